From an optimization exercise on the open Yosys and OpenROAD flow, aimed at small area; shortcuts taken in it are not production practice.
In this exercise RTL edits were held to simulation tests only and were not proved equivalent to the original.
Order is by start time. A run may have started before the one above it ended, and the first run may already hold edits.
Some runs may be left out. An edit can pass the tests and still lose a function that they never use.
Power figures rest on the tool's default switching activity, not on a simulated workload.

<file path="flow/config.mk">
export PLATFORM = sky130hd
export DESIGN_NAME = gen_fifo_ctrl_mult_ch_top
export DESIGN_NICKNAME = gen_fifo_ctrl_mult_ch_top
export VERILOG_FILES = /design/flow/design.v
export SDC_FILE = /design/flow/constraint.sdc
export NUM_CORES = 4
export LEC_CHECK = 0
export CAP_MARGIN = 20
export CORE_MARGIN = 2
export CORE_UTILIZATION = 40
export SLEW_MARGIN = 20
</file>
<file path="flow/constraint.sdc">
create_clock -name core_clock -period 10.0 [get_ports {clk}]
set_input_delay 2.0000 -clock core_clock [delete_from_list [all_inputs] [get_ports {clk}]]
set_output_delay 2.0000 -clock core_clock [all_outputs]
set_load 0.01 [all_outputs]
</file>
<file path="flow/design.v">
module gen_arb_strict_top #(
    parameter WID = 4  
) (
    input  logic [WID-1:0] rqsts ,  
    output logic [WID-1:0] grnts    
);
    logic [WID-1:0] prev_g ;  
    genvar i;
    generate
        for (i = 0; i < WID; i = i + 1) begin: gen_arb_loop
            if (i==0) begin: gen_1st_stage_cond
                assign prev_g[i] = 1'b0     ;  
                assign grnts[i]  = rqsts[i] ;  
            end
            else begin: gen_rest_cond
                assign prev_g[i] = prev_g[i-1] | rqsts[i-1] ;  
                assign grnts[i]  = ~prev_g[i]  & rqsts[i]   ;  
            end
        end
    endgenerate
endmodule
module gen_arb_rr_updt_mask #(
    parameter WID = 16  
) (
    input wire [    0:0] clk   ,  
    input wire [    0:0] rst_n ,  
    input wire [WID-1:0] grnts ,  
    output reg [WID-1:0] mask     
);
wire [WID-1:0] mask_next ;  
genvar II;
generate
    for (II = 0; II < WID ; II = II + 1 ) begin
        if (II==0) begin
            assign mask_next[II] = 1'b0 ;  
        end
        else begin 
            assign mask_next[II] = mask_next[II-1] | grnts[II-1] ; 
        end
    end
endgenerate
always_ff @(posedge clk) begin
    if (!rst_n) begin
        mask <= {WID{1'b0}} ; 
    end
    else begin
        mask <= mask_next ; 
    end
end
endmodule
module gen_arb_rr_top #(
    parameter WID = 16  
) (
    input wire [    0:0] clk   ,  
    input wire [    0:0] rst_n ,  
    input wire [WID-1:0] rqsts ,  
    output reg [WID-1:0] grnts    
);
wire [WID-1:0] base_grnts   ;  
wire [WID-1:0] mask         ;  
wire [WID-1:0] masked_rqsts ;  
wire [WID-1:0] masked_grnts ;  
wire [    0:0] mask_grntd   ;  
assign masked_rqsts = mask & rqsts                           ;  
assign mask_grntd   = |(masked_grnts)                        ;  
assign grnts        = mask_grntd ? masked_grnts : base_grnts ;  
gen_arb_strict_top #(.WID(WID)) i0_arb_strict (
    .rqsts (rqsts       ), 
    .grnts (base_grnts  )
);
gen_arb_strict_top #(.WID(WID)) i1_arb_strict (
    .rqsts (masked_rqsts), 
    .grnts (masked_grnts)
);
gen_arb_rr_updt_mask #(.WID(WID)) i_arb_round_robin_update_mask (
    .clk   (clk  ),
    .rst_n (rst_n),
    .grnts (grnts),
    .mask  (mask )
); 
endmodule
module gen_cnt_top #(
    parameter  CNT_W = 4    
) (
    input  logic [      0:0] clk   ,  
    input  logic [      0:0] rst_n ,  
    input  logic [CNT_W-1:0] lim   ,  
    input  logic [      0:0] inc   ,  
    input  logic [      0:0] dec   ,  
    input  logic [      0:0] clr   ,  
    output logic [CNT_W-1:0] count    
);
logic             msk_inc     ;  
logic             msk_dec     ;  
logic             wrap_cond   ;  
logic [CNT_W-1:0] count_next  ;  
assign msk_inc = inc & ~dec ; 
assign msk_dec = dec & ~inc ; 
assign wrap_cond  = (count==lim) & msk_inc ;  
assign count_next = clr | wrap_cond ? CNT_W'(0) : msk_inc ? count + CNT_W'(1) : msk_dec ? count - CNT_W'(1) : count ; 
always_ff @( posedge clk) begin 
    if (!rst_n) begin
        count <= CNT_W'(0) ;  
    end
    else begin
        count <= count_next ;  
    end
end
endmodule
module gen_crd_mng_top #(
   parameter int CRD_INIT_AMOUNT  = 8 ,  
   parameter int MAX_CRD_GRNT_VAL = 1 ,  
   parameter int MAX_CRD_USED_VAL = 1 ,  
   parameter int CRD_RST_AMOUNT   = CRD_INIT_AMOUNT ,  
   localparam int CRD_CNT_W  = $clog2(CRD_INIT_AMOUNT)  + 1 ,  
   localparam int CRD_GRNT_W = $clog2(MAX_CRD_GRNT_VAL) + 1 ,  
   localparam int CRD_USED_W = $clog2(MAX_CRD_USED_VAL) + 1    
)(
   input  logic                  clk          ,  
   input  logic                  rst_n        ,  
   input  logic [CRD_GRNT_W-1:0] crd_grnt_val ,  
   input  logic                  crd_grnt_en  ,  
   input  logic [CRD_USED_W-1:0] crd_used_val ,  
   input  logic                  crd_used_en  ,  
   output logic [CRD_CNT_W -1:0] crd_cnt      ,  
   output logic                  crd_exist       
);
logic [CRD_CNT_W-1:0] crd_cnt_next     ; 
logic                 inc_y_dec_y_cond ; 
logic                 inc_y_dec_n_cond ; 
logic                 inc_n_dec_y_cond ; 
logic                 inc_n_dec_n_cond ; 
logic [CRD_CNT_W-1:0] inc_y_dec_y_val  ; 
logic [CRD_CNT_W-1:0] inc_y_dec_n_val  ; 
logic [CRD_CNT_W-1:0] inc_n_dec_y_val  ; 
logic [CRD_CNT_W-1:0] inc_n_dec_n_val  ; 
logic [CRD_CNT_W-1:0] crd_grnt_ext     ; 
logic [CRD_CNT_W-1:0] crd_used_ext     ; 
logic [CRD_CNT_W-1:0] crd_used_min     ; 
assign inc_y_dec_y_cond =  crd_grnt_en &  crd_used_en ; 
assign inc_y_dec_n_cond =  crd_grnt_en & ~crd_used_en ; 
assign inc_n_dec_y_cond = ~crd_grnt_en &  crd_used_en ; 
assign inc_n_dec_n_cond = ~crd_grnt_en & ~crd_used_en ; 
assign crd_grnt_ext    = crd_grnt_val                                                  ;  
assign crd_used_ext    = crd_used_val                                                  ;  
assign inc_y_dec_y_val = crd_cnt + crd_grnt_ext - crd_used_ext                         ; 
assign inc_y_dec_n_val = crd_cnt + crd_grnt_ext                                        ; 
assign inc_n_dec_y_val = crd_cnt                - crd_used_ext                         ; 
assign inc_n_dec_n_val = crd_cnt                                                       ; 
assign crd_cnt_next = {CRD_CNT_W{inc_y_dec_y_cond}} & inc_y_dec_y_val | 
                      {CRD_CNT_W{inc_y_dec_n_cond}} & inc_y_dec_n_val | 
                      {CRD_CNT_W{inc_n_dec_y_cond}} & inc_n_dec_y_val | 
                      {CRD_CNT_W{inc_n_dec_n_cond}} & inc_n_dec_n_val ; 
assign crd_used_min = MAX_CRD_USED_VAL ; 
assign crd_exist = crd_cnt >= crd_used_min ; 
always_ff @(posedge clk)  
   if (!rst_n)  
      crd_cnt <= CRD_RST_AMOUNT[CRD_CNT_W-1:0];
   else  
      crd_cnt <= crd_cnt_next ; 
endmodule
module gen_dec_top #(
   parameter  DAT_IN_W  =             2 ,  
   localparam DAT_OUT_W = 2 ** DAT_IN_W    
)(
   input  logic [DAT_IN_W -1:0] dat_in ,  
   input  logic                 en     ,  
   output logic [DAT_OUT_W-1:0] dat_out   
);
genvar BIT ; 
generate
   for (BIT=0; BIT<DAT_OUT_W; BIT++) begin: gen_dec_loop
      assign dat_out[BIT] = (dat_in==DAT_IN_W'(BIT)) & en ; 
   end
endgenerate
endmodule
module gen_enc_top #(
   parameter  DAT_IN_W  =               4 ,  
   localparam DAT_OUT_W = $clog2(DAT_IN_W)   
)(
   input  logic [DAT_IN_W -1:0] dat_in ,  
   output logic [DAT_OUT_W-1:0] dat_out   
);
always_comb begin
   dat_out = DAT_OUT_W'(0) ; 
   for (int i=0; i<DAT_IN_W; i++) begin
      dat_out = dat_in[i] ? DAT_OUT_W'(i) : dat_out ; 
   end
end
endmodule
module gen_pipe_top #(
   parameter           DEPTH       =    2 ,  
   parameter           DAT_W       =    4 ,  
   parameter bit [0:0] LOW_PWR_OPT = 1'b1    
) (
   input  logic [      0:0] clk     ,  
   input  logic [      0:0] rst_n   ,  
   input  logic [DAT_W-1:0] dat_in  ,  
   input  logic [      0:0] vld_in  ,  
   output logic [DAT_W-1:0] dat_out ,  
	output logic [      0:0] vld_out    
);
logic [DEPTH:0][DAT_W-1:0] pipe_dat ; 
logic [DEPTH:0]            pipe_vld ; 
genvar ST ; 
generate
   for (ST = 0; ST<DEPTH; ST++) begin : gen_pipe_loop
      if (ST==0) begin : gen_1st_stage_cond 
         always_ff @(posedge clk) begin
            if (!rst_n) begin
               pipe_dat[1] <= DAT_W'(0) ; 
               pipe_vld[1] <= 1'b0      ;
            end
            else if (pipe_vld[ST] | ~LOW_PWR_OPT) begin
               pipe_dat[1] <= dat_in ; 
               pipe_vld[1] <= vld_in ;
            end
         end
      end
      else begin : gen_2nd_stage_cond
         always_ff @(posedge clk) begin
            if (!rst_n) begin
               pipe_dat[ST+1] <= DAT_W'(0) ; 
               pipe_vld[ST+1] <= 1'b0      ;
            end
            else if (pipe_vld[ST] | ~LOW_PWR_OPT) begin
               pipe_dat[ST+1] <= pipe_dat[ST] ; 
               pipe_vld[ST+1] <= pipe_vld[ST] ;
            end
         end
      end
   end
endgenerate
assign dat_out = DEPTH==0 ? dat_in : pipe_dat[DEPTH] ; 
assign vld_out = DEPTH==0 ? vld_in : pipe_vld[DEPTH] ; 
endmodule
module gen_fifo_ctrl_cfg_size_top #(
    parameter  PTR_W =         4 ,  
    localparam CNT_W = PTR_W + 1    
) (
    input  logic [      0:0] clk        ,  
    input  logic [      0:0] rst_n      ,  
    input  logic [CNT_W-1:0] cfg_size   ,  
    input  logic [CNT_W-1:0] cfg_af_th  ,  
    input  logic [CNT_W-1:0] cfg_ae_th  ,  
    input  logic [      0:0] clr        ,  
    input  logic [      0:0] push       ,  
    input  logic [      0:0] pop        ,  
    output logic [PTR_W-1:0] rd_ptr     ,  
    output logic [PTR_W-1:0] wr_ptr     ,  
    output logic [CNT_W-1:0] sts_count  ,  
    output logic [      0:0] sts_full   ,  
    output logic [      0:0] sts_af     ,  
    output logic [      0:0] sts_ae     ,  
    output logic [      0:0] sts_empty  ,  
    output logic [      0:0] err_ovfl   ,  
    output logic [      0:0] err_udfl      
);
logic             rd_ptr_inc_cond ; 
logic             wr_ptr_inc_cond ; 
logic [PTR_W-1:0] ptr_lim         ; 
assign sts_full  = (sts_count == cfg_size)      ;  
assign sts_af    = (sts_count >= cfg_af_th)     ;  
assign sts_ae    = (sts_count <= cfg_ae_th)     ;  
assign sts_empty = (sts_count == CNT_W'(0))     ;  
assign err_ovfl  = push & sts_full              ;  
assign err_udfl  = pop & sts_empty              ;  
assign ptr_lim = cfg_size[PTR_W-1:0] - PTR_W'(1) ; 
assign rd_ptr_inc_cond = pop & ~sts_empty ;  
gen_cnt_top #(.CNT_W(PTR_W)) i_rd_ptr_cnt (
   .clk   (clk            ),  
   .rst_n (rst_n          ),  
   .lim   (ptr_lim        ),  
   .inc   (rd_ptr_inc_cond),  
   .dec   (1'b0           ),  
   .clr   (clr            ),  
   .count (rd_ptr         )   
);
assign wr_ptr_inc_cond = push & ~sts_full ;  
gen_cnt_top #(.CNT_W(PTR_W)) i_wr_ptr_cnt (
   .clk   (clk            ),  
   .rst_n (rst_n          ),  
   .lim   (ptr_lim        ),  
   .inc   (wr_ptr_inc_cond),  
   .dec   (1'b0           ),  
   .clr   (clr            ),  
   .count (wr_ptr         )   
);
gen_cnt_top #(.CNT_W(CNT_W)) i_count_cnt (
   .clk   (clk            ),  
   .rst_n (rst_n          ),  
   .lim   ({CNT_W{1'b1}}  ),  
   .inc   (wr_ptr_inc_cond),  
   .dec   (rd_ptr_inc_cond),  
   .clr   (clr            ),  
   .count (sts_count      )   
);
endmodule
module gen_fifo_ctrl_mult_ch_top #(
   parameter           CH_N         =    8 ,  
   parameter           ADD_W        =    8 ,  
   parameter           DAT_W        =   32 ,  
   parameter           RQST_CRDT_N  =    8 ,  
   parameter bit [0:0] RR_ARB_OPT   = 1'b1 ,  
   parameter           DLY_USER2MEM =    0 ,  
   parameter           DLY_MEM2USER =    1 ,  
   localparam RQST_CRDT_W = $clog2(RQST_CRDT_N) + 1 ,  
   localparam CH_W        = $clog2(CH_N)            ,  
   localparam CNT_W       = ADD_W + 1                  
)(
   input  logic                              clk               ,  
   input  logic                              rst_n             ,  
   input  logic [CH_N-1:0][ADD_W       -1:0] cfg_vec_dat_base  ,  
   input  logic [CH_N-1:0][CNT_W       -1:0] cfg_vec_dat_size  ,  
   input  logic [CH_N-1:0][CNT_W       -1:0] cfg_vec_dat_af_th ,  
   input  logic [CH_N-1:0][CNT_W       -1:0] cfg_vec_dat_ae_th ,  
   input  logic [CH_N-1:0][RQST_CRDT_W -1:0] cfg_vec_crd_af_th ,  
   input  logic [CH_N-1:0][RQST_CRDT_W -1:0] cfg_vec_crd_ae_th ,  
   input  logic                              clr_rqst          ,  
   input  logic           [CH_W        -1:0] clr_ch_num        ,  
   input  logic                              rd_rqst           ,  
   input  logic           [CH_W        -1:0] rd_ch_num         ,  
   input  logic                              usr_in_vld        ,  
   input  logic           [CH_W        -1:0] usr_in_ch_num     ,  
   input  logic           [DAT_W       -1:0] usr_in_dat        ,  
   output logic                              usr_out_vld       ,  
   output logic           [CH_W        -1:0] usr_out_ch_num    ,  
   output logic           [DAT_W       -1:0] usr_out_dat       ,  
   output logic [CH_N-1:0][CNT_W       -1:0] sts_vec_dat_count ,  
   output logic [CH_N-1:0]                   sts_vec_dat_full  ,  
   output logic [CH_N-1:0]                   sts_vec_dat_af    ,  
   output logic [CH_N-1:0]                   sts_vec_dat_ae    ,  
   output logic [CH_N-1:0]                   sts_vec_dat_empty ,  
   output logic [CH_N-1:0][RQST_CRDT_W -1:0] sts_vec_crd_count ,  
   output logic [CH_N-1:0]                   sts_vec_crd_full  ,  
   output logic [CH_N-1:0]                   sts_vec_crd_af    ,  
   output logic [CH_N-1:0]                   sts_vec_crd_ae    ,  
   output logic [CH_N-1:0]                   sts_vec_crd_empty ,  
   output logic [CH_N-1:0]                   err_vec_dat_ovfl  ,  
   output logic [CH_N-1:0]                   err_vec_dat_udfl  ,  
   output logic [CH_N-1:0]                   err_vec_rqst_ovfl ,  
   output logic [CH_N-1:0]                   err_vec_rqst_udfl ,  
   output logic                              err_clr_rqst_ovfl ,  
   output logic                              func_ch_clrd      ,  
   output logic                              mem_cs            ,  
   output logic                              mem_wen           ,  
   output logic           [ADD_W       -1:0] mem_add           ,  
   output logic           [DAT_W       -1:0] mem_dat_in        ,  
   input  logic           [DAT_W       -1:0] mem_dat_out          
);
typedef enum bit [1:0] {CLR_IDLE=2'b00, CLR_IN_PROG=2'b01, CLR_DONE=2'b10, CLR_RESERVED=2'b11} clr_sts_e ; 
logic                       usr_in_vld_masked     ; 
logic [CH_N-1:0]            clr_ch_oh             ; 
logic [CH_W-1:0]            push_rqst_ch_num      ;                                
logic                       push_rqst_vld         ;                                
logic [CH_N-1:0]            push_ch_oh            ; 
logic [CH_N-1:0][ADD_W-1:0] rd_ptr_vec            ; 
logic [CH_N-1:0][ADD_W-1:0] wr_ptr_vec            ; 
logic [CH_N-1:0][ADD_W-1:0] addr_vec              ; 
logic [CH_N-1:0]            rd_rqst_ch_oh         ;  
logic [CH_N-1:0]            crd_exists_ch         ;  
logic [CH_N-1:0]            pop_ch_oh             ;  
logic [CH_W-1:0]            pop_ch_num            ;  
logic [CH_W-1:0]            addr_mux_sel          ;  
clr_sts_e                   clr_sts_next          ; 
logic                       clr_ch_crd_exist      ;
logic [CH_W-1:0]            int_clr_ch_num_next   ;                             
logic [CH_N-1:0]            int_clr_ch_oh_next    ;                             
logic [CH_N-1:0]            arb_rd_rqsts_vec      ; 
logic [CH_N-1:0]            arb_rd_rqsts_clr_mask ; 
clr_sts_e                   clr_sts_curr          ; 
logic [CH_W-1:0]            int_clr_ch_num        ;                             
gen_dec_top #(
   .DAT_IN_W(CH_W         )   
) i0_gen_dec_top (
   .dat_in  (rd_ch_num    ),  
   .en      (rd_rqst      ),  
   .dat_out (rd_rqst_ch_oh)   
);
gen_dec_top #(
   .DAT_IN_W(CH_W             )   
) i1_gen_dec_top (
   .dat_in  (push_rqst_ch_num ),  
   .en      (push_rqst_vld    ),  
   .dat_out (push_ch_oh       )   
);
genvar CH_IDX ; 
generate
   for (CH_IDX=0; CH_IDX<CH_N; CH_IDX++) begin: gen_controls_loop
      gen_crd_mng_top #(
         .CRD_INIT_AMOUNT  (RQST_CRDT_N),  
         .MAX_CRD_GRNT_VAL (1          ),  
         .MAX_CRD_USED_VAL (1          ),  
         .CRD_RST_AMOUNT   (0          )   
      ) i_gen_crd_mng_top (
         .clk          (clk                       ),  
         .rst_n        (rst_n                     ),  
         .crd_grnt_val (1'b1                      ),  
         .crd_grnt_en  (rd_rqst_ch_oh    [CH_IDX] & ~sts_vec_crd_full[CH_IDX]),  
         .crd_used_val (1'b1                      ),  
         .crd_used_en  (pop_ch_oh        [CH_IDX] ),  
         .crd_cnt      (sts_vec_crd_count[CH_IDX] ),  
         .crd_exist    (crd_exists_ch    [CH_IDX] )   
      );
      assign sts_vec_crd_full [CH_IDX] = sts_vec_crd_count[CH_IDX]==RQST_CRDT_W'(RQST_CRDT_N) ;  
      assign sts_vec_crd_af   [CH_IDX] = sts_vec_crd_count[CH_IDX]>=cfg_vec_crd_af_th[CH_IDX] ;  
      assign sts_vec_crd_ae   [CH_IDX] = sts_vec_crd_count[CH_IDX]<=cfg_vec_crd_ae_th[CH_IDX] ;  
      assign sts_vec_crd_empty[CH_IDX] = sts_vec_crd_count[CH_IDX]==RQST_CRDT_W'(0)           ;  
      assign err_vec_rqst_ovfl[CH_IDX] = sts_vec_crd_full [CH_IDX]& rd_rqst_ch_oh[CH_IDX]     ;  
      assign err_vec_rqst_udfl[CH_IDX] = sts_vec_crd_empty[CH_IDX]& pop_ch_oh    [CH_IDX]     ;  
      gen_fifo_ctrl_cfg_size_top #(
         .PTR_W(ADD_W)   
      ) i_gen_fifo_ctrl_cfg_size_top (
         .clk       (clk                       ),  
         .rst_n     (rst_n                     ),  
         .cfg_size  (cfg_vec_dat_size [CH_IDX] ),  
         .cfg_af_th (cfg_vec_dat_af_th[CH_IDX] ),  
         .cfg_ae_th (cfg_vec_dat_ae_th[CH_IDX] ),  
         .clr       (clr_ch_oh        [CH_IDX] ),  
         .push      (push_ch_oh       [CH_IDX] ),  
         .pop       (pop_ch_oh        [CH_IDX] ),  
         .rd_ptr    (rd_ptr_vec       [CH_IDX] ),  
         .wr_ptr    (wr_ptr_vec       [CH_IDX] ),  
         .sts_count (sts_vec_dat_count[CH_IDX] ),  
         .sts_full  (sts_vec_dat_full [CH_IDX] ),  
         .sts_af    (sts_vec_dat_af   [CH_IDX] ),  
         .sts_ae    (sts_vec_dat_ae   [CH_IDX] ),  
         .sts_empty (sts_vec_dat_empty[CH_IDX] ),  
         .err_ovfl  (err_vec_dat_ovfl [CH_IDX] ),  
         .err_udfl  (err_vec_dat_udfl [CH_IDX] )   
      );
      assign addr_vec[CH_IDX] = push_ch_oh[CH_IDX] ? wr_ptr_vec[CH_IDX] : rd_ptr_vec[CH_IDX] ;  
   end
endgenerate 
assign arb_rd_rqsts_vec = arb_rd_rqsts_clr_mask & crd_exists_ch & {CH_N{~usr_in_vld_masked}} ;  
generate 
   if (RR_ARB_OPT) begin: gen_rr_arb_cond
      gen_arb_rr_top #(
         .WID(CH_N)   
      ) i_gen_arb_rr_top (
         .clk   (clk             ),  
         .rst_n (rst_n           ),  
         .rqsts (arb_rd_rqsts_vec),  
         .grnts (pop_ch_oh       )  
      );
   end
   else begin: gen_strict_arb_cond
      gen_arb_strict_top #(
         .WID(CH_N)   
      ) i_gen_arb_strict_top (
         .rqsts (arb_rd_rqsts_vec),  
         .grnts (pop_ch_oh       )   
      );
   end
endgenerate
gen_enc_top #(
   .DAT_IN_W(CH_N)   
) i_gen_enc_top (
   .dat_in  (pop_ch_oh ),  
   .dat_out (pop_ch_num)   
);
assign addr_mux_sel = usr_in_vld_masked ? usr_in_ch_num : pop_ch_num ; 
assign mem_add = addr_vec[addr_mux_sel] + cfg_vec_dat_base[addr_mux_sel] ;  
assign push_rqst_vld    = usr_in_vld_masked ; 
assign push_rqst_ch_num = usr_in_ch_num     ; 
gen_pipe_top #(
   .DEPTH      (DLY_USER2MEM + DLY_MEM2USER),  
   .DAT_W      (1 + CH_W                   ),  
   .LOW_PWR_OPT(1'b0                       )   
) i_gen_pipe_top (
   .clk     (clk                                                                     ),  
   .rst_n   (rst_n                                                                   ),  
   .dat_in  ({(|(pop_ch_oh)), pop_ch_num                                           }),  
   .vld_in  (1'b1                                                                    ),  
   .dat_out ({usr_out_vld   , usr_out_ch_num                                       }),  
   .vld_out (                                                                        )   
);
assign mem_cs      = 1'b1              ; 
assign mem_dat_in  = usr_in_dat        ; 
assign mem_wen     = usr_in_vld_masked & ~sts_vec_dat_full[usr_in_ch_num] ;  
assign usr_out_dat = mem_dat_out       ;
assign int_clr_ch_num_next = clr_rqst & clr_sts_curr==CLR_IDLE ? clr_ch_num : int_clr_ch_num ; 
assign clr_ch_crd_exist = crd_exists_ch[int_clr_ch_num_next] ; 
always_ff @(posedge clk) begin
   if (!rst_n) begin
      clr_sts_curr   <= CLR_IDLE  ; 
      int_clr_ch_num <= CH_W'(0)  ; 
   end
   else begin
      clr_sts_curr   <= clr_sts_next        ; 
      int_clr_ch_num <= int_clr_ch_num_next ; 
   end
end
always_comb begin   
   case (clr_sts_curr)
      CLR_IDLE   : begin
         if (clr_rqst & ~clr_ch_crd_exist)
            clr_sts_next = CLR_DONE ; 
         else if (clr_rqst) 
            clr_sts_next = CLR_IN_PROG ; 
         else 
            clr_sts_next = CLR_IDLE ; 
      end
      CLR_IN_PROG: begin 
         if (~clr_ch_crd_exist)
            clr_sts_next = CLR_DONE ; 
         else
            clr_sts_next = CLR_IN_PROG ; 
      end
      CLR_DONE   : clr_sts_next = CLR_IDLE ; 
      default    : clr_sts_next = CLR_IDLE ;  
   endcase
end
gen_dec_top #(
   .DAT_IN_W(CH_W       )   
) i2_gen_dec_top (
   .dat_in  (int_clr_ch_num_next ),  
   .en      (1'b1                ),  
   .dat_out (int_clr_ch_oh_next  )   
);
assign arb_rd_rqsts_clr_mask = clr_sts_curr==CLR_IN_PROG ? int_clr_ch_oh_next : {CH_N{1'b1}} ; 
assign err_clr_rqst_ovfl = clr_rqst & clr_sts_curr!=CLR_IDLE ; 
assign func_ch_clrd = clr_sts_curr==CLR_DONE ; 
assign clr_ch_oh = int_clr_ch_oh_next & {CH_N{clr_sts_curr==CLR_DONE}} ; 
assign usr_in_vld_masked = usr_in_vld & (int_clr_ch_num_next!=usr_in_ch_num | clr_sts_curr==CLR_IDLE) ; 
endmodule
</file>
<file path="flow/run.sh">
#!/bin/bash
# synth_recipe.tcl (not shown) runs the flow's synth.tcl, then flattens the netlist and writes it again
# the make line also repeats each setting of config.mk as NAME=value (left out here)
make -C /OpenROAD-flow-scripts/flow DESIGN_CONFIG=/design/flow/config.mk WORK_HOME=/design/flow/orfs CLKGATE_MAP_FILE= SYNTH_SCRIPT=/design/flow/synth_recipe.tcl finish
</file>
==> results.toml, run 1 <==
[worst_setup_path]
crit_path_end_kind = "output pin"
crit_chain = "clkdlybuf4s50_1 > or3b_1 > mux2i_4 > xnor2_1 > o21a_4 > or4_4 > nand2b_4 > a211oi_4 > and3_2 > a32oi_1 > nand3_1 > ha_1 > a21o_1 > a21oi_1 > o21bai_1 > a21oi_1 > o21bai_1 > a21oi_1 > xnor2_1 > clkdlybuf4s50_1"
critPathArrivalTime_ns = 7.56
critical_path.startpoint_type = "primary input"
worst-path-stages = 20
worstPathMaxFanout = 14
worst_path_largest_cell_delay_ns = 0.63
crit_slowest_cell = "sky130_fd_sc_hd__or4_4"
reg2reg_depth = 22
worst-endpoint-required_ns = 8.00
critPathMostFrequentCell = "sky130_fd_sc_hd__a21oi_1"
worstSetupPathType = "in -> out"
critical-path-top-delay-family = "simple AND/OR/NAND/NOR gates"
critPathBufInv = 2

[timing]
maxSlewHeadroom = 0.2674
report.final.hold_viol_count = 0
final-max-slew-violation-count = 0
finalWorstPathRequiredPeriod_ns = 9.564
fin_worst_skew_ns = 0.01177
max_slew.worst_pin.slew_ns = 1.090
final_min_period_over_clock_period = 0.9564
rsz0062_at_grt = "no"
max_freq_ghz = 0.1046
report.final.setup_viol = 0
fin_tns_setup_ns = 0

[clocking]
cts.sinks = 248
tritoncts_clock_tree = "built"
clkSlewWorstSetupHoldPaths_ns = 0.06
clock_tree.buffer_depth = 3
post_cts_resize_count = 0
buffer_count_from_post_cts_setup_fixing = 0
hold_bufs_at_cts = 0
h-tree-depth = 2
total_cts_buffers = 35
clock_tree.root_cell = "sky130_fd_sc_hd__clkbuf_16"
clock_latency_ns = 0.54

[power]
power.static_leakage_nw = 14.50
cell_internal_pwr_mw = 4.752
clockPowerShare = 0.142
netSwitchingPower_mw = 4.090
relative_contribution_of_combinational_cells_to_total_power = 0.681
sw_frac_of_total = 0.4626
max-vdd-ir-drop_mv = 0.3444
pwr-share-seq = 0.177
power_density_mw_per_mm2 = 270.3

[yosys]
yosys_most_used_dff = "sky130_fd_sc_hd__dfxtp_1"
synth_simple_gate_area_frac = 0.2214
yosys_warnings = 8
mux_contribution_to_synthesized_area = 0.04359
synth_top_family_by_area = "simple AND/OR/NAND/NOR gates"
yosys.area_share.adder = 0.1702
avg_inst_size_synth_sq_um = 7.826
async_flop_share = 0
synth-xor-area-share = 0.1578
mappedNetlistArea_sq_mm = 0.02569
synth_cell_types = 85
synth.ff_latch_count = 248
synth_edf_count = 0
synth_compound_gate_area_share = 0.1233
post_synth_inst_count = 3283
synth_seq_area_share = 0.1932

[floorplanning]
chipWidth_um = 257.4
ioPinCount = 702
core_region_area_sq_mm = 0.06331
row_count = 92
initial_core_util = 0.4058
die_height_um = 257.4
dieArea_sq_mm = 0.06627

[detailed_routing]
route.detailed.wl_per_inst_um = 18.90
vias_after_detailed_routing = 23691
post-route-drc-count = 0
initialDrtViolationCount = 1318
drt_pass1_iterations = 5
vias_per_cell = 5.156
antenna_violating_nets_post_route = 0
finalWirelength_um = 86860

[placement]
place.detailed.instances = 4532
dp_hpwl_um = 70890
number_of_port_buffers = 572
globalplace.congestion = 0.9410

[worst_hold_path]
worst_hold_path.num_cells = 2
hold_path.class = "reg -> reg"

[flow_run]
cap_viol_max_count = 0

[grt]
global_route.overflow_total = 0
grt_first_pass_wirelength_um = 133000
first_global_vias = 22648
number_of_antenna_violations_at_the_first_check_in_global_routing = 11
globalRouteTotalUtil = 0.2534
grt_max_degree = 55

[outcome]
run_status = "complete, no violations"

[final_layout]
drive_above_1_share = 0.04058
fill_cells = 6239
areaGrowthSynthToFinish_pct = 27.30
final_core_utilization = 0.5166
final-instance-count-excl-fill = 4595
finish.net_count = 4489
## layout make-up
class | count | area (sq um) | area share
well taps | 846 | 1059 | 0.03236
inverters | 285 | 1070 | 0.03271
clock buffers | 49 | 1031 | 0.03152
repair buffers | 603 | 5958 | 0.1822
diodes | 3 | 7.507 | 0.0002295
multi-input cells | 2550 | 18510 | 0.5658
clock inverters | 11 | 111.4 | 0.003405
flip-flops and latches | 248 | 4965 | 0.1518
## power by group through the flow
stage               combinational, mW  clock (mW)  sequential (mW)
global route                     6.65        1.32             1.61
finish                           6.02        1.25             1.57
detailed placement               5.98           0             1.59
floorplan                        3.85           0             1.47
CTS                              6.03        1.28             1.57
global placement                 5.95           0             1.60
## metal layers
metal	GRT usage	vias up	part of all wire
met5	0	-	0.00093
met2	0.4233	641	0.46
met1	0.3209	10887	0.43
li1	-	12018	-
met3	0.06718	131	0.076
met4	0.06888	14	0.025
## worst register-to-register path, stage by stage (launching register included)
cell and delay (ns):
sky130_fd_sc_hd__dfxtp_1 0.49, sky130_fd_sc_hd__inv_1 0.15, sky130_fd_sc_hd__ha_1 0.21, sky130_fd_sc_hd__nor4b_1 0.64
sky130_fd_sc_hd__a211oi_1 0.20, sky130_fd_sc_hd__nor4_1 0.49, sky130_fd_sc_hd__and4_1 0.26, sky130_fd_sc_hd__o211a_1 0.16
sky130_fd_sc_hd__buf_4 0.20, sky130_fd_sc_hd__nor2b_1 0.73, sky130_fd_sc_hd__inv_1 0.18, sky130_fd_sc_hd__ha_1 0.29
sky130_fd_sc_hd__inv_1 0.27, sky130_fd_sc_hd__ha_1 0.34, sky130_fd_sc_hd__a21o_1 0.18, sky130_fd_sc_hd__a21oi_1 0.26
sky130_fd_sc_hd__o21bai_1 0.09, sky130_fd_sc_hd__a21oi_1 0.23, sky130_fd_sc_hd__o21bai_1 0.09, sky130_fd_sc_hd__a21oi_1 0.17
sky130_fd_sc_hd__xnor2_1 0.09, sky130_fd_sc_hd__or3_1 0.31, sky130_fd_sc_hd__a21oi_1 0.14
## metrics by stage
stage | total power, mW | hold WS (ns) | cell area (sq um) | worst slack (ns)
global placement | 7.549 | 0.4754 | 31490 | 0.3997
finish | 8.842 | 0.5025 | 32710 | 0.4362
CTS | 8.884 | 0.4962 | 32660 | 0.3254
global route | 9.577 | 0.5199 | 32700 | 0.0002451
detailed placement | 7.576 | 0.4888 | 31520 | 0.3525
floorplan | 5.323 | 0.4581 | 25690 | 2.045
## cell usage after synthesis (7+ instances only)
cell                       number  share of area
sky130_fd_sc_hd__nor2_1       386          0.056
sky130_fd_sc_hd__nand2_1      198          0.029
sky130_fd_sc_hd__nand2b_1      69          0.017
sky130_fd_sc_hd__and4_1        13         0.0044
sky130_fd_sc_hd__buf_4        115          0.034
sky130_fd_sc_hd__and2_1        12         0.0029
sky130_fd_sc_hd__nor3b_1       13         0.0038
sky130_fd_sc_hd__a211oi_1       8         0.0023
sky130_fd_sc_hd__or3_1         20         0.0049
sky130_fd_sc_hd__nor2b_1       62          0.015
sky130_fd_sc_hd__xor2_1       221          0.075
sky130_fd_sc_hd__o21bai_1      27         0.0079
sky130_fd_sc_hd__nor3_1        49         0.0095
sky130_fd_sc_hd__o31ai_1       14         0.0041
sky130_fd_sc_hd__o211ai_1      12         0.0035
sky130_fd_sc_hd__a41o_1        16         0.0062
sky130_fd_sc_hd__o21a_1        18         0.0053
sky130_fd_sc_hd__ha_1         335           0.16
sky130_fd_sc_hd__a32oi_1       17         0.0058
sky130_fd_sc_hd__fa_1           9         0.0070
sky130_fd_sc_hd__o21ai_0       85          0.017
sky130_fd_sc_hd__a21o_1        44          0.013
sky130_fd_sc_hd__nand3_1      108          0.021
sky130_fd_sc_hd__a21oi_1      201          0.039
sky130_fd_sc_hd__xnor2_1      242          0.082
sky130_fd_sc_hd__nor4_1        33         0.0080
sky130_fd_sc_hd__mux2_2         9         0.0039
sky130_fd_sc_hd__nand4_1       83          0.020
sky130_fd_sc_hd__mux2i_1       95          0.037
sky130_fd_sc_hd__buf_2         25         0.0049
sky130_fd_sc_hd__o21ai_1        7         0.0014
sky130_fd_sc_hd__inv_1        283          0.041
sky130_fd_sc_hd__nor4b_1       12         0.0041
sky130_fd_sc_hd__and3_1        35         0.0085
sky130_fd_sc_hd__a31oi_1       10         0.0024
sky130_fd_sc_hd__or4_1          7         0.0020
sky130_fd_sc_hd__dfxtp_1      248           0.19
sky130_fd_sc_hd__clkbuf_1      53         0.0077
sky130_fd_sc_hd__nand3b_1      10         0.0029
## cells in the final DEF, fill, tap and decap left out, types with 11 or more instances in the layout
cell,netlist,final
sky130_fd_sc_hd__nand3_1,108,108
sky130_fd_sc_hd__ha_1,335,335
sky130_fd_sc_hd__nor4b_1,12,11
sky130_fd_sc_hd__and4_1,13,13
sky130_fd_sc_hd__buf_4,115,31
sky130_fd_sc_hd__nor3b_1,13,11
sky130_fd_sc_hd__o211ai_1,12,12
sky130_fd_sc_hd__a32oi_1,17,17
sky130_fd_sc_hd__nor2b_1,62,62
sky130_fd_sc_hd__clkbuf_16,0,37
sky130_fd_sc_hd__o21a_1,18,18
sky130_fd_sc_hd__nand2_1,198,198
sky130_fd_sc_hd__a41o_1,16,16
sky130_fd_sc_hd__nand4_1,83,83
sky130_fd_sc_hd__clkdlybuf4s50_1,0,572
sky130_fd_sc_hd__a21oi_1,201,201
sky130_fd_sc_hd__and3_1,35,34
sky130_fd_sc_hd__mux2i_1,95,95
sky130_fd_sc_hd__o21bai_1,27,27
sky130_fd_sc_hd__or3_1,20,20
sky130_fd_sc_hd__xnor2_1,242,242
sky130_fd_sc_hd__a21o_1,44,44
sky130_fd_sc_hd__inv_1,283,283
sky130_fd_sc_hd__and2_1,12,12
sky130_fd_sc_hd__nand2b_1,69,69
sky130_fd_sc_hd__nor2_1,386,385
sky130_fd_sc_hd__dfxtp_1,248,248
sky130_fd_sc_hd__o21ai_0,85,85
sky130_fd_sc_hd__nor4_1,33,29
sky130_fd_sc_hd__xor2_1,221,221
sky130_fd_sc_hd__nor3_1,49,49
## logic make-up after synthesis
family	after synthesis
and+or+nand+nor	1142
AOI/OAI and AO/OA	493
buffers and inverters	485
xor gates and xnor gates	463
adders and majority gates	344
DFF	248
muxes	107
other	1
## worst paths after layout
kind	slack, ns	from	to
min reg2reg	0.50	flop	flop
min	0.50	flop	flop
max reg2reg	3.74	gen_controls_loop[7].i_gen_crd_mng_top.crd_cnt[1]	flop
max	0.44	clr_rqst	mem_add[7]
==> inputs of run 2 (changes only) <==
--- a/flow/design.v
+++ b/flow/design.v
@@ -348,179 +348,163 @@
    output logic           [DAT_W       -1:0] mem_dat_in        ,  
    input  logic           [DAT_W       -1:0] mem_dat_out          
 );
-typedef enum bit [1:0] {CLR_IDLE=2'b00, CLR_IN_PROG=2'b01, CLR_DONE=2'b10, CLR_RESERVED=2'b11} clr_sts_e ; 
-logic                       usr_in_vld_masked     ; 
-logic [CH_N-1:0]            clr_ch_oh             ; 
-logic [CH_W-1:0]            push_rqst_ch_num      ;                                
-logic                       push_rqst_vld         ;                                
-logic [CH_N-1:0]            push_ch_oh            ; 
-logic [CH_N-1:0][ADD_W-1:0] rd_ptr_vec            ; 
-logic [CH_N-1:0][ADD_W-1:0] wr_ptr_vec            ; 
-logic [CH_N-1:0][ADD_W-1:0] addr_vec              ; 
-logic [CH_N-1:0]            rd_rqst_ch_oh         ;  
-logic [CH_N-1:0]            crd_exists_ch         ;  
-logic [CH_N-1:0]            pop_ch_oh             ;  
-logic [CH_W-1:0]            pop_ch_num            ;  
-logic [CH_W-1:0]            addr_mux_sel          ;  
-clr_sts_e                   clr_sts_next          ; 
-logic                       clr_ch_crd_exist      ;
-logic [CH_W-1:0]            int_clr_ch_num_next   ;                             
-logic [CH_N-1:0]            int_clr_ch_oh_next    ;                             
-logic [CH_N-1:0]            arb_rd_rqsts_vec      ; 
-logic [CH_N-1:0]            arb_rd_rqsts_clr_mask ; 
-clr_sts_e                   clr_sts_curr          ; 
-logic [CH_W-1:0]            int_clr_ch_num        ;                             
-gen_dec_top #(
-   .DAT_IN_W(CH_W         )   
-) i0_gen_dec_top (
-   .dat_in  (rd_ch_num    ),  
-   .en      (rd_rqst      ),  
-   .dat_out (rd_rqst_ch_oh)   
-);
-gen_dec_top #(
-   .DAT_IN_W(CH_W             )   
-) i1_gen_dec_top (
-   .dat_in  (push_rqst_ch_num ),  
-   .en      (push_rqst_vld    ),  
-   .dat_out (push_ch_oh       )   
-);
-genvar CH_IDX ; 
-generate
-   for (CH_IDX=0; CH_IDX<CH_N; CH_IDX++) begin: gen_controls_loop
-      gen_crd_mng_top #(
-         .CRD_INIT_AMOUNT  (RQST_CRDT_N),  
-         .MAX_CRD_GRNT_VAL (1          ),  
-         .MAX_CRD_USED_VAL (1          ),  
-         .CRD_RST_AMOUNT   (0          )   
-      ) i_gen_crd_mng_top (
-         .clk          (clk                       ),  
-         .rst_n        (rst_n                     ),  
-         .crd_grnt_val (1'b1                      ),  
-         .crd_grnt_en  (rd_rqst_ch_oh    [CH_IDX] & ~sts_vec_crd_full[CH_IDX]),  
-         .crd_used_val (1'b1                      ),  
-         .crd_used_en  (pop_ch_oh        [CH_IDX] ),  
-         .crd_cnt      (sts_vec_crd_count[CH_IDX] ),  
-         .crd_exist    (crd_exists_ch    [CH_IDX] )   
-      );
-      assign sts_vec_crd_full [CH_IDX] = sts_vec_crd_count[CH_IDX]==RQST_CRDT_W'(RQST_CRDT_N) ;  
-      assign sts_vec_crd_af   [CH_IDX] = sts_vec_crd_count[CH_IDX]>=cfg_vec_crd_af_th[CH_IDX] ;  
-      assign sts_vec_crd_ae   [CH_IDX] = sts_vec_crd_count[CH_IDX]<=cfg_vec_crd_ae_th[CH_IDX] ;  
-      assign sts_vec_crd_empty[CH_IDX] = sts_vec_crd_count[CH_IDX]==RQST_CRDT_W'(0)           ;  
-      assign err_vec_rqst_ovfl[CH_IDX] = sts_vec_crd_full [CH_IDX]& rd_rqst_ch_oh[CH_IDX]     ;  
-      assign err_vec_rqst_udfl[CH_IDX] = sts_vec_crd_empty[CH_IDX]& pop_ch_oh    [CH_IDX]     ;  
-      gen_fifo_ctrl_cfg_size_top #(
-         .PTR_W(ADD_W)   
-      ) i_gen_fifo_ctrl_cfg_size_top (
-         .clk       (clk                       ),  
-         .rst_n     (rst_n                     ),  
-         .cfg_size  (cfg_vec_dat_size [CH_IDX] ),  
-         .cfg_af_th (cfg_vec_dat_af_th[CH_IDX] ),  
-         .cfg_ae_th (cfg_vec_dat_ae_th[CH_IDX] ),  
-         .clr       (clr_ch_oh        [CH_IDX] ),  
-         .push      (push_ch_oh       [CH_IDX] ),  
-         .pop       (pop_ch_oh        [CH_IDX] ),  
-         .rd_ptr    (rd_ptr_vec       [CH_IDX] ),  
-         .wr_ptr    (wr_ptr_vec       [CH_IDX] ),  
-         .sts_count (sts_vec_dat_count[CH_IDX] ),  
-         .sts_full  (sts_vec_dat_full [CH_IDX] ),  
-         .sts_af    (sts_vec_dat_af   [CH_IDX] ),  
-         .sts_ae    (sts_vec_dat_ae   [CH_IDX] ),  
-         .sts_empty (sts_vec_dat_empty[CH_IDX] ),  
-         .err_ovfl  (err_vec_dat_ovfl [CH_IDX] ),  
-         .err_udfl  (err_vec_dat_udfl [CH_IDX] )   
-      );
-      assign addr_vec[CH_IDX] = push_ch_oh[CH_IDX] ? wr_ptr_vec[CH_IDX] : rd_ptr_vec[CH_IDX] ;  
+localparam [1:0] CLR_IDLE = 2'b00, CLR_IN_PROG = 2'b01, CLR_DONE = 2'b10 ;
+function automatic logic f_ge9 (input logic [CNT_W-1:0] a, input logic [CNT_W-1:0] b) ;  
+   logic r ;
+   r = 1'b1 ;
+   for (int i=0; i<CNT_W; i++) r = (a[i] & ~b[i]) | (a[i] & r) | (~b[i] & r) ;
+   f_ge9 = r ;
+endfunction
+function automatic logic f_ge4 (input logic [RQST_CRDT_W-1:0] a, input logic [RQST_CRDT_W-1:0] b) ;  
+   logic r ;
+   r = 1'b1 ;
+   for (int i=0; i<RQST_CRDT_W; i++) r = (a[i] & ~b[i]) | (a[i] & r) | (~b[i] & r) ;
+   f_ge4 = r ;
+endfunction
+function automatic logic [RQST_CRDT_W-1:0] f_updn4 (input logic [RQST_CRDT_W-1:0] a, input logic up, input logic dn) ;
+   logic [RQST_CRDT_W-1:0] r ;
+   logic cu, cd ;
+   cu = up ; cd = dn ;
+   for (int i=0; i<RQST_CRDT_W; i++) begin
+      r[i] = a[i] ^ (cu | cd) ;
+      cu = cu & a[i] ;
+      cd = cd & ~a[i] ;
    end
-endgenerate 
-assign arb_rd_rqsts_vec = arb_rd_rqsts_clr_mask & crd_exists_ch & {CH_N{~usr_in_vld_masked}} ;  
-generate 
-   if (RR_ARB_OPT) begin: gen_rr_arb_cond
-      gen_arb_rr_top #(
-         .WID(CH_N)   
-      ) i_gen_arb_rr_top (
-         .clk   (clk             ),  
-         .rst_n (rst_n           ),  
-         .rqsts (arb_rd_rqsts_vec),  
-         .grnts (pop_ch_oh       )  
-      );
+   f_updn4 = r ;
+endfunction
+logic [CH_N-1:0][CNT_W-1:0]       cnt_q   ;
+logic [CH_N-1:0][ADD_W-1:0]       rd_q    ;
+logic [CH_N-1:0][RQST_CRDT_W-1:0] crd_q   ;
+logic                             ovld_q  ;
+logic [CH_W-1:0]                  och_q   ;
+logic [1:0]                       cst_q   ;
+logic [CH_W-1:0]                  cch_q   ;
+logic            cst_idle, cst_prog, cst_done ;
+logic [CH_W-1:0] icn ;
+logic [CH_N-1:0] crd_ex ;
+logic            cce ;
+logic [1:0]      cst_n ;
+logic            uvm ;
+assign cst_idle = cst_q == CLR_IDLE    ;
+assign cst_prog = cst_q == CLR_IN_PROG ;
+assign cst_done = cst_q == CLR_DONE    ;
+assign icn      = (clr_rqst & cst_idle) ? clr_ch_num : cch_q ;
+assign cce      = crd_ex[icn] ;
+always_comb begin
+   case (cst_q)
+      CLR_IDLE    : cst_n = clr_rqst ? (cce ? CLR_IN_PROG : CLR_DONE) : CLR_IDLE ;
+      CLR_IN_PROG : cst_n = cce ? CLR_IN_PROG : CLR_DONE ;
+      default     : cst_n = CLR_IDLE ;
+   endcase
+end
+assign uvm = usr_in_vld & (cst_idle | (cch_q != usr_in_ch_num)) ;
+logic [CH_N-1:0] rq, rq_m, rr_mask ;
+logic            gv, gv_m ;
+logic [CH_W-1:0] g_idx, g_idx_m, pop_ch ;
+always_comb begin
+   for (int i=0; i<CH_N; i++) begin
+      rq[i]      = crd_ex[i] & ~uvm & (~cst_prog | (cch_q == CH_W'(i))) ;
+      rr_mask[i] = ovld_q & (i > och_q) ;
    end
-   else begin: gen_strict_arb_cond
-      gen_arb_strict_top #(
-         .WID(CH_N)   
-      ) i_gen_arb_strict_top (
-         .rqsts (arb_rd_rqsts_vec),  
-         .grnts (pop_ch_oh       )   
-      );
+   rq_m = rq & rr_mask ;
+   gv = 1'b0 ; g_idx = '0 ;
+   for (int i=CH_N-1; i>=0; i--) if (rq[i]) begin gv = 1'b1 ; g_idx = CH_W'(i) ; end
+   gv_m = 1'b0 ; g_idx_m = '0 ;
+   for (int i=CH_N-1; i>=0; i--) if (rq_m[i]) begin gv_m = 1'b1 ; g_idx_m = CH_W'(i) ; end
+   pop_ch = gv_m ? g_idx_m : g_idx ;
+end
+logic [CH_N-1:0] dat_full, dat_empty ;
+logic [CH_W-1:0] sel ;
+logic [ADD_W-1:0] rd_s, base_s, wr_s, ptr_s ;
+logic [CNT_W-1:0] cnt_s, size_s, sum_s, rd_inc, cnt_n ;
+logic [CNT_W:0]   dif_s ;
+logic [ADD_W-1:0] rd_n ;
+logic             full_s, empty_s, push_ev, pop_ev ;
+assign sel     = uvm ? usr_in_ch_num : pop_ch ;
+assign rd_s    = rd_q[sel] ;
+assign cnt_s   = cnt_q[sel] ;
+assign size_s  = cfg_vec_dat_size[sel] ;
+assign base_s  = cfg_vec_dat_base[sel] ;
+assign full_s  = dat_full[usr_in_ch_num] ;
+assign empty_s = dat_empty[pop_ch] ;
+assign sum_s   = {1'b0, rd_s} + cnt_s ;
+assign dif_s   = {1'b0, sum_s} - {1'b0, size_s} ;
+assign wr_s    = dif_s[CNT_W] ? sum_s[ADD_W-1:0] : dif_s[ADD_W-1:0] ;
+assign ptr_s   = uvm ? wr_s : rd_s ;
+assign mem_add = ptr_s + base_s ;
+assign rd_inc  = {1'b0, rd_s} + 1'b1 ;
+assign rd_n    = (rd_inc == size_s) ? '0 : rd_inc[ADD_W-1:0] ;
+assign cnt_n   = uvm ? cnt_s + 1'b1 : cnt_s - 1'b1 ;
+assign push_ev = uvm & ~full_s ;
+assign pop_ev  = gv & ~empty_s ;
+genvar CH ;
+generate
+   for (CH=0; CH<CH_N; CH++) begin: gen_ch
+      logic is_sel, clr_ch, ld_cnt, ld_rd, crd_inc, crd_dec, pop_c, push_c, rdq_c ;
+      assign is_sel  = sel == CH_W'(CH) ;
+      assign clr_ch  = cst_done & (cch_q == CH_W'(CH)) ;
+      assign ld_cnt  = is_sel & (push_ev | pop_ev) ;
+      assign ld_rd   = is_sel & pop_ev ;
+      assign pop_c   = gv & (pop_ch == CH_W'(CH)) ;
+      assign push_c  = uvm & (usr_in_ch_num == CH_W'(CH)) ;
+      assign rdq_c   = rd_rqst & (rd_ch_num == CH_W'(CH)) ;
+      always_ff @(posedge clk) begin
+         if (!rst_n | clr_ch) begin
+            cnt_q[CH] <= '0 ;
+            rd_q [CH] <= '0 ;
+         end
+         else begin
+            if (ld_cnt) cnt_q[CH] <= cnt_n ;
+            if (ld_rd ) rd_q [CH] <= rd_n ;
+         end
+      end
+      assign crd_inc = rdq_c & ~sts_vec_crd_full[CH] ;
+      assign crd_dec = pop_c ;
+      always_ff @(posedge clk) begin
+         if (!rst_n)
+            crd_q[CH] <= '0 ;
+         else
+            crd_q[CH] <= f_updn4(crd_q[CH], crd_inc & ~crd_dec, crd_dec & ~crd_inc) ;
+      end
+      assign crd_ex[CH]            = |crd_q[CH] ;
+      assign sts_vec_crd_count[CH] = crd_q[CH] ;
+      assign sts_vec_crd_full [CH] = crd_q[CH][RQST_CRDT_W-1] ;  
+      assign sts_vec_crd_af   [CH] = f_ge4(crd_q[CH], cfg_vec_crd_af_th[CH]) ;
+      assign sts_vec_crd_ae   [CH] = f_ge4(cfg_vec_crd_ae_th[CH], crd_q[CH]) ;
+      assign sts_vec_crd_empty[CH] = ~crd_ex[CH] ;
+      assign err_vec_rqst_ovfl[CH] = rdq_c & sts_vec_crd_full[CH] ;
+      assign err_vec_rqst_udfl[CH] = 1'b0 ;  
+      assign sts_vec_dat_count[CH] = cnt_q[CH] ;
+      assign dat_full [CH]         = cnt_q[CH] == cfg_vec_dat_size[CH] ;
+      assign dat_empty[CH]         = cnt_q[CH] == '0 ;
+      assign sts_vec_dat_full [CH] = dat_full[CH] ;
+      assign sts_vec_dat_empty[CH] = dat_empty[CH] ;
+      assign sts_vec_dat_af   [CH] = f_ge9(cnt_q[CH], cfg_vec_dat_af_th[CH]) ;
+      assign sts_vec_dat_ae   [CH] = f_ge9(cfg_vec_dat_ae_th[CH], cnt_q[CH]) ;
+      assign err_vec_dat_ovfl [CH] = push_c & dat_full[CH] ;
+      assign err_vec_dat_udfl [CH] = pop_c & dat_empty[CH] ;
    end
 endgenerate
-gen_enc_top #(
-   .DAT_IN_W(CH_N)   
-) i_gen_enc_top (
-   .dat_in  (pop_ch_oh ),  
-   .dat_out (pop_ch_num)   
-);
-assign addr_mux_sel = usr_in_vld_masked ? usr_in_ch_num : pop_ch_num ; 
-assign mem_add = addr_vec[addr_mux_sel] + cfg_vec_dat_base[addr_mux_sel] ;  
-assign push_rqst_vld    = usr_in_vld_masked ; 
-assign push_rqst_ch_num = usr_in_ch_num     ; 
-gen_pipe_top #(
-   .DEPTH      (DLY_USER2MEM + DLY_MEM2USER),  
-   .DAT_W      (1 + CH_W                   ),  
-   .LOW_PWR_OPT(1'b0                       )   
-) i_gen_pipe_top (
-   .clk     (clk                                                                     ),  
-   .rst_n   (rst_n                                                                   ),  
-   .dat_in  ({(|(pop_ch_oh)), pop_ch_num                                           }),  
-   .vld_in  (1'b1                                                                    ),  
-   .dat_out ({usr_out_vld   , usr_out_ch_num                                       }),  
-   .vld_out (                                                                        )   
-);
-assign mem_cs      = 1'b1              ; 
-assign mem_dat_in  = usr_in_dat        ; 
-assign mem_wen     = usr_in_vld_masked & ~sts_vec_dat_full[usr_in_ch_num] ;  
-assign usr_out_dat = mem_dat_out       ;
-assign int_clr_ch_num_next = clr_rqst & clr_sts_curr==CLR_IDLE ? clr_ch_num : int_clr_ch_num ; 
-assign clr_ch_crd_exist = crd_exists_ch[int_clr_ch_num_next] ; 
 always_ff @(posedge clk) begin
    if (!rst_n) begin
-      clr_sts_curr   <= CLR_IDLE  ; 
-      int_clr_ch_num <= CH_W'(0)  ; 
+      cst_q  <= CLR_IDLE ;
+      cch_q  <= '0 ;
+      ovld_q <= 1'b0 ;
+      och_q  <= '0 ;
    end
    else begin
-      clr_sts_curr   <= clr_sts_next        ; 
-      int_clr_ch_num <= int_clr_ch_num_next ; 
+      cst_q  <= cst_n ;
+      cch_q  <= icn ;
+      ovld_q <= gv ;
+      och_q  <= pop_ch ;
    end
 end
-always_comb begin   
-   case (clr_sts_curr)
-      CLR_IDLE   : begin
-         if (clr_rqst & ~clr_ch_crd_exist)
-            clr_sts_next = CLR_DONE ; 
-         else if (clr_rqst) 
-            clr_sts_next = CLR_IN_PROG ; 
-         else 
-            clr_sts_next = CLR_IDLE ; 
-      end
-      CLR_IN_PROG: begin 
-         if (~clr_ch_crd_exist)
-            clr_sts_next = CLR_DONE ; 
-         else
-            clr_sts_next = CLR_IN_PROG ; 
-      end
-      CLR_DONE   : clr_sts_next = CLR_IDLE ; 
-      default    : clr_sts_next = CLR_IDLE ;  
-   endcase
-end
-gen_dec_top #(
-   .DAT_IN_W(CH_W       )   
-) i2_gen_dec_top (
-   .dat_in  (int_clr_ch_num_next ),  
-   .en      (1'b1                ),  
-   .dat_out (int_clr_ch_oh_next  )   
-);
-assign arb_rd_rqsts_clr_mask = clr_sts_curr==CLR_IN_PROG ? int_clr_ch_oh_next : {CH_N{1'b1}} ; 
-assign err_clr_rqst_ovfl = clr_rqst & clr_sts_curr!=CLR_IDLE ; 
-assign func_ch_clrd = clr_sts_curr==CLR_DONE ; 
-assign clr_ch_oh = int_clr_ch_oh_next & {CH_N{clr_sts_curr==CLR_DONE}} ; 
-assign usr_in_vld_masked = usr_in_vld & (int_clr_ch_num_next!=usr_in_ch_num | clr_sts_curr==CLR_IDLE) ; 
+assign usr_out_vld       = ovld_q ;
+assign usr_out_ch_num    = och_q ;
+assign usr_out_dat       = mem_dat_out ;
+assign mem_cs            = 1'b1 ;
+assign mem_dat_in        = usr_in_dat ;
+assign mem_wen           = push_ev ;
+assign err_clr_rqst_ovfl = clr_rqst & ~cst_idle ;
+assign func_ch_clrd      = cst_done ;
 endmodule
==> results.toml, run 2 <==
[outcome]
run_status = "finished with violations"
failed_layout_checks = "setup timing"

[detailed_routing]
vias_after_detailed_routing = 19160
drt-met1-wl_um = 34070
routed.top_layer = "met5"
initialDrtViolationCount = 1881
antenna_violating_nets_post_route = 0
met2RoutedLength_um = 42770
drt_pass1_iterations = 6
vias_per_cell = 5.859
route.met3.wl_um = 8244
finalWirelength_um = 94500
route.detailed.wl_per_inst_um = 28.90
post-route-drc-count = 0

[worst_setup_path]
rr_startpoint = "cch_q[2]"
crit_slowest_cell = "sky130_fd_sc_hd__fa_2"
worst-endpoint-required_ns = 8.00
critPathMostFrequentCell = "sky130_fd_sc_hd__a21o_1"
worstSetupPathType = "in -> out"
reg2reg_depth = 22
crit_path_end_kind = "output pin"
worstPathMaxFanout = 5
timing.reg2reg.setup_slack_ns = 3.82
worst_path_largest_cell_delay_ns = 0.61
critPathArrivalTime_ns = 8.52
r2r-end = "cnt_q[35]"
critical_path.startpoint_type = "primary input"

[placement]
placed_area_sq_mm = 0.02320
number_of_port_buffers = 564
globalplace.congestion = 1.045
dp_hpwl_um = 79350
place.detailed.instances = 3213

[final_layout]
largest_registers = "cnt_q: 72 flops, rd_q: 64 flops, crd_q: 32 flops"
layout_commonest_cell = "sky130_fd_sc_hd__clkdlybuf4s50_1"
layout_common_cells = "sky130_fd_sc_hd__clkdlybuf4s50_1 (552), sky130_fd_sc_hd__nand2_1 (235), sky130_fd_sc_hd__buf_4 (195), sky130_fd_sc_hd__dfxtp_1 (177), sky130_fd_sc_hd__nor2_1 (173)"
final-instance-count-excl-fill = 3270
areaGrowthSynthToFinish_pct = 46.74
largest_register_ff_count = 72
drive_above_1_share = 0.1301
finish.net_count = 3197
fill_cells = 3713
finish.instance_area_sq_mm = 0.02432
multi_input_area_sq_mm = 0.01161
layout.area.seq_sq_mm = 0.003543
largest-register = "cnt_q"

[grt]
grt_max_degree = 65
globalRouteTotalUtil = 0.4212
grt_first_pass_wirelength_um = 132500
global_route.overflow_total = 0
number_of_antenna_violations_at_the_first_check_in_global_routing = 2
first_global_vias = 18947

[yosys]
yosys-top-cells-area = "sky130_fd_sc_hd__dfxtp_1 (21%), sky130_fd_sc_hd__maj3_1 (9.7%), sky130_fd_sc_hd__xnor2_1 (5.7%)"
yosys_warnings = 1
synth_largest_type_area_fraction = 0.2138
synth_top_cell_by_area = "sky130_fd_sc_hd__dfxtp_1"
netlist_top_cells_count = "sky130_fd_sc_hd__nand2_1 (236), sky130_fd_sc_hd__dfxtp_1 (177), sky130_fd_sc_hd__nor2_1 (176)"
yosys_most_used_dff = "sky130_fd_sc_hd__dfxtp_1"
synth_seq_area_share = 0.2138
synth.ff_latch_count = 177
post-synth-top-count-cell = "sky130_fd_sc_hd__nand2_1"
synth_edf_count = 0
synth_cell_types = 93
mappedNetlistArea_sq_mm = 0.01658
avg_inst_size_synth_sq_um = 7.764
async_flop_share = 0
post_synth_inst_count = 2135

[timing]
max_slew.worst_pin.slew_ns = 1.172
fin_tns_setup_ns = -1.177
maxSlewHeadroom = 0.2135
fin_worst_skew_ns = 0.02010
post-route-worst-setup-slack_ns = -0.5215
report.final.hold_viol_count = 0
rsz0062_at_grt = "yes"
final_min_period_over_clock_period = 1.052
final-max-slew-violation-count = 0
finalWorstPathRequiredPeriod_ns = 10.52
max_freq_ghz = 0.09504
report.final.setup_viol = 4
final.hold.worst_slack_ns = 0.5070

[floorplanning]
chipWidth_um = 207.6
dieArea_sq_mm = 0.04309
ioPinCount = 702
row_count = 74
initial_core_util = 0.4060
core_region_area_sq_mm = 0.04083
die_height_um = 207.6

[power]
relative_contribution_of_combinational_cells_to_total_power = 0.829
sw_frac_of_total = 0.5178
max-vdd-ir-drop_mv = 0.3610
clockPowerShare = 0.065
netSwitchingPower_mw = 5.879
cell_internal_pwr_mw = 5.476
power_density_mw_per_mm2 = 466.8
pwr-share-seq = 0.106
power.static_leakage_nw = 9.235

[clocking]
total_cts_buffers = 17
clock_latency_ns = 0.47
clock_tree.buffer_depth = 2
clock_tree.root_cell = "sky130_fd_sc_hd__clkbuf_16"
hold_bufs_at_cts = 0
cts.sinks = 177
h-tree-depth = 4
clkSlewWorstSetupHoldPaths_ns = 0.08
tritoncts_clock_tree = "built"

[worst_hold_path]
worst_hold_path.num_cells = 1
hold_path.class = "reg -> reg"
timing.hold.worst_endpoint = "rd_q[19]"
hp-start = "rd_q[19]"

[flow_run]
cap_viol_max_count = 0
## run 2: cell types whose count changed after synthesis, moves of 38 or more
cell | previous run | this run
sky130_fd_sc_hd__maj3_1 | 0 | 160
sky130_fd_sc_hd__xnor2_1 | 242 | 108
sky130_fd_sc_hd__nand2b_1 | 69 | 30
sky130_fd_sc_hd__xor2_1 | 221 | 31
sky130_fd_sc_hd__nand4_1 | 83 | 21
sky130_fd_sc_hd__nand2_1 | 198 | 236
sky130_fd_sc_hd__nor2_1 | 386 | 176
sky130_fd_sc_hd__a32o_1 | 0 | 66
sky130_fd_sc_hd__dfxtp_1 | 248 | 177
sky130_fd_sc_hd__a21oi_1 | 201 | 66
sky130_fd_sc_hd__ha_1 | 335 | 48
sky130_fd_sc_hd__inv_1 | 283 | 135
## run 2: metal layers
| layer | vias up | track usage |
|---|---|---|
| met2 | 1196 | 0.6893 |
| met4 | 2 | 0.3438 |
| met1 | 9103 | 0.4660 |
| li1 | 8579 | - |
| met5 | - | 0.01112 |
| met3 | 280 | 0.09924 |
## run 2: kinds of logic after synthesis
| kind of cell | Yosys count | synth area share |
|---|---|---|
| and+or+nand+nor | 771 | 0.2263 |
| DFF | 177 | 0.2138 |
| buffers and inverters | 353 | 0.1119 |
| muxes | 106 | 0.06770 |
| AOI/OAI and AO/OA | 373 | 0.1657 |
| other | 2 | 0.0004530 |
| adders and majority gates | 212 | 0.1377 |
| xor gates and xnor gates | 141 | 0.07646 |
## run 2: through the flow
step	worst slack [ns]	util	power [mW]
after detailed placement	-1.613	0.5682	9.919
after global routing	-0.8492	0.5957	11.92
after CTS	-0.6492	0.5896	10.89
after global placement	-1.464	0.5680	9.845
after floorplan	-0.5869	-	5.736
final	-0.5215	0.5957	11.36
## run 2: critical path, delay by kind of cell
family	cells	cell delay, ns
AOI/OAI and AO/OA	19	3.43
adders and majority gates	4	1.25
buffers and inverters	6	0.64
and+or+nand+nor	5	0.52
xor gates and xnor gates	3	0.44
muxes	1	0.21
## run 2: repair_timing
item,in CTS,in global routing
setup buffers,19,9
setup endpoints to repair,8,8
pin swaps,41,41
gates cloned,0,0
gates resized for setup,73,44
## run 2: cell type report
cell class,count,share of cell area
diodes,2,0.0002058
clock inverters,15,0.007921
flip-flops and latches,177,0.1457
inverters,137,0.02176
repair buffers,778,0.3024
multi-input cells,1612,0.4772
clock buffers,17,0.01749
well taps,532,0.02736
## run 2: how the worst max path moves through the flow
stage | endpoint | start
floorplan | mem_add[7] | usr_in_ch_num[2]
global placement | mem_add[7] | usr_in_ch_num[0]
detailed placement | mem_add[7] | usr_in_ch_num[2]
CTS | mem_add[7] | usr_in_ch_num[1]
global route | mem_add[7] | usr_in_ch_num[2]
finish | mem_add[7] | usr_in_ch_num[2]
## run 2: power groups by stage
stage / registers [mW] / clock network, mW / logic [mW]
2_1_floorplan: 1.12 / 0 / 4.61
6_report: 1.20 / 0.735 / 9.42
3_5_place_dp: 1.20 / 0 / 8.72
5_1_grt: 1.21 / 0.759 / 9.95
3_3_place_gp: 1.20 / 0 / 8.65
4_1_cts: 1.19 / 0.735 / 8.96
==> inputs of run 3 (changes only) <==
--- a/flow/design.v
+++ b/flow/design.v
@@ -398,65 +398,90 @@
    endcase
 end
 assign uvm = usr_in_vld & (cst_idle | (cch_q != usr_in_ch_num)) ;
-logic [CH_N-1:0] rq, rq_m, rr_mask ;
-logic            gv, gv_m ;
-logic [CH_W-1:0] g_idx, g_idx_m, pop_ch ;
+logic [CH_N-1:0] rq, rq_m, rr_mask, g_base, g_msk, gnt_oh, pg_oh, pg_sel ;
+logic            gv, gv_m, pb, pm ;
+logic [CH_W-1:0] pop_ch ;
 always_comb begin
    for (int i=0; i<CH_N; i++) begin
-      rq[i]      = crd_ex[i] & ~uvm & (~cst_prog | (cch_q == CH_W'(i))) ;
+      rq[i]      = crd_ex[i] & (~cst_prog | (cch_q == CH_W'(i))) ;  
       rr_mask[i] = ovld_q & (i > och_q) ;
    end
    rq_m = rq & rr_mask ;
-   gv = 1'b0 ; g_idx = '0 ;
-   for (int i=CH_N-1; i>=0; i--) if (rq[i]) begin gv = 1'b1 ; g_idx = CH_W'(i) ; end
-   gv_m = 1'b0 ; g_idx_m = '0 ;
-   for (int i=CH_N-1; i>=0; i--) if (rq_m[i]) begin gv_m = 1'b1 ; g_idx_m = CH_W'(i) ; end
-   pop_ch = gv_m ? g_idx_m : g_idx ;
+   pb = 1'b0 ; pm = 1'b0 ;
+   for (int i=0; i<CH_N; i++) begin
+      g_base[i] = rq[i]   & ~pb ; pb = pb | rq[i]   ;
+      g_msk [i] = rq_m[i] & ~pm ; pm = pm | rq_m[i] ;
+   end
+   gv_m   = pm ;
+   pg_oh  = gv_m ? g_msk : g_base ;        
+   pg_sel = pg_oh ;
+   pg_sel[0] = pg_oh[0] | ~pb ;            
+   gv     = pb & ~uvm ;
+   gnt_oh = pg_oh & {CH_N{~uvm}} ;
+   pop_ch = '0 ;
+   for (int i=0; i<CH_N; i++) pop_ch = pop_ch | ({CH_W{gnt_oh[i]}} & CH_W'(i)) ;
 end
-logic [CH_N-1:0] dat_full, dat_empty ;
-logic [CH_W-1:0] sel ;
-logic [ADD_W-1:0] rd_s, base_s, wr_s, ptr_s ;
-logic [CNT_W-1:0] cnt_s, size_s, sum_s, rd_inc, cnt_n ;
-logic [CNT_W:0]   dif_s ;
+logic [CH_N-1:0] dat_full, dat_empty, sel_oh, usr_oh ;
+logic [ADD_W-1:0] rd_s, base_s ;
+logic [CNT_W-1:0] cnt_s, size_s, rd_inc, cnt_n, afth_s, aeth_s ;
+logic             full_n, af_n, ae_n ;
 logic [ADD_W-1:0] rd_n ;
 logic             full_s, empty_s, push_ev, pop_ev ;
-assign sel     = uvm ? usr_in_ch_num : pop_ch ;
-assign rd_s    = rd_q[sel] ;
-assign cnt_s   = cnt_q[sel] ;
-assign size_s  = cfg_vec_dat_size[sel] ;
-assign base_s  = cfg_vec_dat_base[sel] ;
-assign full_s  = dat_full[usr_in_ch_num] ;
-assign empty_s = dat_empty[pop_ch] ;
-assign sum_s   = {1'b0, rd_s} + cnt_s ;
-assign dif_s   = {1'b0, sum_s} - {1'b0, size_s} ;
-assign wr_s    = dif_s[CNT_W] ? sum_s[ADD_W-1:0] : dif_s[ADD_W-1:0] ;
-assign ptr_s   = uvm ? wr_s : rd_s ;
-assign mem_add = ptr_s + base_s ;
+always_comb begin
+   for (int i=0; i<CH_N; i++) begin
+      usr_oh[i] = usr_in_ch_num == CH_W'(i) ;
+      sel_oh[i] = uvm ? usr_oh[i] : pg_sel[i] ;
+   end
+   rd_s = '0 ; cnt_s = '0 ; size_s = '0 ; base_s = '0 ; afth_s = '0 ; aeth_s = '0 ; full_s = 1'b0 ; empty_s = 1'b0 ;
+   for (int i=0; i<CH_N; i++) begin
+      rd_s    = rd_s    | ({ADD_W{sel_oh[i]}} & rd_q[i]) ;
+      cnt_s   = cnt_s   | ({CNT_W{sel_oh[i]}} & cnt_q[i]) ;
+      size_s  = size_s  | ({CNT_W{sel_oh[i]}} & cfg_vec_dat_size[i]) ;
+      base_s  = base_s  | ({ADD_W{sel_oh[i]}} & cfg_vec_dat_base[i]) ;
+      afth_s  = afth_s  | ({CNT_W{sel_oh[i]}} & cfg_vec_dat_af_th[i]) ;
+      aeth_s  = aeth_s  | ({CNT_W{sel_oh[i]}} & cfg_vec_dat_ae_th[i]) ;
+      full_s  = full_s  | (usr_oh[i] & dat_full[i]) ;
+      empty_s = empty_s | (gnt_oh[i] & dat_empty[i]) ;
+   end
+end
+logic [ADD_W-1:0] wa0, wa1, ra ;
+logic [CNT_W:0]   wrap_sum ;
+logic             wrap ;
+assign wa0      = base_s + rd_s + cnt_s[ADD_W-1:0] ;
+assign wa1      = base_s + rd_s + cnt_s[ADD_W-1:0] + ~size_s[ADD_W-1:0] + 1'b1 ;
+assign wrap_sum = {2'b0, rd_s} + {1'b0, cnt_s} + {1'b0, ~size_s} + 1'b1 ;
+assign wrap     = wrap_sum[CNT_W] ;  
+assign ra       = base_s + rd_s ;
+assign mem_add  = ~uvm ? ra : wrap ? wa1 : wa0 ;
 assign rd_inc  = {1'b0, rd_s} + 1'b1 ;
 assign rd_n    = (rd_inc == size_s) ? '0 : rd_inc[ADD_W-1:0] ;
 assign cnt_n   = uvm ? cnt_s + 1'b1 : cnt_s - 1'b1 ;
+assign full_n  = cnt_n == size_s ;
+assign af_n    = f_ge9(cnt_n, afth_s) ;
+assign ae_n    = f_ge9(aeth_s, cnt_n) ;
 assign push_ev = uvm & ~full_s ;
 assign pop_ev  = gv & ~empty_s ;
 genvar CH ;
 generate
    for (CH=0; CH<CH_N; CH++) begin: gen_ch
-      logic is_sel, clr_ch, ld_cnt, ld_rd, crd_inc, crd_dec, pop_c, push_c, rdq_c ;
-      assign is_sel  = sel == CH_W'(CH) ;
-      assign clr_ch  = cst_done & (cch_q == CH_W'(CH)) ;
-      assign ld_cnt  = is_sel & (push_ev | pop_ev) ;
-      assign ld_rd   = is_sel & pop_ev ;
-      assign pop_c   = gv & (pop_ch == CH_W'(CH)) ;
-      assign push_c  = uvm & (usr_in_ch_num == CH_W'(CH)) ;
-      assign rdq_c   = rd_rqst & (rd_ch_num == CH_W'(CH)) ;
+      logic clr_ch, keep, ld_cnt, ld_rd, keep_cnt, keep_rd, crd_inc, crd_dec, pop_c, push_c, rdq_c ;
+      assign clr_ch   = cst_done & (cch_q == CH_W'(CH)) ;
+      assign keep     = rst_n & ~clr_ch ;
+      assign ld_cnt   = keep &  (sel_oh[CH] & (push_ev | pop_ev)) ;
+      assign keep_cnt = keep & ~(sel_oh[CH] & (push_ev | pop_ev)) ;
+      assign ld_rd    = keep &  (sel_oh[CH] & pop_ev) ;
+      assign keep_rd  = keep & ~(sel_oh[CH] & pop_ev) ;
+      assign pop_c    = gnt_oh[CH] ;
+      assign push_c   = uvm & usr_oh[CH] ;
+      assign rdq_c    = rd_rqst & (rd_ch_num == CH_W'(CH)) ;
+      logic full_q, af_q, ae_q, af_0 ;
+      assign af_0 = ~|cfg_vec_dat_af_th[CH] ;  
       always_ff @(posedge clk) begin
-         if (!rst_n | clr_ch) begin
-            cnt_q[CH] <= '0 ;
-            rd_q [CH] <= '0 ;
-         end
-         else begin
-            if (ld_cnt) cnt_q[CH] <= cnt_n ;
-            if (ld_rd ) rd_q [CH] <= rd_n ;
-         end
+         cnt_q[CH] <= ({CNT_W{ld_cnt}} & cnt_n) | ({CNT_W{keep_cnt}} & cnt_q[CH]) ;
+         rd_q [CH] <= ({ADD_W{ld_rd }} & rd_n ) | ({ADD_W{keep_rd }} & rd_q [CH]) ;
+         full_q    <= (ld_cnt & full_n) | (keep_cnt & full_q) ;
+         af_q      <= (ld_cnt & af_n  ) | (keep_cnt & af_q  ) | (~keep & af_0) ;
+         ae_q      <= (ld_cnt & ae_n  ) | (keep_cnt & ae_q  ) | ~keep ;
       end
       assign crd_inc = rdq_c & ~sts_vec_crd_full[CH] ;
       assign crd_dec = pop_c ;
@@ -475,12 +500,12 @@
       assign err_vec_rqst_ovfl[CH] = rdq_c & sts_vec_crd_full[CH] ;
       assign err_vec_rqst_udfl[CH] = 1'b0 ;  
       assign sts_vec_dat_count[CH] = cnt_q[CH] ;
-      assign dat_full [CH]         = cnt_q[CH] == cfg_vec_dat_size[CH] ;
+      assign dat_full [CH]         = full_q ;
       assign dat_empty[CH]         = cnt_q[CH] == '0 ;
       assign sts_vec_dat_full [CH] = dat_full[CH] ;
       assign sts_vec_dat_empty[CH] = dat_empty[CH] ;
-      assign sts_vec_dat_af   [CH] = f_ge9(cnt_q[CH], cfg_vec_dat_af_th[CH]) ;
-      assign sts_vec_dat_ae   [CH] = f_ge9(cfg_vec_dat_ae_th[CH], cnt_q[CH]) ;
+      assign sts_vec_dat_af   [CH] = af_q ;
+      assign sts_vec_dat_ae   [CH] = ae_q ;
       assign err_vec_dat_ovfl [CH] = push_c & dat_full[CH] ;
       assign err_vec_dat_udfl [CH] = pop_c & dat_empty[CH] ;
    end
==> flow/flow/run.sh (new file) <==
#!/bin/bash
# Standard ORFS flow (standard.sh), with the I/O port buffers made
# from the smallest buffer cell instead of the default choice.
set -euo pipefail
export BUFFER_PORTS_ARGS="-buffer_cell sky130_fd_sc_hd__buf_1"
bash standard.sh > standard_flow.log 2>&1
==> flow/standard.sh (new file) <==
#!/bin/bash
# synth_recipe.tcl (not shown) runs the flow's synth.tcl, then flattens the netlist and writes it again
# the make line also repeats each setting of config.mk as NAME=value (left out here)
make -C /OpenROAD-flow-scripts/flow DESIGN_CONFIG=/design/flow/config.mk WORK_HOME=/design/flow/orfs CLKGATE_MAP_FILE= SYNTH_SCRIPT=/design/flow/synth_recipe.tcl "${@:-finish}"
--- a/flow/config.mk
+++ b/flow/config.mk
@@ -7,5 +7,5 @@
 export LEC_CHECK = 0
 export CAP_MARGIN = 20
 export CORE_MARGIN = 2
-export CORE_UTILIZATION = 40
+export CORE_UTILIZATION = 25
 export SLEW_MARGIN = 20
removed: flow/run.sh
==> results.toml, run 3 <==
[yosys]
post_synth_inst_count = 2056
synth_cell_types = 87
post-synth-top-count-cell = "sky130_fd_sc_hd__nand2_1"
avg_inst_size_synth_sq_um = 7.597
synth_seq_area_share = 0.2576
mappedNetlistArea_sq_mm = 0.01562
netlist_top_cells_count = "sky130_fd_sc_hd__nand2_1 (269), sky130_fd_sc_hd__nor2_1 (243), sky130_fd_sc_hd__dfxtp_1 (201)"
async_flop_share = 0
yosys-top-cells-area = "sky130_fd_sc_hd__dfxtp_1 (26%), sky130_fd_sc_hd__nand2_1 (6.5%), sky130_fd_sc_hd__a222oi_1 (6.1%)"
yosys_warnings = 1
synth_top_cell_by_area = "sky130_fd_sc_hd__dfxtp_1"
synth.ff_latch_count = 201
yosys_most_used_dff = "sky130_fd_sc_hd__dfxtp_1"
synth_edf_count = 0
synth_largest_type_area_fraction = 0.2576

[worst_hold_path]
timing.hold.worst_endpoint = "rd_q[49]"
hp-start = "rd_q[49]"
hold_path.class = "reg -> reg"
worst_hold_path.num_cells = 2

[worst_setup_path]
timing.reg2reg.setup_slack_ns = 2.58
critPathArrivalTime_ns = 7.70
critical_path.startpoint_type = "primary input"
worstSetupPathType = "in -> out"
worstPathMaxFanout = 11
r2r-end = "gen_ch[7].ae_q"
rr_startpoint = "crd_q[28]"
reg2reg_depth = 25
crit_path_end_kind = "output pin"
worst-endpoint-required_ns = 8.00

[final_layout]
largest_register_ff_count = 72
final_core_utilization = 0.3120
finish.net_count = 2989
layout_common_cells = "sky130_fd_sc_hd__buf_1 (557), sky130_fd_sc_hd__nand2_1 (269), sky130_fd_sc_hd__nor2_1 (242), sky130_fd_sc_hd__dfxtp_1 (201), sky130_fd_sc_hd__a21oi_1 (121)"
finish.instance_area_sq_mm = 0.01925
drive_above_1_share = 0.08734
areaGrowthSynthToFinish_pct = 23.25
largest-register = "cnt_q"
fill_cells = 6773
largest_registers = "cnt_q: 72 flops, rd_q: 64 flops, crd_q: 32 flops"
final-instance-count-excl-fill = 3360
layout_commonest_cell = "sky130_fd_sc_hd__buf_1"

[detailed_routing]
route.detailed.wl_per_inst_um = 26.90
vias_per_cell = 5.489
finalWirelength_um = 90370
drt_pass1_iterations = 7
post-route-drc-count = 0
initialDrtViolationCount = 2355
antenna_violating_nets_post_route = 0
vias_after_detailed_routing = 18443

[flow_run]
cap_viol_max_count = 0

[grt]
grt_max_degree = 65
grt_first_pass_wirelength_um = 122000
global_route.overflow_total = 0
globalRouteTotalUtil = 0.2643
first_global_vias = 16478
number_of_antenna_violations_at_the_first_check_in_global_routing = 6

[timing]
finalWorstPathRequiredPeriod_ns = 9.699
final_min_period_over_clock_period = 0.9699
maxSlewHeadroom = 0.2921
max_slew.worst_pin.slew_ns = 1.059
final-max-slew-violation-count = 0
report.final.setup_viol = 0
post-route-worst-setup-slack_ns = 0.3009
report.final.hold_viol_count = 0
fin_worst_skew_ns = 0.02626
max_freq_ghz = 0.1031

[floorplanning]
row_count = 91
die_height_um = 254.0
dieArea_sq_mm = 0.06450
core_region_area_sq_mm = 0.06171
initial_core_util = 0.2531
ioPinCount = 702
chipWidth_um = 254.0

[clocking]
clkSlewWorstSetupHoldPaths_ns = 0.06
clock_tree.buffer_depth = 3
cts.sinks = 201
clock_tree.root_cell = "sky130_fd_sc_hd__clkbuf_16"
total_cts_buffers = 24
tritoncts_clock_tree = "built"
h-tree-depth = 1
hold_bufs_at_cts = 0
clock_latency_ns = 0.56

[placement]
place.detailed.instances = 3305
number_of_port_buffers = 564
dp_hpwl_um = 73260
dp_slack_ns = -0.02381
placed_area_sq_mm = 0.01828
globalplace.congestion = 0.9443

[outcome]
run_status = "complete, no violations"

[power]
relative_contribution_of_combinational_cells_to_total_power = 0.753
netSwitchingPower_mw = 4.773
pwr-share-seq = 0.143
cell_internal_pwr_mw = 3.841
power_density_mw_per_mm2 = 447.4
sw_frac_of_total = 0.5541
clockPowerShare = 0.104
power.static_leakage_nw = 6.704
max-vdd-ir-drop_mv = 0.2155
[run 3: changes by cell type after synthesis, moves of 59 or more]
cell	before	now
sky130_fd_sc_hd__a21oi_1	66	125
sky130_fd_sc_hd__a222oi_1	0	95
sky130_fd_sc_hd__a32o_1	66	1
sky130_fd_sc_hd__inv_1	135	72
sky130_fd_sc_hd__maj3_1	160	41
sky130_fd_sc_hd__mux2i_1	93	16
sky130_fd_sc_hd__nand3_1	114	25
sky130_fd_sc_hd__nor2_1	176	243
sky130_fd_sc_hd__xnor2_1	108	46
[run 3: what timing repair did]
| item | 4_1_cts | 5_1_grt |
|---|---|---|
| setup buffers | 0 | 7 |
| cloned | 0 | 0 |
| gates resized for setup | 1 | 23 |
| pin swaps | 3 | 11 |
| hold endpoints to repair | 0 | 0 |
| endpoints found under the setup margin | 1 | 5 |
[run 3: kinds of logic after synthesis]
kind of cell,count (synthesis),synth area share
compound gates,482,0.2273
xor+xnor,76,0.04406
fa+ha+maj,107,0.08443
buf+inv,331,0.1147
flops,201,0.2576
mux,18,0.01314
other cells,2,0.0004808
simple gates,839,0.2583
[run 3: layout make-up]
cell class | count | area [sq um] | area share
timing repair buffer | 670 | 3032 | 0.1575
tap | 837 | 1047 | 0.05440
antenna | 4 | 10.01 | 0.0005200
clock buffer | 33 | 664.4 | 0.03451
inverter | 73 | 274.0 | 0.01423
clock inverter | 11 | 138.9 | 0.007214
multi-input combinational | 1531 | 10060 | 0.5226
sequential | 201 | 4024 | 0.2090
[run 3: through the flow]
step	power, mW	TNS [ns]	hold WS [ns]
after floorplan	4.991	0	0.4313
after global placement	7.426	0	0.4420
after detailed placement	7.467	-0.02381	0.4440
after CTS	8.382	0	0.4530
after global routing	9.160	-0.01094	0.4739
final	8.614	0	0.4543
[run 3: per-layer routing]
| metal | global-route usage | vias up | share of wire |
|---|---|---|---|
| li1 | - | 8273 | - |
| met1 | 0.3242 | 8751 | 0.38 |
| met2 | 0.4367 | 1230 | 0.46 |
| met3 | 0.07334 | 181 | 0.12 |
| met4 | 0.1010 | 8 | 0.040 |
| met5 | 0.01081 | - | 0.0015 |
[run 3: critical path, stage by stage]
cell and delay (ns):
sky130_fd_sc_hd__buf_1 0.09, sky130_fd_sc_hd__xor2_1 0.14, sky130_fd_sc_hd__o41a_1 0.58, sky130_fd_sc_hd__buf_6 0.19, sky130_fd_sc_hd__a31o_2 0.23, sky130_fd_sc_hd__or2_4 0.30
sky130_fd_sc_hd__buf_6 0.16, sky130_fd_sc_hd__buf_4 0.18, sky130_fd_sc_hd__a222oi_1 0.34, sky130_fd_sc_hd__buf_4 0.17, sky130_fd_sc_hd__nand4_1 0.23, sky130_fd_sc_hd__ha_4 0.38
sky130_fd_sc_hd__xor2_2 0.19, sky130_fd_sc_hd__ha_1 0.32, sky130_fd_sc_hd__xor2_2 0.18, sky130_fd_sc_hd__ha_1 0.33, sky130_fd_sc_hd__o21ai_1 0.10, sky130_fd_sc_hd__nand2b_1 0.09
sky130_fd_sc_hd__a21o_1 0.18, sky130_fd_sc_hd__a21o_1 0.20, sky130_fd_sc_hd__a21o_1 0.19, sky130_fd_sc_hd__a21oi_2 0.15, sky130_fd_sc_hd__xnor2_1 0.10, sky130_fd_sc_hd__and3_1 0.19
sky130_fd_sc_hd__o21ai_2 0.15, sky130_fd_sc_hd__xnor2_1 0.15, sky130_fd_sc_hd__buf_2 0.16
[run 3: worst max-delay path by stage]
| stage | start | end | slack, ns | cells after the start |
|---|---|---|---|---|
| 5_1_grt | usr_in_ch_num[1] | mem_add[7] | -0.01 | 25 |
| 3_5_place_dp | usr_in_ch_num[1] | mem_add[7] | -0.02 | 25 |
| 6_report | usr_in_ch_num[1] | mem_add[7] | 0.30 | 27 |
| 3_3_place_gp | usr_in_ch_num[1] | mem_add[7] | 0.1 | 28 |
| 2_1_floorplan | usr_in_ch_num[2] | mem_add[7] | 0.06 | 27 |
| 4_1_cts | usr_in_ch_num[0] | mem_add[7] | 0.007 | 25 |
[run 3: power by group through the flow]
| stage | clock, mW | sequential, mW | combinational (mW) |
|---|---|---|---|
| 2_1_floorplan | 0 | 1.17 | 3.82 |
| 3_3_place_gp | 0 | 1.24 | 6.19 |
| 3_5_place_dp | 0 | 1.23 | 6.23 |
| 4_1_cts | 0.904 | 1.22 | 6.26 |
| 5_1_grt | 0.941 | 1.24 | 6.97 |
| 6_report | 0.900 | 1.23 | 6.49 |
==> inputs of run 4 (changes only) <==
--- a/flow/config.mk
+++ b/flow/config.mk
@@ -7,5 +7,6 @@
 export LEC_CHECK = 0
 export CAP_MARGIN = 20
 export CORE_MARGIN = 2
-export CORE_UTILIZATION = 25
+export CORE_UTILIZATION = 40
+export CTS_BUF_LIST = sky130_fd_sc_hd__clkbuf_4
 export SLEW_MARGIN = 20
==> results.toml, run 4 <==
[worst_setup_path]
worst_path_largest_cell_delay_ns = 0.76
critical_path.startpoint_type = "flop"
worst-endpoint-required_ns = 8.00
critPathArrivalTime_ns = 7.73
crit_path_end_kind = "output pin"
worstPathMaxFanout = 9
crit_slowest_cell = "sky130_fd_sc_hd__nor4_2"
worstSetupPathType = "reg -> out"
critPathMostFrequentCell = "sky130_fd_sc_hd__a21o_1"

[placement]
dp_hpwl_um = 76870
number_of_port_buffers = 564
dp_slack_ns = 0.2677
globalplace.congestion = 1.076

[final_layout]
areaGrowthSynthToFinish_pct = 18.74
largest_register_ff_count = 72
multi_input_area_sq_mm = 0.009965
largest_registers = "cnt_q: 72 flops, rd_q: 64 flops, crd_q: 32 flops"
finish.net_count = 3019
layout_common_cells = "sky130_fd_sc_hd__buf_1 (564), sky130_fd_sc_hd__nand2_1 (269), sky130_fd_sc_hd__nor2_1 (242), sky130_fd_sc_hd__dfxtp_1 (200), sky130_fd_sc_hd__a21oi_1 (124)"
largest-register = "cnt_q"
fill_cells = 4032
drive_above_1_share = 0.09540
layout.area.seq_sq_mm = 0.004025
layout_commonest_cell = "sky130_fd_sc_hd__buf_1"

[yosys]
post_synth_inst_count = 2056
yosys-top-cells-area = "sky130_fd_sc_hd__dfxtp_1 (26%), sky130_fd_sc_hd__nand2_1 (6.5%), sky130_fd_sc_hd__a222oi_1 (6.1%)"
yosys_warnings = 1
synth.ff_latch_count = 201
avg_inst_size_synth_sq_um = 7.597
synth_top_cell_by_area = "sky130_fd_sc_hd__dfxtp_1"
synth_largest_type_area_fraction = 0.2576
async_flop_share = 0
post-synth-top-count-cell = "sky130_fd_sc_hd__nand2_1"
synth_cell_types = 87
netlist_top_cells_count = "sky130_fd_sc_hd__nand2_1 (269), sky130_fd_sc_hd__nor2_1 (243), sky130_fd_sc_hd__dfxtp_1 (201)"
yosys_most_used_dff = "sky130_fd_sc_hd__dfxtp_1"
mappedNetlistArea_sq_mm = 0.01562
synth_edf_count = 0
synth_seq_area_share = 0.2576

[floorplanning]
initial_core_util = 0.4051
ioPinCount = 702
chipWidth_um = 201.6
dieArea_sq_mm = 0.04065
core_region_area_sq_mm = 0.03856
row_count = 72
die_height_um = 201.6

[flow_run]
cap_viol_max_count = 0

[grt]
gr-usage-met3 = 0.2381
grt_first_pass_wirelength_um = 128500
globalRouteTotalUtil = 0.4355
global_route.peak_usage_layer = "met2"
gr-usage-met2 = 0.6284
first_global_vias = 17636
number_of_antenna_violations_at_the_first_check_in_global_routing = 8
use_met1 = 0.5440
grt_max_degree = 65
global_route.overflow_total = 0

[detailed_routing]
route.detailed.wl_per_inst_um = 30.03
finalWirelength_um = 92850
drt_pass1_iterations = 11
antenna_violating_nets_post_route = 0
vias_after_detailed_routing = 19196
post-route-drc-count = 0
initialDrtViolationCount = 2931
vias_per_cell = 6.208

[clocking]
clkSlewWorstSetupHoldPaths_ns = 0.07
tritoncts_clock_tree = "built"
clock_tree.root_cell = "sky130_fd_sc_hd__clkbuf_4"
clock_tree.buffer_depth = 3
cts.sinks = 201
hold_bufs_at_cts = 0
clock_latency_ns = 0.74
total_cts_buffers = 53
buffer_count_from_post_cts_setup_fixing = 0
h-tree-depth = 2

[power]
max-vdd-ir-drop_mv = 0.2757
power.static_leakage_nw = 6.649
power_density_mw_per_mm2 = 451.5

[timing]
final_min_period_over_clock_period = 0.9725
post-route-worst-setup-slack_ns = 0.2748
max_slew.worst_pin.slew_ns = 1.219
max_freq_ghz = 0.1028
final-max-slew-violation-count = 0
fin_tns_setup_ns = 0
report.final.hold_viol_count = 0
finalWorstPathRequiredPeriod_ns = 9.725
maxSlewHeadroom = 0.1764
fin_worst_skew_ns = 0.03430
report.final.setup_viol = 0
rsz0062_at_grt = "no"

[worst_hold_path]
hold_path.class = "reg -> reg"

[outcome]
run_status = "complete, no violations"
run 4: cell count changes in the layout (fill, tap and decap cells not counted), moves of 4 or more:
cell / change
sky130_fd_sc_hd__clkbuf_16: -24
sky130_fd_sc_hd__clkbuf_1: -6
sky130_fd_sc_hd__buf_1: +7
sky130_fd_sc_hd__buf_12: -5
sky130_fd_sc_hd__clkinv_2: -4
sky130_fd_sc_hd__clkinv_1: +10
sky130_fd_sc_hd__clkbuf_4: +78
run 4: logic make-up after synthesis:
logic type      after synthesis  share of synthesized area
flops                       201                     0.2576
xor+xnor                     76                    0.04406
simple gates                839                     0.2583
mux                          18                    0.01314
other cells                   2                  0.0004808
compound gates              482                     0.2273
fa+ha+maj                   107                    0.08443
buf+inv                     331                     0.1147
run 4: metrics by stage:
stage | std cells | power [mW] | utilization | hold WS (ns) | instance area, sq um
detailed placement | 2994 | 7.385 | 0.4629 | 0.4499 | 17850
global placement | 2993 | 7.320 | 0.4625 | 0.4494 | 17830
floorplan | 2063 | 4.991 | - | 0.4313 | 15650
finish | 3092 | 8.374 | 0.4810 | 0.4610 | 18550
global route | 3090 | 8.800 | 0.4809 | 0.4847 | 18540
CTS | 3086 | 8.155 | 0.4804 | 0.4592 | 18520
run 4: where the power goes:
part / switching (mW) / total, mW / internal [mW]
registers: 0.242 / 1.21 / 0.968
clock network: 0.370 / 0.752 / 0.382
logic: 4.18 / 6.41 / 2.24
total: 4.79 / 8.37 / 3.59
run 4: path summary, 6_finish.rpt:
kind,from,slack [ns],endpoint,depth (start not counted)
hold / removal,rd_q[49],0.46,rd_q[49],2
hold reg to reg,rd_q[49],0.46,rd_q[49],2
setup reg to reg,crd_q[7],2.38,gen_ch[3].af_q,27
setup / recovery,crd_q[7],0.27,mem_add[7],25
run 4: area by class of cell:
class | instances | share of cell area
well taps | 518 | 0.03495
diodes | 6 | 0.0008096
inverters | 73 | 0.01477
clock inverters | 14 | 0.004790
multi-input cells | 1531 | 0.5373
flip-flops and latches | 201 | 0.2170
repair buffers | 671 | 0.1588
clock buffers | 78 | 0.03157
run 4: what timing repair did:
item                                    in CTS  in global routing
endpoints found under the setup margin       0                  3
gates resized for setup                      0                  5
endpoints found under the hold margin        0                  0
run 4: worst max-delay path: cells and delay by family, from the launching register on:
kind,cells,cell delay (ns)
XOR/XNOR,3,0.44
AO/OA/AOI/OAI,11,2.44
buffers and inverters,3,0.61
flip-flops,1,0.30
adder cells (fa/ha/maj),4,1.48
AND/OR/NAND/NOR,4,1.72
run 4: layer usage:
metal  wire length (um)  part of all wire
met3              15660              0.17
met4               3292             0.035
met2              38460              0.41
met1              35250              0.38
met5                176            0.0019
==> inputs of run 5 (changes only) <==
==> flow/flow/run.sh (replaced) <==
#!/bin/bash
# Standard ORFS flow (standard.sh) with:
#  - I/O port buffers made from the smallest buffer cell,
#  - clock tree built from larger sink clusters and without dummy loads.
set -euo pipefail
export BUFFER_PORTS_ARGS="-buffer_cell sky130_fd_sc_hd__buf_1"
export CTS_ARGS="-sink_clustering_enable -repair_clock_nets -buf_list sky130_fd_sc_hd__clkbuf_8 -sink_clustering_size 14 -sink_clustering_max_diameter 60 -dont_use_dummy_load"
bash standard.sh > standard_flow.log 2>&1
--- a/flow/config.mk
+++ b/flow/config.mk
@@ -5,8 +5,7 @@
 export SDC_FILE = /design/flow/constraint.sdc
 export NUM_CORES = 4
 export LEC_CHECK = 0
-export CAP_MARGIN = 20
+export CAP_MARGIN = 5
 export CORE_MARGIN = 2
 export CORE_UTILIZATION = 40
-export CTS_BUF_LIST = sky130_fd_sc_hd__clkbuf_4
-export SLEW_MARGIN = 20
+export SLEW_MARGIN = 5
==> results.toml, run 5 <==
[final_layout]
fill_cells = 4075
layout_common_cells = "sky130_fd_sc_hd__buf_1 (563), sky130_fd_sc_hd__nand2_1 (269), sky130_fd_sc_hd__nor2_1 (242), sky130_fd_sc_hd__dfxtp_1 (201), sky130_fd_sc_hd__a21oi_1 (123)"
drive_above_1_share = 0.07369
multi_input_area_sq_mm = 0.009971
largest_register_ff_count = 72
areaGrowthSynthToFinish_pct = 16.23
layout.area.seq_sq_mm = 0.004024
layout_commonest_cell = "sky130_fd_sc_hd__buf_1"
largest_registers = "cnt_q: 72 flops, rd_q: 64 flops, crd_q: 32 flops"
largest-register = "cnt_q"
finish.net_count = 2987
final-instance-count-excl-fill = 3021

[timing]
final-max-slew-violation-count = 0
fin_worst_skew_ns = 0.05779
max_freq_ghz = 0.1026
finalWorstPathRequiredPeriod_ns = 9.751
fin_tns_setup_ns = 0
rsz0062_at_grt = "no"
report.final.setup_viol = 0
final_min_period_over_clock_period = 0.9751
report.final.hold_viol_count = 0
max_slew.worst_pin.slew_ns = 1.283
maxSlewHeadroom = 0.1417

[detailed_routing]
route.detailed.wl_per_inst_um = 30.64
vias_per_cell = 6.251
vias_after_detailed_routing = 18883
finalWirelength_um = 92550
post-route-drc-count = 0
antenna_violating_nets_post_route = 0
initialDrtViolationCount = 2693
drt_pass1_iterations = 11

[clocking]
tritoncts_clock_tree = "built"
cts.sinks = 201
clkSlewWorstSetupHoldPaths_ns = 0.09
clock_tree.buffer_depth = 3
h-tree-depth = 1
clock_tree.root_cell = "sky130_fd_sc_hd__clkbuf_8"
total_cts_buffers = 19
hold_bufs_at_cts = 0
clock_latency_ns = 0.56

[worst_setup_path]
worst_path_largest_cell_delay_ns = 0.57
worst-endpoint-required_ns = 8.00
worstSetupPathType = "in -> out"
reg2reg_depth = 26
critPathMostFrequentCell = "sky130_fd_sc_hd__xnor2_1"
crit_path_end_kind = "output pin"
worstPathMaxFanout = 21
critical_path.startpoint_type = "primary input"
crit_slowest_cell = "sky130_fd_sc_hd__a222oi_1"
critPathArrivalTime_ns = 7.75

[yosys]
yosys_most_used_dff = "sky130_fd_sc_hd__dfxtp_1"
avg_inst_size_synth_sq_um = 7.597
synth_cell_types = 87
synth_largest_type_area_fraction = 0.2576
mappedNetlistArea_sq_mm = 0.01562
yosys-top-cells-area = "sky130_fd_sc_hd__dfxtp_1 (26%), sky130_fd_sc_hd__nand2_1 (6.5%), sky130_fd_sc_hd__a222oi_1 (6.1%)"
synth_edf_count = 0
async_flop_share = 0
netlist_top_cells_count = "sky130_fd_sc_hd__nand2_1 (269), sky130_fd_sc_hd__nor2_1 (243), sky130_fd_sc_hd__dfxtp_1 (201)"
yosys_warnings = 1
post-synth-top-count-cell = "sky130_fd_sc_hd__nand2_1"
synth.ff_latch_count = 201
synth_top_cell_by_area = "sky130_fd_sc_hd__dfxtp_1"
post_synth_inst_count = 2056
synth_seq_area_share = 0.2576

[power]
power_density_mw_per_mm2 = 444.6
power.static_leakage_nw = 6.400
post-layout-total-power_mw = 8.071
max-vdd-ir-drop_mv = 0.2787

[grt]
global_route.overflow_total = 0
globalRouteTotalUtil = 0.4326
grt_first_pass_wirelength_um = 127500
grt_max_degree = 65
number_of_antenna_violations_at_the_first_check_in_global_routing = 8
first_global_vias = 17299

[floorplanning]
chipWidth_um = 201.6
ioPinCount = 702
row_count = 72
die_height_um = 201.6
initial_core_util = 0.4051
dieArea_sq_mm = 0.04065
core_region_area_sq_mm = 0.03856

[outcome]
run_status = "complete, no violations"

[placement]
globalplace.congestion = 1.076
place.detailed.instances = 2993
dp_hpwl_um = 76890
number_of_port_buffers = 564

[flow_run]
cap_viol_max_count = 0

[worst_hold_path]
hold_path.class = "reg -> reg"
worst_hold_path.num_cells = 2
run 5: changes by cell type in the layout (fill, tap and decap cells not counted), moves of 2 or more:
cell / change
sky130_fd_sc_hd__buf_4: +2
sky130_fd_sc_hd__clkinv_1: -9
sky130_fd_sc_hd__clkbuf_4: -78
sky130_fd_sc_hd__clkbuf_8: +19
run 5: layout make-up:
class	instances	share of cell area
Inverter	73	0.01509
Multi-Input combinational cell	1531	0.5492
Antenna cell	6	0.0008270
Timing Repair Buffer	673	0.1631
Tap cell	518	0.03570
Sequential cell	201	0.2216
Clock buffer	19	0.01440
run 5: power by group:
part	switching (mW)	internal (mW)
clock network	0.289	0.171
logic	4.17	2.23
registers	0.239	0.967
total	4.70	3.37
run 5: timing repair:
item | 4_1_cts | 5_1_grt
setup buffers | 0 | 3
endpoints found under the setup margin | 0 | 3
gates resized for setup | 0 | 7
run 5: path summary, 6_finish.rpt:
| path | slack [ns] | end | from |
|---|---|---|---|
| worst max-delay path | 0.25 | mem_add[7] | usr_in_ch_num[0] |
| worst min-delay path | 0.46 | rd_q[1] | rd_q[1] |
| worst max register to register | 2.45 | gen_ch[7].af_q | crd_q[7] |
| worst min register to register | 0.46 | rd_q[1] | rd_q[1] |
run 5: cell families (layout without fill, tap and decap cells):
logic type / count (synthesis) / count (layout) / share of synthesized area
AND/OR/NAND/NOR: 839 / 839 / 0.2583
AO/OA/AOI/OAI: 482 / 482 / 0.2273
buffers and inverters: 331 / 765 / 0.1147
flip-flops: 201 / 201 / 0.2576
adder cells (fa/ha/maj): 107 / 107 / 0.08443
XOR/XNOR: 76 / 76 / 0.04406
multiplexers: 18 / 18 / 0.01314
other: 2 / 15 / 0.0004808
run 5: stage by stage:
| step | setup slack [ns] | util | cell area (sq um) | hold WS, ns |
|---|---|---|---|---|
| finish | 0.2492 | 0.4709 | 18150 | 0.4638 |
| global route | 0.01596 | 0.4708 | 18150 | 0.4887 |
| CTS | 0.1845 | 0.4693 | 18090 | 0.4609 |
| detailed placement | 0.2418 | 0.4625 | 17830 | 0.4485 |
| global placement | 0.3488 | 0.4625 | 17830 | 0.4494 |
| floorplan | 0.05739 | - | 15650 | 0.4313 |
run 5: critical path, delay by kind of cell:
family	cells	cell delay, ns
buf+inv	6	0.95
fa+ha+maj	3	1.04
xor+xnor	5	0.87
simple gates	4	0.80
compound gates	7	2.06
run 5: layer usage:
metal | GRT usage | share of wire | wire, um
met5 | 0.02857 | 0.0019 | 175
met4 | 0.1555 | 0.041 | 3754
met2 | 0.6203 | 0.41 | 37990
met1 | 0.5399 | 0.38 | 35260
met3 | 0.2379 | 0.17 | 15370
==> inputs of run 6 (changes only) <==
==> flow/flow/run.sh (replaced) <==
#!/bin/bash
# Standard ORFS flow (standard.sh) with:
#  - synthesis as standard (same ORFS synth.tcl and synth_recipe.tcl, so the
#    same registers and names), except that ABC maps with flow/abc_relaxed.script:
#    an area-oriented script (fraig, scorr, dc2, dch, &nf -R 1000, then ORFS.s
#    buffering and sizing steps),
#  - I/O port buffers made from the smallest buffer cell,
#  - clock tree built from larger sink clusters and without dummy loads.
# Each step's full log is kept by ORFS under orfs/logs/; make's output goes to
# standard_flow.log in this folder.
set -euo pipefail
W=$PWD
mkdir -p "$W/mysyn"
# synth.tcl sourcing the modified preamble
sed "s|source \$::env(SCRIPTS_DIR)/synth_preamble.tcl|source $W/mysyn/synth_preamble.tcl|" \
  "$FLOW_HOME/scripts/synth.tcl" > "$W/mysyn/synth.tcl"
# preamble choosing the relaxed ABC script
sed "s|set abc_script \$::env(SCRIPTS_DIR)/abc_speed.script|set abc_script $W/flow/abc_relaxed.script|" \
  "$FLOW_HOME/scripts/synth_preamble.tcl" > "$W/mysyn/synth_preamble.tcl"
grep -q "abc_relaxed.script" "$W/mysyn/synth_preamble.tcl"
grep -q "mysyn/synth_preamble.tcl" "$W/mysyn/synth.tcl"
# The standard flow's synthesis script, sourcing the modified synth.tcl
sed "s|source \$::env(SCRIPTS_DIR)/synth.tcl|source $W/mysyn/synth.tcl|" \
  "$W/synth_recipe.tcl" > "$W/mysyn/synth_recipe.tcl"
grep -q "mysyn/synth.tcl" "$W/mysyn/synth_recipe.tcl"
# standard.sh with that synthesis script
sed "s|SYNTH_SCRIPT=[^ ]*|SYNTH_SCRIPT=$W/mysyn/synth_recipe.tcl|" "$W/standard.sh" > "$W/mysyn/standard.sh"
grep -q "mysyn/synth_recipe.tcl" "$W/mysyn/standard.sh"
export BUFFER_PORTS_ARGS="-buffer_cell sky130_fd_sc_hd__buf_1"
export CTS_ARGS="-sink_clustering_enable -repair_clock_nets -buf_list sky130_fd_sc_hd__clkbuf_8 -sink_clustering_size 14 -sink_clustering_max_diameter 60 -dont_use_dummy_load"
bash "$W/mysyn/standard.sh" > standard_flow.log 2>&1
==> flow/flow/abc_relaxed.script (new file) <==
strash
&get -n
&fraig -x
&put
scorr
dc2
strash
&get -n
&dch -f
&nf -R 1000
&put
buffer -c
topo
stime -c
upsize -c
dnsize -c
==> results.toml, run 6 <==
[yosys]
post-synth-top-count-cell = "sky130_fd_sc_hd__nand2_1"
synth-xor-area-share = 0.03560
yosys-top-cells-area = "sky130_fd_sc_hd__dfxtp_1 (29%), sky130_fd_sc_hd__a222oi_1 (7.1%), sky130_fd_sc_hd__buf_4 (6.8%)"
synth_edf_count = 0
synth_top_family_by_area = "compound AO/OA/AOI/OAI gates"
avg_inst_size_synth_sq_um = 7.849
async_flop_share = 0
yosys.area_share.adder = 0.08373
post_synth_inst_count = 1782
mux_contribution_to_synthesized_area = 0.008409
synth_compound_gate_area_share = 0.2636
synth_cell_types = 69
synth_seq_area_share = 0.2877
netlist_top_cells_count = "sky130_fd_sc_hd__nand2_1 (242), sky130_fd_sc_hd__dfxtp_1 (201), sky130_fd_sc_hd__o21ai_0 (169)"
yosys_warnings = 1
synth_largest_type_area_fraction = 0.2877
synth_top_cell_by_area = "sky130_fd_sc_hd__dfxtp_1"
yosys_most_used_dff = "sky130_fd_sc_hd__dfxtp_1"
mappedNetlistArea_sq_mm = 0.01399
synth.ff_latch_count = 201
synth_simple_gate_area_frac = 0.2024

[outcome]
flow.stopped_at = "I/O pin placement (3_2_place_iop)"
run_status = "stopped before the end"
err = "[ERROR PPL-0024] Number of IO pins (702) exceeds maximum number of available positions (686). Increase the die perimeter from 763.98um to 954.72um."

[floorplanning]
die_height_um = 191.0
row_count = 68
initial_core_util = 0.4059
chipWidth_um = 191.0
## run 6: cells by family after synthesis
group / Yosys count
simple gates: 575
compound gates: 551
buf+inv: 296
flops: 201
fa+ha+maj: 92
xor+xnor: 56
mux: 9
other cells: 2
==> inputs of run 7 (changes only) <==
--- a/flow/flow/run.sh
+++ b/flow/flow/run.sh
@@ -2,8 +2,7 @@
 # Standard ORFS flow (standard.sh) with:
 #  - synthesis as standard (same ORFS synth.tcl and synth_recipe.tcl, so the
 #    same registers and names), except that ABC maps with flow/abc_relaxed.script:
-#    an area-oriented script (fraig, scorr, dc2, dch, &nf -R 1000, then ORFS.s
-#    buffering and sizing steps),
+#    ORFS's abc_speed.script with a delay relaxation on &nf (-R 1000) for area,
 #  - I/O port buffers made from the smallest buffer cell,
 #  - clock tree built from larger sink clusters and without dummy loads.
 # Each step's full log is kept by ORFS under orfs/logs/; make's output goes to
==> flow/flow/abc_relaxed.script (replaced) <==
&get -n
&st
&dch
&nf -R 1000
&st
&syn2
&if -g -K 6
&synch2
&nf -R 1000
&st
&syn2
&if -g -K 6
&synch2
&nf -R 1000
&st
&syn2
&if -g -K 6
&synch2
&nf -R 1000
&st
&syn2
&if -g -K 6
&synch2
&nf -R 1000
&st
&syn2
&if -g -K 6
&synch2
&nf -R 1000
&put
buffer -c
topo
stime -c
upsize -c
dnsize -c
==> results.toml, run 7 <==
[worst_setup_path]
critical_path.startpoint_type = "primary input"
worstPathMaxFanout = 12
rr_startpoint = "crd_q[4]"
r2r-end = "gen_ch[5].ae_q"
crit_path_end_kind = "output pin"
critPathArrivalTime_ns = 7.63
worstSetupPathType = "in -> out"
timing.reg2reg.setup_slack_ns = 1.88
reg2reg_depth = 26
worst-endpoint-required_ns = 8.00

[detailed_routing]
initialDrtViolationCount = 2118
route.detailed.wl_per_inst_um = 26.31
drt-met1-wl_um = 28680
route.met3.wl_um = 11000
drt_pass1_iterations = 9
finalWirelength_um = 74510
routed.top_layer = "met5"
vias_per_cell = 5.952
met2RoutedLength_um = 32650
antenna_violating_nets_post_route = 0
vias_after_detailed_routing = 16855
post-route-drc-count = 0

[floorplanning]
initial_core_util = 0.4073
die_height_um = 197.5
core_region_area_sq_mm = 0.03679
chipWidth_um = 197.5
ioPinCount = 702
dieArea_sq_mm = 0.03902
row_count = 70

[clocking]
tritoncts_clock_tree = "built"
cts.sinks = 201
clock_tree.buffer_depth = 3
h-tree-depth = 1
hold_bufs_at_cts = 0
total_cts_buffers = 22
clkSlewWorstSetupHoldPaths_ns = 0.07
clock_tree.root_cell = "sky130_fd_sc_hd__clkbuf_8"
clock_latency_ns = 0.57

[grt]
globalRouteTotalUtil = 0.3639
grt_first_pass_wirelength_um = 104600
first_global_vias = 15528
global_route.overflow_total = 0
grt_max_degree = 50
number_of_antenna_violations_at_the_first_check_in_global_routing = 5

[yosys]
avg_inst_size_synth_sq_um = 7.771
synth_edf_count = 0
post-synth-top-count-cell = "sky130_fd_sc_hd__nand2_1"
synth_top_cell_by_area = "sky130_fd_sc_hd__dfxtp_1"
synth.ff_latch_count = 201
post_synth_inst_count = 1928
synth_seq_area_share = 0.2686
yosys_warnings = 1
yosys_most_used_dff = "sky130_fd_sc_hd__dfxtp_1"
yosys-top-cells-area = "sky130_fd_sc_hd__dfxtp_1 (27%), sky130_fd_sc_hd__nand2_1 (7.1%), sky130_fd_sc_hd__buf_4 (6.1%)"
async_flop_share = 0
synth_largest_type_area_fraction = 0.2686
netlist_top_cells_count = "sky130_fd_sc_hd__nand2_1 (283), sky130_fd_sc_hd__dfxtp_1 (201), sky130_fd_sc_hd__nor2_1 (169)"
synth_cell_types = 70
mappedNetlistArea_sq_mm = 0.01498

[timing]
final.hold.worst_slack_ns = 0.4911
final_min_period_over_clock_period = 0.9625
maxSlewHeadroom = 0.2261
report.final.hold_viol_count = 0
finalWorstPathRequiredPeriod_ns = 9.625
fin_tns_setup_ns = 0
max_freq_ghz = 0.1039
max_slew.worst_pin.slew_ns = 1.150
fin_worst_skew_ns = 0.07084
report.final.setup_viol = 0
final-max-slew-violation-count = 0

[worst_hold_path]
timing.hold.worst_endpoint = "rd_q[26]"
hold_path.class = "reg -> reg"
hp-start = "rd_q[26]"
worst_hold_path.num_cells = 2

[final_layout]
multi_input_area_sq_mm = 0.009447
layout_commonest_cell = "sky130_fd_sc_hd__buf_1"
layout.area.seq_sq_mm = 0.004024
largest_registers = "cnt_q: 72 flops, rd_q: 64 flops, crd_q: 32 flops"
fill_cells = 3831
finish.instance_area_sq_mm = 0.01736
areaGrowthSynthToFinish_pct = 15.89
layout_common_cells = "sky130_fd_sc_hd__buf_1 (564), sky130_fd_sc_hd__nand2_1 (282), sky130_fd_sc_hd__dfxtp_1 (201), sky130_fd_sc_hd__nor2_1 (169), sky130_fd_sc_hd__a21oi_1 (131)"
largest-register = "cnt_q"
drive_above_1_share = 0.06644
finish.net_count = 2853
largest_register_ff_count = 72

[placement]
placed_area_sq_mm = 0.01699
dp_hpwl_um = 60570
globalplace.congestion = 0.9788
number_of_port_buffers = 564

[power]
max-vdd-ir-drop_mv = 0.2485
power_density_mw_per_mm2 = 466.9
power.static_leakage_nw = 6.535

[outcome]
run_status = "complete, no violations"

[flow_run]
cap_viol_max_count = 0
-- run 7: layer usage --
metal / up-vias / global-route usage
met2: 1100 / 0.5631
li1: 7634 / -
met3: 147 / 0.1547
met5: - / 0
met4: 6 / 0.09719
met1: 7968 / 0.4629
-- run 7: worst max path at each step --
| stage | from | endpoint | slack [ns] | depth (start not counted) |
|---|---|---|---|---|
| floorplan | usr_in_ch_num[0] | mem_add[7] | 0.02 | 28 |
| global placement | usr_in_ch_num[2] | mem_add[7] | 0.34 | 26 |
| detailed placement | usr_in_ch_num[2] | mem_add[7] | 0.28 | 26 |
| CTS | usr_in_ch_num[2] | mem_add[7] | 0.25 | 29 |
| global route | usr_in_ch_num[0] | mem_add[7] | -0.009 | 25 |
| finish | usr_in_ch_num[0] | mem_add[7] | 0.37 | 25 |
-- run 7: report_power, final --
| group | internal (mW) | switching, mW | total [mW] | leakage (nW) |
|---|---|---|---|---|
| sequential | 0.992 | 0.299 | 1.29 | 1.63 |
| combinational | 2.32 | 4.01 | 6.33 | 4.75 |
| clock | 0.196 | 0.294 | 0.489 | 0.158 |
-- run 7: repair_timing --
| action | CTS | global route |
|---|---|---|
| setup endpoints to repair | 0 | 6 |
| setup buffers | 0 | 6 |
| resized for setup | 0 | 7 |
-- run 7: logic make-up after synthesis --
family,Yosys count,share of synthesized area
AOI/OAI and AO/OA,394,0.1861
xor gates and xnor gates,79,0.04618
adders and majority gates,117,0.09528
buffers and inverters,307,0.1095
DFF,201,0.2686
muxes,62,0.04309
other,2,0.0005012
and+or+nand+nor,766,0.2509
-- run 7: metrics by stage --
| stage | instances | setup slack (ns) | utilization | power [mW] |
|---|---|---|---|---|
| floorplan | 1935 | 0.02137 | - | 5.365 |
| detailed placement | 2803 | 0.2841 | 0.4618 | 7.455 |
| global placement | 2803 | 0.3372 | 0.4618 | 7.421 |
| finish | 2832 | 0.3745 | 0.4720 | 8.107 |
| global route | 2832 | -0.009322 | 0.4720 | 8.655 |
| CTS | 2825 | 0.2484 | 0.4701 | 7.961 |
-- run 7: critical path, stage by stage --
cell and delay [ns]:
sky130_fd_sc_hd__buf_1 0.13, sky130_fd_sc_hd__xor2_1 0.16, sky130_fd_sc_hd__o41a_1 0.54, sky130_fd_sc_hd__buf_4 0.21, sky130_fd_sc_hd__nand2_1 0.15, sky130_fd_sc_hd__buf_4 0.17
sky130_fd_sc_hd__o21ai_4 0.15, sky130_fd_sc_hd__a222oi_1 0.36, sky130_fd_sc_hd__nand4_1 0.17, sky130_fd_sc_hd__ha_1 0.27, sky130_fd_sc_hd__fa_2 0.64, sky130_fd_sc_hd__fa_1 0.49
sky130_fd_sc_hd__ha_1 0.31, sky130_fd_sc_hd__nor2b_1 0.13, sky130_fd_sc_hd__o21ai_0 0.13, sky130_fd_sc_hd__nand2b_1 0.10, sky130_fd_sc_hd__a21o_1 0.19, sky130_fd_sc_hd__a21o_1 0.20
sky130_fd_sc_hd__a21o_1 0.18, sky130_fd_sc_hd__a21oi_1 0.16, sky130_fd_sc_hd__xor2_1 0.19, sky130_fd_sc_hd__a21oi_1 0.11, sky130_fd_sc_hd__nor3_2 0.18, sky130_fd_sc_hd__xnor2_1 0.13
sky130_fd_sc_hd__buf_1 0.17
-- run 7: layout make-up --
type | count | area share
multi-input combinational | 1427 | 0.5440
inverter | 68 | 0.01484
tap | 468 | 0.03372
timing repair buffer | 645 | 0.1581
antenna | 1 | 0.0001441
clock buffer | 22 | 0.01744
sequential | 201 | 0.2317
==> inputs of run 8 (changes only) <==
--- a/flow/design.v
+++ b/flow/design.v
@@ -372,6 +372,18 @@
    end
    f_updn4 = r ;
 endfunction
+function automatic logic f_crd_ge (input logic [RQST_CRDT_W-1:0] c, input logic [RQST_CRDT_W-1:0] t) ;  
+   logic r ;
+   r = 1'b1 ;
+   for (int i=0; i<RQST_CRDT_W-1; i++) r = (c[i] & ~t[i]) | (c[i] & r) | (~t[i] & r) ;
+   f_crd_ge = c[RQST_CRDT_W-1] ? (~t[RQST_CRDT_W-1] | ~|t[RQST_CRDT_W-2:0]) : (~t[RQST_CRDT_W-1] & r) ;
+endfunction
+function automatic logic f_crd_le (input logic [RQST_CRDT_W-1:0] c, input logic [RQST_CRDT_W-1:0] t) ;  
+   logic r ;
+   r = 1'b1 ;
+   for (int i=0; i<RQST_CRDT_W-1; i++) r = (t[i] & ~c[i]) | (t[i] & r) | (~c[i] & r) ;
+   f_crd_le = c[RQST_CRDT_W-1] ? t[RQST_CRDT_W-1] : (t[RQST_CRDT_W-1] | r) ;
+endfunction
 logic [CH_N-1:0][CNT_W-1:0]       cnt_q   ;
 logic [CH_N-1:0][ADD_W-1:0]       rd_q    ;
 logic [CH_N-1:0][RQST_CRDT_W-1:0] crd_q   ;
@@ -494,8 +506,8 @@
       assign crd_ex[CH]            = |crd_q[CH] ;
       assign sts_vec_crd_count[CH] = crd_q[CH] ;
       assign sts_vec_crd_full [CH] = crd_q[CH][RQST_CRDT_W-1] ;  
-      assign sts_vec_crd_af   [CH] = f_ge4(crd_q[CH], cfg_vec_crd_af_th[CH]) ;
-      assign sts_vec_crd_ae   [CH] = f_ge4(cfg_vec_crd_ae_th[CH], crd_q[CH]) ;
+      assign sts_vec_crd_af   [CH] = f_crd_ge(crd_q[CH], cfg_vec_crd_af_th[CH]) ;
+      assign sts_vec_crd_ae   [CH] = f_crd_le(crd_q[CH], cfg_vec_crd_ae_th[CH]) ;
       assign sts_vec_crd_empty[CH] = ~crd_ex[CH] ;
       assign err_vec_rqst_ovfl[CH] = rdq_c & sts_vec_crd_full[CH] ;
       assign err_vec_rqst_udfl[CH] = 1'b0 ;  
--- a/flow/flow/run.sh
+++ b/flow/flow/run.sh
@@ -2,7 +2,8 @@
 # Standard ORFS flow (standard.sh) with:
 #  - synthesis as standard (same ORFS synth.tcl and synth_recipe.tcl, so the
 #    same registers and names), except that ABC maps with flow/abc_relaxed.script:
-#    ORFS's abc_speed.script with a delay relaxation on &nf (-R 1000) for area,
+#    an area-oriented script (fraig, scorr, dc2, dch, then &nf with delay
+#    relaxation -R 1000, followed by ORFS's usual buffering and sizing steps),
 #  - I/O port buffers made from the smallest buffer cell,
 #  - clock tree built from larger sink clusters and without dummy loads.
 # Each step's full log is kept by ORFS under orfs/logs/; make's output goes to
==> flow/flow/abc_relaxed.script (replaced) <==
strash
&get -n
&fraig -x
&put
scorr
dc2
strash
&get -n
&dch -f
&nf -R 1000 -F 8 -C 32
&put
buffer -c
topo
stime -c
upsize -c
dnsize -c
--- a/flow/config.mk
+++ b/flow/config.mk
@@ -6,6 +6,6 @@
 export NUM_CORES = 4
 export LEC_CHECK = 0
 export CAP_MARGIN = 5
-export CORE_MARGIN = 2
-export CORE_UTILIZATION = 40
+export CORE_AREA = 2 2 198 198
+export DIE_AREA = 0 0 200 200
 export SLEW_MARGIN = 5
==> results.toml, run 8 <==
[detailed_routing]
finalWirelength_um = 77390
vias_after_detailed_routing = 16131
drt_pass1_iterations = 13
antenna_violating_nets_post_route = 0
vias_per_cell = 6.221
post-route-drc-count = 0
route.detailed.wl_per_inst_um = 29.85
initialDrtViolationCount = 2186

[yosys]
synth_largest_type_area_fraction = 0.2898
post-synth-top-count-cell = "sky130_fd_sc_hd__dfxtp_1"
netlist_top_cells_count = "sky130_fd_sc_hd__dfxtp_1 (201), sky130_fd_sc_hd__nand2_1 (141), sky130_fd_sc_hd__a22o_1 (139)"
synth_edf_count = 0
async_flop_share = 0
post_synth_inst_count = 1657
synth.ff_latch_count = 201
mappedNetlistArea_sq_mm = 0.01389
synth_seq_area_share = 0.2898
yosys-top-cells-area = "sky130_fd_sc_hd__dfxtp_1 (29%), sky130_fd_sc_hd__a22o_1 (8.8%), sky130_fd_sc_hd__a222oi_1 (7.4%)"
yosys_most_used_dff = "sky130_fd_sc_hd__dfxtp_1"
synth_top_cell_by_area = "sky130_fd_sc_hd__dfxtp_1"
yosys_warnings = 1
synth_cell_types = 71
avg_inst_size_synth_sq_um = 8.380

[floorplanning]
chipWidth_um = 200
initial_core_util = 0.3678
core_region_area_sq_mm = 0.03776
ioPinCount = 702
die_height_um = 200
row_count = 71
dieArea_sq_mm = 0.04000

[timing]
fin_worst_skew_ns = 0.06808
final_min_period_over_clock_period = 0.9528
report.final.hold_viol_count = 0
final-max-slew-violation-count = 0
max_freq_ghz = 0.1050
finalWorstPathRequiredPeriod_ns = 9.528
max_slew.worst_pin.slew_ns = 1.265
maxSlewHeadroom = 0.1566
report.final.setup_viol = 0

[final_layout]
largest_registers = "cnt_q: 72 flops, rd_q: 64 flops, crd_q: 32 flops"
largest_register_ff_count = 72
finish.net_count = 2560
finish.instance_area_sq_mm = 0.01606
areaGrowthSynthToFinish_pct = 15.64
layout_commonest_cell = "sky130_fd_sc_hd__buf_1"
layout_common_cells = "sky130_fd_sc_hd__buf_1 (560), sky130_fd_sc_hd__dfxtp_1 (201), sky130_fd_sc_hd__a22o_1 (139), sky130_fd_sc_hd__nand2_1 (134), sky130_fd_sc_hd__a222oi_1 (103)"
drive_above_1_share = 0.05507
largest-register = "cnt_q"
fill_cells = 3932

[worst_setup_path]
crit_slowest_cell = "sky130_fd_sc_hd__a221oi_1"
critical_path.startpoint_type = "primary input"
worst-endpoint-required_ns = 8.00
worstSetupPathType = "in -> out"
worst-path-stages = 25
critical-path-top-delay-family = "compound AO/OA/AOI/OAI gates"
crit_path_end_kind = "output pin"
critPathMostFrequentCell = "sky130_fd_sc_hd__o21ai_0"
worst_path_largest_cell_delay_ns = 0.68
worstPathMaxFanout = 34
critPathBufInv = 6
critPathArrivalTime_ns = 7.53
reg2reg_depth = 31

[clocking]
tritoncts_clock_tree = "built"
total_cts_buffers = 18
clock_latency_ns = 0.55
h-tree-depth = 1
hold_bufs_at_cts = 0
cts.sinks = 201
clkSlewWorstSetupHoldPaths_ns = 0.09
clock_tree.buffer_depth = 3
clock_tree.root_cell = "sky130_fd_sc_hd__clkbuf_8"

[grt]
globalRouteTotalUtil = 0.3634
grt_max_degree = 49
first_global_vias = 14581
number_of_antenna_violations_at_the_first_check_in_global_routing = 12
grt_first_pass_wirelength_um = 104300
global_route.overflow_total = 0

[outcome]
run_status = "complete, no violations"

[power]
power.static_leakage_nw = 6.019
post-layout-total-power_mw = 7.646
power_density_mw_per_mm2 = 476.2
max-vdd-ir-drop_mv = 0.2299

[worst_hold_path]
hold_path.class = "reg -> reg"
worst_hold_path.num_cells = 1

[flow_run]
cap_viol_max_count = 0

[placement]
globalplace.congestion = 1.035
number_of_port_buffers = 564
placed_area_sq_mm = 0.01574
dp_hpwl_um = 62180
run 8: path summary, 6_finish.rpt:
check | slack (ns) | to | start
worst max-delay path | 0.47 | mem_add[4] | usr_in_ch_num[1]
worst min-delay path | 0.49 | rd_q[8] | rd_q[8]
worst max register to register | 2.53 | gen_ch[3].full_q | crd_q[9]
worst min register to register | 0.49 | rd_q[8] | rd_q[8]
run 8: kinds of logic (layout without fill, tap and decap cells):
logic type / after synthesis / in the layout / share of synthesized area
other cells: 2 / 21 / 0.0005408
simple gates: 405 / 405 / 0.1497
compound gates: 598 / 598 / 0.3232
xor+xnor: 49 / 49 / 0.03091
buf+inv: 311 / 717 / 0.1203
flops: 201 / 201 / 0.2898
mux: 9 / 9 / 0.008650
fa+ha+maj: 82 / 82 / 0.07695
run 8: repair_timing:
item | CTS | global route
setup endpoints to repair | 0 | 2
setup buffers | 0 | 2
resized for setup | 0 | 10
run 8: area by class of cell:
type,count,area (sq um),share of cell area
antenna,12,30.03,0.001870
clock buffer,18,247.7,0.01543
inverter,85,319.1,0.01987
multi-input combinational,1152,8263,0.5146
sequential,201,4024,0.2506
tap,511,639.4,0.03982
timing repair buffer,614,2535,0.1579
run 8: stage by stage:
step	cells	setup TNS, ns	setup WS (ns)	utilization	hold slack (ns)
6_report	2593	0	0.4722	0.4253	0.4862
5_1_grt	2593	-0.007190	-0.007190	0.4253	0.5007
4_1_cts	2579	0	0.3043	0.4234	0.4812
3_5_place_dp	2561	0	0.3263	0.4168	0.4633
3_3_place_gp	2561	0	0.4041	0.4168	0.4474
2_1_floorplan	1664	0	0.07614	-	0.4358
run 8: report_power, final:
part           internal, mW  switching, mW  total (mW)
clock network         0.162          0.282       0.444
logic                  2.12           3.78        5.90
registers             0.993          0.312        1.31
run 8: per-layer routing:
layer / GRT usage / part of all wire / up-vias
met5: 0.01235 / 0.00083 / -
met4: 0.3070 / 0.096 / 2
met3: 0.07661 / 0.090 / 218
met2: 0.5934 / 0.46 / 1093
met1: 0.4059 / 0.35 / 7754
li1: - / - / 7064
==> inputs of run 9 (changes only) <==
--- a/flow/flow/run.sh
+++ b/flow/flow/run.sh
@@ -4,6 +4,8 @@
 #    same registers and names), except that ABC maps with flow/abc_relaxed.script:
 #    an area-oriented script (fraig, scorr, dc2, dch, then &nf with delay
 #    relaxation -R 1000, followed by ORFS's usual buffering and sizing steps),
+#    and with no separate adder mapping (ADDER_MAP_FILE empty), so that ABC
+#    maps the adders together with the rest of the logic,
 #  - I/O port buffers made from the smallest buffer cell,
 #  - clock tree built from larger sink clusters and without dummy loads.
 # Each step's full log is kept by ORFS under orfs/logs/; make's output goes to
@@ -26,6 +28,7 @@
 # standard.sh with that synthesis script
 sed "s|SYNTH_SCRIPT=[^ ]*|SYNTH_SCRIPT=$W/mysyn/synth_recipe.tcl|" "$W/standard.sh" > "$W/mysyn/standard.sh"
 grep -q "mysyn/synth_recipe.tcl" "$W/mysyn/standard.sh"
+export ADDER_MAP_FILE=
 export BUFFER_PORTS_ARGS="-buffer_cell sky130_fd_sc_hd__buf_1"
 export CTS_ARGS="-sink_clustering_enable -repair_clock_nets -buf_list sky130_fd_sc_hd__clkbuf_8 -sink_clustering_size 14 -sink_clustering_max_diameter 60 -dont_use_dummy_load"
 bash "$W/mysyn/standard.sh" > standard_flow.log 2>&1
==> results.toml, run 9 <==
[worst_setup_path]
worstSetupPathType = "in -> out"
worst-endpoint-required_ns = 8.00
crit_path_end_kind = "output pin"
critical_path.startpoint_type = "primary input"
critPathArrivalTime_ns = 7.65
timing.reg2reg.setup_slack_ns = 2.58
worstPathMaxFanout = 11

[yosys]
synth_edf_count = 0
mappedNetlistArea_sq_mm = 0.01360
post-synth-top-count-cell = "sky130_fd_sc_hd__dfxtp_1"
yosys-top-cells-area = "sky130_fd_sc_hd__dfxtp_1 (30%), sky130_fd_sc_hd__a22o_1 (8.8%), sky130_fd_sc_hd__a222oi_1 (7.7%)"
async_flop_share = 0
synth_largest_type_area_fraction = 0.2958
yosys_most_used_dff = "sky130_fd_sc_hd__dfxtp_1"
yosys.area_share.adder = 0.03955
netlist_top_cells_count = "sky130_fd_sc_hd__dfxtp_1 (201), sky130_fd_sc_hd__a22o_1 (137), sky130_fd_sc_hd__nand2_1 (137)"
synth_simple_gate_area_frac = 0.1785
synth_seq_area_share = 0.2958
synth_top_cell_by_area = "sky130_fd_sc_hd__dfxtp_1"
synth_compound_gate_area_share = 0.2989
mux_contribution_to_synthesized_area = 0.006255
synth.ff_latch_count = 201
post_synth_inst_count = 1650
yosys_warnings = 1
synth-xor-area-share = 0.06852
synth_top_family_by_area = "compound AO/OA/AOI/OAI gates"
avg_inst_size_synth_sq_um = 8.244
synth_cell_types = 81

[grt]
globalRouteTotalUtil = 0.3590
number_of_antenna_violations_at_the_first_check_in_global_routing = 4
global_route.overflow_total = 0
grt_first_pass_wirelength_um = 103700
first_global_vias = 14131
grt_max_degree = 53

[detailed_routing]
finalWirelength_um = 76710
route.detailed.wl_per_inst_um = 29.49
antenna_violating_nets_post_route = 0
drt_pass1_iterations = 10
vias_per_cell = 6.177
vias_after_detailed_routing = 16066
initialDrtViolationCount = 2432
post-route-drc-count = 0

[clocking]
clock_latency_ns = 0.56
h-tree-depth = 1
total_cts_buffers = 20
clock_tree.buffer_depth = 3
clock_tree.root_cell = "sky130_fd_sc_hd__clkbuf_8"
hold_bufs_at_cts = 0
tritoncts_clock_tree = "built"
cts.sinks = 201
clkSlewWorstSetupHoldPaths_ns = 0.09

[outcome]
run_status = "complete, no violations"

[timing]
fin_worst_skew_ns = 0.06658
finalWorstPathRequiredPeriod_ns = 9.649
report.final.setup_viol = 0
final_min_period_over_clock_period = 0.9649
max_slew.worst_pin.slew_ns = 1.317
rsz0062_at_grt = "no"
maxSlewHeadroom = 0.1187
max_freq_ghz = 0.1036
final-max-slew-violation-count = 0
report.final.hold_viol_count = 0
fin_tns_setup_ns = 0
final.hold.worst_slack_ns = 0.4647

[final_layout]
finish.net_count = 2511
layout_commonest_cell = "sky130_fd_sc_hd__buf_1"
largest_register_ff_count = 72
areaGrowthSynthToFinish_pct = 17.86
layout_common_cells = "sky130_fd_sc_hd__buf_1 (560), sky130_fd_sc_hd__dfxtp_1 (201), sky130_fd_sc_hd__a22o_1 (137), sky130_fd_sc_hd__nand2_1 (133), sky130_fd_sc_hd__nor2_1 (115)"
finish.instance_area_sq_mm = 0.01603
largest_registers = "cnt_q: 72 flops, rd_q: 64 flops, crd_q: 32 flops"
final_core_utilization = 0.4247
largest-register = "cnt_q"
drive_above_1_share = 0.07858
fill_cells = 4016

[placement]
placed_area_sq_mm = 0.01566
number_of_port_buffers = 564
dp_hpwl_um = 62030
globalplace.congestion = 0.9515

[worst_hold_path]
hold_path.class = "reg -> reg"

[floorplanning]
row_count = 71
initial_core_util = 0.3603
ioPinCount = 702
dieArea_sq_mm = 0.04000
die_height_um = 200
chipWidth_um = 200
core_region_area_sq_mm = 0.03776

[power]
cell_internal_pwr_mw = 3.170
sw_frac_of_total = 0.5566
post-layout-total-power_mw = 7.150
power_density_mw_per_mm2 = 445.9
max-vdd-ir-drop_mv = 0.1793
netSwitchingPower_mw = 3.980
relative_contribution_of_combinational_cells_to_total_power = 0.756
pwr-share-seq = 0.179
power.static_leakage_nw = 5.618
clockPowerShare = 0.065

[flow_run]
cap_viol_max_count = 0
## run 9: changes by cell type after synthesis, moves of 16 or more
cell	previous run	this run
sky130_fd_sc_hd__and3_1	16	35
sky130_fd_sc_hd__xnor2_1	36	78
sky130_fd_sc_hd__clkbuf_1	57	77
sky130_fd_sc_hd__maj3_1	16	38
sky130_fd_sc_hd__a21oi_1	103	78
sky130_fd_sc_hd__nand3_1	40	24
sky130_fd_sc_hd__nor2_1	56	115
sky130_fd_sc_hd__inv_1	80	46
sky130_fd_sc_hd__ha_1	55	0
sky130_fd_sc_hd__buf_2	33	10
## run 9: stage by stage
| step | instances | worst slack (ns) |
|---|---|---|
| after floorplan | 1657 | 0.5243 |
| after global placement | 2573 | 0.3199 |
| after detailed placement | 2573 | 0.2230 |
| after CTS | 2593 | 0.1853 |
| after global routing | 2600 | 0.0005320 |
| final | 2601 | 0.3508 |
## run 9: path summary, 6_finish.rpt
path	start	endpoint	cells after the start
worst min-delay path	gen_ch[5].af_q	gen_ch[5].af_q	2
worst max-delay path	usr_in_ch_num[1]	mem_add[7]	26
worst max register to register	crd_q[0]	gen_ch[1].af_q	23
worst min register to register	gen_ch[5].af_q	gen_ch[5].af_q	2
## run 9: final cells by class
type | instances | area (sq um) | area share
clock buffer | 20 | 275.3 | 0.01717
inverter | 49 | 183.9 | 0.01147
sequential | 201 | 4024 | 0.2510
multi-input combinational | 1178 | 8192 | 0.5109
tap | 511 | 639.4 | 0.03988
antenna | 3 | 7.507 | 0.0004682
timing repair buffer | 639 | 2711 | 0.1691
## run 9: power groups by stage
stage / combinational, mW / clock, mW / sequential [mW]
floorplan: 3.48 / 0 / 1.22
global placement: 5.17 / 0 / 1.28
detailed placement: 5.23 / 0 / 1.29
CTS: 5.26 / 0.464 / 1.27
global route: 5.75 / 0.495 / 1.30
finish: 5.41 / 0.462 / 1.28
## run 9: kinds of logic (layout without fill, tap and decap cells)
group	Yosys count	after routing
buffers and inverters	278	708
AOI/OAI and AO/OA	524	524
muxes	6	6
other	2	12
xor gates and xnor gates	103	103
adders and majority gates	52	52
and+or+nand+nor	484	484
DFF	201	201
## run 9: per-layer routing
metal,vias to the layer above,track usage,share of wire
met2,1168,0.5113,0.41
met1,7742,0.4729,0.39
met4,2,0.09465,0.027
met5,-,0,0.00016
met3,149,0.1863,0.17
li1,7005,-,-
## run 9: repair_timing
item                                    in CTS  in global routing
setup buffers                                0                  5
resized for setup                            0                 13
endpoints found under the setup margin       0                  1
endpoints found under the hold margin        0                  0
## run 9: critical path, cell delays in order
cell	delay, ns
sky130_fd_sc_hd__buf_1	0.09
sky130_fd_sc_hd__buf_4	0.17
sky130_fd_sc_hd__o2111ai_2	0.22
sky130_fd_sc_hd__o21ai_2	0.09
sky130_fd_sc_hd__buf_4	0.17
sky130_fd_sc_hd__nand2_1	0.21
sky130_fd_sc_hd__nand2_4	0.19
sky130_fd_sc_hd__a222oi_1	0.33
sky130_fd_sc_hd__and3_1	0.26
sky130_fd_sc_hd__or2_4	0.15
sky130_fd_sc_hd__nand2_1	0.09
sky130_fd_sc_hd__or2_1	0.25
sky130_fd_sc_hd__maj3_1	0.41
sky130_fd_sc_hd__maj3_1	0.42
sky130_fd_sc_hd__xnor2_1	0.18
sky130_fd_sc_hd__or2_2	0.30
sky130_fd_sc_hd__nand2_1	0.09
sky130_fd_sc_hd__o21ai_1	0.11
sky130_fd_sc_hd__maj3_1	0.41
sky130_fd_sc_hd__maj3_2	0.34
sky130_fd_sc_hd__maj3_1	0.35
sky130_fd_sc_hd__xnor2_1	0.14
sky130_fd_sc_hd__or3_1	0.30
sky130_fd_sc_hd__a21oi_1	0.13
sky130_fd_sc_hd__a21oi_1	0.07
sky130_fd_sc_hd__buf_4	0.17
==> inputs of run 10 (changes only) <==
--- a/flow/design.v
+++ b/flow/design.v
@@ -372,18 +372,6 @@
    end
    f_updn4 = r ;
 endfunction
-function automatic logic f_crd_ge (input logic [RQST_CRDT_W-1:0] c, input logic [RQST_CRDT_W-1:0] t) ;  
-   logic r ;
-   r = 1'b1 ;
-   for (int i=0; i<RQST_CRDT_W-1; i++) r = (c[i] & ~t[i]) | (c[i] & r) | (~t[i] & r) ;
-   f_crd_ge = c[RQST_CRDT_W-1] ? (~t[RQST_CRDT_W-1] | ~|t[RQST_CRDT_W-2:0]) : (~t[RQST_CRDT_W-1] & r) ;
-endfunction
-function automatic logic f_crd_le (input logic [RQST_CRDT_W-1:0] c, input logic [RQST_CRDT_W-1:0] t) ;  
-   logic r ;
-   r = 1'b1 ;
-   for (int i=0; i<RQST_CRDT_W-1; i++) r = (t[i] & ~c[i]) | (t[i] & r) | (~c[i] & r) ;
-   f_crd_le = c[RQST_CRDT_W-1] ? t[RQST_CRDT_W-1] : (t[RQST_CRDT_W-1] | r) ;
-endfunction
 logic [CH_N-1:0][CNT_W-1:0]       cnt_q   ;
 logic [CH_N-1:0][ADD_W-1:0]       rd_q    ;
 logic [CH_N-1:0][RQST_CRDT_W-1:0] crd_q   ;
@@ -506,8 +494,8 @@
       assign crd_ex[CH]            = |crd_q[CH] ;
       assign sts_vec_crd_count[CH] = crd_q[CH] ;
       assign sts_vec_crd_full [CH] = crd_q[CH][RQST_CRDT_W-1] ;  
-      assign sts_vec_crd_af   [CH] = f_crd_ge(crd_q[CH], cfg_vec_crd_af_th[CH]) ;
-      assign sts_vec_crd_ae   [CH] = f_crd_le(crd_q[CH], cfg_vec_crd_ae_th[CH]) ;
+      assign sts_vec_crd_af   [CH] = f_ge4(crd_q[CH], cfg_vec_crd_af_th[CH]) ;
+      assign sts_vec_crd_ae   [CH] = f_ge4(cfg_vec_crd_ae_th[CH], crd_q[CH]) ;
       assign sts_vec_crd_empty[CH] = ~crd_ex[CH] ;
       assign err_vec_rqst_ovfl[CH] = rdq_c & sts_vec_crd_full[CH] ;
       assign err_vec_rqst_udfl[CH] = 1'b0 ;  
--- a/flow/config.mk
+++ b/flow/config.mk
@@ -5,7 +5,7 @@
 export SDC_FILE = /design/flow/constraint.sdc
 export NUM_CORES = 4
 export LEC_CHECK = 0
-export CAP_MARGIN = 5
+export CAP_MARGIN = 20
 export CORE_AREA = 2 2 198 198
 export DIE_AREA = 0 0 200 200
-export SLEW_MARGIN = 5
+export SLEW_MARGIN = 20
==> results.toml, run 10 <==
[outcome]
run_status = "complete, no violations"

[yosys]
synth_largest_type_area_fraction = 0.2982
synth_edf_count = 0
mappedNetlistArea_sq_mm = 0.01349
yosys_warnings = 1
netlist_top_cells_count = "sky130_fd_sc_hd__dfxtp_1 (201), sky130_fd_sc_hd__nand2_1 (174), sky130_fd_sc_hd__buf_4 (121)"
async_flop_share = 0
avg_inst_size_synth_sq_um = 8.055
post_synth_inst_count = 1675
synth_cell_types = 71
yosys_most_used_dff = "sky130_fd_sc_hd__dfxtp_1"
yosys-top-cells-area = "sky130_fd_sc_hd__dfxtp_1 (30%), sky130_fd_sc_hd__a222oi_1 (7.2%), sky130_fd_sc_hd__buf_4 (6.7%)"
synth_top_cell_by_area = "sky130_fd_sc_hd__dfxtp_1"
synth_seq_area_share = 0.2982
post-synth-top-count-cell = "sky130_fd_sc_hd__dfxtp_1"
synth.ff_latch_count = 201

[floorplanning]
dieArea_sq_mm = 0.04000
row_count = 71
die_height_um = 200
core_region_area_sq_mm = 0.03776
chipWidth_um = 200
ioPinCount = 702
initial_core_util = 0.3573

[worst_setup_path]
worst-endpoint-required_ns = 8.00
rr_startpoint = "crd_q[8]"
worst-path-stages = 26
r2r-end = "gen_ch[2].af_q"
crit_path_end_kind = "output pin"
worstSetupPathType = "in -> out"
critical_path.startpoint_type = "primary input"
crit_slowest_cell = "sky130_fd_sc_hd__a2111o_1"
worst_setup_path_startpoint = "usr_in_ch_num[2]"
worstPathMaxFanout = 6
critPathMostFrequentCell = "sky130_fd_sc_hd__xnor2_1"
timing.reg2reg.setup_slack_ns = 2.07
critPathArrivalTime_ns = 7.65
reg2reg_depth = 25
critical-path-top-delay-family = "compound AO/OA/AOI/OAI gates"
critPathCapture = "mem_add[7]"
critPathBufInv = 3
worst_path_largest_cell_delay_ns = 0.42

[clocking]
clock_latency_ns = 0.57
h-tree-depth = 1
total_cts_buffers = 21
hold_bufs_at_cts = 0
clkSlewWorstSetupHoldPaths_ns = 0.09
clock_tree.root_cell = "sky130_fd_sc_hd__clkbuf_8"
tritoncts_clock_tree = "built"
clock_tree.buffer_depth = 3
cts.sinks = 201

[final_layout]
finish.instance_area_sq_mm = 0.01604
largest-register = "cnt_q"
areaGrowthSynthToFinish_pct = 18.86
layout_commonest_cell = "sky130_fd_sc_hd__buf_1"
drive_above_1_share = 0.07987
largest_register_ff_count = 72
layout_common_cells = "sky130_fd_sc_hd__buf_1 (564), sky130_fd_sc_hd__dfxtp_1 (201), sky130_fd_sc_hd__nand2_1 (171), sky130_fd_sc_hd__o21ai_0 (114), sky130_fd_sc_hd__a222oi_1 (97)"
final_core_utilization = 0.4248
largest_registers = "cnt_q: 72 flops, rd_q: 64 flops, crd_q: 32 flops"
fill_cells = 4014
finish.net_count = 2540

[placement]
dp_hpwl_um = 61330
globalplace.congestion = 1.079
number_of_port_buffers = 564
dp_slack_ns = 0.1149
placed_area_sq_mm = 0.01554

[power]
power_density_mw_per_mm2 = 408.8
max-vdd-ir-drop_mv = 0.2031
power.static_leakage_nw = 5.492

[timing]
post-route-worst-setup-slack_ns = 0.3521
report.final.setup_viol = 0
finalWorstPathRequiredPeriod_ns = 9.648
maxSlewHeadroom = 0.2169
fin_tns_setup_ns = 0
final.hold.worst_slack_ns = 0.4494
final_min_period_over_clock_period = 0.9648
fin_worst_skew_ns = 0.09102
max_freq_ghz = 0.1037
report.final.hold_viol_count = 0
final-max-slew-violation-count = 0
max_slew.worst_pin.slew_ns = 1.162

[detailed_routing]
drt_pass1_iterations = 13
vias_after_detailed_routing = 15925
initialDrtViolationCount = 2422
antenna_violating_nets_post_route = 0
post-route-drc-count = 0
route.detailed.wl_per_inst_um = 28.57
vias_per_cell = 6.053
finalWirelength_um = 75160

[grt]
grt_max_degree = 42
global_route.overflow_total = 0
first_global_vias = 14262
globalRouteTotalUtil = 0.3505
number_of_antenna_violations_at_the_first_check_in_global_routing = 3
grt_first_pass_wirelength_um = 101400

[worst_hold_path]
hold_path.class = "reg -> reg"

[flow_run]
cap_viol_max_count = 0
## run 10: area by class of cell
type | instances | area (sq um) | share of cell area
tap | 511 | 639.4 | 0.03987
sequential | 201 | 4024 | 0.2509
inverter | 60 | 225.2 | 0.01404
antenna | 4 | 10.01 | 0.0006242
clock buffer | 21 | 289.0 | 0.01802
timing repair buffer | 639 | 2696 | 0.1681
multi-input combinational | 1195 | 8153 | 0.5084
## run 10: cell families after synthesis
group,Yosys count,share of synthesized area
other,2,0.0005566
adders and majority gates,73,0.05574
and+or+nand+nor,500,0.1812
xor gates and xnor gates,102,0.06733
muxes,5,0.005657
AOI/OAI and AO/OA,506,0.2758
DFF,201,0.2982
buffers and inverters,286,0.1155
## run 10: what timing repair did
| action | CTS | global route |
|---|---|---|
| gates resized for setup | 0 | 20 |
| buffers inserted | 0 | 10 |
| endpoints found under the setup margin | 0 | 3 |
## run 10: worst min-delay path: cells and delay by family (launching register included)
family / cells / cell delay (ns)
flip-flops: 1 / 0.32
AND/OR/NAND/NOR: 2 / 0.09
## run 10: through the flow
stage,total power [mW],cells
finish,6.556,2631
global route,6.909,2630
CTS,6.319,2617
detailed placement,5.843,2596
global placement,5.785,2596
floorplan,4.266,1682
## run 10: layer usage
layer	wire length (um)	track usage	vias up
li1	-	-	7003
met1	28840	0.4486	7650
met2	30840	0.4943	1076
met3	12080	0.1764	194
met4	3214	0.1383	2
met5	191	0.03333	-
## run 10: worst min-delay path by stage
| stage | cells after the start | slack, ns | endpoint | from |
|---|---|---|---|---|
| after detailed placement | 2 | 0.44 | gen_ch[7].af_q | gen_ch[7].af_q |
| after floorplan | 2 | 0.42 | gen_ch[6].af_q | gen_ch[6].af_q |
| after CTS | 2 | 0.45 | gen_ch[7].af_q | gen_ch[7].af_q |
| after global placement | 2 | 0.43 | gen_ch[7].af_q | gen_ch[7].af_q |
| final | 2 | 0.45 | gen_ch[7].af_q | gen_ch[7].af_q |
| after global routing | 2 | 0.46 | gen_ch[7].af_q | gen_ch[7].af_q |
## run 10: power by group
group | internal (mW) | switching (mW)
combinational | 1.81 | 3.05
clock | 0.187 | 0.281
sequential | 0.967 | 0.262
total | 2.97 | 3.59
==> inputs of run 11 (changes only) <==
--- a/flow/design.v
+++ b/flow/design.v
@@ -372,6 +372,18 @@
    end
    f_updn4 = r ;
 endfunction
+function automatic logic f_crd_ge (input logic [RQST_CRDT_W-1:0] c, input logic [RQST_CRDT_W-1:0] t) ;  
+   logic r ;
+   r = 1'b1 ;
+   for (int i=0; i<RQST_CRDT_W-1; i++) r = (c[i] & ~t[i]) | (c[i] & r) | (~t[i] & r) ;
+   f_crd_ge = c[RQST_CRDT_W-1] ? (~t[RQST_CRDT_W-1] | ~|t[RQST_CRDT_W-2:0]) : (~t[RQST_CRDT_W-1] & r) ;
+endfunction
+function automatic logic f_crd_le (input logic [RQST_CRDT_W-1:0] c, input logic [RQST_CRDT_W-1:0] t) ;  
+   logic r ;
+   r = 1'b1 ;
+   for (int i=0; i<RQST_CRDT_W-1; i++) r = (t[i] & ~c[i]) | (t[i] & r) | (~c[i] & r) ;
+   f_crd_le = c[RQST_CRDT_W-1] ? t[RQST_CRDT_W-1] : (t[RQST_CRDT_W-1] | r) ;
+endfunction
 logic [CH_N-1:0][CNT_W-1:0]       cnt_q   ;
 logic [CH_N-1:0][ADD_W-1:0]       rd_q    ;
 logic [CH_N-1:0][RQST_CRDT_W-1:0] crd_q   ;
@@ -494,8 +506,8 @@
       assign crd_ex[CH]            = |crd_q[CH] ;
       assign sts_vec_crd_count[CH] = crd_q[CH] ;
       assign sts_vec_crd_full [CH] = crd_q[CH][RQST_CRDT_W-1] ;  
-      assign sts_vec_crd_af   [CH] = f_ge4(crd_q[CH], cfg_vec_crd_af_th[CH]) ;
-      assign sts_vec_crd_ae   [CH] = f_ge4(cfg_vec_crd_ae_th[CH], crd_q[CH]) ;
+      assign sts_vec_crd_af   [CH] = f_crd_ge(crd_q[CH], cfg_vec_crd_af_th[CH]) ;
+      assign sts_vec_crd_ae   [CH] = f_crd_le(crd_q[CH], cfg_vec_crd_ae_th[CH]) ;
       assign sts_vec_crd_empty[CH] = ~crd_ex[CH] ;
       assign err_vec_rqst_ovfl[CH] = rdq_c & sts_vec_crd_full[CH] ;
       assign err_vec_rqst_udfl[CH] = 1'b0 ;  
--- a/flow/flow/run.sh
+++ b/flow/flow/run.sh
@@ -3,7 +3,8 @@
 #  - synthesis as standard (same ORFS synth.tcl and synth_recipe.tcl, so the
 #    same registers and names), except that ABC maps with flow/abc_relaxed.script:
 #    an area-oriented script (fraig, scorr, dc2, dch, then &nf with delay
-#    relaxation -R 1000, followed by ORFS's usual buffering and sizing steps),
+#    relaxation -R 1000, followed by ORFS's buffering and down-sizing steps but
+#    no up-sizing, left to the placement's timing repair),
 #    and with no separate adder mapping (ADDER_MAP_FILE empty), so that ABC
 #    maps the adders together with the rest of the logic,
 #  - I/O port buffers made from the smallest buffer cell,
==> flow/flow/abc_relaxed.script (replaced) <==
strash
&get -n
&fraig -x
&put
scorr
dc2
strash
&get -n
&dch -f
&nf -R 1000 -F 8 -C 32
&put
buffer -c
topo
stime -c
dnsize -c
==> results.toml, run 11 <==
[power]
pwr-share-seq = 0.173
relative_contribution_of_combinational_cells_to_total_power = 0.764
max-vdd-ir-drop_mv = 0.2558
clockPowerShare = 0.064
netSwitchingPower_mw = 4.027
power.static_leakage_nw = 5.712
cell_internal_pwr_mw = 3.364
sw_frac_of_total = 0.5449
post-layout-total-power_mw = 7.392
power_density_mw_per_mm2 = 457.5

[yosys]
yosys_most_used_dff = "sky130_fd_sc_hd__dfxtp_1"
post_synth_inst_count = 1650
synth_top_cell_by_area = "sky130_fd_sc_hd__dfxtp_1"
async_flop_share = 0
avg_inst_size_synth_sq_um = 8.112
synth_seq_area_share = 0.3006
synth.ff_latch_count = 201
netlist_top_cells_count = "sky130_fd_sc_hd__dfxtp_1 (201), sky130_fd_sc_hd__nand2_1 (139), sky130_fd_sc_hd__a22o_1 (137)"
yosys-top-cells-area = "sky130_fd_sc_hd__dfxtp_1 (30%), sky130_fd_sc_hd__a22o_1 (9.0%), sky130_fd_sc_hd__a222oi_1 (7.8%)"
mappedNetlistArea_sq_mm = 0.01339
synth_largest_type_area_fraction = 0.3006
yosys_warnings = 1
synth_edf_count = 0
post-synth-top-count-cell = "sky130_fd_sc_hd__dfxtp_1"
synth_cell_types = 60

[placement]
globalplace.congestion = 0.9708
number_of_port_buffers = 564
dp_hpwl_um = 63010
place.detailed.instances = 2595
placed_area_sq_mm = 0.01563

[worst_setup_path]
reg2reg_depth = 29
crit_path_end_kind = "output pin"
worstPathMaxFanout = 4
r2r-end = "gen_ch[0].ae_q"
rr_startpoint = "cch_q[1]"
critPathArrivalTime_ns = 7.67
timing.reg2reg.setup_slack_ns = 2.24
worstSetupPathType = "in -> out"
worst-endpoint-required_ns = 8.00
critical_path.startpoint_type = "primary input"

[timing]
final_min_period_over_clock_period = 0.9673
final.hold.worst_slack_ns = 0.4563
fin_worst_skew_ns = 0.07981
report.final.setup_viol = 0
final-max-slew-violation-count = 0
report.final.hold_viol_count = 0
maxSlewHeadroom = 0.1475
finalWorstPathRequiredPeriod_ns = 9.673
max_slew.worst_pin.slew_ns = 1.274
max_freq_ghz = 0.1034

[final_layout]
finish.net_count = 2534
layout_common_cells = "sky130_fd_sc_hd__buf_1 (556), sky130_fd_sc_hd__dfxtp_1 (201), sky130_fd_sc_hd__a22o_1 (137), sky130_fd_sc_hd__nand2_1 (134), sky130_fd_sc_hd__nor2_1 (114)"
largest_register_ff_count = 72
final-instance-count-excl-fill = 2622
largest-register = "cnt_q"
areaGrowthSynthToFinish_pct = 20.70
drive_above_1_share = 0.08199
fill_cells = 4031
final_core_utilization = 0.4279
largest_registers = "cnt_q: 72 flops, rd_q: 64 flops, crd_q: 32 flops"
layout_commonest_cell = "sky130_fd_sc_hd__buf_1"
finish.instance_area_sq_mm = 0.01616

[grt]
global_route.overflow_total = 0
globalRouteTotalUtil = 0.3639
grt_first_pass_wirelength_um = 105400
first_global_vias = 14400
number_of_antenna_violations_at_the_first_check_in_global_routing = 3
grt_max_degree = 54

[detailed_routing]
antenna_violating_nets_post_route = 0
finalWirelength_um = 77630
route.detailed.wl_per_inst_um = 29.61
post-route-drc-count = 0
initialDrtViolationCount = 2556
vias_after_detailed_routing = 16105
vias_per_cell = 6.142
drt_pass1_iterations = 10

[floorplanning]
core_region_area_sq_mm = 0.03776
row_count = 71
ioPinCount = 702
die_height_um = 200
dieArea_sq_mm = 0.04000
initial_core_util = 0.3545
chipWidth_um = 200

[clocking]
clock_latency_ns = 0.56
hold_bufs_at_cts = 0
h-tree-depth = 1
total_cts_buffers = 21
clock_tree.root_cell = "sky130_fd_sc_hd__clkbuf_8"
clock_tree.buffer_depth = 3
tritoncts_clock_tree = "built"
clkSlewWorstSetupHoldPaths_ns = 0.09
cts.sinks = 201

[worst_hold_path]
hp-start = "gen_ch[5].af_q"
timing.hold.worst_endpoint = "gen_ch[5].af_q"
worst_hold_path.num_cells = 2
hold_path.class = "reg -> reg"

[flow_run]
cap_viol_max_count = 0

[outcome]
run_status = "complete, no violations"
[run 11: cells by family after synthesis]
| kind of cell | share of synthesized area |
|---|---|
| simple gates | 0.1752 |
| fa+ha+maj | 0.03889 |
| compound gates | 0.2990 |
| buf+inv | 0.1120 |
| mux | 0.006356 |
| flops | 0.3006 |
| other cells | 0.0005611 |
| xor+xnor | 0.06740 |
[run 11: worst max path at each step]
stage | slack, ns | to | from | depth (start not counted)
finish | 0.33 | mem_add[7] | usr_in_ch_num[1] | 24
global route | -0.0005 | mem_add[7] | usr_in_ch_num[1] | 25
CTS | 0.02 | mem_add[7] | usr_in_ch_num[0] | 24
detailed placement | -0.03 | mem_add[7] | usr_in_ch_num[0] | 24
global placement | 0.16 | mem_add[7] | usr_in_ch_num[0] | 24
floorplan | 0.06 | mem_add[7] | usr_in_ch_num[0] | 26
[run 11: power groups by stage]
stage / Clock, mW / Sequential, mW / Combinational [mW]
3_5_place_dp: 0 / 1.27 / 5.36
4_1_cts: 0.471 / 1.26 / 5.40
5_1_grt: 0.505 / 1.29 / 6.01
2_1_floorplan: 0 / 1.21 / 3.33
3_3_place_gp: 0 / 1.27 / 5.29
6_report: 0.472 / 1.28 / 5.64
[run 11: cell type report]
type                    count  area, sq um  share of cell area
clock buffers              21        289.0             0.01789
multi-input cells        1178         8094              0.5010
diodes                      1        2.502           0.0001549
repair buffers            661         2924              0.1810
flip-flops and latches    201         4024              0.2491
inverters                  49        183.9             0.01138
well taps                 511        639.4             0.03957
[run 11: what timing repair did]
action | CTS | global route
resized for setup | 2 | 37
setup endpoints to repair | 1 | 3
pin swaps | 0 | 8
cloned | 0 | 1
buffers inserted | 0 | 3
[run 11: per-stage QoR]
step	TNS (ns)	setup slack (ns)
6_report	0	0.3270
5_1_grt	-0.0004778	-0.0004778
4_1_cts	0	0.01955
3_5_place_dp	-0.02828	-0.02828
3_3_place_gp	0	0.1600
2_1_floorplan	0	0.05954
[run 11: critical path, stage by stage]
cell and delay [ns]:
sky130_fd_sc_hd__buf_1 0.10, sky130_fd_sc_hd__a21oi_1 0.17, sky130_fd_sc_hd__o2111ai_2 0.19, sky130_fd_sc_hd__o21ai_4 0.28, sky130_fd_sc_hd__nand2_1 0.14, sky130_fd_sc_hd__a221oi_2 0.24, sky130_fd_sc_hd__a21o_2 0.19, sky130_fd_sc_hd__a222oi_1 0.10
sky130_fd_sc_hd__and3_1 0.21, sky130_fd_sc_hd__or2_4 0.28, sky130_fd_sc_hd__maj3_1 0.40, sky130_fd_sc_hd__maj3_1 0.44, sky130_fd_sc_hd__maj3_2 0.38, sky130_fd_sc_hd__maj3_1 0.43, sky130_fd_sc_hd__maj3_2 0.37, sky130_fd_sc_hd__xnor2_2 0.24
sky130_fd_sc_hd__xnor2_2 0.12, sky130_fd_sc_hd__xnor2_2 0.17, sky130_fd_sc_hd__maj3_1 0.38, sky130_fd_sc_hd__xnor2_1 0.14, sky130_fd_sc_hd__or3_1 0.31, sky130_fd_sc_hd__a21oi_1 0.13, sky130_fd_sc_hd__a21oi_1 0.08, sky130_fd_sc_hd__buf_4 0.16
[run 11: metal layers]
layer  GRT usage  vias to the layer above  routed length (um)
li1            -                     7033                   -
met1      0.4916                     7796               31050
met2      0.4969                     1090               30930
met3      0.1719                      178               12440
met4      0.1141                        8                2610
met5     0.09877                        -                 601

-- afterwards: timing with drivers on the ports --
How much do the figures lean on ideal ports? The routed layouts below were timed once more, with nothing changed but the port constraints.
Step 1 (the two cells are an assumption about what drives the block):
set clk [get_ports {clk}]
set_driving_cell -lib_cell sky130_fd_sc_hd__clkbuf_16 $clk
set_driving_cell -lib_cell sky130_fd_sc_hd__buf_2 [delete_from_list [all_inputs] $clk]
Step 2 adds t to the input delays and takes it off the output delays; t is the mean of the earliest and latest rising clock arrival at the registers after step 1. Input paths then give back, and output paths get back, about the clock's delay inside the block.
a / b / c = no drivers / after step 1 / after step 2; a / b = the first two.
run	t (ns)	setup slack, ns	worst hold slack (ns)	clock arrival spread, ns
run 1	0.591	0.436 / 0.374 / 0.374	0.503 / 0.503 / 0.503	0.013 / 0.013
run 2	0.496	-0.522 / -0.553 / -0.553	0.507 / 0.507 / 0.507	0.020 / 0.020
run 3	0.601	0.301 / 0.279 / 0.279	0.454 / 0.454 / 0.454	0.027 / 0.026
run 4	0.769	0.275 / 0.201 / 0.201	0.461 / 0.461 / 0.461	0.034 / 0.034
run 5	0.589	0.249 / 0.167 / 0.167	0.464 / 0.464 / 0.464	0.058 / 0.057
run 7	0.594	0.375 / 0.355 / 0.355	0.491 / 0.491 / 0.491	0.070 / 0.071
run 8	0.567	0.472 / 0.427 / 0.427	0.486 / 0.486 / 0.486	0.068 / 0.068
run 9	0.575	0.351 / 0.307 / 0.307	0.465 / 0.465 / 0.465	0.066 / 0.067
run 10	0.574	0.352 / 0.302 / 0.302	0.449 / 0.449 / 0.449	0.091 / 0.091
run 11	0.571	0.327 / 0.276 / 0.276	0.456 / 0.456 / 0.456	0.080 / 0.080
For run 5, which loses most, drivers alone change the setup slack by -0.082 ns; drivers and shift together by -0.082 ns.
